This design comes from an exercise in tuning for small area, a short achievable clock period and few clock cycles on the open sky130 flow, not from production work. RTL that was checked went through simulation tests only; none was proved equivalent to the original. The runs stand in the order in which they began. Some may have run side by side, so a run need not build on the results above it, and the first need not be the original design. Some runs may be left out. An edit can pass the tests and still lose a function that they never use. No functional check of the RTL was part of runs 5 to 10, 17, 18, 27, 28, 31 and 35. Power and IR drop assume default switching activity.

[flow/config.mk]
export PLATFORM = sky130hd
export DESIGN_NAME = Core
export DESIGN_NICKNAME = Core
export VERILOG_FILES = /design/flow/design.v
export SDC_FILE = /design/flow/constraint.sdc
export NUM_CORES = 4
export LEC_CHECK = 0
export CAP_MARGIN = 20
export CORE_MARGIN = 2
export CORE_UTILIZATION = 40
export SLEW_MARGIN = 20
[flow/constraint.sdc]
create_clock -name core_clock -period 7.0 [get_ports {clk}]
set_input_delay 1.4000 -clock core_clock [delete_from_list [all_inputs] [get_ports {clk}]]
set_output_delay 1.4000 -clock core_clock [all_outputs]
set_load 0.01 [all_outputs]
[flow/design.v]
`timescale 1ns / 1ps
module reg_file(
	input clk,
	input write_en,
	input [3:0] wrData,
	input [15:0] DataIn,
	input [3:0] rdDataA,
	input [3:0] rdDataB,
	output reg [15:0] A,
	output reg [15:0] B);
	reg [15:0] reg1,  reg2,  reg3,  reg4;
   reg [15:0] reg5,  reg6,  reg7,  reg8;
   reg [15:0] reg9,  reg10, reg11, reg12;
   reg [15:0] reg13, reg14, reg15;
	always@(*)
	begin
		case (rdDataA)
		 0 : A = 0;
		 1 : A = reg1;
		 2 : A = reg2;
		 3 : A = reg3;
		 4 : A = reg4;
		 5 : A = reg5;
		 6 : A = reg6;
		 7 : A = reg7;
		 8 : A = reg8;
		 9 : A = reg9;
		 10 : A = reg10;
		 11 : A = reg11;
		 12 : A = reg12;
		 13 : A = reg13;
		 14 : A = reg14;
		 15 : A = reg15;
		endcase
		case (rdDataB)
		 0 : B = 0;
		 1 : B = reg1;
		 2 : B = reg2;
		 3 : B = reg3;
		 4 : B = reg4;
		 5 : B = reg5;
		 6 : B = reg6;
		 7 : B = reg7;
		 8 : B = reg8;
		 9 : B = reg9;
		 10 : B = reg10;
		 11 : B = reg11;
		 12 : B = reg12;
		 13 : B = reg13;
		 14 : B = reg14;
		 15 : B = reg15;
		endcase	
	end
	always@(posedge clk)
	begin
	   if (write_en)
			case (wrData)
				0 : begin end
				1 : reg1 <= DataIn;
				2 : reg2 <= DataIn;
				3 : reg3 <= DataIn;
				4 : reg4 <= DataIn;
				5 : reg5 <= DataIn;
				6 : reg6 <= DataIn;
				7 : reg7 <= DataIn;
				8 : reg8 <= DataIn;
				9 : reg9 <= DataIn;
			  10 : reg10 <= DataIn;
			  11 : reg11 <= DataIn;
			  12 : reg12 <= DataIn;
			  13 : reg13 <= DataIn;
			  14 : reg14 <= DataIn;
			  15 : reg15 <= DataIn;
			endcase
	end
endmodule
`timescale 1ns / 1ps
module Core(
	input             clk,
	input             rst,                        
	input      [15:0] mem_to_core_data,           
	output reg [15:0] core_to_mem_data,           
	output reg [23:0] core_to_mem_address,        
	output reg        core_to_mem_write_enable);  
	parameter ADD  = 4'b0000;
	parameter ADDI = 4'b0001;
	parameter SUB  = 4'b0010;
	parameter LW   = 4'b0011;
	parameter SW   = 4'b0100;
	parameter LUI  = 4'b0101;
	parameter CMP  = 4'b0110;
	parameter BR   = 4'b0111;
	parameter JMP  = 4'b1000;
	parameter SLL  = 4'b1001;
	parameter SLR  = 4'b1010;
	parameter AND  = 4'b1011;
	parameter NAND = 4'b1100;
	parameter OR   = 4'b1101;
	parameter NOT  = 4'b1110;
	parameter LLI  = 4'b1111;
	parameter FETCH   = 3'b000;
	parameter DECODE  = 3'b001;
	parameter EXECUTE = 3'b010;
	parameter LOAD1   = 3'b011;
	parameter LOAD2   = 3'b100;
	parameter STORE   = 3'b101;
	parameter BRANCH  = 3'b110;
	parameter JUMP    = 3'b111;
	reg        zero;                   
	reg        negative;               
	reg        addr_ext;               
	reg [2:0]  core_state;             
	reg [23:0] pc;                     
	reg [3:0]  opcode;
	reg [3:0]  offset;
	reg [3:0]  dest_index;
	reg [3:0]  branch_index;
	reg [7:0]  immediate;
	reg [15:0] reg_data1;
	reg [15:0] reg_data2;
	reg         write_enable;
	reg  [3:0]  read_index1;
	reg  [3:0]  read_index2;
	reg  [3:0]  write_index;
	reg  [15:0] write_data;
	wire [15:0] read_data1;
	wire [15:0] read_data2;
	reg_file _reg_file(
	 .clk      (clk), 
	 .rdDataA  (read_index1),
	 .rdDataB  (read_index2),
	 .write_en (write_enable),
	 .DataIn   (write_data),
	 .wrData   (write_index),
	 .A		  (read_data1),
	 .B		  (read_data2));
	always@(*)
	begin
	 read_index1  = 0;
	 read_index2  = 0;
	 write_data   = 0;
	 write_enable = 0;
	 write_index  = 0;
	 core_to_mem_address      = 0;
	 core_to_mem_data         = 0;
	 core_to_mem_write_enable = 0;
	 case (core_state)
	  FETCH:   core_to_mem_address = pc;
	  DECODE:  begin 
				   read_index1 = mem_to_core_data[11:8];  
				   read_index2 = mem_to_core_data[7:4];   
			     end
	  EXECUTE: begin 
	            write_index  = dest_index;
				   write_enable = 1;
				   if      (opcode == ADD)
				    write_data = reg_data1 + reg_data2;
				   else if (opcode == ADDI)
				    write_data = reg_data1 + immediate;
				   else if (opcode == SUB)
				    write_data = reg_data2 - reg_data1;						 
				   else if (opcode == SLL)
				    write_data = reg_data1 << offset;
				   else if (opcode == SLR)
				    write_data = reg_data1 >> offset;
				   else if (opcode == AND)
				    write_data = reg_data1 & reg_data2;
				   else if (opcode == NAND)
				    write_data = ~(reg_data1 & reg_data2);
				   else if (opcode == OR)
				    write_data = reg_data1 | reg_data2;
				   else if (opcode == NOT)
				    write_data = ~reg_data1;
				   else if (opcode == LUI)
				    write_data = {immediate, reg_data1[7:0]};
				   else if (opcode == LLI)
				    write_data = {reg_data1[15:8], immediate};
				   else if (opcode == CMP)
				    write_enable = 0;
				  end
	  LOAD1:   begin
					if (addr_ext == 0)
				    core_to_mem_address = pc;
					else
					 core_to_mem_address = {immediate, mem_to_core_data};
				  end
	  LOAD2:   begin
				   write_enable = 1;
				   write_index  = dest_index;
				   write_data   = mem_to_core_data;
				  end
	  STORE:   begin
					if (addr_ext == 0)
					 core_to_mem_address = pc;
					else
					 begin
					  core_to_mem_address      = {immediate,mem_to_core_data};
					  core_to_mem_data         = reg_data1;
				     core_to_mem_write_enable = 1;
					 end
				  end
	  BRANCH: begin 
					if (addr_ext == 0)
				    core_to_mem_address = pc;
					else
					 core_to_mem_address = core_to_mem_address;
				 end
	  JUMP:   begin 
			      if (addr_ext == 0)
				    core_to_mem_address = pc;
					else
					 core_to_mem_address = core_to_mem_address;
				 end
	 endcase
	end
	always@(posedge clk)
	 begin	
	 if (rst)
	  begin
	   core_state <= FETCH;
	   pc         <= 24'h3c8c;
	   addr_ext   <= 0;
	  end
	 else
	 case (core_state)
	  FETCH:   begin 
			      core_state <= DECODE;
			      pc         <= pc + 1'b1;
			     end
	  DECODE:  begin
				   opcode        = mem_to_core_data[15:12];
				   immediate    <= mem_to_core_data[7:0];
				   offset       <= mem_to_core_data[3:0];
				   reg_data1    <= read_data1;
				   reg_data2    <= read_data2;
					branch_index <= mem_to_core_data[11:8];
				   if (opcode == LW || opcode == LUI || opcode == LLI || opcode == ADDI)
				    dest_index <= mem_to_core_data[11:8];
				   else
				    dest_index <= mem_to_core_data[7:4];
				   if (opcode == ADD  ||
				       opcode == ADDI ||
				       opcode == SUB  ||
				       opcode == CMP  ||
				       opcode == SLL  ||
				       opcode == SLR  ||
				       opcode == AND  ||
				       opcode == NAND ||
				       opcode == OR   ||
				       opcode == LUI  ||
				       opcode == LLI  ||
				       opcode == NOT)
				    core_state <= EXECUTE;
				   else if (opcode == LW)
				    core_state <= LOAD1;
				   else if (opcode == SW)
				    core_state <= STORE;
				   else if (opcode == BR)
				    core_state <= BRANCH;
				   else if (opcode == JMP)
				    core_state <= JUMP;
				  end
	  EXECUTE: begin 
				   if (opcode == CMP) 
				    begin
					  zero <= reg_data1 == reg_data2;
					  if (reg_data1 < reg_data2)
					   negative <= 1;	
					  else
					   negative <= 0;
				    end
				   core_state <= FETCH;
				  end
	  LOAD1:   begin
				   if (addr_ext == 1)
				    begin 
				     core_state <= LOAD2;
			        addr_ext   <= 0;
				    end
				   else
				    addr_ext <= 1;
				  end
	  LOAD2:   begin
	            core_state <= FETCH;
					pc         <= pc + 1'b1;
	           end
	  STORE:   begin
				   if (addr_ext == 1)
					 begin
				     core_state <= FETCH;
					  pc         <= pc + 1'b1;
					  addr_ext   <= 0;
					 end
				   else
				    addr_ext <= 1;
				  end
	  BRANCH:  begin
					if (addr_ext == 1)
				    begin 
				     if      (branch_index == 4'b0000)  
				      if (zero)
				       pc <= {immediate, mem_to_core_data};
				      else
				       pc <= pc + 1'b1; 
				     else if (branch_index == 4'b0001)  
				      if (!zero)
				       pc <= {immediate, mem_to_core_data};	
				      else
				       pc <= pc + 1'b1; 					  
				     else if (branch_index == 4'b0010)  
				      if (negative)
				       pc <= {immediate, mem_to_core_data};	
				      else
				       pc <= pc + 1'b1;
				     else if (branch_index == 4'b0011)  
				      if (zero || negative)
				       pc <= {immediate, mem_to_core_data};	
				      else
				       pc <= pc + 1'b1;					  
				     else if (branch_index == 4'b0100)  
				      if (!negative && !zero)
				       pc <= {immediate, mem_to_core_data}; 
				      else
				       pc <= pc + 1'b1;
				     else if (branch_index == 4'b0101)  
				      if (!negative || zero)
				       pc <= {immediate, mem_to_core_data};
				      else
				       pc <= pc + 1'b1;  
				     core_state <= FETCH;
				     addr_ext   <= 0;
				    end
				   else
				    addr_ext <= 1;
				  end
	  JUMP:    begin
				   if (addr_ext == 1)
				    begin 
			        pc <= {immediate, mem_to_core_data};
				     core_state <= FETCH;
			        addr_ext <= 0;
				    end
				   else
				    addr_ext <= 1;
				  end	
	  endcase
	 end
endmodule
[flow/run.sh]
#!/bin/bash
# synth_recipe.tcl (not shown) runs the flow's synth.tcl, then flattens the netlist and writes it again
# the make line also repeats each setting of config.mk as NAME=value (left out here)
make -C /OpenROAD-flow-scripts/flow DESIGN_CONFIG=/design/flow/config.mk WORK_HOME=/design/flow/orfs CLKGATE_MAP_FILE= SYNTH_SCRIPT=/design/flow/synth_recipe.tcl finish
==> run notes, run 1 <==
P&R area growth vs syn=12.6%; leakage power=7.63 nW; Slew Limit Headroom=20.1%; most frequent cells in the layout=edfxtp_1, a22oi_1, nor2_1, nand2_1, o21ai_0; DR vias=18794; core area=0.0511 sq mm; Crit Path Max Fanout=39; Hold EP=pc[22]; share of layout cells above drive strength 1=11.2%; Crit path largest cell delay=0.76 ns; Critical-path top delay cell=nor2_4; FFs w/ async S/R, synth=0%; Routability Congestion=0.984; Post-DP HPWL=54100 microns; via-per-instance ratio=6.81; Top-Level Pins=59; post-route clock period utilization=70.6%; mux share of post-synthesis cell area=4.24%; latest clock arrival within the worst-skew pair=0.56 ns; reg2reg start=immediate[0]; placed cells=2692; Final Critical Period=4.94 ns; area fraction in compound gates after synthesis=24.3%; synth warn=2; crit path DAT=3.54 ns; Setup CP Type=flip-flop to primary output; H-tree depth=2; clk sinks=322; worst-path cell chain=buf_4, nand2_1, nor2_4, a22oi_1, o21ai_0, clkdlybuf4s50_1; WP data required=5.60 ns; Net Count, Synth=2124; Yosys cell types=94; first-pass GRT wire length=119000 microns; Pins Over Slew Limit=0; Worst VDD drop=0.000246 V; hold path startpoint=pc[22]; register area=0.00939 sq mm; Worst Clk Skew=0.0156 ns; row count=83; Most flops, register=pc; antenna violations before repair=0; Post-CTS Setup Inserts=0; gr usage total=29.8%; setup TNS=0 ns; reg2reg setup slack=2.42 ns; number of global-route vias before repair=17836; DRC errors left=0; largest family of logic cells by synthesized area=compound AO/OA/AOI/OAI gates; final hold violations=0; Seq/Total Area, Yosys=45.6%; CTS Buf Count=37; Hold WC Path Type=flip-flop to flip-flop; Setup crit start kind=flip-flop; Adder-Cell Fraction of Synth Area=3.81%; drt total wl=80800 microns; initial core utilization=40.3%; DRT Pass-1 Iters=9; Die Area=0.0533 sq mm; die height=231 microns; hold buffers post-CTS=0; TritonCTS clock tree=yes; Non-Filler Instances=2759; Post-Synth Simple-Gate Area=15.1%; Top FF cell, synth=edfxtp_1; leading cell type in the layout, fill and taps excluded=edfxtp_1; result of the run=finished clean; Synth Area in XOR/XNOR=2.25%; setup repair after global routing missed its margin=no; Post-synth EDFFs=294; R2R depth=12; total gr overflow=0; Port Buffer Count=58; post-route ant nets=0; Max Fclk=202 MHz; WL/cell=29.3 microns; max reg flops=24; DIE WIDTH=231 microns; final setup fails=0; Max Root-Sink Buffers=3; Mapped Area=0.0206 sq mm; MaxCap Viol Count=0; Final nets=2130; post-CTS sizing=0; Post-Synthesis Cells=2045; post-synthesis register bit count=322; reg2reg end=_reg_file.reg9[14]; Tightest Pin Transition=1.20 ns; clk root buf=clkbuf_16; synthesized area per cell=10.1 sq um; largest net degree at the start of global routing=53; initial DRC count=2861; clock-pin transition on the worst setup and hold timing paths=0.06 ns; Multi-input gate area=0.0104 sq mm; WHS=0.570 ns; cell area power density=238 mW/mm^2; fill cell count=4834; CP Capture Type=primary output; WHS Path Cells=2
per-stage QoR:
step | setup WS, ns | utilization [%] | area, sq um | power (W)
after floorplan | 2.71 | - | 20600 | 0.00311
after global placement | 2.23 | 43.0 | 22000 | 0.00354
after detailed placement | 2.19 | 43.0 | 22000 | 0.00355
after CTS | 1.73 | 45.4 | 23200 | 0.00549
after global routing | 1.82 | 45.4 | 23200 | 0.00571
final | 2.06 | 45.4 | 23200 | 0.00552
where the power goes:
part | internal [W] | leakage, nW | total, W | switching (W)
Combinational | 0.000439 | 4.11 | 0.00124 | 0.000805
Sequential | 0.00220 | 2.92 | 0.00231 | 0.000111
Clock | 0.00115 | 0.597 | 0.00197 | 0.000815
kinds of logic (layout without fill, tap and decap cells):
family,after synthesis,count (layout)
AOI/OAI and AO/OA,706,706
xor gates and xnor gates,52,52
and+or+nand+nor,603,603
muxes,72,72
other,0,1
buffers and inverters,229,262
DFF,322,322
adders and majority gates,61,61
worst max-delay path by stage:
| stage | end | slack, ns | startpoint |
|---|---|---|---|
| final | core_to_mem_address[6] | 2.06 | core_state[2] |
| after global routing | core_to_mem_address[16] | 1.82 | core_state[2] |
| after CTS | core_to_mem_address[17] | 1.73 | core_state[2] |
| after detailed placement | core_to_mem_address[8] | 2.19 | mem_to_core_data[8] |
| after global placement | core_to_mem_address[11] | 2.23 | mem_to_core_data[11] |
| after floorplan | branch_index[0] | 2.71 | rst |
worst max-delay path: cells and delay by family, from the launching register on:
family	cells	cell delay, ns
AOI/OAI and AO/OA	2	0.31
and+or+nand+nor	2	1.44
DFF	1	0.31
buffers and inverters	2	0.91
synthesized netlist by cell type, types with 8 or more instances:
| library cell | count | area (sq um) |
|---|---|---|
| o31ai_1 | 14 | 105 |
| a22oi_1 | 179 | 1340 |
| and3_1 | 40 | 250 |
| buf_2 | 49 | 245 |
| o221ai_1 | 10 | 87.6 |
| mux2i_1 | 39 | 390 |
| nor2_1 | 179 | 672 |
| a31oi_1 | 15 | 93.8 |
| o22ai_1 | 22 | 138 |
| ha_1 | 58 | 726 |
| xor2_1 | 14 | 123 |
| nor2b_1 | 14 | 87.6 |
| a22o_1 | 39 | 342 |
| nand2_1 | 136 | 510 |
| dfxtp_1 | 28 | 561 |
| mux4_2 | 10 | 225 |
| nand4_1 | 37 | 231 |
| or3_1 | 8 | 50.1 |
| o2bb2ai_1 | 9 | 78.8 |
| nand3b_1 | 10 | 75.1 |
| nor3_1 | 51 | 255 |
| mux2_2 | 23 | 259 |
| inv_1 | 65 | 244 |
| xnor2_1 | 37 | 324 |
| a221oi_1 | 48 | 420 |
| edfxtp_1 | 294 | 8830 |
| nand2b_1 | 25 | 156 |
| o21ai_0 | 112 | 561 |
| nand3_1 | 41 | 205 |
| a21o_1 | 9 | 67.6 |
| a21oi_1 | 109 | 546 |
| a222oi_1 | 29 | 290 |
| buf_4 | 10 | 75.1 |
| and2_1 | 9 | 56.3 |
| a211oi_1 | 24 | 180 |
| o211ai_1 | 19 | 143 |
| clkbuf_1 | 94 | 353 |
layer usage:
metal / vias up / part of all wire [%] / GRT usage [%]
met4: 0 / 5.5 / 14.8
met3: 320 / 11 / 6.05
met1: 9108 / 40 / 40.1
li1: 8037 / - / -
met5: - / 0 / 0
met2: 1329 / 44 / 45.7
layout make-up:
| type | instances | area share, % |
|---|---|---|
| inverters | 66 | 1.07 |
| diodes | 1 | 0.0108 |
| clock inverters | 24 | 1.12 |
| clock buffers | 42 | 4.16 |
| multi-input cells | 1494 | 44.7 |
| repair buffers | 130 | 4.83 |
| flip-flops and latches | 322 | 40.5 |
| well taps | 680 | 3.67 |
Testbench counts, summed over its fixed seeds: cycles 110,023.
==> inputs of run 2 (changes only) <==
==> flow/design.v (replaced) <==
`timescale 1ns / 1ps
module reg_file(
	input         clk,
	input         we_hi,
	input         we_lo,
	input  [3:0]  wr_idx,
	input  [15:0] wr_data,
	input  [3:0]  rd_idx_a,
	input  [3:0]  rd_idx_b,
	output [15:0] rd_a,
	output [15:0] rd_b);
	reg [15:0] regs [1:15];
	assign rd_a = (rd_idx_a == 4'd0) ? 16'h0000 : regs[rd_idx_a];
	assign rd_b = (rd_idx_b == 4'd0) ? 16'h0000 : regs[rd_idx_b];
	integer i;
	always @(posedge clk)
		for (i = 1; i < 16; i = i + 1)
			if (wr_idx == i) begin
				if (we_hi) regs[i][15:8] <= wr_data[15:8];
				if (we_lo) regs[i][7:0]  <= wr_data[7:0];
			end
endmodule
`timescale 1ns / 1ps
module Core(
	input             clk,
	input             rst,                        
	input      [15:0] mem_to_core_data,           
	output     [15:0] core_to_mem_data,           
	output     [23:0] core_to_mem_address,        
	output            core_to_mem_write_enable);  
	localparam ADD  = 4'b0000;
	localparam ADDI = 4'b0001;
	localparam SUB  = 4'b0010;
	localparam LW   = 4'b0011;
	localparam SW   = 4'b0100;
	localparam LUI  = 4'b0101;
	localparam CMP  = 4'b0110;
	localparam BR   = 4'b0111;
	localparam JMP  = 4'b1000;
	localparam SLL  = 4'b1001;
	localparam SLR  = 4'b1010;
	localparam AND  = 4'b1011;
	localparam NAND = 4'b1100;
	localparam OR   = 4'b1101;
	localparam NOT  = 4'b1110;
	localparam LLI  = 4'b1111;
	wire [15:0] md = mem_to_core_data;
	reg [23:0] addr;         
	reg [23:0] save;         
	reg        dslot;        
	reg        dslot_ld;     
	reg        we;           
	reg        a_data;       
	reg        a_ld;         
	reg        nf_lo;        
	reg        nf_kill;      
	reg [3:0]  ld_dest;
	reg        ld_we;
	reg [15:0] ir;           
	reg        r_valid;      
	reg        zero, negative;
	reg [15:0] opa, opb;
	reg        e_valid;      
	reg        e_cmp;
	reg        e_sub;        
	reg [1:0]  e_sel;        
	reg [3:0]  e_tt;         
	reg        e_we_hi, e_we_lo;
	reg [3:0]  e_dest;
	wire [15:0] a_in = e_sub ? ~opa : opa;
	wire [16:0] sum  = {1'b0, opb} + {1'b0, a_in} + {16'b0, e_sub};
	wire        eq   = (opa == opb);
	wire        lt   = sum[16] & ~eq;    
	reg  [15:0] logic_r;
	integer k;
	always @(*)
		for (k = 0; k < 16; k = k + 1)
			logic_r[k] = e_tt[{opa[k], opb[k]}];
	reg [15:0] result;
	always @(*)
		case (e_sel)
			2'd0: result = sum[15:0];
			2'd1: result = logic_r;
			2'd2: result = opa << opb[3:0];
			default: result = opa >> opb[3:0];
		endcase
	wire        w_hi  = a_ld ? ld_we : (e_valid & e_we_hi);
	wire        w_lo  = a_ld ? ld_we : (e_valid & e_we_lo);
	wire [3:0]  w_idx = a_ld ? ld_dest : e_dest;
	wire [15:0] w_data = a_ld ? md : result;
	wire [3:0] op = ir[15:12];
	wire [3:0] ra = ir[11:8];
	wire [3:0] rb = ir[7:4];
	wire [7:0] imm = ir[7:0];
	wire [15:0] rf_a, rf_b;
	reg_file _reg_file(
		.clk(clk), .we_hi(w_hi), .we_lo(w_lo), .wr_idx(w_idx), .wr_data(w_data),
		.rd_idx_a(ra), .rd_idx_b(rb), .rd_a(rf_a), .rd_b(rf_b));
	wire hit_a = (w_idx == ra);
	wire hit_b = (w_idx == rb);
	wire [15:0] fwd_a = {(hit_a & w_hi) ? w_data[15:8] : rf_a[15:8],
	                     (hit_a & w_lo) ? w_data[7:0]  : rf_a[7:0]};
	wire [15:0] fwd_b = {(hit_b & w_hi) ? w_data[15:8] : rf_b[15:8],
	                     (hit_b & w_lo) ? w_data[7:0]  : rf_b[7:0]};
	reg        d_alu, d_cmp, d_sub, d_imm, d_hi, d_lo, d_desta;
	reg [1:0]  d_sel;
	reg [3:0]  d_tt;
	reg [15:0] d_immv;
	always @(*) begin
		d_alu = 1; d_cmp = 0; d_sub = 0; d_imm = 0; d_hi = 1; d_lo = 1; d_desta = 0;
		d_sel = 2'd0; d_tt = 4'b0000; d_immv = {8'h00, imm};
		case (op)
			ADD:  ;
			ADDI: begin d_imm = 1; d_desta = 1; end
			SUB:  d_sub = 1;
			CMP:  begin d_cmp = 1; d_sub = 1; d_hi = 0; d_lo = 0; end
			SLL:  begin d_imm = 1; d_sel = 2'd2; end
			SLR:  begin d_imm = 1; d_sel = 2'd3; end
			AND:  begin d_sel = 2'd1; d_tt = 4'b1000; end
			NAND: begin d_sel = 2'd1; d_tt = 4'b0111; end
			OR:   begin d_sel = 2'd1; d_tt = 4'b1110; end
			NOT:  begin d_sel = 2'd1; d_tt = 4'b0011; end
			LUI:  begin d_imm = 1; d_sel = 2'd1; d_tt = 4'b1010; d_desta = 1; d_lo = 0; d_immv = {imm, imm}; end
			LLI:  begin d_imm = 1; d_sel = 2'd1; d_tt = 4'b1010; d_desta = 1; d_hi = 0; d_immv = {imm, imm}; end
			default: begin d_alu = 0; d_hi = 0; d_lo = 0; end
		endcase
	end
	wire [3:0] d_dest = d_desta ? ra : rb;
	wire       d_dnz  = (d_dest != 4'd0);
	wire a_fs    = ~a_data;
	wire is_ins  = a_fs & ~nf_lo & ~nf_kill;
	wire is_lo   = a_fs & nf_lo;
	wire [3:0] mop = md[15:12];
	wire needs_lo = (mop == LW) | (mop == SW) | (mop == JMP) |
	                ((mop == BR) & (md[11:8] < 4'd6));
	wire z_eff = (e_valid & e_cmp) ? eq : zero;
	wire n_eff = (e_valid & e_cmp) ? lt : negative;
	reg  cond;
	always @(*)
		case (ra[2:0])
			3'd0: cond = z_eff;
			3'd1: cond = ~z_eff;
			3'd2: cond = n_eff;
			3'd3: cond = z_eff | n_eff;
			3'd4: cond = ~n_eff & ~z_eff;
			default: cond = ~n_eff | z_eff;
		endcase
	wire lo_ldst  = is_lo & ((op == LW) | (op == SW));
	wire lo_jump  = is_lo & ((op == JMP) | ((op == BR) & cond));
	always @(posedge clk) begin
		save <= addr + 24'd1;
		if (rst) begin
			addr    <= 24'h3c8c;
			dslot   <= 0;
			we      <= 0;
			a_data  <= 0;
			nf_lo   <= 0;
			nf_kill <= 1;
			r_valid <= 0;
			e_valid <= 0;
			a_ld    <= 0;
		end else begin
			if (dslot)
				addr <= save;
			else if (lo_ldst | lo_jump)
				addr <= {imm, md};
			else
				addr <= addr + 24'd1;
			dslot    <= lo_ldst;
			dslot_ld <= is_lo & (op == LW);
			we       <= is_lo & (op == SW);
			a_data   <= dslot;
			a_ld     <= dslot & dslot_ld;
			if (a_fs) begin
				nf_lo   <= is_ins & needs_lo;
				nf_kill <= lo_jump;
			end
			r_valid <= is_ins;
			e_valid <= r_valid & d_alu;
		end
		if (is_lo) begin
			ld_dest <= ra;
			ld_we   <= (ra != 4'd0);
		end
		if (is_ins)
			ir <= md;
		if (e_valid & e_cmp) begin
			zero     <= eq;
			negative <= lt;
		end
		if (r_valid)
			opa <= fwd_a;           
		opb <= d_imm ? d_immv : fwd_b;
		e_cmp   <= d_cmp;
		e_sub   <= d_sub;
		e_sel   <= d_sel;
		e_tt    <= d_tt;
		e_we_hi <= d_hi & d_dnz;
		e_we_lo <= d_lo & d_dnz;
		e_dest  <= d_dest;
	end
	assign core_to_mem_address      = addr;
	assign core_to_mem_data         = opa;
	assign core_to_mem_write_enable = we;
endmodule
==> run notes, run 2 <==
H-tree depth=2; gr usage total=27.5%; crit path DAT=5.07 ns; clk root buf=clkbuf_16; DIE WIDTH=222 microns; share of layout cells above drive strength 1=13.3%; dpl ws=2.38 ns; Seq/Total Area, Yosys=53.0%; drt total wl=69600 microns; Yosys cell types=86; CTS Buf Count=41; CP Capture Point=addr[23]; Post-synth EDFFs=278; Top FF cell, synth=edfxtp_1; Top-Level Pins=59; Hold WC Path Type=flip-flop to flip-flop; Comb pwr share=19.2%; Max Fclk=218 MHz; result of the run=finished clean; die height=222 microns; Most flops, register=_reg_file.regs; final hold violations=0; leading cell type in the layout, fill and taps excluded=edfxtp_1; core area=0.0468 sq mm; clk sinks=366; Synth area leader=edfxtp_1; synth warn=19; antenna violations before repair=0; Tightest Pin Transition=1.28 ns; number of global-route vias before repair=15222; Net Count, Synth=1739; Worst VDD drop=0.000220 V; Final nets=1762; R2R depth=10; DRC errors left=0; cell area power density=274 mW/mm^2; Post-Synthesis Cells=1703; P_int=0.00422 W; reg2reg end=addr[23]; largest net degree at the start of global routing=45; WP data required=7.48 ns; synthesized area per cell=11.2 sq um; post-route ant nets=0; Post-CTS Setup Inserts=0; reg2reg start=e_sub; Largest regs=_reg_file.regs x240, addr x24, save x24; Post-DP HPWL=45500 microns; MaxCap Viol Count=0; Antenna diodes=0; Port Buffer Count=58; total gr overflow=0; latest clock arrival within the worst-skew pair=0.58 ns; hold buffers post-CTS=0; CP startpoint=e_sub; clock group share of total power=36.8%; Pins Over Slew Limit=0; most frequent cells after synthesis=edfxtp_1, nor2_1, nand2_1; CP Capture Type=flip-flop; Seq pwr share=44.0%; Routability Congestion=0.964; Mapped Area=0.0191 sq mm; Crit Path Max Fanout=16; P&R area growth vs syn=14.6%; reg2reg setup slack=2.40 ns; Max Root-Sink Buffers=3; top cells by area, synth=edfxtp_1, dfxtp_1, a22oi_1; WHS=0.455 ns; Post-DP Area=0.0204 sq mm; clock-pin transition on the worst setup and hold timing paths=0.06 ns; switching share of power=29.5%; count leader, synth=edfxtp_1; setup TNS=0 ns; Slew Limit Headroom=14.5%; Worst Clk Skew=0.0329 ns; FFs w/ async S/R, synth=0%; design area=0.0218 sq mm; post-synthesis register bit count=366; via-per-instance ratio=6.69; post-synth top area share=43.8%; first-pass GRT wire length=101000 microns; NetSw=0.00176 W; Final Worst Setup Slack=2.40 ns; Die Area=0.0494 sq mm; max reg flops=240; Setup CP Type=flip-flop to flip-flop; final setup fails=0; leakage power=7.50 nW; WL/cell=29.4 microns; Setup crit start kind=flip-flop; DRT Pass-1 Iters=7; DR vias=15832; initial core utilization=40.8%; row count=79; Final Critical Period=4.60 ns; initial DRC count=2397; post-CTS sizing=0; most frequent cells in the layout=edfxtp_1, nor2_1, nand2_1, a22oi_1, dfxtp_1; post-route clock period utilization=65.7%; setup repair after global routing missed its margin=no; TritonCTS clock tree=yes
## run 2: cell types whose count changed in the layout (fill, tap and decap cells not counted), moves of 17 or more
cell and delta:
a22oi_1 -67, mux4_2 +20, buf_4 -20, inv_1 -39
and3_1 -19, a221oi_1 -20, a22o_1 -17, o21ai_0 -57
dfxtp_1 +59, ha_1 -41, xor2_1 +27, a21oi_1 -24
nor2_1 -28
## run 2: kinds of logic after synthesis
group / after synthesis / synth area share [%]
compound gates: 506 / 19.3
fa+ha+maj: 18 / 1.22
flops: 366 / 53.0
simple gates: 489 / 12.5
xor+xnor: 66 / 3.03
buf+inv: 159 / 3.54
mux: 99 / 7.32
## run 2: power by group through the flow
| stage | Combinational, W | Clock, W | Sequential, W |
|---|---|---|---|
| final | 0.00115 | 0.00220 | 0.00263 |
| after global routing | 0.00123 | 0.00229 | 0.00264 |
| after CTS | 0.00112 | 0.00221 | 0.00263 |
| after detailed placement | 0.00111 | 0 | 0.00267 |
| after global placement | 0.00111 | 0 | 0.00267 |
| after floorplan | 0.000751 | 0 | 0.00262 |
## run 2: per-stage QoR
step	power (W)	util (%)	std cells
finish	0.00598	46.7	2365
global placement	0.00378	43.7	2286
CTS	0.00595	46.6	2362
floorplan	0.00337	-	1703
detailed placement	0.00378	43.7	2287
global route	0.00615	46.7	2365
## run 2: layout make-up
class                   instances  area [sq um]
clock buffers                  50          1110
clock inverters                25           260
fillers                      4216         24900
inverters                      26          97.6
multi-input cells            1178          8510
flip-flops and latches        366         10100
well taps                     607           759
repair buffers                113          1000
## run 2: how the worst min path moves through the flow
stage | startpoint | to | slack [ns] | cells after the start
2_1_floorplan | save[10] | addr[10] | 0.42 | 2
3_3_place_gp | save[10] | addr[10] | 0.43 | 2
5_1_grt | save[10] | addr[10] | 0.47 | 2
6_report | save[13] | addr[13] | 0.46 | 2
4_1_cts | save[10] | addr[10] | 0.45 | 2
3_5_place_dp | save[13] | addr[13] | 0.43 | 2
## run 2: layer usage
metal	global-route usage [%]	share of wire, %
met4	13.9	5.7
met2	42.3	44
met5	0	0
met3	7.00	12
met1	36.1	39
## run 2: critical path: stages (launching register included)
cell and delay [ns]:
dfxtp_1 0.96, xor2_1 0.15, ha_1 0.43, o21ai_0 0.19, o21a_1 0.27, nor4_4 0.42, o311a_1 0.26, o21bai_2 0.11
a41oi_1 0.91, nand2_1 0.49, o221ai_1 0.32
Testbench counts for the RTL of run 2, summed over its fixed seeds: cycles 52,730.
==> inputs of run 3 (changes only) <==
--- a/flow/config.mk
+++ b/flow/config.mk
@@ -6,6 +6,8 @@
 export NUM_CORES = 4
 export LEC_CHECK = 0
+export ABC_AREA = 1
 export CAP_MARGIN = 20
 export CORE_MARGIN = 2
 export CORE_UTILIZATION = 40
+export SETUP_SLACK_MARGIN = 3.5
 export SLEW_MARGIN = 20
==> run notes, run 3 <==
WP data required=7.21 ns; switching share of power=31.1%; clk root buf=clkbuf_16; MaxCap Viol Count=0; Post-Synthesis Cells=2192; Post-DP HPWL=51000 microns; post-synthesis register bit count=366; DRT Pass-1 Iters=7; Synth area leader=edfxtp_1; final setup fails=0; WHS=0.424 ns; Seq/Total Area, Yosys=53.1%; Worst Clk Skew=0.0451 ns; Final Critical Period=3.54 ns; Max Root-Sink Buffers=3; Mapped Area=0.0190 sq mm; Routability Congestion=1.03; leading cell type in the layout, fill and taps excluded=nand2_1; hold buffers post-CTS=0; initial core utilization=40.7%; share of layout cells above drive strength 1=5.91%; initial DRC count=1875; top cells by area, synth=edfxtp_1, dfxtp_1, nand2_1; total gr overflow=0; count leader, synth=nand2_1; CTS Buf Count=40; Seq pwr share=45.5%; crit path DAT=3.75 ns; Multi-input gate area=0.00748 sq mm; Post-synth EDFFs=278; P&R area growth vs syn=13.8%; CP Capture Type=flip-flop; most frequent cells in the layout=nand2_1, inv_1, edfxtp_1, o21ai_0, a21oi_1; cell area power density=266 mW/mm^2; synth warn=19; WL/cell=23.9 microns; number of global-route vias before repair=16225; Port Buffer Count=58; leakage power=8.57 nW; post-synth top area share=43.8%; TritonCTS clock tree=yes; Max Fclk=282 MHz; Pins Over Slew Limit=0; Most flops, register=_reg_file.regs; result of the run=finished clean; Top-Level Pins=59; Yosys cell types=56; clock group share of total power=35.5%; final hold violations=0; Final Worst Setup Slack=3.46 ns; Setup CP Type=flip-flop to flip-flop; latest clock arrival within the worst-skew pair=0.59 ns; Die Area=0.0494 sq mm; most frequent cells after synthesis=nand2_1, inv_1, edfxtp_1; clock-pin transition on the worst setup and hold timing paths=0.06 ns; FFs w/ async S/R, synth=0%; max reg flops=240; Final nets=2291; Largest regs=_reg_file.regs x240, addr x24, save x24; register area=0.0101 sq mm; largest net degree at the start of global routing=36; clk sinks=366; Antenna diodes=0; antenna violations before repair=2; drt total wl=69000 microns; Setup crit start kind=flip-flop; H-tree depth=2; first-pass GRT wire length=102000 microns; Tightest Pin Transition=0.998 ns; post-route ant nets=0; Hold WC Path Type=flip-flop to flip-flop; die height=222 microns; synthesized area per cell=8.69 sq um; fill cell count=4586; core area=0.0468 sq mm; P_int=0.00397 W; DR vias=16997; DRC errors left=0; Worst VDD drop=0.000199 V; Crit Path Max Fanout=24; dpl ws=3.14 ns; Net Count, Synth=2228; Slew Limit Headroom=33.2%; setup repair after global routing missed its margin=yes; row count=79; NetSw=0.00180 W; gr usage total=27.4%; post-route clock period utilization=50.6%; Comb pwr share=19.0%; setup TNS=0 ns; DIE WIDTH=222 microns; via-per-instance ratio=5.88; Top FF cell, synth=edfxtp_1
==> run 3: changes by cell type after synthesis, moves of 71 or more <==
cell,previous run,this run
a22oi_1,112,2
nand2_1,125,466
nand3_1,41,112
o21ai_0,56,171
inv_1,26,302
a21oi_1,86,157
==> run 3: cell type report <==
type	count	share of cell area (%)
Sequential cell	366	46.7
Clock inverter	15	0.687
Clock buffer	57	5.05
Timing Repair Buffer	93	3.89
Tap cell	607	3.51
Inverter	322	5.64
Multi-Input combinational cell	1431	34.5
Timing Repair inverter	1	0.0231
==> run 3: cells by family after synthesis <==
family / synth area share, %
AO/OA/AOI/OAI: 18.1
XOR/XNOR: 1.93
adder cells (fa/ha/maj): 1.22
buffers and inverters: 8.06
flip-flops: 53.1
multiplexers: 0.105
AND/OR/NAND/NOR: 17.5
==> run 3: worst max-delay path: stages (launching register included) <==
cell and delay, ns:
dfxtp_1 0.31, buf_4 0.33, inv_2 0.28, or2_1 0.28, o21ai_0 0.31, inv_1 0.28
nor2_1 0.47, nand2_1 0.17, nor2_1 0.73
==> run 3: path summary, 6_finish.rpt <==
kind / startpoint / to / slack, ns / cells past startpoint
setup / recovery: a_ld / _reg_file.regs[6][13] / 3.46 / 8
setup reg to reg: a_ld / _reg_file.regs[6][13] / 3.46 / 8
hold reg to reg: save[22] / addr[22] / 0.42 / 2
hold / removal: save[22] / addr[22] / 0.42 / 2
==> run 3: metrics by stage <==
stage | instance area (sq um) | power, W | utilization [%] | std cells
2_1_floorplan | 19000 | 0.00328 | - | 2192
3_3_place_gp | 20300 | 0.00370 | 43.4 | 2809
3_5_place_dp | 20300 | 0.00371 | 43.4 | 2809
4_1_cts | 21500 | 0.00575 | 46.1 | 2882
5_1_grt | 21700 | 0.00597 | 46.3 | 2892
6_report | 21700 | 0.00577 | 46.3 | 2892
==> run 3: power by group through the flow <==
stage / Sequential, W / Combinational, W / Clock (W)
after floorplan: 0.00262 / 0.000660 / 0
after CTS: 0.00262 / 0.00105 / 0.00207
after detailed placement: 0.00267 / 0.00104 / 0
after global placement: 0.00267 / 0.00103 / 0
final: 0.00262 / 0.00110 / 0.00205
after global routing: 0.00263 / 0.00120 / 0.00215
==> run 3: per-layer routing <==
layer / global-route usage (%) / share of wire (%)
met1: 37.7 / 42
met2: 43.1 / 45
met3: 4.84 / 9.2
met4: 10.6 / 4.0
met5: 0 / 0.035
==> run 3: timing repair <==
item,CTS,global route
cloned,1,1
setup buffers,0,9
pin swaps,0,1
resized for setup,5,13
setup endpoints to repair,121,128
==> inputs of run 4 (changes only) <==
--- a/flow/config.mk
+++ b/flow/config.mk
@@ -6,5 +6,4 @@
 export NUM_CORES = 4
 export LEC_CHECK = 0
-export ABC_AREA = 1
 export CAP_MARGIN = 20
 export CORE_MARGIN = 2
==> run notes, run 4 <==
crit path DAT=3.88 ns; Die Area=0.0494 sq mm; gr usage total=27.9%; DR vias=16257; core area=0.0468 sq mm; count leader, synth=edfxtp_1; Slew Limit Headroom=15.5%; drt total wl=71200 microns; initial DRC count=2506; Antenna diodes=0; most frequent cells in the layout=edfxtp_1, nor2_1, nand2_1, a22oi_1, a21oi_1; largest net degree at the start of global routing=45; MaxCap Viol Count=0; antenna violations before repair=0; Max Root-Sink Buffers=3; leakage power=7.67 nW; hold path startpoint=save[13]; clock-pin transition on the worst setup and hold timing paths=0.06 ns; Top FF cell, synth=edfxtp_1; design area=0.0223 sq mm; WL/cell=29.7 microns; Setup CP Type=flip-flop to flip-flop; result of the run=finished clean; Crit Path Max Fanout=10; Max Fclk=291 MHz; via-per-instance ratio=6.78; setup repair after global routing missed its margin=yes; Top-Level Pins=59; die height=222 microns; latest clock arrival within the worst-skew pair=0.58 ns; number of global-route vias before repair=15373; Pins Over Slew Limit=0; CP startpoint=opa[0]; R2R depth=10; Largest regs=_reg_file.regs x240, addr x24, save x24; H-tree depth=2; share of layout cells above drive strength 1=15.8%; initial core utilization=40.8%; Mapped Area=0.0191 sq mm; synth warn=19; final hold violations=0; DRC errors left=0; post-synthesis register bit count=366; Post-DP HPWL=45400 microns; Final nets=1797; post-route ant nets=0; Util after Layout=47.6%; Port Buffer Count=58; clk root buf=clkbuf_16; post-route clock period utilization=49.1%; Final Critical Period=3.44 ns; Worst VDD drop=0.000211 V; max reg flops=240; Routability Congestion=0.967; top cells by area, synth=edfxtp_1, dfxtp_1, a22oi_1; reg2reg start=opa[0]; Tightest Pin Transition=1.26 ns; Post-synth EDFFs=278; DIE WIDTH=222 microns; TritonCTS clock tree=yes; Setup crit start kind=flip-flop; P&R area growth vs syn=16.7%; Net Count, Synth=1739; Hold WC Path Type=flip-flop to flip-flop; Seq/Total Area, Yosys=53.0%; Post-DP Area=0.0205 sq mm; final setup fails=0; row count=79; WHS Path Cells=2; Synth area leader=edfxtp_1; setup TNS=0 ns; total gr overflow=0; post-synth top area share=43.8%; CP Capture Type=flip-flop; first-pass GRT wire length=102000 microns; Post-Synthesis Cells=1703; leading cell type in the layout, fill and taps excluded=edfxtp_1; Yosys cell types=86; DRT Pass-1 Iters=7; CTS Buf Count=41; synthesized area per cell=11.2 sq um; Most flops, register=_reg_file.regs; Worst Clk Skew=0.0370 ns; clk sinks=366; cell area power density=271 mW/mm^2; FFs w/ async S/R, synth=0%; WP data required=7.45 ns; most frequent cells after synthesis=edfxtp_1, nor2_1, nand2_1
## run 4: cells by family after synthesis
group | Yosys count | share of synthesized area, %
muxes | 99 | 7.32
xor gates and xnor gates | 66 | 3.03
and+or+nand+nor | 489 | 12.5
buffers and inverters | 159 | 3.54
adders and majority gates | 18 | 1.22
AOI/OAI and AO/OA | 506 | 19.3
DFF | 366 | 53.0
## run 4: per-stage QoR
stage               power [W]  hold WS [ns]  worst slack (ns)  std cells
finish                0.00603         0.450              3.56       2399
global route          0.00621         0.471              3.46       2399
CTS                   0.00597         0.451              3.50       2374
detailed placement    0.00378         0.442              2.62       2288
global placement      0.00378         0.427              2.67       2287
floorplan             0.00337         0.420              3.59       1703
## run 4: what timing repair did
action	CTS	global route
setup endpoints to repair	191	119
gates cloned	1	2
hold buffers	0	0
endpoints found under the hold margin	0	0
setup buffers	11	20
gates resized for setup	20	11
pin swaps	2	6
## run 4: per-layer routing
layer	global-route usage (%)	vias to the layer above	routed length, microns	share of wire, %
met5	0	-	0	0
met4	14.3	0	3870	5.4
met3	6.32	301	8140	11
met2	43.4	1206	32000	45
met1	36.5	7907	27200	38
li1	-	6843	-	-
## run 4: cell type report
type / instances / area (sq um)
fillers: 4212 / 24500
flip-flops and latches: 366 / 10100
multi-input cells: 1180 / 8640
repair buffers: 146 / 1270
clock buffers: 50 / 1080
well taps: 607 / 759
clock inverters: 24 / 277
inverters: 26 / 101
## run 4: report_power, final
group / internal [W] / switching (W)
Combinational: 0.000436 / 0.000787
Sequential: 0.00253 / 0.0000910
Clock: 0.00127 / 0.000913
Total: 0.00424 / 0.00179
## run 4: critical path: stages, from the launching register on
cell      delay [ns]
edfxtp_1        0.40
mux2_2          0.39
fa_1            0.46
a211oi_2        0.31
o21a_2          0.25
nor4_4          0.08
o311a_1         0.40
o21bai_4        0.23
a41o_4          0.32
nor2_1          0.13
a311o_1         0.34
## run 4: worst paths after layout
check             end  slack [ns]
max reg2reg  addr[16]        3.56
min          addr[13]        0.45
max          addr[16]        3.56
min reg2reg  addr[13]        0.45
==> inputs of run 5 (changes only) <==
--- a/flow/design.v
+++ b/flow/design.v
@@ -70,6 +70,22 @@
 	wire [15:0] a_in = e_sub ? ~opa : opa;
 	wire [16:0] sum  = {1'b0, opb} + {1'b0, a_in} + {16'b0, e_sub};
-	wire        eq   = (opa == opb);
-	wire        lt   = sum[16] & ~eq;    
+	wire [15:0] c_eq = ~(opa ^ opb);
+	wire [15:0] c_lt = ~opa & opb;
+	reg  [15:0] ge, gl;
+	reg  [15:0] te, tl;
+	integer lv, j;
+	always @(*) begin
+		te = c_eq; tl = c_lt;
+		for (lv = 1; lv < 16; lv = lv * 2) begin
+			ge = te; gl = tl;
+			for (j = 0; j < 16; j = j + 2 * lv) begin
+				gl[j] = tl[j + lv] | (te[j + lv] & tl[j]);
+				ge[j] = te[j + lv] & te[j];
+			end
+			te = ge; tl = gl;
+		end
+	end
+	wire eq = te[0];
+	wire lt = tl[0];
 	reg  [15:0] logic_r;
 	integer k;
@@ -77,14 +93,12 @@
 		for (k = 0; k < 16; k = k + 1)
 			logic_r[k] = e_tt[{opa[k], opb[k]}];
-	reg [15:0] result;
-	always @(*)
-		case (e_sel)
-			2'd0: result = sum[15:0];
-			2'd1: result = logic_r;
-			2'd2: result = opa << opb[3:0];
-			default: result = opa >> opb[3:0];
-		endcase
-	wire        w_hi  = a_ld ? ld_we : (e_valid & e_we_hi);
-	wire        w_lo  = a_ld ? ld_we : (e_valid & e_we_lo);
+	wire [15:0] other  = ({16{e_sel == 2'd1}} & logic_r) |
+	                     ({16{e_sel == 2'd2}} & (opa << opb[3:0])) |
+	                     ({16{e_sel == 2'd3}} & (opa >> opb[3:0]));
+	wire [15:0] result = (e_sel == 2'd0) ? sum[15:0] : other;
+	wire        e_hi  = e_valid & e_we_hi;
+	wire        e_lo  = e_valid & e_we_lo;
+	wire        w_hi  = a_ld ? ld_we : e_hi;
+	wire        w_lo  = a_ld ? ld_we : e_lo;
 	wire [3:0]  w_idx = a_ld ? ld_dest : e_dest;
 	wire [15:0] w_data = a_ld ? md : result;
@@ -97,10 +111,12 @@
 		.clk(clk), .we_hi(w_hi), .we_lo(w_lo), .wr_idx(w_idx), .wr_data(w_data),
 		.rd_idx_a(ra), .rd_idx_b(rb), .rd_a(rf_a), .rd_b(rf_b));
-	wire hit_a = (w_idx == ra);
-	wire hit_b = (w_idx == rb);
-	wire [15:0] fwd_a = {(hit_a & w_hi) ? w_data[15:8] : rf_a[15:8],
-	                     (hit_a & w_lo) ? w_data[7:0]  : rf_a[7:0]};
-	wire [15:0] fwd_b = {(hit_b & w_hi) ? w_data[15:8] : rf_b[15:8],
-	                     (hit_b & w_lo) ? w_data[7:0]  : rf_b[7:0]};
+	wire ea = (e_dest == ra), eb = (e_dest == rb);
+	wire la = a_ld & ld_we & (ld_dest == ra), lb = a_ld & ld_we & (ld_dest == rb);
+	wire [15:0] ld_a = la ? md : rf_a;
+	wire [15:0] ld_b = lb ? md : rf_b;
+	wire [15:0] fwd_a = {(ea & e_hi) ? result[15:8] : ld_a[15:8],
+	                     (ea & e_lo) ? result[7:0]  : ld_a[7:0]};
+	wire [15:0] fwd_b = {(eb & e_hi) ? result[15:8] : ld_b[15:8],
+	                     (eb & e_lo) ? result[7:0]  : ld_b[7:0]};
 	reg        d_alu, d_cmp, d_sub, d_imm, d_hi, d_lo, d_desta;
 	reg [1:0]  d_sel;
@@ -161,8 +177,8 @@
 			a_ld    <= 0;
 		end else begin
-			if (dslot)
+			if (lo_ldst | lo_jump)
+				addr <= {imm, md};
+			else if (dslot)
 				addr <= save;
-			else if (lo_ldst | lo_jump)
-				addr <= {imm, md};
 			else
 				addr <= addr + 24'd1;
--- a/flow/config.mk
+++ b/flow/config.mk
@@ -9,4 +9,4 @@
 export CORE_MARGIN = 2
 export CORE_UTILIZATION = 40
-export SETUP_SLACK_MARGIN = 3.5
+export SETUP_SLACK_MARGIN = 4.0
 export SLEW_MARGIN = 20
==> run notes, run 5 <==
latest clock arrival within the worst-skew pair=0.58 ns; DIE WIDTH=225 microns; Net Count, Synth=1781; CP Depth=2; Crit Path Max Fanout=10; max reg flops=240; Mapped Area=0.0195 sq mm; H-tree depth=2; Post-DP Area=0.0209 sq mm; Port Buffer Count=58; worst-path cell chain=buf_4, clkdlybuf4s50_1; P&R area growth vs syn=22.6%; post-synthesis register bit count=366; Synth area leader=edfxtp_1; Setup CP Type=flip-flop to primary output; cell family with most CP delay=buffers and inverters; top cells by area, synth=edfxtp_1, dfxtp_1, a22oi_1; Final Critical Period=3.19 ns; drt total wl=75600 microns; post-synth top area share=42.9%; leading cell type in the layout, fill and taps excluded=edfxtp_1; FFs w/ async S/R, synth=0%; WL met2=32800 microns; DRT Pass-1 Iters=7; Yosys cell types=77; Max Root-Sink Buffers=3; Crit path largest cell delay=0.56 ns; Post-synth EDFFs=278; initial core utilization=40.7%; Setup crit start kind=flip-flop; Routability Congestion=0.885; result of the run=finished clean; initial DRC count=2781; synthesized area per cell=11.2 sq um; post-route clock period utilization=45.6%; clock-pin transition on the worst setup and hold timing paths=0.06 ns; antenna violations before repair=1; DR vias=16962; WP data required=5.60 ns; hold path startpoint=addr[0]; synth warn=19; Post-Synthesis Cells=1730; met3 wire length=9900 microns; Largest regs=_reg_file.regs x240, addr x24, save x24; reg2reg setup slack=3.82 ns; DRC errors left=0; setup TNS=0 ns; Pins Over Slew Limit=0; cell area power density=265 mW/mm^2; most frequent cells after synthesis=edfxtp_1, nand2_1, a22oi_1; Tightest Pin Transition=1.25 ns; Hold EP=save[0]; worst path buffer plus inverter count=2; die height=225 microns; Seq/Total Area, Yosys=52.0%; Max Fclk=313 MHz; leakage power=8.30 nW; share of layout cells above drive strength 1=23.3%; post-route ant nets=0; reg2reg start=opa[8]; total gr overflow=0; crit path DAT=1.79 ns; row count=80; reg2reg end=_reg_file.regs[8][12]; R2R depth=12; CTS Buf Count=41; design area=0.0239 sq mm; TritonCTS clock tree=yes; Die Area=0.0504 sq mm; CP Capture Type=primary output; final setup fails=0; core area=0.0478 sq mm; setup repair after global routing missed its margin=yes; Non-Filler Instances=2498; Final nets=1901; Critical-path top delay cell=clkdlybuf4s50_1; Hold WC Path Type=flip-flop to flip-flop; number of global-route vias before repair=15727; Top FF cell, synth=edfxtp_1; placed cells=2316; via-per-instance ratio=6.79; Antenna diodes=0; WL/cell=30.3 microns; fill cell count=4154; most frequent cells in the layout=edfxtp_1, nand2_1, a22oi_1, buf_4, nor2_1; Slew Limit Headroom=16.7%; Most flops, register=_reg_file.regs; Worst VDD drop=0.000161 V; Top-Level Pins=59; count leader, synth=edfxtp_1; Util after Layout=49.9%; Post-DP HPWL=45900 microns; WHS Path Cells=1; clk root buf=clkbuf_16; largest net degree at the start of global routing=44; Top Layer Used=met4; final hold violations=0; Worst Clk Skew=0.0408 ns; gr usage total=29.1%; MaxCap Viol Count=0; M1 wire length=28500 microns; first-pass GRT wire length=108000 microns; clk sinks=366
==> run 5: per-stage QoR <==
step           hold WS [ns]  setup WS [ns]  total power [W]
2_1_floorplan         0.418           4.00          0.00340
3_3_place_gp          0.423           3.17          0.00380
3_5_place_dp          0.453           3.07          0.00382
4_1_cts               0.441           3.81          0.00612
5_1_grt               0.465           3.74          0.00651
6_report              0.441           3.81          0.00631
==> run 5: per-layer routing <==
metal | GRT usage (%) | vias up
met5 | 0 | -
met3 | 5.87 | 320
met1 | 39.8 | 8207
met2 | 44.4 | 1381
met4 | 14.1 | 0
li1 | - | 7054
==> run 5: cells by family (layout without fill, tap and decap cells) <==
family	count (synthesis)	after routing	share of synthesized area, %
mux	120	124	8.99
flops	366	366	52.0
xor+xnor	63	63	2.84
fa+ha+maj	33	33	2.16
simple gates	447	447	11.1
compound gates	519	519	19.1
buf+inv	182	331	3.78
==> run 5: how the worst max path moves through the flow <==
stage          startpoint                     to
6_report           opa[9]    core_to_mem_data[9]
5_1_grt            opa[5]               addr[10]
4_1_cts            opa[9]    core_to_mem_data[9]
3_5_place_dp        e_sub  _reg_file.regs[7][10]
3_3_place_gp        e_sub  _reg_file.regs[10][8]
2_1_floorplan       e_sub  _reg_file.regs[10][9]
==> run 5: final cells by class <==
class | count | area [sq um] | area share [%]
Clock buffer | 52 | 1150 | 4.82
Inverter | 38 | 144 | 0.603
Tap cell | 615 | 769 | 3.23
Sequential cell | 366 | 10100 | 42.4
Timing Repair Buffer | 217 | 2080 | 8.71
Multi-Input combinational cell | 1186 | 9400 | 39.4
Clock inverter | 24 | 194 | 0.813
==> run 5: repair_timing <==
item                                   CTS  global route
setup endpoints to repair              286           248
endpoints found under the hold margin    0             0
hold buffers                             0             0
pin swaps                               30            33
gates cloned                             5             5
buffers inserted                        72            24
gates resized for setup                100            72
==> run 5: where the power goes <==
part | internal, W | leakage [nW] | total, W | switching, W
Sequential | 0.00253 | 3.26 | 0.00261 | 0.0000818
Clock | 0.00124 | 0.675 | 0.00215 | 0.000909
Combinational | 0.000646 | 4.37 | 0.00155 | 0.000902
==> inputs of run 6 (changes only) <==
--- a/flow/config.mk
+++ b/flow/config.mk
@@ -9,4 +9,4 @@
 export CORE_MARGIN = 2
 export CORE_UTILIZATION = 40
-export SETUP_SLACK_MARGIN = 4.0
+export SETUP_SLACK_MARGIN = 4.6
 export SLEW_MARGIN = 20
==> run notes, run 6 <==
clock group share of total power=33.3%; setup TNS=0 ns; Worst Clk Skew=0.0440 ns; total power=0.00656 W; share of layout cells above drive strength 1=32.4%; MaxCap Viol Count=0; mux share of post-synthesis cell area=8.99%; setup repair after global routing missed its margin=yes; most frequent cells after synthesis=edfxtp_1, nand2_1, a22oi_1; Largest regs=_reg_file.regs x240, addr x24, save x24; Seq pwr share=39.9%; Setup crit start kind=flip-flop; Post-Synth Simple-Gate Area=11.1%; cell area power density=260 mW/mm^2; Port Buffer Count=58; Setup CP Type=flip-flop to flip-flop; Most flops, register=_reg_file.regs; Tightest Pin Transition=1.36 ns; first-pass GRT wire length=108000 microns; Non-Filler Instances=2573; die height=225 microns; WL/cell=30.0 microns; Max Root-Sink Buffers=3; Synth Area in XOR/XNOR=2.84%; DR vias=17386; final setup fails=0; largest net degree at the start of global routing=40; CTS Buf Count=40; result of the run=finished clean; WHS=0.490 ns; post-synthesis register bit count=366; clock-pin transition on the worst setup and hold timing paths=0.06 ns; count leader, synth=edfxtp_1; Post-synth EDFFs=278; switching share of power=30.5%; FFs w/ async S/R, synth=0%; CP Capture Type=flip-flop; post-synth top area share=42.9%; leakage power=8.89 nW; post-route ant nets=0; Post-Synthesis Cells=1730; Net Count, Synth=1781; Routability Congestion=0.919; Die Area=0.0504 sq mm; Final Critical Period=3.40 ns; antenna violations before repair=5; DRT Pass-1 Iters=13; Synth area leader=edfxtp_1; H-tree depth=2; Adder-Cell Fraction of Synth Area=2.16%; DRC errors left=0; dpl ws=3.17 ns; most frequent cells in the layout=edfxtp_1, buf_4, nand2_1, a22oi_1, buf_6; Top-Level Pins=59; Hold WC Path Type=flip-flop to flip-flop; total gr overflow=0; hold buffers post-CTS=0; Top FF cell, synth=edfxtp_1; synth warn=19; Multi-input gate area=0.00988 sq mm; Comb pwr share=26.8%; Worst VDD drop=0.000173 V; P_int=0.00456 W; largest family of logic cells by synthesized area=compound AO/OA/AOI/OAI gates; core area=0.0478 sq mm; latest clock arrival within the worst-skew pair=0.60 ns; drt total wl=77100 microns; Mapped Area=0.0195 sq mm; Yosys cell types=77; clk sinks=366; Final Worst Setup Slack=3.60 ns; Seq/Total Area, Yosys=52.0%; Post-DP HPWL=44900 microns; clk root buf=clkbuf_16; Pins Over Slew Limit=0; max reg flops=240; WP data required=7.44 ns; number of global-route vias before repair=16186; P&R area growth vs syn=29.8%; initial DRC count=2802; Max Fclk=294 MHz; Final nets=1976; gr usage total=29.1%; top cells by area, synth=edfxtp_1, dfxtp_1, a22oi_1; register area=0.0102 sq mm; initial core utilization=40.7%; via-per-instance ratio=6.76; leading cell type in the layout, fill and taps excluded=edfxtp_1; area fraction in compound gates after synthesis=19.1%; NetSw=0.00200 W; placed cells=2304; final hold violations=0; DIE WIDTH=225 microns; TritonCTS clock tree=yes; crit path DAT=3.84 ns; Crit Path Max Fanout=5; row count=80; fill cell count=4003; post-route clock period utilization=48.6%; synthesized area per cell=11.2 sq um; Slew Limit Headroom=9.45%
==> run 6: cell count changes in the layout (fill, tap and decap cells not counted), moves of 7 or more <==
cell	before	now
buf_6	19	103
clkdlybuf4s50_1	43	15
dfxtp_4	1	17
buf_4	123	146
a21oi_1	87	79
nor2_4	0	22
mux2_4	12	19
clkinv_2	15	6
dfxtp_1	78	57
nor2_1	107	87
dlygate4sd2_1	15	0
o21ai_0	50	35
==> run 6: logic make-up (layout without fill, tap and decap cells) <==
group | after synthesis | count (layout)
fa+ha+maj | 33 | 33
flops | 366 | 366
other cells | 0 | 2
mux | 120 | 127
xor+xnor | 63 | 63
simple gates | 447 | 447
buf+inv | 182 | 401
compound gates | 519 | 519
==> run 6: area by class of cell <==
| type | count | area share [%] |
|---|---|---|
| multi-input cells | 1189 | 39.1 |
| clock inverters | 25 | 1.15 |
| inverters | 38 | 0.605 |
| diodes | 2 | 0.0198 |
| clock buffers | 48 | 4.17 |
| repair buffers | 289 | 11.5 |
| well taps | 615 | 3.05 |
| flip-flops and latches | 366 | 40.4 |
| repair inverters | 1 | 0.0297 |
==> run 6: power groups by stage <==
| stage | Combinational (W) | Clock, W | Sequential [W] |
|---|---|---|---|
| 2_1_floorplan | 0.000839 | 0 | 0.00262 |
| 4_1_cts | 0.00151 | 0.00220 | 0.00262 |
| 5_1_grt | 0.00184 | 0.00229 | 0.00262 |
| 3_5_place_dp | 0.00117 | 0 | 0.00270 |
| 6_report | 0.00176 | 0.00219 | 0.00261 |
| 3_3_place_gp | 0.00115 | 0 | 0.00270 |
==> run 6: final timing paths <==
| path | start | endpoint | slack [ns] | cells past startpoint |
|---|---|---|---|---|
| setup / recovery | opa[7] | addr[23] | 3.60 | 12 |
| hold / removal | nf_kill | r_valid | 0.49 | 1 |
| setup reg to reg | opa[7] | addr[23] | 3.60 | 12 |
| hold reg to reg | nf_kill | r_valid | 0.49 | 1 |
==> run 6: through the flow <==
step | instance area, sq um | utilization, %
floorplan | 19800 | -
global placement | 21000 | 43.9
detailed placement | 21000 | 43.9
CTS | 24400 | 51.1
global route | 25200 | 52.8
finish | 25300 | 52.8
==> run 6: repair_timing <==
item | 4_1_cts | 5_1_grt
gates resized for setup | 428 | 116
setup endpoints to repair | 580 | 526
buffers inserted | 136 | 42
cloned | 11 | 5
pin swaps | 36 | 30
endpoints found under the hold margin | 0 | 0
==> run 6: critical path: stages, from the launching register on <==
cell and delay, ns:
edfxtp_1 0.47, inv_2 0.07, ha_4 0.26, nand4_1 0.26
or4_4 0.59, o21ai_4 0.31, mux2i_2 0.32, a211oi_4 0.07
o41ai_4 0.28, buf_4 0.23, buf_12 0.14, mux2i_1 0.21
nor2_1 0.06
==> run 6: layer usage <==
layer	GRT usage, %	wire (microns)	vias up
met2	43.8	33300	1386
met3	8.16	10100	334
met1	39.2	29200	8434
li1	-	-	7226
met5	0	78	-
met4	13.4	4360	6
==> inputs of run 7 (changes only) <==
--- a/flow/design.v
+++ b/flow/design.v
@@ -70,22 +70,6 @@
 	wire [15:0] a_in = e_sub ? ~opa : opa;
 	wire [16:0] sum  = {1'b0, opb} + {1'b0, a_in} + {16'b0, e_sub};
-	wire [15:0] c_eq = ~(opa ^ opb);
-	wire [15:0] c_lt = ~opa & opb;
-	reg  [15:0] ge, gl;
-	reg  [15:0] te, tl;
-	integer lv, j;
-	always @(*) begin
-		te = c_eq; tl = c_lt;
-		for (lv = 1; lv < 16; lv = lv * 2) begin
-			ge = te; gl = tl;
-			for (j = 0; j < 16; j = j + 2 * lv) begin
-				gl[j] = tl[j + lv] | (te[j + lv] & tl[j]);
-				ge[j] = te[j + lv] & te[j];
-			end
-			te = ge; tl = gl;
-		end
-	end
-	wire eq = te[0];
-	wire lt = tl[0];
+	wire eq = (opa == opb);
+	wire lt = sum[16] & ~eq;    
 	reg  [15:0] logic_r;
 	integer k;
@@ -111,12 +95,4 @@
 		.clk(clk), .we_hi(w_hi), .we_lo(w_lo), .wr_idx(w_idx), .wr_data(w_data),
 		.rd_idx_a(ra), .rd_idx_b(rb), .rd_a(rf_a), .rd_b(rf_b));
-	wire ea = (e_dest == ra), eb = (e_dest == rb);
-	wire la = a_ld & ld_we & (ld_dest == ra), lb = a_ld & ld_we & (ld_dest == rb);
-	wire [15:0] ld_a = la ? md : rf_a;
-	wire [15:0] ld_b = lb ? md : rf_b;
-	wire [15:0] fwd_a = {(ea & e_hi) ? result[15:8] : ld_a[15:8],
-	                     (ea & e_lo) ? result[7:0]  : ld_a[7:0]};
-	wire [15:0] fwd_b = {(eb & e_hi) ? result[15:8] : ld_b[15:8],
-	                     (eb & e_lo) ? result[7:0]  : ld_b[7:0]};
 	reg        d_alu, d_cmp, d_sub, d_imm, d_hi, d_lo, d_desta;
 	reg [1:0]  d_sel;
@@ -144,24 +120,36 @@
 	wire [3:0] d_dest = d_desta ? ra : rb;
 	wire       d_dnz  = (d_dest != 4'd0);
+	wire ea = (e_dest == ra), eb = (e_dest == rb) & ~d_imm;
+	wire la = a_ld & ld_we & (ld_dest == ra), lb = a_ld & ld_we & (ld_dest == rb);
+	wire [15:0] ld_a = la ? md : rf_a;
+	wire [15:0] ld_b = d_imm ? d_immv : lb ? md : rf_b;
+	wire [15:0] fwd_a = {(ea & e_hi) ? result[15:8] : ld_a[15:8],
+	                     (ea & e_lo) ? result[7:0]  : ld_a[7:0]};
+	wire [15:0] fwd_b = {(eb & e_hi) ? result[15:8] : ld_b[15:8],
+	                     (eb & e_lo) ? result[7:0]  : ld_b[7:0]};
 	wire a_fs    = ~a_data;
-	wire is_ins  = a_fs & ~nf_lo & ~nf_kill;
-	wire is_lo   = a_fs & nf_lo;
+	wire kill    = nf_kill | b_hit;
+	wire is_ins  = a_fs & ~kill & ~nf_lo;
+	wire is_lo   = a_fs & ~kill & nf_lo;
 	wire [3:0] mop = md[15:12];
 	wire needs_lo = (mop == LW) | (mop == SW) | (mop == JMP) |
 	                ((mop == BR) & (md[11:8] < 4'd6));
-	wire z_eff = (e_valid & e_cmp) ? eq : zero;
-	wire n_eff = (e_valid & e_cmp) ? lt : negative;
 	reg  cond;
 	always @(*)
 		case (ra[2:0])
-			3'd0: cond = z_eff;
-			3'd1: cond = ~z_eff;
-			3'd2: cond = n_eff;
-			3'd3: cond = z_eff | n_eff;
-			3'd4: cond = ~n_eff & ~z_eff;
-			default: cond = ~n_eff | z_eff;
+			3'd0: cond = zero;
+			3'd1: cond = ~zero;
+			3'd2: cond = negative;
+			3'd3: cond = zero | negative;
+			3'd4: cond = ~negative & ~zero;
+			default: cond = ~negative | zero;
 		endcase
+	reg  bpend;              
+	wire b_adj    = e_valid & e_cmp;
 	wire lo_ldst  = is_lo & ((op == LW) | (op == SW));
-	wire lo_jump  = is_lo & ((op == JMP) | ((op == BR) & cond));
+	wire lo_jump  = is_lo & ((op == JMP) | ((op == BR) & (b_adj | cond)));
+	wire b_pred   = is_lo & (op == BR) & b_adj;
+	wire b_miss   = bpend & ~cond;       
+	wire b_hit    = bpend & cond;        
 	always @(posedge clk) begin
 		save <= addr + 24'd1;
@@ -176,8 +164,9 @@
 			e_valid <= 0;
 			a_ld    <= 0;
+			bpend   <= 0;
 		end else begin
 			if (lo_ldst | lo_jump)
 				addr <= {imm, md};
-			else if (dslot)
+			else if (dslot | b_miss)
 				addr <= save;
 			else
@@ -189,7 +178,9 @@
 			a_ld     <= dslot & dslot_ld;
 			if (a_fs) begin
-				nf_lo   <= is_ins & needs_lo;
-				nf_kill <= lo_jump;
+				if (~kill)
+					nf_lo <= is_ins & needs_lo;
+				nf_kill <= (lo_jump & ~b_pred) | b_miss;
 			end
+			bpend <= b_pred;
 			r_valid <= is_ins;
 			e_valid <= r_valid & d_alu;
@@ -207,5 +198,5 @@
 		if (r_valid)
 			opa <= fwd_a;           
-		opb <= d_imm ? d_immv : fwd_b;
+		opb <= fwd_b;
 		e_cmp   <= d_cmp;
 		e_sub   <= d_sub;
--- a/flow/config.mk
+++ b/flow/config.mk
@@ -9,4 +9,4 @@
 export CORE_MARGIN = 2
 export CORE_UTILIZATION = 40
-export SETUP_SLACK_MARGIN = 4.6
+export SETUP_SLACK_MARGIN = 4.0
 export SLEW_MARGIN = 20
==> run notes, run 7 <==
most frequent cells after synthesis=edfxtp_1, nor2_1, nand2_1; leakage power=8.56 nW; total power=0.00643 W; result of the run=finished clean; post-route ant nets=0; DRC errors left=0; fill cell count=4701; clk root buf=clkbuf_16; Yosys cell types=83; Top FF cell, synth=edfxtp_1; leading cell type in the layout, fill and taps excluded=edfxtp_1; area fraction in compound gates after synthesis=18.8%; mux share of post-synthesis cell area=11.4%; DR vias=17933; number of global-route vias before repair=16991; Seq/Total Area, Yosys=49.0%; Port Buffer Count=58; Net Count, Synth=1962; Crit Path Max Fanout=8; initial DRC count=2714; Synth area leader=edfxtp_1; Top-Level Pins=59; Worst VDD drop=0.000158 V; latest clock arrival within the worst-skew pair=0.60 ns; clock group share of total power=33.1%; Setup CP Type=flip-flop to flip-flop; first-pass GRT wire length=118000 microns; Critical-path top delay cell=or4_4; MaxCap Viol Count=0; post-synthesis register bit count=367; Post-synth EDFFs=280; Routability Congestion=0.985; switching share of power=31.9%; count leader, synth=edfxtp_1; post-route clock period utilization=47.9%; Hold WC Path Type=flip-flop to flip-flop; Max Root-Sink Buffers=3; most frequent CP cell=mux2_4; gr usage total=29.7%; setup TNS=0 ns; top cells by area, synth=edfxtp_1, dfxtp_1, mux2i_1; most frequent cells in the layout=edfxtp_1, nor2_1, nand2_1, a21oi_1, buf_4; final setup fails=0; Post-DP HPWL=54000 microns; DIE WIDTH=232 microns; worst path buffer plus inverter count=0; setup repair after global routing missed its margin=yes; Tightest Pin Transition=0.973 ns; Die Area=0.0537 sq mm; via-per-instance ratio=6.60; Final nets=2042; Final Critical Period=3.35 ns; total gr overflow=0; worst-path cell chain=mux2_4, fa_2, a21oi_4, o211ai_2, a211oi_4, xor2_1, nor2_1, or4_4, mux2_4; largest family of logic cells by synthesized area=compound AO/OA/AOI/OAI gates; cell area power density=263 mW/mm^2; final hold violations=0; Slew Limit Headroom=35.0%; cell family with most CP delay=multiplexers; NetSw=0.00205 W; WP data required=7.32 ns; P_int=0.00438 W; share of layout cells above drive strength 1=18.8%; Synth Area in XOR/XNOR=3.38%; row count=83; synthesized area per cell=10.8 sq um; Max Fclk=298 MHz; P&R area growth vs syn=17.9%; antenna violations before repair=2; clock-pin transition on the worst setup and hold timing paths=0.06 ns; Seq pwr share=41.1%; Most flops, register=_reg_file.regs; drt total wl=81000 microns; synth warn=19; core area=0.0513 sq mm; Comb pwr share=25.8%; Mapped Area=0.0207 sq mm; Adder-Cell Fraction of Synth Area=1.12%; CP Capture Type=flip-flop; Post-Synthesis Cells=1926; die height=232 microns; Util after Layout=47.6%; FFs w/ async S/R, synth=0%; Worst Clk Skew=0.0375 ns; H-tree depth=2; Pins Over Slew Limit=0; TritonCTS clock tree=yes; initial core utilization=40.4%; largest net degree at the start of global routing=49; Post-Synth Simple-Gate Area=12.1%; Setup crit start kind=flip-flop; post-synth top area share=40.6%; clk sinks=367; Crit path largest cell delay=0.61 ns; CTS Buf Count=40; DRT Pass-1 Iters=6; crit path DAT=3.67 ns; max reg flops=240; WL/cell=29.8 microns; Largest regs=_reg_file.regs x240, addr x24, save x24
-- run 7: cell types whose count changed after synthesis, sizes merged, moves of 15 or more --
cell,change
a21oi,+33
a222oi,-29
a22oi,-69
a32oi,+20
buf,+51
clkbuf,-36
ha,-15
mux2,+18
mux2i,+55
nor2,+17
nor2b,+31
xnor2,+25
-- run 7: what timing repair did --
| action | in CTS | in global routing |
|---|---|---|
| resized for setup | 80 | 49 |
| hold buffers | 0 | 0 |
| pin swaps | 15 | 6 |
| buffers inserted | 60 | 14 |
| setup endpoints to repair | 336 | 327 |
| gates cloned | 2 | 1 |
-- run 7: power groups by stage --
stage               sequential [W]  combinational [W]  clock (W)
floorplan                  0.00264           0.000911          0
detailed placement         0.00271            0.00133          0
CTS                        0.00264            0.00154    0.00214
global route               0.00265            0.00173    0.00222
finish                     0.00264            0.00166    0.00213
global placement           0.00271            0.00131          0
-- run 7: through the flow --
stage               area [sq um]  setup slack [ns]  cells  hold WS (ns)
floorplan                  20700              3.84   1926         0.420
global placement           21900              2.88   2561         0.432
detailed placement         22000              2.84   2566         0.443
CTS                        24100              3.70   2700         0.463
global route               24400              3.62   2716         0.482
finish                     24400              3.65   2717         0.456
-- run 7: cell type report --
class / count / area, sq um / share of cell area, %
Inverter: 38 / 151 / 0.620
Tap cell: 680 / 851 / 3.48
Sequential cell: 367 / 10200 / 41.6
Multi-Input combinational cell: 1365 / 10200 / 41.6
Clock buffer: 50 / 1060 / 4.33
Antenna cell: 1 / 2.50 / 0.0102
Timing Repair Buffer: 194 / 1810 / 7.39
Clock inverter: 22 / 233 / 0.953
-- run 7: final timing paths --
kind / startpoint / end / slack (ns) / cells past startpoint
hold / removal: dslot_ld / a_ld / 0.46 / 1
setup / recovery: opa[0] / _reg_file.regs[5][10] / 3.65 / 9
setup reg to reg: opa[0] / _reg_file.regs[5][10] / 3.65 / 9
hold reg to reg: dslot_ld / a_ld / 0.46 / 1
-- run 7: logic make-up (layout without fill, tap and decap cells) --
logic type	after synthesis	in the layout
AOI/OAI and AO/OA	560	560
xor gates and xnor gates	80	80
adders and majority gates	18	18
buffers and inverters	197	304
DFF	367	367
muxes	187	190
other	0	1
and+or+nand+nor	517	517
-- run 7: layer usage --
metal	vias to the layer above	part of all wire [%]	GRT usage (%)
met4	2	7.0	17.1
met3	324	12	7.65
met1	8701	39	39.9
met2	1293	42	43.3
li1	7613	-	-
met5	-	0.016	0
==> inputs of run 8 (changes only) <==
--- a/flow/design.v
+++ b/flow/design.v
@@ -61,15 +61,13 @@
 	reg        zero, negative;
 	reg [15:0] opa, opb;
-	reg        e_valid;      
-	reg        e_cmp;
-	reg        e_sub;        
-	reg [1:0]  e_sel;        
+	reg        e_cmp;        
+	reg        e_kadd, e_ksub, e_klog, e_kshl, e_kshr;    
 	reg [3:0]  e_tt;         
 	reg        e_we_hi, e_we_lo;
 	reg [3:0]  e_dest;
-	wire [15:0] a_in = e_sub ? ~opa : opa;
-	wire [16:0] sum  = {1'b0, opb} + {1'b0, a_in} + {16'b0, e_sub};
+	wire [15:0] sum_add = opa + opb;
+	wire [16:0] sum_sub = {1'b0, opb} + {1'b0, ~opa} + 17'd1;
 	wire eq = (opa == opb);
-	wire lt = sum[16] & ~eq;    
+	wire lt = sum_sub[16] & ~eq;    
 	reg  [15:0] logic_r;
 	integer k;
@@ -77,14 +75,14 @@
 		for (k = 0; k < 16; k = k + 1)
 			logic_r[k] = e_tt[{opa[k], opb[k]}];
-	wire [15:0] other  = ({16{e_sel == 2'd1}} & logic_r) |
-	                     ({16{e_sel == 2'd2}} & (opa << opb[3:0])) |
-	                     ({16{e_sel == 2'd3}} & (opa >> opb[3:0]));
-	wire [15:0] result = (e_sel == 2'd0) ? sum[15:0] : other;
-	wire        e_hi  = e_valid & e_we_hi;
-	wire        e_lo  = e_valid & e_we_lo;
+	wire [15:0] other  = ({16{e_klog}} & logic_r) |
+	                     ({16{e_kshl}} & (opa << opb[3:0])) |
+	                     ({16{e_kshr}} & (opa >> opb[3:0]));
+	wire [15:0] result = ({16{e_kadd}} & sum_add) | ({16{e_ksub}} & sum_sub[15:0]) | other;
+	wire        e_hi  = e_we_hi;
+	wire        e_lo  = e_we_lo;
 	wire        w_hi  = a_ld ? ld_we : e_hi;
 	wire        w_lo  = a_ld ? ld_we : e_lo;
 	wire [3:0]  w_idx = a_ld ? ld_dest : e_dest;
-	wire [15:0] w_data = a_ld ? md : result;
+	wire [15:0] w_data = ({16{a_ld}} & md) | result;    
 	wire [3:0] op = ir[15:12];
 	wire [3:0] ra = ir[11:8];
@@ -146,5 +144,5 @@
 		endcase
 	reg  bpend;              
-	wire b_adj    = e_valid & e_cmp;
+	wire b_adj    = e_cmp;
 	wire lo_ldst  = is_lo & ((op == LW) | (op == SW));
 	wire lo_jump  = is_lo & ((op == JMP) | ((op == BR) & (b_adj | cond)));
@@ -162,5 +160,4 @@
 			nf_kill <= 1;
 			r_valid <= 0;
-			e_valid <= 0;
 			a_ld    <= 0;
 			bpend   <= 0;
@@ -184,5 +181,4 @@
 			bpend <= b_pred;
 			r_valid <= is_ins;
-			e_valid <= r_valid & d_alu;
 		end
 		if (is_lo) begin
@@ -192,5 +188,5 @@
 		if (is_ins)
 			ir <= md;
-		if (e_valid & e_cmp) begin
+		if (e_cmp) begin
 			zero     <= eq;
 			negative <= lt;
@@ -199,10 +195,24 @@
 			opa <= fwd_a;           
 		opb <= fwd_b;
-		e_cmp   <= d_cmp;
-		e_sub   <= d_sub;
-		e_sel   <= d_sel;
 		e_tt    <= d_tt;
-		e_we_hi <= d_hi & d_dnz;
-		e_we_lo <= d_lo & d_dnz;
+		if (rst) begin
+			e_cmp   <= 0;
+			e_kadd  <= 0;
+			e_ksub  <= 0;
+			e_klog  <= 0;
+			e_kshl  <= 0;
+			e_kshr  <= 0;
+			e_we_hi <= 0;
+			e_we_lo <= 0;
+		end else begin
+			e_cmp   <= r_valid & d_cmp;
+			e_kadd  <= r_valid & d_alu & (d_sel == 2'd0) & ~d_sub;
+			e_ksub  <= r_valid & d_alu & (d_sel == 2'd0) & d_sub & ~d_cmp;
+			e_klog  <= r_valid & d_alu & (d_sel == 2'd1);
+			e_kshl  <= r_valid & d_alu & (d_sel == 2'd2);
+			e_kshr  <= r_valid & d_alu & (d_sel == 2'd3);
+			e_we_hi <= r_valid & d_hi & d_dnz;
+			e_we_lo <= r_valid & d_lo & d_dnz;
+		end
 		e_dest  <= d_dest;
 	end
==> run notes, run 8 <==
Mapped Area=0.0212 sq mm; CP Capture Type=flip-flop; worst path buffer plus inverter count=1; Hold EP=a_ld; Slew Limit Headroom=21.9%; number of global-route vias before repair=18233; H-tree depth=2; Routability Congestion=0.955; Most flops, register=_reg_file.regs; Top FF cell, synth=edfxtp_1; Crit path largest cell delay=0.53 ns; total gr overflow=0; Post-Synth Simple-Gate Area=11.9%; Pins Over Slew Limit=0; core area=0.0524 sq mm; leading cell type in the layout, fill and taps excluded=edfxtp_1; synthesized area per cell=10.4 sq um; crit path DAT=3.49 ns; result of the run=finished clean; total power=0.00619 W; mux share of post-synthesis cell area=11.0%; latest clock arrival within the worst-skew pair=0.58 ns; Worst Clk Skew=0.0274 ns; drt total wl=87000 microns; row count=84; clk root buf=clkbuf_16; most frequent cells in the layout=edfxtp_1, nor2_1, a21oi_1, nand2_1, buf_4; post-route ant nets=0; P&R area growth vs syn=21.5%; via-per-instance ratio=6.73; Largest regs=_reg_file.regs x240, addr x24, save x24; post-synth top area share=39.7%; DRT Pass-1 Iters=7; WP data required=7.31 ns; final setup fails=0; Top-Level Pins=59; Port Buffer Count=58; synth warn=19; cell family with most CP delay=compound AO/OA/AOI/OAI gates; Setup crit start kind=flip-flop; reg2reg end=opa[15]; die height=234 microns; Tightest Pin Transition=1.17 ns; dpl ws=2.80 ns; WL/cell=30.3 microns; Post-Synthesis Cells=2037; top cells by area, synth=edfxtp_1, dfxtp_1, mux2i_1; area fraction in compound gates after synthesis=20.7%; largest net degree at the start of global routing=60; Setup CP Type=flip-flop to flip-flop; Hold WC Path Type=flip-flop to flip-flop; CTS Buf Count=40; placed cells=2687; TritonCTS clock tree=yes; WHS Path Cells=1; Post-synth EDFFs=280; post-route clock period utilization=45.3%; MaxCap Viol Count=0; initial core utilization=40.3%; FFs w/ async S/R, synth=0%; reg2reg start=opa[8]; Final nets=2199; clk sinks=368; DRC errors left=0; final hold violations=0; antenna violations before repair=0; max reg flops=240; Seq/Total Area, Yosys=48.1%; largest family of logic cells by synthesized area=compound AO/OA/AOI/OAI gates; setup TNS=0 ns; Synth area leader=edfxtp_1; setup repair after global routing missed its margin=yes; Adder-Cell Fraction of Synth Area=2.08%; hold buffers post-CTS=0; Non-Filler Instances=2867; Post-DP HPWL=54900 microns; DR vias=19284; clock-pin transition on the worst setup and hold timing paths=0.06 ns; Max Root-Sink Buffers=3; R2R depth=10; Synth Area in XOR/XNOR=1.78%; hold path startpoint=dslot_ld; worst-path cell chain=inv_2, ha_4, nor2_1, a221o_1, a221oi_2, o2111a_2, nor4_2, or4_1, o41a_4, mux2_4; reg2reg setup slack=3.83 ns; Worst VDD drop=0.000139 V; cell area power density=241 mW/mm^2; gr usage total=30.8%; most frequent cells after synthesis=edfxtp_1, nor2_1, nand2_1; Yosys cell types=86; design area=0.0257 sq mm; Post-DP Area=0.0225 sq mm; Critical-path top delay cell=or4_1; share of layout cells above drive strength 1=20.9%; first-pass GRT wire length=123000 microns; Final Worst Setup Slack=3.83 ns; count leader, synth=edfxtp_1; DIE WIDTH=234 microns; Final Critical Period=3.17 ns; initial DRC count=3131; leakage power=9.42 nW; post-synthesis register bit count=368; Crit Path Max Fanout=6; Net Count, Synth=2089; Max Fclk=315 MHz; Die Area=0.0547 sq mm
[run 8: cell types whose count changed in the layout (fill, tap and decap cells not counted), sizes merged, moves of 15 or more]
cell | before | now
inv | 37 | 68
a21oi | 131 | 153
a21o | 2 | 17
xnor2 | 49 | 23
a221oi | 28 | 55
a22oi | 60 | 43
nand2 | 130 | 157
ha | 17 | 32
nand3 | 58 | 39
nor2 | 145 | 187
[run 8: metrics by stage]
step	utilization (%)	hold slack, ns
2_1_floorplan	-	0.420
3_3_place_gp	42.8	0.450
3_5_place_dp	42.9	0.449
4_1_cts	47.7	0.474
5_1_grt	49.0	0.483
6_report	49.0	0.464
[run 8: how the worst max path moves through the flow]
stage / cells after the start / endpoint / start / slack, ns
CTS: 10 / opa[15] / opa[1] / 3.86
floorplan: 11 / opa[15] / opa[8] / 3.98
global placement: 8 / opa[3] / ir[11] / 2.53
finish: 10 / opa[15] / opa[8] / 3.83
global route: 12 / _reg_file.regs[1][13] / opa[5] / 3.79
detailed placement: 8 / opa[3] / ir[11] / 2.80
[run 8: cell type report]
| type | count | area [sq um] |
|---|---|---|
| Inverter | 74 | 313 |
| Timing Repair Buffer | 214 | 2130 |
| Clock buffer | 57 | 1150 |
| Tap cell | 688 | 861 |
| Multi-Input combinational cell | 1448 | 10900 |
| Fill cell | 4696 | 26800 |
| Antenna cell | 1 | 2.50 |
| Sequential cell | 368 | 10200 |
| Timing Repair inverter | 1 | 5.00 |
| Clock inverter | 16 | 143 |
[run 8: timing repair]
| item | in CTS | in global routing |
|---|---|---|
| cloned | 9 | 6 |
| pin swaps | 33 | 14 |
| hold endpoints to repair | 0 | 0 |
| setup buffers | 65 | 25 |
| setup endpoints to repair | 329 | 263 |
| gates resized for setup | 160 | 82 |
[run 8: power breakdown]
group / total (W) / leakage [nW] / internal (W) / switching, W
Combinational: 0.00153 / 5.51 / 0.000593 / 0.000941
Clock: 0.00212 / 0.629 / 0.00122 / 0.000902
Sequential: 0.00254 / 3.28 / 0.00246 / 0.0000759
[run 8: per-layer routing]
metal	vias up	track usage [%]	wire, microns
met2	1517	47.5	38100
met3	344	8.09	10700
met1	9353	40.2	32700
li1	8070	-	-
met4	0	15.1	5360
met5	-	0	0
[run 8: logic make-up (layout without fill, tap and decap cells)]
kind of cell	count (synthesis)	in the layout
other cells	0	1
buf+inv	227	362
fa+ha+maj	34	34
flops	368	368
simple gates	553	555
mux	188	188
compound gates	624	628
xor+xnor	43	43
==> inputs of run 9 (changes only) <==
==> flow/flow/run.sh (new file) <==
#!/bin/bash
# The standard layout (standard.sh, unchanged synthesis and steps), except
# that the input and output port buffers are buf_4 cells instead of the delay
# buffers (clkdlybuf4s50_1) that buffer_ports picks by default.
set -euo pipefail
export BUFFER_PORTS_ARGS="-buffer_cell sky130_fd_sc_hd__buf_4"
bash standard.sh > standard.log 2>&1
==> flow/standard.sh (new file) <==
#!/bin/bash
# synth_recipe.tcl (not shown) runs the flow's synth.tcl, then flattens the netlist and writes it again
# the make line also repeats each setting of config.mk as NAME=value (left out here)
make -C /OpenROAD-flow-scripts/flow DESIGN_CONFIG=/design/flow/config.mk WORK_HOME=/design/flow/orfs CLKGATE_MAP_FILE= SYNTH_SCRIPT=/design/flow/synth_recipe.tcl "${@:-finish}"
removed: flow/run.sh
==> run notes, run 9 <==
result of the run=finished clean; Final nets=2190; Seq/Total Area, Yosys=48.1%; die height=234 microns; antenna violations before repair=1; CTS Buf Count=40; clk sinks=368; most frequent cells after synthesis=edfxtp_1, nor2_1, nand2_1; Final Critical Period=3.26 ns; row count=84; setup repair after global routing missed its margin=yes; Pins Over Slew Limit=0; TritonCTS clock tree=yes; first-pass GRT wire length=122000 microns; DR vias=19385; Tightest Pin Transition=1.15 ns; Worst VDD drop=0.000159 V; post-route clock period utilization=46.6%; Max Root-Sink Buffers=3; Hold WC Path Type=flip-flop to flip-flop; Largest regs=_reg_file.regs x240, addr x24, save x24; Post-DP Area=0.0223 sq mm; leakage power=9.41 nW; cell area power density=244 mW/mm^2; Post-synth EDFFs=280; count leader, synth=edfxtp_1; clock-pin transition on the worst setup and hold timing paths=0.06 ns; number of global-route vias before repair=17810; Routability Congestion=0.985; WP data required=7.30 ns; post-route ant nets=0; Post-Synthesis Cells=2037; post-synth top area share=39.7%; H-tree depth=2; Yosys cell types=86; Setup crit start kind=flip-flop; initial DRC count=3374; Top FF cell, synth=edfxtp_1; Slew Limit Headroom=22.9%; Max Fclk=307 MHz; via-per-instance ratio=6.78; initial core utilization=40.3%; total gr overflow=0; Net Count, Synth=2089; WL/cell=30.4 microns; design area=0.0255 sq mm; Top-Level Pins=59; MaxCap Viol Count=0; top cells by area, synth=edfxtp_1, dfxtp_1, mux2i_1; gr usage total=30.4%; Synth area leader=edfxtp_1; post-synthesis register bit count=368; Util after Layout=48.6%; FFs w/ async S/R, synth=0%; Mapped Area=0.0212 sq mm; Post-DP HPWL=55100 microns; final hold violations=0; share of layout cells above drive strength 1=23.0%; Most flops, register=_reg_file.regs; largest net degree at the start of global routing=59; leading cell type in the layout, fill and taps excluded=edfxtp_1; max reg flops=240; DRT Pass-1 Iters=7; crit path DAT=3.56 ns; setup TNS=0 ns; synth warn=19; Setup CP Type=flip-flop to flip-flop; drt total wl=86800 microns; clk root buf=clkbuf_16; Crit Path Max Fanout=5; latest clock arrival within the worst-skew pair=0.57 ns; Antenna diodes=0; P&R area growth vs syn=20.5%; core area=0.0524 sq mm; DIE WIDTH=234 microns; DRC errors left=0; synthesized area per cell=10.4 sq um; Worst Clk Skew=0.0255 ns; Port Buffer Count=58; final setup fails=0; most frequent cells in the layout=edfxtp_1, buf_4, nor2_1, a21oi_1, nand2_1; CP Capture Type=flip-flop; Die Area=0.0547 sq mm
run 9: cell counts after synthesis:
No cell type changed its count.
run 9: layout make-up:
cell class                 count  area (sq um)
multi-input combinational   1449         10900
clock inverter                25           215
timing repair buffer         205          1950
inverter                      74           300
clock buffer                  49          1080
sequential                   368         10200
tap                          688           861
fill                        4668         27000
run 9: stage by stage:
| stage | hold slack (ns) | instances | power [W] | worst slack, ns |
|---|---|---|---|---|
| floorplan | 0.420 | 2037 | 0.00337 | 3.98 |
| global placement | 0.446 | 2684 | 0.00377 | 3.15 |
| detailed placement | 0.452 | 2685 | 0.00378 | 3.05 |
| CTS | 0.471 | 2821 | 0.00604 | 3.80 |
| global route | 0.503 | 2858 | 0.00639 | 3.71 |
| finish | 0.461 | 2858 | 0.00622 | 3.74 |
run 9: final timing paths:
| check | cells past startpoint | to | startpoint | slack (ns) |
|---|---|---|---|---|
| max | 8 | opa[15] | opa[7] | 3.74 |
| min | 1 | a_ld | dslot_ld | 0.46 |
| max reg2reg | 8 | opa[15] | opa[7] | 3.74 |
| min reg2reg | 1 | a_ld | dslot_ld | 0.46 |
run 9: kinds of logic after synthesis:
| logic type | share of synthesized area, % |
|---|---|
| and+or+nand+nor | 11.9 |
| AOI/OAI and AO/OA | 20.7 |
| xor gates and xnor gates | 1.78 |
| adders and majority gates | 2.08 |
| DFF | 48.1 |
| buffers and inverters | 4.38 |
| muxes | 11.0 |
run 9: worst max-delay path, cell delays in order (launching register included):
cell and delay, ns:
edfxtp_1 0.53, buf_6 0.20, buf_4 0.16, mux4_2 0.46
mux2i_2 0.25, o221ai_1 0.33, or4_4 0.60, o41a_4 0.17
mux2_4 0.29
run 9: per-layer routing:
metal  global-route usage, %  wire (microns)  vias to the layer above
met4                    15.8            5670                        4
met2                    46.1           37200                     1598
met1                    40.4           32400                     9363
met5                   0.714              51                        -
met3                    7.42           11400                      370
li1                        -               -                     8050
run 9: repair_timing:
item,4_1_cts,5_1_grt
resized for setup,126,77
endpoints found under the hold margin,0,0
hold buffers,0,0
endpoints found under the setup margin,308,245
setup buffers,53,31
cloned,9,5
pin swaps,24,22
run 9: where the power goes:
group	internal, W	total (W)	switching [W]
Clock	0.00121	0.00211	0.000901
Sequential	0.00246	0.00254	0.0000786
Combinational	0.000605	0.00157	0.000965
==> inputs of run 10 (changes only) <==
==> flow/flow/run.sh (replaced) <==
#!/bin/bash
# The standard layout (standard.sh: same synthesis script, registers and
# steps), with two changes to how cells are picked:
#  - ADDER_MAP_FILE is empty, so synthesis leaves adders to abc as plain logic
#    instead of fixed full/half adder cells;
#  - the input and output port buffers are buf_4 cells instead of the delay
#    buffers (clkdlybuf4s50_1) that buffer_ports picks by default.
# ORFS writes each step's full log under orfs/logs; make's output goes to
# standard.log.
set -euo pipefail
export ADDER_MAP_FILE=
export BUFFER_PORTS_ARGS="-buffer_cell sky130_fd_sc_hd__buf_4"
bash standard.sh > standard.log 2>&1
==> run notes, run 10 <==
Worst VDD drop=0.000196 V; Seq pwr share=43.4%; largest net degree at the start of global routing=47; clk root buf=clkbuf_16; MaxCap Viol Count=0; max reg flops=240; hold buffers post-CTS=0; H-tree depth=2; final setup fails=0; final hold violations=0; reg2reg setup slack=3.89 ns; core area=0.0478 sq mm; die height=224 microns; cell area power density=246 mW/mm^2; Max Root-Sink Buffers=3; Most flops, register=_reg_file.regs; Pins Over Slew Limit=0; DR vias=16794; drt total wl=71200 microns; Port Buffer Count=58; P&R area growth vs syn=20.3%; CP Capture Point=_reg_file.regs[1][15]; TritonCTS clock tree=yes; R2R depth=9; Final Critical Period=3.11 ns; Worst Clk Skew=0.0262 ns; reg2reg end=_reg_file.regs[1][15]; top cells by area, synth=edfxtp_1, dfxtp_1, a22oi_1; reg2reg start=opa[13]; Final nets=1963; Routability Congestion=0.946; DRC errors left=0; most frequent cells in the layout=edfxtp_1, buf_4, nor2_1, nand2_1, a22oi_1; Final Worst Setup Slack=3.89 ns; Post-synth EDFFs=280; DRT Pass-1 Iters=9; Yosys cell types=95; Setup crit start kind=flip-flop; Top-Level Pins=59; post-route clock period utilization=44.5%; Largest regs=_reg_file.regs x240, addr x24, save x24; clock group share of total power=37.3%; P_int=0.00412 W; Antenna diodes=0; antenna violations before repair=0; post-route ant nets=0; first-pass GRT wire length=104000 microns; leakage power=8.30 nW; WL/cell=27.5 microns; FFs w/ async S/R, synth=0%; setup TNS=0 ns; dpl ws=2.90 ns; Hold WC Path Type=flip-flop to flip-flop; Synth area leader=edfxtp_1; Net Count, Synth=1851; WP data required=7.29 ns; gr usage total=27.6%; Tightest Pin Transition=1.22 ns; post-synth top area share=43.3%; latest clock arrival within the worst-skew pair=0.57 ns; NetSw=0.00164 W; Top FF cell, synth=edfxtp_1; Setup CP Type=flip-flop to flip-flop; Util after Layout=48.8%; leading cell type in the layout, fill and taps excluded=edfxtp_1; crit path DAT=3.41 ns; CTS Buf Count=40; Comb pwr share=19.4%; clk sinks=368; DIE WIDTH=224 microns; CP startpoint=opa[13]; synth warn=19; via-per-instance ratio=6.49; number of global-route vias before repair=15985; Max Fclk=321 MHz; Die Area=0.0504 sq mm; Seq/Total Area, Yosys=52.3%; CP Capture Type=flip-flop; Crit Path Max Fanout=8; initial DRC count=2425; setup repair after global routing missed its margin=yes; initial core utilization=40.6%; Post-Synthesis Cells=1833; share of layout cells above drive strength 1=21.3%; most frequent cells after synthesis=edfxtp_1, nor2_1, nand2_1; total gr overflow=0; Mapped Area=0.0194 sq mm; Post-DP HPWL=44400 microns; row count=80; result of the run=finished clean; clock-pin transition on the worst setup and hold timing paths=0.06 ns; synthesized area per cell=10.6 sq um; Slew Limit Headroom=18.6%; count leader, synth=edfxtp_1; post-synthesis register bit count=368; switching share of power=28.5%
==> run 10: routing by layer <==
layer | vias up | wire (microns) | track usage (%)
met1 | 8126 | 28200 | 37.1
met4 | 0 | 3870 | 13.7
met3 | 278 | 7380 | 5.20
met5 | - | 0 | 0
li1 | 7278 | - | -
met2 | 1112 | 31700 | 42.9
==> run 10: worst max-delay path, cell delays in order (launching register included) <==
cell	delay (ns)
edfxtp_1	0.47
xor2_4	0.19
or4_4	0.56
or3b_4	0.42
a211oi_4	0.33
o21ai_2	0.15
a21oi_2	0.21
o311ai_4	0.12
buf_12	0.17
a21o_4	0.23
==> run 10: power groups by stage <==
| stage | combinational, W | sequential [W] | clock (W) |
|---|---|---|---|
| final | 0.00111 | 0.00250 | 0.00215 |
| after global routing | 0.00119 | 0.00250 | 0.00224 |
| after CTS | 0.00101 | 0.00249 | 0.00216 |
| after detailed placement | 0.000857 | 0.00256 | 0 |
| after global placement | 0.000852 | 0.00256 | 0 |
| after floorplan | 0.000673 | 0.00248 | 0 |
==> run 10: cell type report <==
| type | instances | area, sq um |
|---|---|---|
| inverters | 41 | 164 |
| repair buffers | 199 | 1740 |
| fillers | 4282 | 24500 |
| multi-input cells | 1295 | 9200 |
| well taps | 615 | 769 |
| clock buffers | 50 | 1090 |
| flip-flops and latches | 368 | 10200 |
| clock inverters | 21 | 219 |
==> run 10: cells by family (layout without fill, tap and decap cells) <==
group	after synthesis	count (layout)	share of synthesized area, %
adders and majority gates	11	11	0.567
AOI/OAI and AO/OA	569	571	20.3
xor gates and xnor gates	73	73	3.37
and+or+nand+nor	543	546	13.3
buffers and inverters	175	311	3.82
DFF	368	368	52.3
muxes	94	94	6.25
==> run 10: timing repair <==
action / in CTS / in global routing
buffers inserted: 66 / 28
gates cloned: 5 / 3
endpoints found under the setup margin: 297 / 281
pin swaps: 24 / 14
gates resized for setup: 84 / 44
==> run 10: through the flow <==
stage / cell area, sq um / hold WS [ns] / cells / power [W]
floorplan: 19400 / 0.420 / 1833 / 0.00315
global placement: 20500 / 0.444 / 2414 / 0.00341
detailed placement: 20500 / 0.437 / 2414 / 0.00342
CTS: 22900 / 0.449 / 2556 / 0.00567
global route: 23400 / 0.474 / 2589 / 0.00593
finish: 23400 / 0.444 / 2589 / 0.00576
==> run 10: how the worst min path moves through the flow <==
stage	from	endpoint	slack (ns)	cells after the start
finish	dslot_ld	a_ld	0.44	1
CTS	dslot_ld	a_ld	0.45	1
global route	dslot_ld	a_ld	0.47	1
floorplan	dslot_ld	a_ld	0.42	1
global placement	dslot_ld	a_ld	0.44	1
detailed placement	dslot_ld	a_ld	0.44	1
==> inputs of run 11 (changes only) <==
--- a/flow/design.v
+++ b/flow/design.v
@@ -61,4 +61,5 @@
 	reg        zero, negative;
 	reg [15:0] opa, opb;
+	reg [15:0] sdata;        
 	reg        e_cmp;        
 	reg        e_kadd, e_ksub, e_klog, e_kshl, e_kshr;    
@@ -66,6 +67,8 @@
 	reg        e_we_hi, e_we_lo;
 	reg [3:0]  e_dest;
-	wire [15:0] sum_add = opa + opb;
-	wire [16:0] sum_sub = {1'b0, opb} + {1'b0, ~opa} + 17'd1;
+	wire [15:0] sum_add;
+	wire [16:0] sum_sub;
+	add16 _add(.a(opa),  .b(opb), .cin(1'b0), .s(sum_add), .cout());
+	add16 _sub(.a(~opa), .b(opb), .cin(1'b1), .s(sum_sub[15:0]), .cout(sum_sub[16]));
 	wire eq = (opa == opb);
 	wire lt = sum_sub[16] & ~eq;    
@@ -192,6 +195,7 @@
 			negative <= lt;
 		end
-		if (r_valid)
-			opa <= fwd_a;           
+		opa <= fwd_a;
+		if (r_valid & (op == SW))
+			sdata <= fwd_a;
 		opb <= fwd_b;
 		e_tt    <= d_tt;
@@ -218,5 +222,51 @@
 	end
 	assign core_to_mem_address      = addr;
-	assign core_to_mem_data         = opa;
+	assign core_to_mem_data         = sdata;
 	assign core_to_mem_write_enable = we;
 endmodule
+module add16(
+	input  [15:0] a,
+	input  [15:0] b,
+	input         cin,
+	output [15:0] s,
+	output        cout);
+	wire [15:0] p = a ^ b;
+	wire [15:0] g0 = a & b;
+	wire [15:0] g = {g0[15:1], g0[0] | (p[0] & cin)};
+	wire [15:0] G1, P1, G2, P2, G3, P3, G4, P4;
+	genvar i;
+	generate
+		for (i = 0; i < 16; i = i + 1) begin : pf
+			if (i & 1) begin
+				assign G1[i] = g[i] | (p[i] & g[i - 1]);
+				assign P1[i] = p[i] & p[i - 1];
+			end else begin
+				assign G1[i] = g[i];
+				assign P1[i] = p[i];
+			end
+			if (i & 2) begin
+				assign G2[i] = G1[i] | (P1[i] & G1[(i & ~3) + 1]);
+				assign P2[i] = P1[i] & P1[(i & ~3) + 1];
+			end else begin
+				assign G2[i] = G1[i];
+				assign P2[i] = P1[i];
+			end
+			if (i & 4) begin
+				assign G3[i] = G2[i] | (P2[i] & G2[(i & ~7) + 3]);
+				assign P3[i] = P2[i] & P2[(i & ~7) + 3];
+			end else begin
+				assign G3[i] = G2[i];
+				assign P3[i] = P2[i];
+			end
+			if (i & 8) begin
+				assign G4[i] = G3[i] | (P3[i] & G3[(i & ~15) + 7]);
+				assign P4[i] = P3[i] & P3[(i & ~15) + 7];
+			end else begin
+				assign G4[i] = G3[i];
+				assign P4[i] = P3[i];
+			end
+		end
+	endgenerate
+	assign s = p ^ {G4[14:0], cin};
+	assign cout = G4[15];
+endmodule
==> run notes, run 11 <==
H-tree depth=2; post-route clock period utilization=44.4%; most frequent cells in the layout=edfxtp_1, buf_4, nor2_1, nand2_1, a22oi_1; Yosys cell types=95; most frequent cells after synthesis=edfxtp_1, nor2_1, nand2_1; Worst VDD drop=0.000188 V; initial core utilization=40.2%; WHS Path Cells=1; DIE WIDTH=228 microns; crit path DAT=3.40 ns; count leader, synth=edfxtp_1; Hold WC Path Type=flip-flop to flip-flop; largest net degree at the start of global routing=35; Final Critical Period=3.11 ns; DRC errors left=0; reg2reg start=opb[0]; fill cell count=4411; post-synth top area share=41.9%; hold path startpoint=dslot_ld; setup TNS=0 ns; first-pass GRT wire length=108000 microns; Most flops, register=_reg_file.regs; share of layout cells above drive strength 1=23.3%; Slew Limit Headroom=18.2%; total gr overflow=0; Max Fclk=322 MHz; Routability Congestion=0.974; leading cell type in the layout, fill and taps excluded=edfxtp_1; Crit Path Max Fanout=15; post-synthesis register bit count=384; WL/cell=28.5 microns; Final nets=1935; number of global-route vias before repair=16303; hold buffers post-CTS=0; Synth area leader=edfxtp_1; DRT Pass-1 Iters=9; DR vias=17366; latest clock arrival within the worst-skew pair=0.58 ns; Setup CP Type=flip-flop to flip-flop; Mapped Area=0.0201 sq mm; synth warn=19; leakage power=8.52 nW; setup repair after global routing missed its margin=yes; P&R area growth vs syn=20.2%; result of the run=finished clean; MaxCap Viol Count=0; TritonCTS clock tree=yes; clock-pin transition on the worst setup and hold timing paths=0.06 ns; Seq/Total Area, Yosys=52.3%; Port Buffer Count=58; reg2reg end=_reg_file.regs[15][13]; Net Count, Synth=1848; top cells by area, synth=edfxtp_1, dfxtp_1, a22oi_1; Largest regs=_reg_file.regs x240, addr x24, save x24; drt total wl=74800 microns; CP Capture Type=flip-flop; CTS Buf Count=42; core area=0.0499 sq mm; cell area power density=258 mW/mm^2; Die Area=0.0519 sq mm; final hold violations=0; R2R depth=10; WP data required=7.30 ns; Top FF cell, synth=edfxtp_1; row count=82; gr usage total=27.5%; Antenna diodes=0; final setup fails=0; Hold EP=a_ld; clk sinks=384; Pins Over Slew Limit=0; Post-Synthesis Cells=1830; clk root buf=clkbuf_16; initial DRC count=3210; Crit path largest cell delay=0.52 ns; antenna violations before repair=1; Top-Level Pins=59; FFs w/ async S/R, synth=0%; Post-synth EDFFs=280; Max Root-Sink Buffers=3; Worst Clk Skew=0.0264 ns; max reg flops=240; via-per-instance ratio=6.63; worst-path cell chain=buf_4, clkbuf_16, mux2_2, nand2_1, o21ai_2, mux4_2, a211oi_2, o21ai_1, a2111o_1, a21o_4; post-route ant nets=0; reg2reg setup slack=3.89 ns; Setup crit start kind=flip-flop; Tightest Pin Transition=1.22 ns; Post-DP HPWL=46600 microns; Critical-path top delay cell=mux4_2; synthesized area per cell=11.0 sq um; die height=228 microns; total power=0.00623 W
run 11: cell types whose count changed after synthesis, moves of 15 or more:
cell	previous run	this run
nand2_1	162	141
dfxtp_1	88	104
o21ai_0	107	76
a22oi_1	145	121
a21oi_1	117	100
a221oi_1	16	32
a22o_1	9	24
run 11: where the power goes:
group / leakage, nW / switching [W] / total, W / internal (W)
clock: 0.675 / 0.000937 / 0.00223 / 0.00129
combinational: 4.41 / 0.000763 / 0.00133 / 0.000571
sequential: 3.43 / 0.000153 / 0.00266 / 0.00251
run 11: worst max-delay path by stage:
stage	startpoint	slack (ns)	endpoint	cells past startpoint
floorplan	opb[0]	4.09	_reg_file.regs[10][11]	9
global placement	opb[3]	2.85	_reg_file.regs[7][11]	8
detailed placement	opb[3]	2.79	_reg_file.regs[2][11]	8
CTS	opb[4]	4.01	_reg_file.regs[7][8]	8
global route	opb[0]	3.86	_reg_file.regs[15][13]	10
finish	opb[0]	3.89	_reg_file.regs[15][13]	10
run 11: critical path: cells and delay by family (launching register included):
kind	cells	cell delay [ns]
DFF	1	0.39
AOI/OAI and AO/OA	5	1.17
muxes	2	0.88
buffers and inverters	2	0.28
and+or+nand+nor	1	0.11
run 11: cell families after synthesis:
group | after synthesis | synth area share (%)
XOR/XNOR | 72 | 3.29
AO/OA/AOI/OAI | 539 | 19.2
flip-flops | 384 | 52.3
multiplexers | 127 | 8.40
buffers and inverters | 182 | 3.88
adder cells (fa/ha/maj) | 10 | 0.512
AND/OR/NAND/NOR | 516 | 12.4
run 11: what timing repair did:
| item | 4_1_cts | 5_1_grt |
|---|---|---|
| pin swaps | 18 | 28 |
| endpoints found under the setup margin | 310 | 268 |
| setup buffers | 21 | 38 |
| cloned | 8 | 5 |
| gates resized for setup | 77 | 88 |
run 11: through the flow:
stage	hold slack, ns	instances	worst slack, ns	util, %	instance area, sq um
final	0.465	2621	3.89	48.3	24100
after global routing	0.486	2621	3.86	48.3	24100
after CTS	0.471	2574	4.01	46.8	23300
after detailed placement	0.444	2469	2.79	42.8	21300
after global placement	0.449	2468	2.85	42.7	21300
after floorplan	0.420	1830	4.09	-	20100
run 11: final cells by class:
type	count	area, sq um	share of cell area (%)
repair buffers	184	1630	6.75
inverters	36	139	0.576
flip-flops and latches	384	10600	43.8
clock inverters	21	209	0.867
multi-input cells	1268	9570	39.7
clock buffers	55	1160	4.82
repair inverters	1	5.00	0.0208
well taps	672	841	3.49
run 11: layer usage:
metal | vias to the layer above | global-route usage, % | routed length (microns)
met2 | 1376 | 41.5 | 32100
met1 | 8340 | 36.4 | 28600
li1 | 7321 | - | -
met3 | 329 | 7.96 | 9710
met5 | - | 0 | 0
met4 | 0 | 13.0 | 4470
Testbench counts for the RTL of run 11, summed over its fixed seeds: cycles 53,178.
==> inputs of run 12 (changes only) <==
--- a/flow/config.mk
+++ b/flow/config.mk
@@ -9,4 +9,6 @@
 export CORE_MARGIN = 2
 export CORE_UTILIZATION = 40
+export CTS_CLUSTER_DIAMETER = 150
+export CTS_CLUSTER_SIZE = 20
 export SETUP_SLACK_MARGIN = 4.0
 export SLEW_MARGIN = 20
==> run notes, run 12 <==
setup repair after global routing missed its margin=yes; total gr overflow=0; first-pass GRT wire length=107000 microns; CTS Buf Count=23; initial core utilization=40.2%; worst path buffer plus inverter count=1; Top FF cell, synth=edfxtp_1; Setup CP Type=flip-flop to flip-flop; P&R area growth vs syn=15.7%; DIE WIDTH=228 microns; Worst Clk Skew=0.0351 ns; final setup fails=0; Post-synth EDFFs=280; via-per-instance ratio=6.63; count leader, synth=edfxtp_1; Post-DP HPWL=46600 microns; post-synth top area share=41.9%; Adder-Cell Fraction of Synth Area=0.512%; R2R depth=9; Synth Area in XOR/XNOR=3.29%; final hold violations=0; most frequent cells after synthesis=edfxtp_1, nor2_1, nand2_1; WL/cell=28.7 microns; Seq/Total Area, Yosys=52.3%; Largest regs=_reg_file.regs x240, addr x24, save x24; cell family with most CP delay=compound AO/OA/AOI/OAI gates; crit path DAT=3.44 ns; Slew Limit Headroom=16.3%; Final nets=1904; setup TNS=0 ns; Port Buffer Count=58; Tightest Pin Transition=1.25 ns; WP data required=7.33 ns; Post-Synth Simple-Gate Area=12.4%; hold path startpoint=dslot_ld; hold buffers post-CTS=0; result of the run=finished clean; post-route clock period utilization=44.4%; largest net degree at the start of global routing=35; antenna violations before repair=0; Worst VDD drop=0.000250 V; DR vias=17075; latest clock arrival within the worst-skew pair=0.59 ns; H-tree depth=1; Routability Congestion=0.974; Final Critical Period=3.11 ns; mux share of post-synthesis cell area=8.40%; FFs w/ async S/R, synth=0%; fill cell count=4519; row count=82; top cells by area, synth=edfxtp_1, dfxtp_1, a22oi_1; CP Capture Type=flip-flop; Setup crit start kind=flip-flop; leading cell type in the layout, fill and taps excluded=edfxtp_1; DRC errors left=0; cell area power density=232 mW/mm^2; gr usage total=27.2%; number of global-route vias before repair=16114; largest family of logic cells by synthesized area=compound AO/OA/AOI/OAI gates; leakage power=8.07 nW; WHS Path Cells=1; DRT Pass-1 Iters=7; Yosys cell types=95; synth warn=19; Multi-input gate area=0.00950 sq mm; initial DRC count=3238; post-synthesis register bit count=384; Pins Over Slew Limit=0; Top-Level Pins=59; reg2reg start=opb[0]; Mapped Area=0.0201 sq mm; WHS=0.479 ns; reg2reg end=sdata[13]; Antenna diodes=0; reg2reg setup slack=3.89 ns; drt total wl=74000 microns; TritonCTS clock tree=yes; area fraction in compound gates after synthesis=19.2%; max reg flops=240; clock-pin transition on the worst setup and hold timing paths=0.09 ns; core area=0.0499 sq mm; register area=0.0105 sq mm; die height=228 microns; Hold WC Path Type=flip-flop to flip-flop; Die Area=0.0519 sq mm; Crit Path Max Fanout=6; Max Fclk=322 MHz; share of layout cells above drive strength 1=20.8%; post-route ant nets=0; Post-DP Area=0.0213 sq mm; Crit path largest cell delay=0.54 ns; synthesized area per cell=11.0 sq um; Most flops, register=_reg_file.regs; MaxCap Viol Count=0; Max Root-Sink Buffers=3; design area=0.0232 sq mm; Critical-path top delay cell=mux4_2; clk root buf=clkbuf_16; Hold EP=a_ld; most frequent cells in the layout=edfxtp_1, buf_4, nor2_1, nand2_1, a22oi_1; Net Count, Synth=1848; worst-path cell chain=buf_12, nand2b_1, a21boi_1, nor2_1, mux4_2, a211oi_2, o21ai_0, a2111o_1, mux2_4; clk sinks=384; Post-Synthesis Cells=1830; Synth area leader=edfxtp_1
[run 12: cell counts after synthesis]
No cell type changed its count.
[run 12: worst max path at each step]
stage,start,endpoint,cells after the start
after global routing,opb[0],sdata[13],9
after floorplan,opb[0],_reg_file.regs[10][11],9
after detailed placement,opb[3],_reg_file.regs[2][11],8
after global placement,opb[3],_reg_file.regs[7][11],8
after CTS,opb[2],_reg_file.regs[5][15],12
final,opb[0],sdata[13],9
[run 12: cell families (layout without fill, tap and decap cells)]
logic type | count (synthesis) | after routing
compound gates | 539 | 541
xor+xnor | 72 | 72
fa+ha+maj | 10 | 10
buf+inv | 182 | 251
flops | 384 | 384
mux | 127 | 127
simple gates | 516 | 518
[run 12: repair_timing]
item | in CTS | in global routing
buffers inserted | 31 | 20
setup endpoints to repair | 310 | 252
cloned | 8 | 2
gates resized for setup | 85 | 55
pin swaps | 18 | 20
[run 12: power by group]
group / internal, W / total, W / switching [W]
Sequential: 0.00251 / 0.00266 / 0.000152
Clock: 0.000636 / 0.00143 / 0.000793
Combinational: 0.000539 / 0.00128 / 0.000741
Total: 0.00368 / 0.00537 / 0.00169
[run 12: worst register-to-register path, stage by stage (launching register included)]
cell      delay (ns)
dfxtp_4         0.42
buf_12          0.14
nand2b_1        0.12
a21boi_1        0.30
nor2_1          0.18
mux4_2          0.54
a211oi_2        0.24
o21ai_0         0.13
a2111o_1        0.46
mux2_4          0.33
[run 12: metrics by stage]
stage          power [W]  cells  setup WS [ns]  utilization (%)
6_report         0.00537   2575           3.89             46.5
5_1_grt          0.00553   2575           3.85             46.5
4_1_cts          0.00527   2550           3.97             45.6
3_5_place_dp     0.00372   2469           2.79             42.8
3_3_place_gp     0.00372   2468           2.85             42.7
2_1_floorplan    0.00341   1830           4.09                -
[run 12: routing by layer]
layer	global-route usage, %	routed length (microns)	vias up
li1	-	-	7224
met1	36.6	28400	8225
met2	41.0	31700	1323
met3	7.03	9280	303
met4	13.0	4570	0
met5	0	0	-
[run 12: layout make-up]
class                           count  area share, %
Sequential cell                   384           45.5
Clock inverter                      2          0.156
Inverter                           36          0.604
Clock buffer                       40           2.76
Tap cell                          672           3.63
Multi-Input combinational cell   1268           41.0
Timing Repair inverter              1         0.0216
Timing Repair Buffer              172           6.43
==> inputs of run 13 (changes only) <==
--- a/flow/design.v
+++ b/flow/design.v
@@ -6,12 +6,18 @@
 	input  [3:0]  wr_idx,
 	input  [15:0] wr_data,
-	input  [3:0]  rd_idx_a,
-	input  [3:0]  rd_idx_b,
-	output [15:0] rd_a,
-	output [15:0] rd_b);
+	input  [15:1] sel_a,
+	input  [15:1] sel_b,
+	output reg [15:0] rd_a,
+	output reg [15:0] rd_b);
 	reg [15:0] regs [1:15];
-	assign rd_a = (rd_idx_a == 4'd0) ? 16'h0000 : regs[rd_idx_a];
-	assign rd_b = (rd_idx_b == 4'd0) ? 16'h0000 : regs[rd_idx_b];
 	integer i;
+	always @(*) begin
+		rd_a = 16'h0000;
+		rd_b = 16'h0000;
+		for (i = 1; i < 16; i = i + 1) begin
+			rd_a = rd_a | (regs[i] & {16{sel_a[i]}});
+			rd_b = rd_b | (regs[i] & {16{sel_b[i]}});
+		end
+	end
 	always @(posedge clk)
 		for (i = 1; i < 16; i = i + 1)
@@ -58,4 +64,5 @@
 	reg        ld_we;
 	reg [15:0] ir;           
+	reg [15:1] oh_a, oh_b;   
 	reg        r_valid;      
 	reg        zero, negative;
@@ -63,5 +70,6 @@
 	reg [15:0] sdata;        
 	reg        e_cmp;        
-	reg        e_kadd, e_ksub, e_klog, e_kshl, e_kshr;    
+	reg        e_kadd, e_ksub, e_klog;    
+	reg [3:0]  e_s0l, e_s0r, e_s1;        
 	reg [3:0]  e_tt;         
 	reg        e_we_hi, e_we_lo;
@@ -78,7 +86,19 @@
 		for (k = 0; k < 16; k = k + 1)
 			logic_r[k] = e_tt[{opa[k], opb[k]}];
+	reg [15:0] shl1, shr1, shl, shr;
+	integer m;
+	always @(*) begin
+		shl1 = 16'h0000; shr1 = 16'h0000; shl = 16'h0000; shr = 16'h0000;
+		for (m = 0; m < 4; m = m + 1) begin
+			shl1 = shl1 | ((opa << m) & {16{e_s0l[m]}});
+			shr1 = shr1 | ((opa >> m) & {16{e_s0r[m]}});
+		end
+		for (m = 0; m < 4; m = m + 1) begin
+			shl = shl | ((shl1 << (4 * m)) & {16{e_s1[m]}});
+			shr = shr | ((shr1 >> (4 * m)) & {16{e_s1[m]}});
+		end
+	end
 	wire [15:0] other  = ({16{e_klog}} & logic_r) |
-	                     ({16{e_kshl}} & (opa << opb[3:0])) |
-	                     ({16{e_kshr}} & (opa >> opb[3:0]));
+	                     shl | shr;
 	wire [15:0] result = ({16{e_kadd}} & sum_add) | ({16{e_ksub}} & sum_sub[15:0]) | other;
 	wire        e_hi  = e_we_hi;
@@ -95,5 +115,5 @@
 	reg_file _reg_file(
 		.clk(clk), .we_hi(w_hi), .we_lo(w_lo), .wr_idx(w_idx), .wr_data(w_data),
-		.rd_idx_a(ra), .rd_idx_b(rb), .rd_a(rf_a), .rd_b(rf_b));
+		.sel_a(oh_a), .sel_b(oh_b), .rd_a(rf_a), .rd_b(rf_b));
 	reg        d_alu, d_cmp, d_sub, d_imm, d_hi, d_lo, d_desta;
 	reg [1:0]  d_sel;
@@ -153,4 +173,5 @@
 	wire b_miss   = bpend & ~cond;       
 	wire b_hit    = bpend & cond;        
+	integer q;
 	always @(posedge clk) begin
 		save <= addr + 24'd1;
@@ -191,4 +212,8 @@
 		if (is_ins)
 			ir <= md;
+		for (q = 1; q < 16; q = q + 1) begin
+			oh_a[q] <= (md[11:8] == q);
+			oh_b[q] <= (md[7:4] == q);
+		end
 		if (e_cmp) begin
 			zero     <= eq;
@@ -200,4 +225,6 @@
 		opb <= fwd_b;
 		e_tt    <= d_tt;
+		for (q = 0; q < 4; q = q + 1)
+			e_s1[q] <= (imm[3:2] == q);
 		if (rst) begin
 			e_cmp   <= 0;
@@ -205,6 +232,6 @@
 			e_ksub  <= 0;
 			e_klog  <= 0;
-			e_kshl  <= 0;
-			e_kshr  <= 0;
+			e_s0l   <= 0;
+			e_s0r   <= 0;
 			e_we_hi <= 0;
 			e_we_lo <= 0;
@@ -214,6 +241,8 @@
 			e_ksub  <= r_valid & d_alu & (d_sel == 2'd0) & d_sub & ~d_cmp;
 			e_klog  <= r_valid & d_alu & (d_sel == 2'd1);
-			e_kshl  <= r_valid & d_alu & (d_sel == 2'd2);
-			e_kshr  <= r_valid & d_alu & (d_sel == 2'd3);
+			for (q = 0; q < 4; q = q + 1) begin
+				e_s0l[q] <= r_valid & (d_sel == 2'd2) & (imm[1:0] == q);
+				e_s0r[q] <= r_valid & (d_sel == 2'd3) & (imm[1:0] == q);
+			end
 			e_we_hi <= r_valid & d_hi & d_dnz;
 			e_we_lo <= r_valid & d_lo & d_dnz;
==> run notes, run 13 <==
fill cell count=4728; die height=229 microns; final setup fails=0; clk sinks=424; max reg flops=240; cell area power density=228 mW/mm^2; Seq pwr share=57.0%; row count=82; latest clock arrival within the worst-skew pair=0.58 ns; most frequent cells after synthesis=edfxtp_1, nand2_1, a22oi_1; drt total wl=70700 microns; clock-pin transition on the worst setup and hold timing paths=0.10 ns; final hold violations=0; Seq/Total Area, Yosys=55.7%; post-synth top area share=41.5%; most frequent cells in the layout=edfxtp_1, nand2_1, a22oi_1, nor2_1, dfxtp_1; Top-Level Pins=59; largest net degree at the start of global routing=33; via-per-instance ratio=6.59; Final Critical Period=2.93 ns; antenna violations before repair=0; Post-DP Area=0.0212 sq mm; Final Worst Setup Slack=4.07 ns; share of layout cells above drive strength 1=12.5%; Net Count, Synth=1873; reg2reg start=opb[11]; P_int=0.00368 W; H-tree depth=1; gr usage total=26.1%; CP startpoint=opb[11]; Worst VDD drop=0.000182 V; DRT Pass-1 Iters=10; post-synthesis register bit count=424; DRC errors left=0; dpl ws=3.21 ns; Setup CP Type=flip-flop to flip-flop; top cells by area, synth=edfxtp_1, dfxtp_1, a22oi_1; CTS Buf Count=25; Comb pwr share=13.0%; switching share of power=27.3%; Largest regs=_reg_file.regs x240, addr x24, save x24; DIE WIDTH=229 microns; initial DRC count=2410; Yosys cell types=70; Critical-path top delay cell=dfxtp_1; Slew Limit Headroom=16.6%; Post-DP HPWL=45700 microns; Post-synth EDFFs=280; setup TNS=0 ns; setup repair after global routing missed its margin=no; Mapped Area=0.0203 sq mm; MaxCap Viol Count=0; post-route clock period utilization=41.8%; total gr overflow=0; NetSw=0.00138 W; Routability Congestion=0.932; Crit Path Max Fanout=15; Pins Over Slew Limit=0; total power=0.00506 W; core area=0.0501 sq mm; WHS=0.449 ns; Most flops, register=_reg_file.regs; Antenna diodes=0; Final nets=1833; leakage power=7.33 nW; Top FF cell, synth=edfxtp_1; P&R area growth vs syn=9.52%; Die Area=0.0524 sq mm; result of the run=finished clean; Hold WC Path Type=flip-flop to flip-flop; number of global-route vias before repair=15415; Synth area leader=edfxtp_1; DR vias=16508; FFs w/ async S/R, synth=0%; Tightest Pin Transition=1.25 ns; crit path DAT=3.24 ns; WP data required=7.31 ns; Port Buffer Count=58; count leader, synth=edfxtp_1; clk root buf=clkbuf_16; Max Fclk=341 MHz; hold path startpoint=dslot_ld; design area=0.0222 sq mm; WL/cell=28.2 microns; synth warn=3; clock group share of total power=30.0%; Setup crit start kind=flip-flop; initial core utilization=40.5%; Crit path largest cell delay=0.55 ns; TritonCTS clock tree=yes; Post-Synthesis Cells=1855; CP Capture Type=flip-flop; first-pass GRT wire length=103000 microns; post-route ant nets=0; synthesized area per cell=10.9 sq um; Max Root-Sink Buffers=3; Worst Clk Skew=0.0331 ns; worst-path cell chain=xor2_1, or4_4, nand2b_1, o221a_4, a32o_1, a2111oi_4, buf_4, nand2_4; leading cell type in the layout, fill and taps excluded=edfxtp_1
==> run 13: cell types whose count changed after synthesis, sizes merged, moves of 14 or more <==
cell,delta
a21oi,-47
nor2,-22
mux2,-21
a211oi,-16
clkbuf,+53
a22oi,+37
a221oi,+20
and3,+14
mux4,-14
dfxtp,+40
mux2i,-37
a22o,+25
nand2,+30
buf,-29
==> run 13: cell families after synthesis <==
group	synth area share, %
simple gates	12.1
fa+ha+maj	0.667
xor+xnor	3.11
flops	55.7
compound gates	20.7
mux	3.74
buf+inv	3.90
==> run 13: final cells by class <==
class / count / area, sq um / share of cell area (%)
flip-flops and latches: 424 / 11300 / 51.1
multi-input cells: 1228 / 8400 / 37.9
well taps: 672 / 841 / 3.79
repair buffers: 102 / 766 / 3.45
clock buffers: 44 / 697 / 3.14
inverters: 34 / 128 / 0.575
clock inverters: 1 / 16.3 / 0.0733
==> run 13: repair_timing <==
item	CTS	global route
hold buffers	0	0
gates cloned	0	1
endpoints found under the setup margin	166	236
buffers inserted	2	4
resized for setup	36	33
pin swaps	2	5
==> run 13: worst paths after layout <==
path | slack, ns | to | cells after the start
worst min register to register | 0.45 | a_ld | 1
worst min-delay path | 0.45 | a_ld | 1
worst max-delay path | 4.07 | _reg_file.regs[8][13] | 8
worst max register to register | 4.07 | _reg_file.regs[8][13] | 8
==> run 13: per-layer routing <==
layer / vias to the layer above / global-route usage (%) / part of all wire (%)
met5: - / 0 / 0
met4: 0 / 11.9 / 5.7
met3: 305 / 5.23 / 12
met2: 1123 / 40.2 / 44
met1: 8000 / 35.5 / 38
li1: 7080 / - / -
==> run 13: critical path: cells and delay by family (launching register included) <==
family	cells	cell delay [ns]
AOI/OAI and AO/OA	3	0.87
xor gates and xnor gates	1	0.26
buffers and inverters	1	0.20
DFF	1	0.55
and+or+nand+nor	3	0.77
==> run 13: power groups by stage <==
stage          logic, W  registers (W)  clock network, W
3_3_place_gp   0.000605        0.00293                 0
6_report       0.000659        0.00289           0.00152
2_1_floorplan  0.000528        0.00281                 0
3_5_place_dp   0.000609        0.00293                 0
4_1_cts        0.000623        0.00288           0.00153
5_1_grt        0.000711        0.00290           0.00162
==> run 13: per-stage QoR <==
| stage | util, % | cells |
|---|---|---|
| after floorplan | - | 1855 |
| after global placement | 42.2 | 2451 |
| after detailed placement | 42.3 | 2453 |
| after CTS | 44.0 | 2500 |
| after global routing | 44.3 | 2505 |
| final | 44.3 | 2505 |
Testbench counts for the RTL of run 13, summed over its fixed seeds: cycles 53,178.
==> inputs of run 14 (changes only) <==
--- a/flow/config.mk
+++ b/flow/config.mk
@@ -11,4 +11,4 @@
 export CTS_CLUSTER_DIAMETER = 150
 export CTS_CLUSTER_SIZE = 20
-export SETUP_SLACK_MARGIN = 4.0
+export SETUP_SLACK_MARGIN = 4.3
 export SLEW_MARGIN = 20
==> run notes, run 14 <==
Top-Level Pins=59; TritonCTS clock tree=yes; Critical-path top delay cell=nor2_1; Crit path largest cell delay=0.96 ns; result of the run=finished clean; mux share of post-synthesis cell area=3.74%; largest family of logic cells by synthesized area=compound AO/OA/AOI/OAI gates; Most flops, register=_reg_file.regs; Routability Congestion=0.941; via-per-instance ratio=6.64; number of global-route vias before repair=15533; WL/cell=28.9 microns; Synth Area in XOR/XNOR=3.11%; most frequent cells in the layout=edfxtp_1, nand2_1, a22oi_1, buf_4, nor2_1; Yosys cell types=70; WP data required=7.20 ns; Non-Filler Instances=2557; crit path DAT=3.10 ns; fill cell count=4608; gr usage total=26.5%; drt total wl=73800 microns; Slew Limit Headroom=9.15%; DRC errors left=0; cell family with most CP delay=simple AND/OR/NAND/NOR gates; clk sinks=424; count leader, synth=edfxtp_1; setup TNS=0 ns; CTS Buf Count=25; Worst Clk Skew=0.0261 ns; Die Area=0.0524 sq mm; cell area power density=227 mW/mm^2; antenna violations before repair=0; post-synthesis register bit count=424; Port Buffer Count=58; clk root buf=clkbuf_16; Tightest Pin Transition=1.36 ns; Seq/Total Area, Yosys=55.7%; worst-path cell chain=buf_4, mux2i_1, nand2_1, nor2_1; Post-DP HPWL=46000 microns; leading cell type in the layout, fill and taps excluded=edfxtp_1; DIE WIDTH=229 microns; register area=0.0114 sq mm; WHS=0.474 ns; Final nets=1885; hold buffers post-CTS=0; Multi-input gate area=0.00879 sq mm; DR vias=16989; Mapped Area=0.0203 sq mm; post-route ant nets=0; Worst VDD drop=0.000156 V; leakage power=7.75 nW; Final Critical Period=2.91 ns; Net Count, Synth=1873; FFs w/ async S/R, synth=0%; post-synth top area share=41.5%; row count=82; Top FF cell, synth=edfxtp_1; Adder-Cell Fraction of Synth Area=0.667%; total gr overflow=0; Antenna diodes=0; most frequent cells after synthesis=edfxtp_1, nand2_1, a22oi_1; Pins Over Slew Limit=0; DRT Pass-1 Iters=7; synthesized area per cell=10.9 sq um; post-route clock period utilization=41.6%; Max Root-Sink Buffers=3; largest net degree at the start of global routing=33; Crit Path Max Fanout=32; max reg flops=240; setup repair after global routing missed its margin=yes; P&R area growth vs syn=13.7%; initial DRC count=3289; Setup crit start kind=flip-flop; synth warn=3; final hold violations=0; H-tree depth=1; Final Worst Setup Slack=4.09 ns; Synth area leader=edfxtp_1; first-pass GRT wire length=105000 microns; Post-Synth Simple-Gate Area=12.1%; Post-synth EDFFs=280; clock-pin transition on the worst setup and hold timing paths=0.09 ns; placed cells=2453; latest clock arrival within the worst-skew pair=0.58 ns; final setup fails=0; area fraction in compound gates after synthesis=20.7%; MaxCap Viol Count=0; reg2reg setup slack=4.09 ns; Max Fclk=344 MHz; Hold WC Path Type=flip-flop to flip-flop; Largest regs=_reg_file.regs x240, addr x24, save x24; share of layout cells above drive strength 1=18.0%; Post-Synthesis Cells=1855; top cells by area, synth=edfxtp_1, dfxtp_1, a22oi_1; Setup CP Type=flip-flop to flip-flop; CP Capture Type=flip-flop; die height=229 microns; dpl ws=3.32 ns; worst path buffer plus inverter count=1; initial core utilization=40.5%; core area=0.0501 sq mm
==> run 14: cells by family after synthesis <==
group	Yosys count
buffers and inverters	204
AO/OA/AOI/OAI	562
flip-flops	424
adder cells (fa/ha/maj)	13
AND/OR/NAND/NOR	525
multiplexers	55
XOR/XNOR	72
==> run 14: cell type report <==
cell class              instances  area share (%)
repair buffers                149            5.04
inverters                      34           0.571
multi-input cells            1233            38.2
well taps                     672            3.65
clock buffers                  43            3.10
flip-flops and latches        424            49.3
clock inverters                 2           0.109
==> run 14: report_power, final <==
| part | internal (W) | switching [W] |
|---|---|---|
| clock | 0.000703 | 0.000851 |
| combinational | 0.000334 | 0.000457 |
| sequential | 0.00273 | 0.000147 |
| total | 0.00377 | 0.00146 |
==> run 14: path summary, 6_finish.rpt <==
kind | depth (start not counted) | endpoint | start
worst min-delay path | 1 | a_data | dslot
worst min register to register | 1 | a_data | dslot
worst max-delay path | 4 | _reg_file.regs[2][9] | a_ld
worst max register to register | 4 | _reg_file.regs[2][9] | a_ld
==> run 14: metrics by stage <==
stage	total power (W)	util (%)	area (sq um)
6_report	0.00522	46.0	23000
5_1_grt	0.00537	46.0	23000
4_1_cts	0.00513	44.9	22500
3_5_place_dp	0.00355	42.3	21200
3_3_place_gp	0.00354	42.2	21200
2_1_floorplan	0.00334	-	20300
==> run 14: layer usage <==
metal  part of all wire, %  vias to the layer above  track usage, %
met5                     0                        -               0
met4                   5.2                        0            11.3
met3                    12                      260            5.50
met2                    44                     1255            40.6
met1                    39                     8287            36.4
li1                      -                     7187               -
==> run 14: worst reg2reg max path, delay by kind of cell, from the launching register on <==
family	cells	cell delay, ns
buffers and inverters	1	0.39
muxes	1	0.59
DFF	1	0.33
and+or+nand+nor	2	1.22
==> run 14: repair_timing <==
| action | CTS | global route |
|---|---|---|
| buffers inserted | 23 | 29 |
| gates resized for setup | 99 | 66 |
| gates cloned | 3 | 3 |
| pin swaps | 21 | 15 |
| setup endpoints to repair | 350 | 304 |
==> inputs of run 15 (changes only) <==
--- a/flow/config.mk
+++ b/flow/config.mk
@@ -11,4 +11,4 @@
 export CTS_CLUSTER_DIAMETER = 150
 export CTS_CLUSTER_SIZE = 20
-export SETUP_SLACK_MARGIN = 4.3
+export SETUP_SLACK_MARGIN = 4.6
 export SLEW_MARGIN = 20
==> run notes, run 15 <==
result of the run=finished clean; H-tree depth=1; M1 wire length=28200 microns; NetSw=0.00146 W; Most flops, register=_reg_file.regs; reg2reg start=opa[8]; antenna violations before repair=1; synth warn=3; WL met2=31700 microns; clock group share of total power=29.5%; total power=0.00527 W; first-pass GRT wire length=106000 microns; Final Worst Setup Slack=4.25 ns; Worst VDD drop=0.000180 V; MaxCap Viol Count=0; CP Capture Type=flip-flop; clock-pin transition on the worst setup and hold timing paths=0.10 ns; largest net degree at the start of global routing=33; initial core utilization=40.5%; DRT Pass-1 Iters=7; WP data required=7.31 ns; reg2reg end=_reg_file.regs[14][13]; met3 wire length=8860 microns; Crit Path Max Fanout=15; latest clock arrival within the worst-skew pair=0.59 ns; Seq/Total Area, Yosys=55.7%; CP startpoint=opa[8]; Synth area leader=edfxtp_1; Routability Congestion=0.908; Die Area=0.0524 sq mm; row count=82; Net Count, Synth=1873; post-route clock period utilization=39.3%; Port Buffer Count=58; fill cell count=4518; Yosys cell types=70; synthesized area per cell=10.9 sq um; Antenna diodes=0; FFs w/ async S/R, synth=0%; number of global-route vias before repair=15966; dpl ws=3.68 ns; reg2reg setup slack=4.25 ns; DRC errors left=0; die height=229 microns; Max Fclk=363 MHz; post-synth top area share=41.5%; P&R area growth vs syn=18.8%; leading cell type in the layout, fill and taps excluded=edfxtp_1; drt total wl=73500 microns; Setup crit start kind=flip-flop; hold buffers post-CTS=0; Final nets=1938; DR vias=17032; Post-synth EDFFs=280; crit path DAT=3.06 ns; Worst Clk Skew=0.0310 ns; WL/cell=28.2 microns; total gr overflow=0; leakage power=8.14 nW; Comb pwr share=16.0%; Post-DP HPWL=45400 microns; DIE WIDTH=229 microns; Hold WC Path Type=flip-flop to flip-flop; final hold violations=0; Slew Limit Headroom=16.0%; P_int=0.00380 W; post-synthesis register bit count=424; Max Root-Sink Buffers=3; Tightest Pin Transition=1.26 ns; post-route ant nets=0; share of layout cells above drive strength 1=23.7%; top cells by area, synth=edfxtp_1, dfxtp_1, a22oi_1; count leader, synth=edfxtp_1; clk root buf=clkbuf_16; hold path startpoint=dslot; CTS Buf Count=25; via-per-instance ratio=6.53; switching share of power=27.8%; Largest regs=_reg_file.regs x240, addr x24, save x24; most frequent cells in the layout=edfxtp_1, a22oi_1, nand2_1, buf_4, nor2_1; R2R depth=9; core area=0.0501 sq mm; setup repair after global routing missed its margin=yes; initial DRC count=2607; most frequent cells after synthesis=edfxtp_1, nand2_1, a22oi_1; gr usage total=26.8%; Top Layer Used=met4; clk sinks=424; cell area power density=219 mW/mm^2; final setup fails=0; max reg flops=240; Post-Synthesis Cells=1855; Final Critical Period=2.75 ns; setup TNS=0 ns; Seq pwr share=54.5%; CP Capture Point=_reg_file.regs[14][13]; Setup CP Type=flip-flop to flip-flop; Top-Level Pins=59; Mapped Area=0.0203 sq mm; TritonCTS clock tree=yes; Top FF cell, synth=edfxtp_1; Pins Over Slew Limit=0
-- run 15: worst min path at each step --
stage / slack (ns) / depth (start not counted) / to
6_report: 0.49 / 1 / a_data
2_1_floorplan: 0.42 / 1 / a_ld
3_5_place_dp: 0.47 / 1 / a_data
5_1_grt: 0.50 / 1 / a_data
3_3_place_gp: 0.47 / 1 / save[23]
4_1_cts: 0.49 / 1 / a_data
-- run 15: critical path: stages, from the launching register on --
cell and delay, ns:
dfxtp_4 0.39, nand2b_4 0.15, maj3_2 0.30, maj3_2 0.29, maj3_2 0.33, o221a_4 0.14, a32o_2 0.26, a2111oi_4 0.32
buf_6 0.19, nand2_8 0.09
-- run 15: repair_timing --
action | CTS | global route
cloned | 2 | 5
setup buffers | 68 | 39
resized for setup | 225 | 94
endpoints found under the setup margin | 489 | 479
pin swaps | 20 | 26
-- run 15: cell type report --
class	count	area, sq um	share of cell area, %
Inverter	34	136	0.567
Sequential cell	424	11400	47.6
Multi-Input combinational cell	1234	9080	37.7
Clock inverter	2	46.3	0.192
Tap cell	672	841	3.49
Timing Repair Buffer	201	1820	7.58
Clock buffer	43	693	2.88
-- run 15: per-layer routing --
| metal | vias up | GRT usage [%] |
|---|---|---|
| met3 | 300 | 6.06 |
| li1 | 7295 | - |
| met1 | 8206 | 35.8 |
| met2 | 1231 | 40.8 |
| met5 | - | 0 |
| met4 | 0 | 13.7 |
-- run 15: power groups by stage --
stage	clock network, W	registers [W]	logic [W]
4_1_cts	0.00156	0.00286	0.000753
3_5_place_dp	0	0.00294	0.000624
5_1_grt	0.00165	0.00288	0.000899
2_1_floorplan	0	0.00281	0.000555
6_report	0.00155	0.00287	0.000844
3_3_place_gp	0	0.00294	0.000620
-- run 15: through the flow --
stage	hold slack (ns)	instances	utilization (%)	cell area [sq um]
6_report	0.486	2610	48.1	24100
5_1_grt	0.505	2610	48.1	24100
4_1_cts	0.487	2564	46.6	23300
3_5_place_dp	0.474	2449	42.5	21300
3_3_place_gp	0.470	2448	42.5	21300
2_1_floorplan	0.420	1855	-	20400
-- run 15: kinds of logic (layout without fill, tap and decap cells) --
| logic type | count (synthesis) | in the layout | synth area share (%) |
|---|---|---|---|
| XOR/XNOR | 72 | 72 | 3.11 |
| AND/OR/NAND/NOR | 525 | 532 | 12.1 |
| multiplexers | 55 | 55 | 3.74 |
| buffers and inverters | 204 | 280 | 3.90 |
| flip-flops | 424 | 424 | 55.7 |
| AO/OA/AOI/OAI | 562 | 562 | 20.7 |
| adder cells (fa/ha/maj) | 13 | 13 | 0.667 |
==> inputs of run 16 (changes only) <==
--- a/flow/config.mk
+++ b/flow/config.mk
@@ -8,5 +8,5 @@
 export CAP_MARGIN = 20
 export CORE_MARGIN = 2
-export CORE_UTILIZATION = 40
+export CORE_UTILIZATION = 60
 export CTS_CLUSTER_DIAMETER = 150
 export CTS_CLUSTER_SIZE = 20
==> run notes, run 16 <==
DRC errors left=0; die height=188 microns; Pins Over Slew Limit=0; Final nets=1937; gr usage total=39.4%; largest net degree at the start of global routing=33; synthesized area per cell=10.9 sq um; Die Area=0.0352 sq mm; Crit Path Max Fanout=15; Max Fclk=368 MHz; synth warn=3; setup repair after global routing missed its margin=yes; total gr overflow=0; WP data required=7.31 ns; Non-Filler Instances=2386; Net Count, Synth=1873; number of global-route vias before repair=16374; DRT Pass-1 Iters=7; post-route ant nets=0; Slew Limit Headroom=14.8%; cell area power density=222 mW/mm^2; via-per-instance ratio=7.27; Final Worst Setup Slack=4.29 ns; share of layout cells above drive strength 1=24.7%; row count=67; count leader, synth=edfxtp_1; max reg flops=240; Routability Congestion=0.967; final hold violations=0; Largest regs=_reg_file.regs x240, addr x24, save x24; Post-Synthesis Cells=1855; Worst VDD drop=0.000212 V; H-tree depth=1; clock-pin transition on the worst setup and hold timing paths=0.09 ns; P&R area growth vs syn=18.1%; core area=0.0334 sq mm; Mapped Area=0.0203 sq mm; MaxCap Viol Count=0; most frequent cells in the layout=edfxtp_1, a22oi_1, nand2_1, buf_4, nor2_1; setup TNS=0 ns; Yosys cell types=70; Worst Clk Skew=0.0356 ns; initial DRC count=2570; Post-DP HPWL=43600 microns; Synth area leader=edfxtp_1; clk sinks=424; antenna violations before repair=1; CTS Buf Count=25; placed cells=2215; design area=0.0239 sq mm; Post-synth EDFFs=280; DR vias=17349; CP Capture Type=flip-flop; Final Critical Period=2.71 ns; leakage power=8.22 nW; post-route clock period utilization=38.8%; Seq/Total Area, Yosys=55.7%; latest clock arrival within the worst-skew pair=0.58 ns; post-synthesis register bit count=424; leading cell type in the layout, fill and taps excluded=edfxtp_1; Post-DP Area=0.0209 sq mm; Top FF cell, synth=edfxtp_1; most frequent cells after synthesis=edfxtp_1, nand2_1, a22oi_1; DIE WIDTH=188 microns; TritonCTS clock tree=yes; final setup fails=0; Most flops, register=_reg_file.regs; FFs w/ async S/R, synth=0%; Max Root-Sink Buffers=3; Port Buffer Count=58; Setup CP Type=flip-flop to flip-flop; post-synth top area share=41.5%; top cells by area, synth=edfxtp_1, dfxtp_1, a22oi_1; result of the run=finished clean; WL/cell=30.1 microns; crit path DAT=3.02 ns; first-pass GRT wire length=104000 microns; dpl ws=3.58 ns; clk root buf=clkbuf_16; Util after Layout=71.7%; Top-Level Pins=59; Hold WC Path Type=flip-flop to flip-flop; drt total wl=71900 microns; Setup crit start kind=flip-flop; initial core utilization=60.7%; Tightest Pin Transition=1.28 ns
[run 16: cell count changes in the layout (fill, tap and decap cells not counted), moves of 5 or more]
cell / previous run / this run
a21o_4: 0 / 7
buf_6: 55 / 63
dfxtp_1: 84 / 79
dfxtp_2: 27 / 33
nor2_2: 3 / 24
nor2_4: 19 / 2
xnor2_1: 50 / 44
[run 16: final timing paths]
| kind | from | to | slack [ns] | cells past startpoint |
|---|---|---|---|---|
| max | opa[8] | _reg_file.regs[1][13] | 4.29 | 9 |
| min | dslot | a_data | 0.50 | 1 |
| max reg2reg | opa[8] | _reg_file.regs[1][13] | 4.29 | 9 |
| min reg2reg | dslot | a_data | 0.50 | 1 |
[run 16: area by class of cell]
type,instances,area [sq um]
diodes,1,2.50
clock buffers,43,693
clock inverters,2,25.0
fillers,2371,9450
inverters,34,134
multi-input cells,1233,9250
flip-flops and latches,424,11500
well taps,448,561
repair buffers,201,1810
[run 16: cells by family (layout without fill, tap and decap cells)]
logic type / count (synthesis) / count (layout) / share of synthesized area [%]
multiplexers: 55 / 55 / 3.74
XOR/XNOR: 72 / 72 / 3.11
flip-flops: 424 / 424 / 55.7
adder cells (fa/ha/maj): 13 / 13 / 0.667
other: 0 / 1 / 0
buffers and inverters: 204 / 280 / 3.90
AO/OA/AOI/OAI: 562 / 563 / 20.7
AND/OR/NAND/NOR: 525 / 530 / 12.1
[run 16: repair_timing]
action / 4_1_cts / 5_1_grt
pin swaps: 27 / 23
cloned: 4 / 2
gates resized for setup: 268 / 77
hold buffers: 0 / 0
setup endpoints to repair: 492 / 363
setup buffers: 77 / 42
[run 16: per-layer routing]
metal / GRT usage [%] / vias to the layer above / wire, microns
met5: 0.275 / - / 0
li1: - / 7280 / -
met3: 8.37 / 298 / 9500
met2: 62.3 / 1447 / 32600
met4: 18.0 / 0 / 4040
met1: 52.6 / 8324 / 25800
[run 16: power breakdown]
part	switching (W)	total [W]	internal [W]
Clock	0.000824	0.00151	0.000683
Sequential	0.000158	0.00289	0.00273
Combinational	0.000508	0.000925	0.000416
[run 16: critical path, cell delays in order, from the launching register on]
cell	delay [ns]
dfxtp_4	0.38
nand2b_4	0.14
maj3_2	0.29
maj3_2	0.29
maj3_2	0.34
o221a_4	0.15
a32o_2	0.27
a2111oi_4	0.30
buf_6	0.19
nand2_8	0.09
[run 16: metrics by stage]
stage          power, W  hold WS [ns]
3_3_place_gp    0.00355         0.470
4_1_cts         0.00520         0.494
5_1_grt         0.00547         0.520
3_5_place_dp    0.00356         0.486
6_report        0.00532         0.496
2_1_floorplan   0.00337         0.420
==> inputs of run 17 (changes only) <==
--- a/flow/design.v
+++ b/flow/design.v
@@ -108,4 +108,7 @@
 	wire [3:0]  w_idx = a_ld ? ld_dest : e_dest;
 	wire [15:0] w_data = ({16{a_ld}} & md) | result;    
+	reg        wb_hi, wb_lo;
+	reg [3:0]  wb_idx;
+	reg [15:0] wb_data;
 	wire [3:0] op = ir[15:12];
 	wire [3:0] ra = ir[11:8];
@@ -114,5 +117,5 @@
 	wire [15:0] rf_a, rf_b;
 	reg_file _reg_file(
-		.clk(clk), .we_hi(w_hi), .we_lo(w_lo), .wr_idx(w_idx), .wr_data(w_data),
+		.clk(clk), .we_hi(wb_hi), .we_lo(wb_lo), .wr_idx(wb_idx), .wr_data(wb_data),
 		.sel_a(oh_a), .sel_b(oh_b), .rd_a(rf_a), .rd_b(rf_b));
 	reg        d_alu, d_cmp, d_sub, d_imm, d_hi, d_lo, d_desta;
@@ -143,6 +146,11 @@
 	wire ea = (e_dest == ra), eb = (e_dest == rb) & ~d_imm;
 	wire la = a_ld & ld_we & (ld_dest == ra), lb = a_ld & ld_we & (ld_dest == rb);
-	wire [15:0] ld_a = la ? md : rf_a;
-	wire [15:0] ld_b = d_imm ? d_immv : lb ? md : rf_b;
+	wire wa = (wb_idx == ra), wb_ = (wb_idx == rb) & ~d_imm;
+	wire [15:0] rw_a = {(wa & wb_hi) ? wb_data[15:8] : rf_a[15:8],
+	                    (wa & wb_lo) ? wb_data[7:0]  : rf_a[7:0]};
+	wire [15:0] rw_b = {(wb_ & wb_hi) ? wb_data[15:8] : rf_b[15:8],
+	                    (wb_ & wb_lo) ? wb_data[7:0]  : rf_b[7:0]};
+	wire [15:0] ld_a = la ? md : rw_a;
+	wire [15:0] ld_b = d_imm ? d_immv : lb ? md : rw_b;
 	wire [15:0] fwd_a = {(ea & e_hi) ? result[15:8] : ld_a[15:8],
 	                     (ea & e_lo) ? result[7:0]  : ld_a[7:0]};
@@ -221,4 +229,13 @@
 		end
 		opa <= fwd_a;
+		wb_data <= w_data;
+		wb_idx  <= w_idx;
+		if (rst) begin
+			wb_hi <= 0;
+			wb_lo <= 0;
+		end else begin
+			wb_hi <= w_hi;
+			wb_lo <= w_lo;
+		end
 		if (r_valid & (op == SW))
 			sdata <= fwd_a;
==> run notes, run 17 <==
drt total wl=72500 microns; Post-DP HPWL=44000 microns; Max Root-Sink Buffers=3; Die Area=0.0365 sq mm; Crit path largest cell delay=0.38 ns; Post-synth EDFFs=280; DR vias=17807; Yosys cell types=72; total gr overflow=0; H-tree depth=1; DIE WIDTH=191 microns; crit path DAT=3.04 ns; Hold WC Path Type=flip-flop to flip-flop; clk sinks=446; Pins Over Slew Limit=0; most frequent cells in the layout=edfxtp_1, buf_4, a22oi_1, nand2_1, nor2_1; Top-Level Pins=59; CP Capture Type=flip-flop; via-per-instance ratio=7.25; Max Fclk=368 MHz; fill cell count=2472; latest clock arrival within the worst-skew pair=0.60 ns; Worst Clk Skew=0.0212 ns; DRT Pass-1 Iters=8; antenna violations before repair=1; Net Count, Synth=1919; number of global-route vias before repair=16610; Tightest Pin Transition=1.22 ns; TritonCTS clock tree=yes; Worst VDD drop=0.000244 V; count leader, synth=edfxtp_1; Slew Limit Headroom=18.4%; post-route clock period utilization=38.8%; Top FF cell, synth=edfxtp_1; clock-pin transition on the worst setup and hold timing paths=0.09 ns; Post-Synthesis Cells=1901; P&R area growth vs syn=16.9%; MaxCap Viol Count=0; WP data required=7.33 ns; Synth area leader=edfxtp_1; max reg flops=240; die height=191 microns; clk root buf=clkbuf_16; WL/cell=29.5 microns; Port Buffer Count=58; post-synth top area share=40.1%; post-route ant nets=0; result of the run=finished clean; Seq/Total Area, Yosys=55.9%; post-synthesis register bit count=446; Antenna diodes=0; setup TNS=0 ns; Final nets=1999; Setup crit start kind=flip-flop; synthesized area per cell=11.0 sq um; Crit Path Max Fanout=5; Largest regs=_reg_file.regs x240, addr x24, save x24; final setup fails=0; cell area power density=228 mW/mm^2; Routability Congestion=0.951; setup repair after global routing missed its margin=yes; initial DRC count=2941; Setup CP Type=flip-flop to flip-flop; Final Critical Period=2.71 ns; worst-path cell chain=nand2b_4, maj3_2, maj3_2, o21a_1, nor3b_4, maj3_2, xor2_1, a221oi_2, mux2i_1; Util after Layout=71.2%; core area=0.0345 sq mm; row count=68; top cells by area, synth=edfxtp_1, dfxtp_1, a22oi_1; leakage power=8.78 nW; synth warn=3; CTS Buf Count=26; most frequent cells after synthesis=edfxtp_1, dfxtp_1, a22oi_1; most frequent CP cell=maj3_2; final hold violations=0; largest net degree at the start of global routing=42; DRC errors left=0; Most flops, register=_reg_file.regs; Mapped Area=0.0210 sq mm; leading cell type in the layout, fill and taps excluded=edfxtp_1; initial core utilization=60.9%; share of layout cells above drive strength 1=23.8%; gr usage total=38.4%; FFs w/ async S/R, synth=0%; first-pass GRT wire length=104000 microns; Critical-path top delay cell=dfxtp_4
[run 17: changes by cell type in the layout (fill, tap and decap cells not counted), moves of 16 or more]
cell	previous run	this run
nand2b_1	24	41
buf_4	131	162
a21oi_1	38	54
o21ai_0	56	73
nor2_2	24	7
nand2_1	154	135
[run 17: layout make-up]
type                       count  area, sq um  share of cell area, %
inverter                      26         97.6                  0.398
multi-input combinational   1261         9300                   37.9
clock buffer                  46          726                   2.96
sequential                   446        11900                   48.6
clock inverter                 2         46.3                  0.189
timing repair buffer         220         1880                   7.65
tap                          455          569                   2.32
[run 17: what timing repair did]
action,in CTS,in global routing
pin swaps,21,49
hold buffers,0,0
endpoints found under the setup margin,129,124
gates cloned,1,5
setup buffers,75,66
resized for setup,205,95
[run 17: path summary, 6_finish.rpt]
check / endpoint / slack, ns / start / cells after the start
min: a_ld / 0.45 / dslot_ld / 1
max reg2reg: sdata[13] / 4.29 / opa[8] / 9
max: sdata[13] / 4.29 / opa[8] / 9
min reg2reg: a_ld / 0.45 / dslot_ld / 1
[run 17: stage by stage]
stage	setup slack [ns]	power [W]	hold WS (ns)	instance area (sq um)	cells
detailed placement	3.66	0.00374	0.438	21500	2258
finish	4.29	0.00559	0.454	24500	2456
global route	4.18	0.00575	0.473	24500	2456
global placement	3.68	0.00373	0.430	21500	2256
floorplan	4.38	0.00354	0.420	21000	1901
CTS	4.28	0.00542	0.456	23600	2382
[run 17: worst max-delay path: cells and delay by family, from the launching register on]
family	cells	cell delay [ns]
AOI/OAI and AO/OA	2	0.49
xor gates and xnor gates	1	0.17
adders and majority gates	3	0.98
DFF	1	0.38
muxes	1	0.13
and+or+nand+nor	2	0.30
[run 17: kinds of logic after synthesis]
group,Yosys count,share of synthesized area (%)
and+or+nand+nor,532,12.3
buffers and inverters,198,3.62
adders and majority gates,5,0.256
DFF,446,55.9
xor gates and xnor gates,81,3.49
muxes,66,4.16
AOI/OAI and AO/OA,573,20.3
[run 17: layer usage]
metal	track usage, %	part of all wire (%)	vias to the layer above
li1	-	-	7534
met1	52.7	37	8501
met2	56.7	43	1451
met3	11.0	14	317
met4	17.3	5.5	4
met5	0.824	0.070	-
[run 17: power by group]
part	switching, W	internal, W
sequential	0.000200	0.00286
combinational	0.000499	0.000438
clock	0.000877	0.000717
==> inputs of run 18 (changes only) <==
--- a/flow/config.mk
+++ b/flow/config.mk
@@ -11,4 +11,4 @@
 export CTS_CLUSTER_DIAMETER = 150
 export CTS_CLUSTER_SIZE = 20
-export SETUP_SLACK_MARGIN = 4.6
+export SETUP_SLACK_MARGIN = 4.0
 export SLEW_MARGIN = 20
==> run notes, run 18 <==
result of the run=finished clean; DRC errors left=0; Final nets=1856; Setup CP Type=flip-flop to flip-flop; Largest regs=_reg_file.regs x240, addr x24, save x24; Multi-input gate area=0.00869 sq mm; DRT Pass-1 Iters=9; clock-pin transition on the worst setup and hold timing paths=0.10 ns; Mapped Area=0.0210 sq mm; top cells by area, synth=edfxtp_1, dfxtp_1, a22oi_1; row count=68; final setup fails=0; setup TNS=0 ns; post-route ant nets=0; Comb pwr share=12.3%; Worst VDD drop=0.000316 V; DIE WIDTH=191 microns; Tightest Pin Transition=1.35 ns; hold buffers post-CTS=0; post-synth top area share=40.1%; total gr overflow=0; count leader, synth=edfxtp_1; WP data required=7.31 ns; max reg flops=240; Yosys cell types=72; Top FF cell, synth=edfxtp_1; worst path buffer plus inverter count=0; cell area power density=236 mW/mm^2; Top-Level Pins=59; MaxCap Viol Count=0; Pins Over Slew Limit=0; die height=191 microns; post-synthesis register bit count=446; P&R area growth vs syn=7.35%; Crit path largest cell delay=0.43 ns; Net Count, Synth=1919; Post-synth EDFFs=280; leading cell type in the layout, fill and taps excluded=edfxtp_1; design area=0.0225 sq mm; largest net degree at the start of global routing=33; reg2reg setup slack=4.12 ns; first-pass GRT wire length=101000 microns; Seq pwr share=58.0%; WL/cell=29.9 microns; Setup crit start kind=flip-flop; initial DRC count=2870; CTS Buf Count=26; gr usage total=37.3%; register area=0.0118 sq mm; cell family with most CP delay=adder cells; clock group share of total power=29.8%; Slew Limit Headroom=9.66%; crit path DAT=3.19 ns; switching share of power=27.4%; number of global-route vias before repair=15972; Crit Path Max Fanout=18; latest clock arrival within the worst-skew pair=0.59 ns; most frequent cells after synthesis=edfxtp_1, dfxtp_1, a22oi_1; clk sinks=446; post-route clock period utilization=41.2%; Worst Clk Skew=0.0307 ns; Die Area=0.0365 sq mm; core area=0.0345 sq mm; NetSw=0.00145 W; final hold violations=0; Critical-path top delay cell=dfxtp_4; share of layout cells above drive strength 1=11.5%; drt total wl=69300 microns; most frequent CP cell=maj3_2; synthesized area per cell=11.0 sq um; TritonCTS clock tree=yes; Routability Congestion=0.928; Most flops, register=_reg_file.regs; P_int=0.00386 W; setup repair after global routing missed its margin=yes; Post-Synthesis Cells=1901; Synth area leader=edfxtp_1; leakage power=7.81 nW; via-per-instance ratio=7.30; antenna violations before repair=1; Hold WC Path Type=flip-flop to flip-flop; CP Capture Type=flip-flop; Post-DP HPWL=44500 microns; most frequent cells in the layout=edfxtp_1, a22oi_1, nand2_1, dfxtp_1, nor2_1; fill cell count=2662; Final Critical Period=2.88 ns; Post-DP Area=0.0215 sq mm; Max Fclk=347 MHz; DR vias=16898; FFs w/ async S/R, synth=0%; initial core utilization=60.9%; H-tree depth=1; Port Buffer Count=58; clk root buf=clkbuf_16; worst-path cell chain=nand2b_4, maj3_2, maj3_2, o21a_1, nor3b_1, maj3_2, xor2_1, a221oi_2, mux2i_1; synth warn=3; Max Root-Sink Buffers=3; Seq/Total Area, Yosys=55.9%
run 18: cell type report:
type,count,area share [%]
antenna,1,0.0111
tap,455,2.53
clock inverter,2,0.205
multi-input combinational,1258,38.6
sequential,446,52.3
inverter,26,0.433
clock buffer,46,3.22
timing repair buffer,80,2.73
run 18: path summary, 6_finish.rpt:
path,startpoint,endpoint,cells past startpoint
max reg2reg,opa[8],sdata[13],9
max,opa[8],sdata[13],9
min,dslot_ld,a_ld,1
min reg2reg,dslot_ld,a_ld,1
run 18: cells by family after synthesis:
group | Yosys count | synth area share [%]
flops | 446 | 55.9
mux | 66 | 4.16
compound gates | 573 | 20.3
xor+xnor | 81 | 3.49
simple gates | 532 | 12.3
buf+inv | 198 | 3.62
fa+ha+maj | 5 | 0.256
run 18: timing repair:
action,CTS,global route
pin swaps,0,2
setup buffers,0,3
setup endpoints to repair,37,60
gates cloned,0,1
gates resized for setup,17,37
run 18: metal layers:
layer | up-vias | routed length (microns) | global-route usage, %
li1 | 7234 | - | -
met1 | 8138 | 26100 | 52.8
met4 | 0 | 3210 | 15.9
met3 | 228 | 10200 | 9.44
met5 | - | 0 | 0
met2 | 1298 | 29700 | 54.6
run 18: stage by stage:
step / setup WS (ns) / total power, W / util (%) / hold WS [ns] / instances
6_report: 4.12 / 0.00532 / 65.4 / 0.450 / 2314
5_1_grt: 3.96 / 0.00547 / 65.4 / 0.465 / 2313
4_1_cts: 3.93 / 0.00526 / 64.7 / 0.452 / 2307
3_5_place_dp: 3.59 / 0.00373 / 62.3 / 0.433 / 2259
3_3_place_gp: 3.65 / 0.00372 / 62.3 / 0.429 / 2257
2_1_floorplan: 4.36 / 0.00352 / - / 0.420 / 1901
run 18: power by group through the flow:
stage | Combinational, W | Sequential, W | Clock [W]
after CTS | 0.000616 | 0.00306 | 0.00158
final | 0.000653 | 0.00308 | 0.00158
after detailed placement | 0.000607 | 0.00312 | 0
after global routing | 0.000705 | 0.00309 | 0.00167
after floorplan | 0.000563 | 0.00296 | 0
after global placement | 0.000598 | 0.00312 | 0
==> inputs of run 19 (changes only) <==
--- a/flow/design.v
+++ b/flow/design.v
@@ -108,7 +108,4 @@
 	wire [3:0]  w_idx = a_ld ? ld_dest : e_dest;
 	wire [15:0] w_data = ({16{a_ld}} & md) | result;    
-	reg        wb_hi, wb_lo;
-	reg [3:0]  wb_idx;
-	reg [15:0] wb_data;
 	wire [3:0] op = ir[15:12];
 	wire [3:0] ra = ir[11:8];
@@ -117,5 +114,5 @@
 	wire [15:0] rf_a, rf_b;
 	reg_file _reg_file(
-		.clk(clk), .we_hi(wb_hi), .we_lo(wb_lo), .wr_idx(wb_idx), .wr_data(wb_data),
+		.clk(clk), .we_hi(w_hi), .we_lo(w_lo), .wr_idx(w_idx), .wr_data(w_data),
 		.sel_a(oh_a), .sel_b(oh_b), .rd_a(rf_a), .rd_b(rf_b));
 	reg        d_alu, d_cmp, d_sub, d_imm, d_hi, d_lo, d_desta;
@@ -146,11 +143,6 @@
 	wire ea = (e_dest == ra), eb = (e_dest == rb) & ~d_imm;
 	wire la = a_ld & ld_we & (ld_dest == ra), lb = a_ld & ld_we & (ld_dest == rb);
-	wire wa = (wb_idx == ra), wb_ = (wb_idx == rb) & ~d_imm;
-	wire [15:0] rw_a = {(wa & wb_hi) ? wb_data[15:8] : rf_a[15:8],
-	                    (wa & wb_lo) ? wb_data[7:0]  : rf_a[7:0]};
-	wire [15:0] rw_b = {(wb_ & wb_hi) ? wb_data[15:8] : rf_b[15:8],
-	                    (wb_ & wb_lo) ? wb_data[7:0]  : rf_b[7:0]};
-	wire [15:0] ld_a = la ? md : rw_a;
-	wire [15:0] ld_b = d_imm ? d_immv : lb ? md : rw_b;
+	wire [15:0] ld_a = la ? md : rf_a;
+	wire [15:0] ld_b = d_imm ? d_immv : lb ? md : rf_b;
 	wire [15:0] fwd_a = {(ea & e_hi) ? result[15:8] : ld_a[15:8],
 	                     (ea & e_lo) ? result[7:0]  : ld_a[7:0]};
@@ -229,13 +221,4 @@
 		end
 		opa <= fwd_a;
-		wb_data <= w_data;
-		wb_idx  <= w_idx;
-		if (rst) begin
-			wb_hi <= 0;
-			wb_lo <= 0;
-		end else begin
-			wb_hi <= w_hi;
-			wb_lo <= w_lo;
-		end
 		if (r_valid & (op == SW))
 			sdata <= fwd_a;
==> run notes, run 19 <==
Non-Filler Instances=2277; crit path DAT=3.22 ns; synthesized area per cell=10.9 sq um; via-per-instance ratio=7.24; Die Area=0.0352 sq mm; Util after Layout=65.6%; fill cell count=2605; R2R depth=8; largest net degree at the start of global routing=32; reg2reg setup slack=4.08 ns; TritonCTS clock tree=yes; Adder-Cell Fraction of Synth Area=0.667%; most frequent cells in the layout=edfxtp_1, nand2_1, a22oi_1, nor2_1, dfxtp_1; largest family of logic cells by synthesized area=compound AO/OA/AOI/OAI gates; DRT Pass-1 Iters=9; Final nets=1828; initial DRC count=2413; Post-DP HPWL=43100 microns; Largest regs=_reg_file.regs x240, addr x24, save x24; Pins Over Slew Limit=0; CP Capture Type=flip-flop; most frequent cells after synthesis=edfxtp_1, nand2_1, a22oi_1; Crit Path Max Fanout=17; register area=0.0113 sq mm; MaxCap Viol Count=0; result of the run=finished clean; Most flops, register=_reg_file.regs; Hold EP=save[23]; Setup crit start kind=flip-flop; WHS Path Cells=1; post-route clock period utilization=41.7%; leakage power=7.31 nW; post-synthesis register bit count=424; first-pass GRT wire length=97900 microns; total gr overflow=0; hold path startpoint=addr[23]; synth warn=3; top cells by area, synth=edfxtp_1, dfxtp_1, a22oi_1; number of global-route vias before repair=15314; post-route ant nets=0; Routability Congestion=0.990; Multi-input gate area=0.00837 sq mm; WL/cell=29.5 microns; drt total wl=67100 microns; cell area power density=231 mW/mm^2; Worst Clk Skew=0.0233 ns; die height=188 microns; Setup CP Type=flip-flop to flip-flop; count leader, synth=edfxtp_1; clock-pin transition on the worst setup and hold timing paths=0.09 ns; DIE WIDTH=188 microns; Slew Limit Headroom=11.5%; FFs w/ async S/R, synth=0%; Post-Synth Simple-Gate Area=12.1%; Net Count, Synth=1873; Seq/Total Area, Yosys=55.7%; WP data required=7.30 ns; hold buffers post-CTS=0; antenna violations before repair=2; row count=67; Hold WC Path Type=flip-flop to flip-flop; Yosys cell types=70; max reg flops=240; initial core utilization=60.7%; Final Critical Period=2.92 ns; Top-Level Pins=59; Max Fclk=342 MHz; H-tree depth=1; P&R area growth vs syn=7.99%; Tightest Pin Transition=1.32 ns; placed cells=2221; latest clock arrival within the worst-skew pair=0.58 ns; post-synth top area share=41.5%; core area=0.0334 sq mm; leading cell type in the layout, fill and taps excluded=edfxtp_1; DR vias=16494; Port Buffer Count=58; reg2reg start=opa[10]; Synth area leader=edfxtp_1; gr usage total=37.1%; Max Root-Sink Buffers=3; setup repair after global routing missed its margin=no; area fraction in compound gates after synthesis=20.7%; clk root buf=clkbuf_16; reg2reg end=_reg_file.regs[10][13]; final hold violations=0; Worst VDD drop=0.000276 V; Top FF cell, synth=edfxtp_1; share of layout cells above drive strength 1=12.0%; clk sinks=424; Synth Area in XOR/XNOR=3.11%; setup TNS=0 ns; mux share of post-synthesis cell area=3.74%; DRC errors left=0; Post-synth EDFFs=280; Mapped Area=0.0203 sq mm; Post-Synthesis Cells=1855; final setup fails=0; CTS Buf Count=25
-- run 19: power breakdown --
part | internal [W] | leakage, nW | total, W | switching (W)
logic | 0.000267 | 3.21 | 0.000655 | 0.000388
clock network | 0.000687 | 0.346 | 0.00151 | 0.000820
registers | 0.00273 | 3.76 | 0.00289 | 0.000162
-- run 19: how the worst max path moves through the flow --
stage                  from                endpoint  slack (ns)  depth (start not counted)
floorplan            opa[8]  _reg_file.regs[10][13]        4.19                          9
global placement    opa[10]  _reg_file.regs[11][14]        3.27                          7
detailed placement   opa[5]    _reg_file.regs[2][8]        3.16                          8
CTS                   ir[8]                 addr[7]        4.02                          8
global route         opb[6]   _reg_file.regs[8][10]        4.00                          8
finish              opa[10]  _reg_file.regs[10][13]        4.08                          8
-- run 19: area by class of cell --
class / instances / share of cell area, %
repair buffers: 98 / 3.43
clock inverters: 2 / 0.166
inverters: 34 / 0.583
multi-input cells: 1227 / 38.3
well taps: 448 / 2.56
clock buffers: 43 / 3.17
diodes: 1 / 0.0114
flip-flops and latches: 424 / 51.8
-- run 19: cell families after synthesis --
| family | Yosys count |
|---|---|
| compound gates | 562 |
| buf+inv | 204 |
| mux | 55 |
| flops | 424 |
| fa+ha+maj | 13 |
| simple gates | 525 |
| xor+xnor | 72 |
-- run 19: through the flow --
stage	setup WS [ns]	hold slack [ns]	total power, W	cell area [sq um]
floorplan	4.19	0.420	0.00334	20300
global placement	3.27	0.463	0.00353	20800
detailed placement	3.16	0.477	0.00354	20800
CTS	4.02	0.489	0.00502	21700
global route	4.00	0.509	0.00521	21900
finish	4.08	0.490	0.00505	21900
-- run 19: metal layers --
| layer | up-vias | part of all wire, % | GRT usage (%) |
|---|---|---|---|
| li1 | 7058 | - | - |
| met1 | 7835 | 38 | 50.7 |
| met2 | 1267 | 43 | 55.9 |
| met3 | 332 | 13 | 8.65 |
| met4 | 2 | 6.7 | 18.9 |
| met5 | - | 0.016 | 0 |
-- run 19: worst max-delay path: stages, from the launching register on --
cell and delay [ns]:
dfxtp_4 0.47, xor2_1 0.19, or4_4 0.59, nand2b_1 0.19, o221a_4 0.26, a32o_1 0.29, a2111oi_4 0.33, buf_4 0.20
nand2_4 0.11
-- run 19: repair_timing --
action | in CTS | in global routing
endpoints found under the setup margin | 200 | 233
setup buffers | 0 | 7
pin swaps | 2 | 4
gates resized for setup | 41 | 24
Testbench counts for the RTL of run 19, summed over its fixed seeds: cycles 53,178.
==> inputs of run 20 (changes only) <==
==> flow/flow/run.sh (replaced) <==
#!/bin/bash
# The standard layout (standard.sh: same synthesis script, registers and
# steps), with three changes to how cells are picked:
#  - ADDER_MAP_FILE is empty, so synthesis leaves adders to abc as plain logic
#    instead of fixed full/half adder cells;
#  - the slow 4-input OR cells are not used (added to DONT_USE_CELLS);
#  - the input and output port buffers are buf_4 cells instead of the delay
#    buffers (clkdlybuf4s50_1) that buffer_ports picks by default.
# ORFS writes each step's full log under orfs/logs; make's output goes to
# standard.log.
set -euo pipefail
export ADDER_MAP_FILE=
export DONT_USE_CELLS="sky130_fd_sc_hd__or4_1 sky130_fd_sc_hd__or4_2 sky130_fd_sc_hd__or4_4 sky130_fd_sc_hd__or4b_1 sky130_fd_sc_hd__or4b_2 sky130_fd_sc_hd__or4b_4 sky130_fd_sc_hd__or4bb_1 sky130_fd_sc_hd__or4bb_2 sky130_fd_sc_hd__or4bb_4"
export BUFFER_PORTS_ARGS="-buffer_cell sky130_fd_sc_hd__buf_4"
bash standard.sh > standard.log 2>&1
==> run notes, run 20 <==
switching share of power=27.1%; Max Root-Sink Buffers=3; TritonCTS clock tree=yes; number of global-route vias before repair=15314; most frequent cells after synthesis=edfxtp_1, nand2_1, a22oi_1; DIE WIDTH=188 microns; Hold WC Path Type=flip-flop to flip-flop; Post-DP HPWL=43100 microns; result of the run=finished clean; clk root buf=clkbuf_16; initial core utilization=60.7%; Setup crit start kind=flip-flop; Top FF cell, synth=edfxtp_1; first-pass GRT wire length=97900 microns; largest net degree at the start of global routing=32; met3 wire length=8640 microns; P&R area growth vs syn=7.99%; P_int=0.00368 W; clk sinks=424; Tightest Pin Transition=1.32 ns; WP data required=7.30 ns; WHS=0.490 ns; total power=0.00505 W; setup TNS=0 ns; drt total wl=67100 microns; Port Buffer Count=58; final hold violations=0; CP Capture Type=flip-flop; post-synth top area share=41.5%; share of layout cells above drive strength 1=12.0%; Comb pwr share=13.0%; WL/cell=29.5 microns; cell area power density=231 mW/mm^2; Synth area leader=edfxtp_1; Routability Congestion=0.990; post-route ant nets=0; Slew Limit Headroom=11.5%; Pins Over Slew Limit=0; top cells by area, synth=edfxtp_1, dfxtp_1, a22oi_1; Die Area=0.0352 sq mm; row count=67; synth warn=3; DR vias=16494; Net Count, Synth=1873; clock group share of total power=29.8%; DRC errors left=0; die height=188 microns; CTS Buf Count=25; max reg flops=240; synthesized area per cell=10.9 sq um; WL met2=28800 microns; Post-Synthesis Cells=1855; FFs w/ async S/R, synth=0%; Top-Level Pins=59; Top Layer Used=met5; leading cell type in the layout, fill and taps excluded=edfxtp_1; Final Critical Period=2.92 ns; DRT Pass-1 Iters=9; Seq/Total Area, Yosys=55.7%; via-per-instance ratio=7.24; Final nets=1828; gr usage total=37.1%; clock-pin transition on the worst setup and hold timing paths=0.09 ns; Setup CP Type=flip-flop to flip-flop; latest clock arrival within the worst-skew pair=0.58 ns; Most flops, register=_reg_file.regs; post-route clock period utilization=41.7%; leakage power=7.31 nW; NetSw=0.00137 W; most frequent cells in the layout=edfxtp_1, nand2_1, a22oi_1, nor2_1, dfxtp_1; Seq pwr share=57.2%; Worst VDD drop=0.000276 V; M1 wire length=25200 microns; MaxCap Viol Count=0; final setup fails=0; post-synthesis register bit count=424; Crit Path Max Fanout=17; initial DRC count=2413; Mapped Area=0.0203 sq mm; Post-synth EDFFs=280; count leader, synth=edfxtp_1; H-tree depth=1; antenna violations before repair=2; setup repair after global routing missed its margin=no; core area=0.0334 sq mm; total gr overflow=0; Worst Clk Skew=0.0233 ns; Largest regs=_reg_file.regs x240, addr x24, save x24; crit path DAT=3.22 ns; Yosys cell types=70; Max Fclk=342 MHz
[run 20: cell counts after synthesis]
No cell type changed its count.
[run 20: path summary, 6_finish.rpt]
check	startpoint	end	cells past startpoint	slack (ns)
worst max-delay path	opa[10]	_reg_file.regs[10][13]	8	4.08
worst min-delay path	addr[23]	save[23]	1	0.49
worst max register to register	opa[10]	_reg_file.regs[10][13]	8	4.08
worst min register to register	addr[23]	save[23]	1	0.49
[run 20: power by group through the flow]
| stage | registers (W) | clock network (W) | logic [W] |
|---|---|---|---|
| 6_report | 0.00289 | 0.00151 | 0.000655 |
| 5_1_grt | 0.00290 | 0.00161 | 0.000700 |
| 4_1_cts | 0.00288 | 0.00151 | 0.000623 |
| 3_5_place_dp | 0.00293 | 0 | 0.000605 |
| 3_3_place_gp | 0.00293 | 0 | 0.000601 |
| 2_1_floorplan | 0.00281 | 0 | 0.000528 |
[run 20: per-stage QoR]
stage | util, % | setup WS, ns | cells | area [sq um]
floorplan | - | 4.19 | 1855 | 20300
global placement | 62.4 | 3.27 | 2220 | 20800
detailed placement | 62.4 | 3.16 | 2221 | 20800
CTS | 65.0 | 4.02 | 2266 | 21700
global route | 65.5 | 4.00 | 2276 | 21900
finish | 65.6 | 4.08 | 2277 | 21900
[run 20: final cells by class]
type | count | area [sq um]
fill | 2605 | 11500
sequential | 424 | 11300
multi-input combinational | 1227 | 8370
timing repair buffer | 98 | 751
clock buffer | 43 | 693
tap | 448 | 561
inverter | 34 | 128
clock inverter | 2 | 36.3
antenna | 1 | 2.50
[run 20: repair_timing]
| item | in CTS | in global routing |
|---|---|---|
| hold buffers | 0 | 0 |
| buffers inserted | 0 | 7 |
| setup endpoints to repair | 200 | 233 |
| resized for setup | 41 | 24 |
| pin swaps | 2 | 4 |
| cloned | 0 | 0 |
[run 20: cells by family after synthesis]
| family | count (synthesis) | synth area share (%) |
|---|---|---|
| compound gates | 562 | 20.7 |
| xor+xnor | 72 | 3.11 |
| fa+ha+maj | 13 | 0.667 |
| buf+inv | 204 | 3.90 |
| flops | 424 | 55.7 |
| mux | 55 | 3.74 |
| simple gates | 525 | 12.1 |
[run 20: metal layers]
layer	global-route usage, %	vias up
li1	-	7058
met5	0	-
met3	8.65	332
met1	50.7	7835
met4	18.9	2
met2	55.9	1267
[run 20: critical path, stage by stage, from the launching register on]
cell       delay (ns)
dfxtp_4          0.47
xor2_1           0.19
or4_4            0.59
nand2b_1         0.19
o221a_4          0.26
a32o_1           0.29
a2111oi_4        0.33
buf_4            0.20
nand2_4          0.11
==> inputs of run 21 (changes only) <==
==> flow/flow/run.sh (replaced) <==
#!/bin/bash
# The standard layout (standard.sh: same synthesis script, registers and
# steps), with two changes to how cells are picked:
#  - ADDER_MAP_FILE is empty, so synthesis leaves adders to abc as plain logic
#    instead of fixed full/half adder cells;
#  - the input and output port buffers are buf_4 cells instead of the delay
#    buffers (clkdlybuf4s50_1) that buffer_ports picks by default.
# ORFS writes each step's full log under orfs/logs; make's output goes to
# standard.log.
set -euo pipefail
export ADDER_MAP_FILE=
export BUFFER_PORTS_ARGS="-buffer_cell sky130_fd_sc_hd__buf_4"
bash standard.sh > standard.log 2>&1
--- a/flow/config.mk
+++ b/flow/config.mk
@@ -11,4 +11,4 @@
 export CTS_CLUSTER_DIAMETER = 150
 export CTS_CLUSTER_SIZE = 20
-export SETUP_SLACK_MARGIN = 4.0
+export SETUP_SLACK_MARGIN = 4.2
 export SLEW_MARGIN = 20
==> run notes, run 21 <==
P_int=0.00373 W; Port Buffer Count=58; cell area power density=230 mW/mm^2; total gr overflow=0; Non-Filler Instances=2299; first-pass GRT wire length=99400 microns; Routability Congestion=0.939; final setup fails=0; largest family of logic cells by synthesized area=compound AO/OA/AOI/OAI gates; WP data required=7.33 ns; clk sinks=424; Max Root-Sink Buffers=3; antenna violations before repair=1; area fraction in compound gates after synthesis=20.7%; MaxCap Viol Count=0; Seq/Total Area, Yosys=55.7%; Max Fclk=354 MHz; top cells by area, synth=edfxtp_1, dfxtp_1, a22oi_1; Post-Synth Simple-Gate Area=12.1%; gr usage total=37.8%; Synth area leader=edfxtp_1; H-tree depth=1; leading cell type in the layout, fill and taps excluded=edfxtp_1; Largest regs=_reg_file.regs x240, addr x24, save x24; clock group share of total power=29.6%; CTS Buf Count=25; most frequent cells in the layout=edfxtp_1, nand2_1, a22oi_1, nor2_1, dfxtp_1; NetSw=0.00140 W; placed cells=2223; setup repair after global routing missed its margin=yes; fill cell count=2625; clk root buf=clkbuf_16; Worst VDD drop=0.000285 V; register area=0.0113 sq mm; Top-Level Pins=59; crit path DAT=3.16 ns; result of the run=finished clean; hold buffers post-CTS=0; Hold WC Path Type=flip-flop to flip-flop; FFs w/ async S/R, synth=0%; Net Count, Synth=1873; TritonCTS clock tree=yes; DRT Pass-1 Iters=8; Setup crit start kind=flip-flop; synthesized area per cell=10.9 sq um; Seq pwr share=56.3%; Comb pwr share=14.1%; latest clock arrival within the worst-skew pair=0.60 ns; DR vias=16693; synth warn=3; Tightest Pin Transition=1.28 ns; post-synth top area share=41.5%; WL/cell=29.7 microns; Util after Layout=66.9%; switching share of power=27.3%; Post-Synthesis Cells=1855; Slew Limit Headroom=14.3%; clock-pin transition on the worst setup and hold timing paths=0.09 ns; Pins Over Slew Limit=0; Yosys cell types=70; most frequent cells after synthesis=edfxtp_1, nand2_1, a22oi_1; post-synthesis register bit count=424; die height=188 microns; Worst Clk Skew=0.0543 ns; count leader, synth=edfxtp_1; Adder-Cell Fraction of Synth Area=0.667%; Final Critical Period=2.83 ns; leakage power=7.52 nW; core area=0.0334 sq mm; Antenna diodes=0; number of global-route vias before repair=15318; largest net degree at the start of global routing=33; Die Area=0.0352 sq mm; row count=67; Final nets=1851; initial DRC count=2462; post-route ant nets=0; drt total wl=68300 microns; Top FF cell, synth=edfxtp_1; Mapped Area=0.0203 sq mm; initial core utilization=60.7%; max reg flops=240; via-per-instance ratio=7.26; WHS=0.501 ns; mux share of post-synthesis cell area=3.74%; DRC errors left=0; DIE WIDTH=188 microns; Post-DP HPWL=43400 microns; Multi-input gate area=0.00859 sq mm; final hold violations=0; post-route clock period utilization=40.4%; Crit Path Max Fanout=8; Setup CP Type=flip-flop to flip-flop; Most flops, register=_reg_file.regs; Post-synth EDFFs=280; Synth Area in XOR/XNOR=3.11%; setup TNS=0 ns; P&R area growth vs syn=10.1%; share of layout cells above drive strength 1=14.4%; CP Capture Type=flip-flop
run 21: cell counts after synthesis:
No cell type changed its count.
run 21: stage by stage:
step	area (sq um)	worst slack, ns	power, W
final	22300	4.17	0.00513
after global placement	20800	3.12	0.00353
after global routing	22300	4.09	0.00528
after floorplan	20300	4.22	0.00334
after CTS	21800	4.18	0.00503
after detailed placement	20800	3.06	0.00354
run 21: power by group through the flow:
| stage | Clock (W) | Sequential (W) | Combinational [W] |
|---|---|---|---|
| final | 0.00152 | 0.00289 | 0.000722 |
| after global routing | 0.00161 | 0.00290 | 0.000769 |
| after CTS | 0.00152 | 0.00288 | 0.000630 |
| after detailed placement | 0 | 0.00294 | 0.000598 |
| after global placement | 0 | 0.00293 | 0.000595 |
| after floorplan | 0 | 0.00281 | 0.000528 |
run 21: worst paths after layout:
path,slack (ns),endpoint,depth (start not counted),from
min,0.50,a_data,1,dslot
max,4.17,_reg_file.regs[12][13],10,opa[8]
max reg2reg,4.17,_reg_file.regs[12][13],10,opa[8]
min reg2reg,0.50,a_data,1,dslot
run 21: final cells by class:
cell class / instances / area share [%]
clock buffers: 43 / 3.11
repair buffers: 118 / 4.29
flip-flops and latches: 424 / 50.9
multi-input cells: 1230 / 38.5
well taps: 448 / 2.51
clock inverters: 2 / 0.163
inverters: 34 / 0.572
run 21: repair_timing:
| item | in CTS | in global routing |
|---|---|---|
| endpoints found under the setup margin | 244 | 255 |
| gates resized for setup | 63 | 55 |
| pin swaps | 7 | 18 |
| setup buffers | 7 | 21 |
| cloned | 1 | 2 |
run 21: kinds of logic after synthesis:
group                    after synthesis
AO/OA/AOI/OAI                        562
AND/OR/NAND/NOR                      525
flip-flops                           424
buffers and inverters                204
XOR/XNOR                              72
multiplexers                          55
adder cells (fa/ha/maj)               13
run 21: metal layers:
metal | share of wire, % | vias up | wire length [microns] | global-route usage, %
met5 | 0 | - | 0 | 0
met4 | 6.5 | 0 | 4460 | 20.1
met3 | 13 | 323 | 8760 | 6.25
met2 | 44 | 1361 | 29900 | 57.6
met1 | 37 | 7896 | 25200 | 52.2
li1 | - | 7113 | - | -
run 21: critical path: stages (launching register included):
cell and delay [ns]:
dfxtp_2 0.34, buf_12 0.13, nand2b_4 0.13, maj3_2 0.29
maj3_2 0.29, maj3_2 0.33, o221a_4 0.15, a32o_2 0.26
a2111oi_4 0.35, buf_6 0.22, nand2_8 0.09
==> inputs of run 22 (changes only) <==
--- a/flow/config.mk
+++ b/flow/config.mk
@@ -11,4 +11,4 @@
 export CTS_CLUSTER_DIAMETER = 150
 export CTS_CLUSTER_SIZE = 20
-export SETUP_SLACK_MARGIN = 4.2
+export SETUP_SLACK_MARGIN = 3.7
 export SLEW_MARGIN = 20
==> run notes, run 22 <==
result of the run=finished clean; leakage power=7.26 nW; Worst VDD drop=0.000275 V; first-pass GRT wire length=97900 microns; GR Util met3=8.82%; initial core utilization=60.7%; core area=0.0334 sq mm; Final nets=1820; Worst Clk Skew=0.0255 ns; design area=0.0217 sq mm; dpl ws=3.16 ns; Post-DP HPWL=43100 microns; initial DRC count=2576; Top-Level Pins=59; Pins Over Slew Limit=0; WL/cell=29.5 microns; Crit Path Max Fanout=15; latest clock arrival within the worst-skew pair=0.58 ns; Hold WC Path Type=flip-flop to flip-flop; met1 Resource Use GR=50.7%; Routability Congestion=0.990; Post-synth EDFFs=280; post-synthesis register bit count=424; top cells by area, synth=edfxtp_1, dfxtp_1, a22oi_1; FFs w/ async S/R, synth=0%; setup repair after global routing missed its margin=no; Max Fclk=316 MHz; clock-pin transition on the worst setup and hold timing paths=0.10 ns; TritonCTS clock tree=yes; clk root buf=clkbuf_16; DRC errors left=0; total power=0.00504 W; Net Count, Synth=1873; MaxCap Viol Count=0; share of layout cells above drive strength 1=10.5%; post-route clock period utilization=45.3%; Seq/Total Area, Yosys=55.7%; DR vias=16410; hold buffers post-CTS=0; CTS Buf Count=25; antenna violations before repair=1; CP Capture Type=flip-flop; gr usage total=37.1%; leading cell type in the layout, fill and taps excluded=edfxtp_1; Setup crit start kind=flip-flop; cell area power density=232 mW/mm^2; clk sinks=424; grt met2 use=55.6%; post-route ant nets=0; crit path DAT=3.32 ns; Most flops, register=_reg_file.regs; DIE WIDTH=188 microns; count leader, synth=edfxtp_1; Final Worst Setup Slack=3.83 ns; Slew Limit Headroom=11.3%; final hold violations=0; fill cell count=2612; Antenna diodes=0; number of global-route vias before repair=15285; synth warn=3; Yosys cell types=70; die height=188 microns; WP data required=7.15 ns; Setup CP Type=flip-flop to flip-flop; Final Critical Period=3.17 ns; Port Buffer Count=58; synthesized area per cell=10.9 sq um; Die Area=0.0352 sq mm; DRT Pass-1 Iters=9; Post-CTS Setup Inserts=0; Post-DP Area=0.0208 sq mm; Tightest Pin Transition=1.33 ns; row count=67; Top FF cell, synth=edfxtp_1; max reg flops=240; Mapped Area=0.0203 sq mm; Post-Synthesis Cells=1855; Max Root-Sink Buffers=3; Synth area leader=edfxtp_1; H-tree depth=1; most frequent cells after synthesis=edfxtp_1, nand2_1, a22oi_1; layer with the highest usage=met2; P&R area growth vs syn=7.08%; total gr overflow=0; largest net degree at the start of global routing=32; most frequent cells in the layout=edfxtp_1, nand2_1, a22oi_1, nor2_1, dfxtp_1; Largest regs=_reg_file.regs x240, addr x24, save x24; final setup fails=0; via-per-instance ratio=7.24; setup TNS=0 ns; post-synth top area share=41.5%; drt total wl=66800 microns
run 22: layout make-up:
cell class / count / area (sq um) / area share, %
repair buffers: 90 / 683 / 3.15
well taps: 448 / 561 / 2.58
multi-input cells: 1227 / 8280 / 38.2
inverters: 34 / 128 / 0.588
clock inverters: 2 / 36.3 / 0.167
clock buffers: 43 / 693 / 3.20
flip-flops and latches: 424 / 11300 / 52.2
run 22: path summary, 6_finish.rpt:
path | startpoint | to | slack [ns] | cells after the start
max | opa[1] | _reg_file.regs[4][3] | 3.83 | 6
min | addr[23] | save[23] | 0.49 | 1
max reg2reg | opa[1] | _reg_file.regs[4][3] | 3.83 | 6
min reg2reg | addr[23] | save[23] | 0.49 | 1
run 22: power breakdown:
| group | internal, W | switching [W] | leakage (nW) |
|---|---|---|---|
| Clock | 0.000687 | 0.000822 | 0.346 |
| Combinational | 0.000260 | 0.000378 | 3.16 |
| Sequential | 0.00273 | 0.000162 | 3.75 |
run 22: repair_timing:
| item | 4_1_cts | 5_1_grt |
|---|---|---|
| endpoints found under the hold margin | 0 | 0 |
| endpoints found under the setup margin | 108 | 150 |
| resized for setup | 13 | 18 |
run 22: layer usage:
metal,routed length [microns],up-vias
met1,24700,7773
met2,28700,1271
met4,4480,2
met5,52,-
met3,8930,324
li1,-,7040
run 22: worst max-delay path: stages, from the launching register on:
cell	delay (ns)
dfxtp_1	0.55
inv_1	0.10
maj3_1	0.40
a21oi_1	0.26
xnor2_1	0.11
a221oi_1	0.73
nand2_1	0.57
run 22: cells by family after synthesis:
| group | after synthesis | synth area share, % |
|---|---|---|
| AO/OA/AOI/OAI | 562 | 20.7 |
| XOR/XNOR | 72 | 3.11 |
| adder cells (fa/ha/maj) | 13 | 0.667 |
| buffers and inverters | 204 | 3.90 |
| flip-flops | 424 | 55.7 |
| multiplexers | 55 | 3.74 |
| AND/OR/NAND/NOR | 525 | 12.1 |
run 22: stage by stage:
| step | instances | hold WS, ns | util [%] |
|---|---|---|---|
| after global placement | 2220 | 0.463 | 62.4 |
| after floorplan | 1855 | 0.420 | - |
| after CTS | 2266 | 0.489 | 64.7 |
| after global routing | 2268 | 0.509 | 65.0 |
| after detailed placement | 2221 | 0.477 | 62.4 |
| final | 2268 | 0.490 | 65.0 |
==> inputs of run 23 (changes only) <==
--- a/flow/config.mk
+++ b/flow/config.mk
@@ -11,4 +11,4 @@
 export CTS_CLUSTER_DIAMETER = 150
 export CTS_CLUSTER_SIZE = 20
-export SETUP_SLACK_MARGIN = 3.7
+export SETUP_SLACK_MARGIN = 4.4
 export SLEW_MARGIN = 20
==> run notes, run 23 <==
most frequent cells after synthesis=edfxtp_1, nand2_1, a22oi_1; Tightest Pin Transition=1.30 ns; via-per-instance ratio=7.29; Most flops, register=_reg_file.regs; reg2reg setup slack=4.29 ns; cell family with most CP delay=adder cells; Worst VDD drop=0.000233 V; Comb pwr share=16.3%; switching share of power=27.9%; Largest regs=_reg_file.regs x240, addr x24, save x24; CP startpoint=opa[8]; FFs w/ async S/R, synth=0%; initial core utilization=60.7%; H-tree depth=1; max reg flops=240; Synth area leader=edfxtp_1; antenna violations before repair=0; synth warn=3; DRT Pass-1 Iters=6; Seq pwr share=54.9%; Die Area=0.0352 sq mm; Top-Level Pins=59; most frequent cells in the layout=edfxtp_1, nand2_1, a22oi_1, buf_4, nor2_1; leakage power=7.78 nW; Worst Clk Skew=0.0246 ns; final hold violations=0; Slew Limit Headroom=13.0%; cell area power density=229 mW/mm^2; Final nets=1884; WL/cell=29.8 microns; Yosys cell types=70; Hold WC Path Type=flip-flop to flip-flop; Port Buffer Count=58; Max Fclk=369 MHz; synthesized area per cell=10.9 sq um; Seq/Total Area, Yosys=55.7%; setup repair after global routing missed its margin=yes; CP Depth=9; Post-DP HPWL=43400 microns; post-synthesis register bit count=424; reg2reg start=opa[8]; drt total wl=69600 microns; post-route clock period utilization=38.7%; DIE WIDTH=188 microns; placed cells=2217; Critical-path top delay cell=dfxtp_4; leading cell type in the layout, fill and taps excluded=edfxtp_1; largest net degree at the start of global routing=33; first-pass GRT wire length=102000 microns; final setup fails=0; Setup crit start kind=flip-flop; gr usage total=38.5%; Setup CP Type=flip-flop to flip-flop; total power=0.00526 W; post-synth top area share=41.5%; Crit path largest cell delay=0.37 ns; clk root buf=clkbuf_16; clock-pin transition on the worst setup and hold timing paths=0.09 ns; top cells by area, synth=edfxtp_1, dfxtp_1, a22oi_1; share of layout cells above drive strength 1=18.8%; TritonCTS clock tree=yes; CTS Buf Count=25; core area=0.0334 sq mm; MaxCap Viol Count=0; result of the run=finished clean; crit path DAT=3.03 ns; latest clock arrival within the worst-skew pair=0.57 ns; die height=188 microns; Top FF cell, synth=edfxtp_1; Final Critical Period=2.71 ns; Net Count, Synth=1873; count leader, synth=edfxtp_1; Post-synth EDFFs=280; reg2reg end=_reg_file.regs[11][13]; Pins Over Slew Limit=0; Non-Filler Instances=2332; CP Capture Point=_reg_file.regs[11][13]; CP Capture Type=flip-flop; Max Root-Sink Buffers=3; Routability Congestion=0.954; clk sinks=424; R2R depth=9; Crit Path Max Fanout=7; post-route ant nets=0; Post-Synthesis Cells=1855; WP data required=7.32 ns; total gr overflow=0; setup TNS=0 ns; worst path buffer plus inverter count=1; P_int=0.00379 W; worst-path cell chain=nand2b_4, maj3_2, maj3_2, maj3_2, o221a_4, a32o_2, a2111oi_4, buf_6, nand2_4; Mapped Area=0.0203 sq mm; DR vias=17007; P&R area growth vs syn=13.5%; hold path startpoint=addr[0]; Antenna diodes=0; number of global-route vias before repair=15753; NetSw=0.00147 W; DRC errors left=0; initial DRC count=2708; clock group share of total power=28.8%; row count=67; most frequent CP cell=maj3_2
## run 23: cell count changes in the layout (fill, tap and decap cells not counted), moves of 6 or more
cell	delta
nand2_8	+9
nor2_2	+8
nor2_1	-8
xnor2_1	-6
o21ai_0	-9
buf_4	+45
a21oi_2	+10
buf_6	+8
dfxtp_1	-17
nand2_1	-9
dfxtp_4	+18
a21oi_1	-13
## run 23: repair_timing
item / in CTS / in global routing
cloned: 6 / 0
setup buffers: 39 / 25
pin swaps: 27 / 21
resized for setup: 137 / 72
endpoints found under the hold margin: 0 / 0
endpoints found under the setup margin: 291 / 362
hold buffers: 0 / 0
## run 23: worst min path at each step
stage	end	slack, ns	depth (start not counted)
6_report	save[0]	0.46	1
4_1_cts	save[0]	0.46	1
3_5_place_dp	a_ld	0.47	1
2_1_floorplan	a_ld	0.42	1
5_1_grt	save[0]	0.47	1
3_3_place_gp	a_ld	0.47	1
## run 23: area by class of cell
type / instances / area (sq um)
sequential: 424 / 11400
fill: 2556 / 10400
multi-input combinational: 1233 / 9000
timing repair buffer: 148 / 1200
clock buffer: 43 / 693
tap: 448 / 561
inverter: 34 / 131
clock inverter: 2 / 25.0
## run 23: per-stage QoR
stage,cell area [sq um],hold WS [ns],setup slack (ns),util [%]
2_1_floorplan,20300,0.420,4.38,-
3_3_place_gp,20800,0.467,3.18,62.4
3_5_place_dp,20800,0.469,3.15,62.4
4_1_cts,22500,0.455,4.25,67.3
5_1_grt,23000,0.473,4.20,68.9
6_report,23000,0.457,4.29,68.9
## run 23: cell families after synthesis
family / after synthesis / share of synthesized area, %
compound gates: 562 / 20.7
simple gates: 525 / 12.1
flops: 424 / 55.7
buf+inv: 204 / 3.90
xor+xnor: 72 / 3.11
mux: 55 / 3.74
fa+ha+maj: 13 / 0.667
## run 23: routing by layer
metal | vias to the layer above | global-route usage, % | routed length [microns]
li1 | 7185 | - | -
met1 | 8066 | 52.4 | 25600
met2 | 1441 | 58.6 | 30200
met3 | 315 | 8.97 | 9400
met4 | 0 | 18.5 | 4410
met5 | - | 0 | 0
## run 23: power groups by stage
stage	sequential, W	clock, W	combinational, W
floorplan	0.00281	0	0.000533
global placement	0.00294	0	0.000598
detailed placement	0.00294	0	0.000602
CTS	0.00288	0.00151	0.000748
global route	0.00289	0.00159	0.000907
finish	0.00289	0.00151	0.000857
## run 23: worst reg2reg max path, cell delays in order (launching register included)
cell       delay [ns]
dfxtp_4          0.37
nand2b_4         0.14
maj3_2           0.29
maj3_2           0.29
maj3_2           0.33
o221a_4          0.15
a32o_2           0.27
a2111oi_4        0.31
buf_6            0.21
nand2_4          0.09
==> inputs of run 24 (changes only) <==
--- a/flow/design.v
+++ b/flow/design.v
@@ -70,15 +70,15 @@
 	reg [15:0] sdata;        
 	reg        e_cmp;        
-	reg        e_kadd, e_ksub, e_klog;    
+	reg        e_kadd, e_klog;            
+	reg        e_cin;                     
 	reg [3:0]  e_s0l, e_s0r, e_s1;        
 	reg [3:0]  e_tt;         
 	reg        e_we_hi, e_we_lo;
 	reg [3:0]  e_dest;
-	wire [15:0] sum_add;
-	wire [16:0] sum_sub;
-	add16 _add(.a(opa),  .b(opb), .cin(1'b0), .s(sum_add), .cout());
-	add16 _sub(.a(~opa), .b(opb), .cin(1'b1), .s(sum_sub[15:0]), .cout(sum_sub[16]));
-	wire eq = (opa == opb);
-	wire lt = sum_sub[16] & ~eq;    
+	wire [15:0] sum;
+	wire        cout;
+	add16 _add(.a(opa), .b(opb), .cin(e_cin), .s(sum), .cout(cout));
+	wire eq = &(opa ^ opb);
+	wire lt = cout & ~eq;    
 	reg  [15:0] logic_r;
 	integer k;
@@ -101,5 +101,5 @@
 	wire [15:0] other  = ({16{e_klog}} & logic_r) |
 	                     shl | shr;
-	wire [15:0] result = ({16{e_kadd}} & sum_add) | ({16{e_ksub}} & sum_sub[15:0]) | other;
+	wire [15:0] result = ({16{e_kadd}} & sum) | other;
 	wire        e_hi  = e_we_hi;
 	wire        e_lo  = e_we_lo;
@@ -144,9 +144,18 @@
 	wire la = a_ld & ld_we & (ld_dest == ra), lb = a_ld & ld_we & (ld_dest == rb);
 	wire [15:0] ld_a = la ? md : rf_a;
-	wire [15:0] ld_b = d_imm ? d_immv : lb ? md : rf_b;
+	wire [15:0] ld_br = lb ? md : rf_b;
+	wire [15:0] ld_b = d_imm ? d_immv : ld_br;
 	wire [15:0] fwd_a = {(ea & e_hi) ? result[15:8] : ld_a[15:8],
 	                     (ea & e_lo) ? result[7:0]  : ld_a[7:0]};
-	wire [15:0] fwd_b = {(eb & e_hi) ? result[15:8] : ld_b[15:8],
-	                     (eb & e_lo) ? result[7:0]  : ld_b[7:0]};
+	wire        ebr = (e_dest == rb);
+	wire        xa_hi = d_sub ? (ebr & e_hi) : (ea & e_hi);
+	wire        xa_lo = d_sub ? (ebr & e_lo) : (ea & e_lo);
+	wire        xb_hi = d_sub ? (ea & e_hi) : (eb & e_hi);
+	wire        xb_lo = d_sub ? (ea & e_lo) : (eb & e_lo);
+	wire [15:0] sa = d_sub ? ld_br : ld_a;
+	wire [15:0] sb = d_sub ? ~ld_a : ld_b;
+	wire [15:0] rx = d_sub ? ~result : result;
+	wire [15:0] opa_n = {xa_hi ? result[15:8] : sa[15:8], xa_lo ? result[7:0] : sa[7:0]};
+	wire [15:0] opb_n = {xb_hi ? rx[15:8] : sb[15:8], xb_lo ? rx[7:0] : sb[7:0]};
 	wire a_fs    = ~a_data;
 	wire kill    = nf_kill | b_hit;
@@ -220,8 +229,8 @@
 			negative <= lt;
 		end
-		opa <= fwd_a;
+		opa <= opa_n;
 		if (r_valid & (op == SW))
 			sdata <= fwd_a;
-		opb <= fwd_b;
+		opb <= opb_n;
 		e_tt    <= d_tt;
 		for (q = 0; q < 4; q = q + 1)
@@ -230,5 +239,5 @@
 			e_cmp   <= 0;
 			e_kadd  <= 0;
-			e_ksub  <= 0;
+			e_cin   <= 0;
 			e_klog  <= 0;
 			e_s0l   <= 0;
@@ -238,6 +247,6 @@
 		end else begin
 			e_cmp   <= r_valid & d_cmp;
-			e_kadd  <= r_valid & d_alu & (d_sel == 2'd0) & ~d_sub;
-			e_ksub  <= r_valid & d_alu & (d_sel == 2'd0) & d_sub & ~d_cmp;
+			e_kadd  <= r_valid & d_alu & (d_sel == 2'd0) & ~d_cmp;
+			e_cin   <= d_sub;
 			e_klog  <= r_valid & d_alu & (d_sel == 2'd1);
 			for (q = 0; q < 4; q = q + 1) begin
--- a/flow/config.mk
+++ b/flow/config.mk
@@ -11,4 +11,4 @@
 export CTS_CLUSTER_DIAMETER = 150
 export CTS_CLUSTER_SIZE = 20
-export SETUP_SLACK_MARGIN = 4.4
+export SETUP_SLACK_MARGIN = 4.2
 export SLEW_MARGIN = 20
==> run notes, run 24 <==
core area=0.0327 sq mm; setup repair after global routing missed its margin=yes; die height=187 microns; CP Capture Type=flip-flop; Setup CP Type=flip-flop to flip-flop; final setup fails=0; CTS Buf Count=25; Non-Filler Instances=2290; Net Count, Synth=1867; top cells by area, synth=edfxtp_1, dfxtp_1, nand2_1; post-synthesis register bit count=424; leading cell type in the layout, fill and taps excluded=edfxtp_1; clk sinks=424; TritonCTS clock tree=yes; Slew Limit Headroom=11.5%; Post-Synthesis Cells=1849; Max Fclk=354 MHz; DR vias=16496; Hold WC Path Type=flip-flop to flip-flop; Pins Over Slew Limit=0; DRC errors left=0; MaxCap Viol Count=0; clock-pin transition on the worst setup and hold timing paths=0.08 ns; first-pass GRT wire length=98700 microns; FFs w/ async S/R, synth=0%; via-per-instance ratio=7.20; Die Area=0.0349 sq mm; clock group share of total power=30.6%; Final nets=1846; NetSw=0.00133 W; switching share of power=26.7%; Setup crit start kind=flip-flop; DRT Pass-1 Iters=10; Crit Path Max Fanout=16; post-route ant nets=0; Top-Level Pins=59; initial DRC count=2394; post-synth top area share=41.9%; Worst VDD drop=0.000253 V; setup TNS=0 ns; most frequent cells after synthesis=edfxtp_1, nand2_1, nor2_1; hold buffers post-CTS=0; crit path DAT=3.17 ns; placed cells=2214; Largest regs=_reg_file.regs x240, addr x24, save x24; Post-synth EDFFs=280; total gr overflow=0; count leader, synth=edfxtp_1; WP data required=7.35 ns; Tightest Pin Transition=1.32 ns; gr usage total=37.6%; number of global-route vias before repair=15486; synthesized area per cell=10.8 sq um; Final Critical Period=2.82 ns; initial core utilization=61.3%; Post-DP HPWL=42300 microns; leakage power=7.67 nW; total power=0.00500 W; result of the run=finished clean; Mapped Area=0.0201 sq mm; clk root buf=clkbuf_16; Comb pwr share=11.6%; Yosys cell types=71; reg2reg setup slack=4.18 ns; DIE WIDTH=187 microns; final hold violations=0; Max Root-Sink Buffers=3; max reg flops=240; Seq/Total Area, Yosys=56.3%; largest net degree at the start of global routing=38; Port Buffer Count=58; post-route clock period utilization=40.3%; H-tree depth=1; P&R area growth vs syn=8.73%; latest clock arrival within the worst-skew pair=0.58 ns; Seq pwr share=57.7%; drt total wl=67400 microns; WL/cell=29.4 microns; cell area power density=229 mW/mm^2; share of layout cells above drive strength 1=13.5%; Routability Congestion=1.00; synth warn=3; row count=66; P_int=0.00366 W; Worst Clk Skew=0.0248 ns; most frequent cells in the layout=edfxtp_1, nand2_1, nor2_1, a22oi_1, dfxtp_1; Top FF cell, synth=edfxtp_1; antenna violations before repair=1; Synth area leader=edfxtp_1; Most flops, register=_reg_file.regs
[run 24: timing repair]
action                                 4_1_cts  5_1_grt
endpoints found under the hold margin        0        0
resized for setup                           45       37
setup endpoints to repair                  426      239
pin swaps                                    3        6
setup buffers                                5       24
[run 24: logic make-up (layout without fill, tap and decap cells)]
| logic type | Yosys count | count (layout) | synth area share [%] |
|---|---|---|---|
| adder cells (fa/ha/maj) | 6 | 6 | 0.299 |
| multiplexers | 59 | 59 | 4.04 |
| buffers and inverters | 189 | 187 | 3.73 |
| other | 0 | 1 | 0 |
| flip-flops | 424 | 424 | 56.3 |
| XOR/XNOR | 70 | 70 | 3.09 |
| AND/OR/NAND/NOR | 568 | 568 | 12.6 |
| AO/OA/AOI/OAI | 533 | 533 | 20.0 |
[run 24: worst max-delay path, stage by stage (launching register included)]
cell	delay (ns)
dfxtp_1	1.09
a22oi_1	0.24
and3_1	0.26
a41oi_1	0.72
nand2_1	0.10
o21ai_0	0.20
[run 24: cell type report]
class / instances / area, sq um
clock buffers: 44 / 697
multi-input cells: 1236 / 8190
diodes: 1 / 2.50
fillers: 2553 / 10900
repair buffers: 112 / 853
well taps: 442 / 553
flip-flops and latches: 424 / 11400
inverters: 29 / 109
clock inverters: 2 / 36.3
[run 24: path summary, 6_finish.rpt]
path | from | end | cells after the start
setup reg to reg | oh_a[4] | sdata[13] | 5
hold reg to reg | addr[0] | save[0] | 1
setup / recovery | oh_a[4] | sdata[13] | 5
hold / removal | addr[0] | save[0] | 1
[run 24: power groups by stage]
stage / Combinational (W) / Clock (W) / Sequential [W]
2_1_floorplan: 0.000438 / 0 / 0.00282
3_3_place_gp: 0.000512 / 0 / 0.00293
3_5_place_dp: 0.000516 / 0 / 0.00293
4_1_cts: 0.000532 / 0.00152 / 0.00288
5_1_grt: 0.000627 / 0.00162 / 0.00289
6_report: 0.000582 / 0.00153 / 0.00288
[run 24: metal layers]
layer  GRT usage (%)  part of all wire, %  vias up
met1            50.2                   36     7797
met5               0                0.092        -
met2            57.5                   44     1333
met3            8.61                   13      335
met4            20.5                  6.8        2
li1                -                    -     7029
[run 24: stage by stage]
| stage | util (%) | setup WS (ns) | hold WS (ns) | area (sq um) |
|---|---|---|---|---|
| after global routing | 66.7 | 4.15 | 0.474 | 21800 |
| after global placement | 63.0 | 3.61 | 0.469 | 20600 |
| after CTS | 65.8 | 4.20 | 0.469 | 21500 |
| after floorplan | - | 4.28 | 0.420 | 20100 |
| final | 66.7 | 4.18 | 0.465 | 21800 |
| after detailed placement | 63.0 | 3.56 | 0.488 | 20600 |
Testbench counts for the RTL of run 24, summed over its fixed seeds: cycles 53,178.
==> inputs of run 25 (changes only) <==
--- a/flow/config.mk
+++ b/flow/config.mk
@@ -11,4 +11,4 @@
 export CTS_CLUSTER_DIAMETER = 150
 export CTS_CLUSTER_SIZE = 20
-export SETUP_SLACK_MARGIN = 4.2
+export SETUP_SLACK_MARGIN = 4.6
 export SLEW_MARGIN = 20
==> run notes, run 25 <==
Max Root-Sink Buffers=3; core area=0.0327 sq mm; Die Area=0.0349 sq mm; Slew Limit Headroom=21.9%; synthesized area per cell=10.8 sq um; post-synthesis register bit count=424; Post-Synthesis Cells=1849; FFs w/ async S/R, synth=0%; count leader, synth=edfxtp_1; Final nets=1928; DRT Pass-1 Iters=9; H-tree depth=1; final hold violations=0; synth warn=3; Critical-path top delay cell=or4_4; Top FF cell, synth=edfxtp_1; first-pass GRT wire length=101000 microns; max reg flops=240; Multi-input gate area=0.00882 sq mm; most frequent cells in the layout=edfxtp_1, nand2_1, nor2_1, buf_4, a22oi_1; dpl ws=3.56 ns; setup repair after global routing missed its margin=yes; via-per-instance ratio=7.22; cell area power density=220 mW/mm^2; share of layout cells above drive strength 1=24.5%; Crit path largest cell delay=0.54 ns; CP Capture Type=flip-flop; die height=187 microns; Routability Congestion=0.970; clk sinks=424; latest clock arrival within the worst-skew pair=0.60 ns; hold path startpoint=dslot; initial DRC count=2506; Net Count, Synth=1867; clock-pin transition on the worst setup and hold timing paths=0.10 ns; WL/cell=29.9 microns; Seq/Total Area, Yosys=56.3%; final setup fails=0; Worst VDD drop=0.000265 V; leakage power=8.24 nW; Final Worst Setup Slack=4.25 ns; number of global-route vias before repair=16051; Largest regs=_reg_file.regs x240, addr x24, save x24; Antenna diodes=0; post-route ant nets=0; fill cell count=2353; MaxCap Viol Count=0; result of the run=finished clean; clk root buf=clkbuf_16; Mapped Area=0.0201 sq mm; Most flops, register=_reg_file.regs; CP startpoint=opa[4]; total gr overflow=0; Post-synth EDFFs=280; top cells by area, synth=edfxtp_1, dfxtp_1, nand2_1; leading cell type in the layout, fill and taps excluded=edfxtp_1; antenna violations before repair=0; WP data required=7.30 ns; post-route clock period utilization=39.3%; Yosys cell types=71; Setup crit start kind=flip-flop; DIE WIDTH=187 microns; Top-Level Pins=59; most frequent cells after synthesis=edfxtp_1, nand2_1, nor2_1; reg2reg start=opa[4]; most frequent CP cell=a21o_1; crit path DAT=3.05 ns; Worst Clk Skew=0.0301 ns; row count=66; Setup CP Type=flip-flop to flip-flop; setup TNS=0 ns; drt total wl=70900 microns; CTS Buf Count=25; largest net degree at the start of global routing=38; P&R area growth vs syn=16.5%; Hold WC Path Type=flip-flop to flip-flop; Port Buffer Count=58; post-synth top area share=41.9%; worst-path cell chain=a21o_1, a211oi_2, or4_4, a222oi_1, a21o_1, buf_4, xor2_1, a21oi_4, nand2_4; Post-DP HPWL=42300 microns; DR vias=17108; Synth area leader=edfxtp_1; Crit Path Max Fanout=8; gr usage total=38.7%; TritonCTS clock tree=yes; Tightest Pin Transition=1.17 ns; DRC errors left=0; hold buffers post-CTS=0; Max Fclk=364 MHz; register area=0.0115 sq mm; Pins Over Slew Limit=0; Final Critical Period=2.75 ns; initial core utilization=61.3%
==> run 25: cell counts after synthesis <==
No cell type changed its count.
==> run 25: routing by layer <==
layer | wire [microns] | share of wire, % | GRT usage [%] | vias up
met1 | 25600 | 36 | 50.8 | 8169
met4 | 4960 | 7.0 | 21.3 | 0
met2 | 31200 | 44 | 59.4 | 1400
met5 | 0 | 0 | 0 | -
met3 | 9150 | 13 | 9.61 | 344
li1 | - | - | - | 7195
==> run 25: cell type report <==
cell class,count,area share [%]
clock buffers,44,2.98
clock inverters,2,0.155
inverters,29,0.482
multi-input cells,1241,37.7
flip-flops and latches,424,49.0
well taps,442,2.37
repair buffers,189,7.28
==> run 25: worst paths after layout <==
| path | to | slack, ns | cells after the start |
|---|---|---|---|
| max | _reg_file.regs[9][10] | 4.25 | 9 |
| min | a_data | 0.49 | 1 |
| max reg2reg | _reg_file.regs[9][10] | 4.25 | 9 |
| min reg2reg | a_data | 0.49 | 1 |
==> run 25: report_power, final <==
part	switching, W	internal [W]	total (W)	leakage, nW
Sequential	0.000144	0.00273	0.00287	3.76
Clock	0.000847	0.000689	0.00154	0.348
Combinational	0.000410	0.000317	0.000728	4.14
==> run 25: cell families (layout without fill, tap and decap cells) <==
logic type	Yosys count	in the layout	synth area share [%]
xor gates and xnor gates	70	70	3.09
DFF	424	424	56.3
and+or+nand+nor	568	572	12.6
adders and majority gates	6	6	0.299
buffers and inverters	189	264	3.73
muxes	59	59	4.04
AOI/OAI and AO/OA	533	534	20.0
==> run 25: worst max-delay path: cells and delay by family, from the launching register on <==
family | cells | cell delay (ns)
buf+inv | 1 | 0.11
compound gates | 5 | 1.17
xor+xnor | 1 | 0.09
simple gates | 2 | 0.70
flops | 1 | 0.39
==> run 25: per-stage QoR <==
step                hold WS (ns)  util (%)  std cells  total power, W  instance area [sq um]
CTS                        0.481      69.2       2336         0.00502                  22600
global placement           0.441      63.4       2215         0.00346                  20700
detailed placement         0.444      63.4       2215         0.00347                  20700
finish                     0.486      71.5       2371         0.00513                  23400
global route               0.503      71.5       2371         0.00526                  23400
floorplan                  0.420         -       1849         0.00328                  20200
==> run 25: timing repair <==
action	CTS	global route
gates resized for setup	210	112
gates cloned	2	3
pin swaps	37	43
setup buffers	73	32
endpoints found under the setup margin	569	414
==> inputs of run 26 (changes only) <==
--- a/flow/config.mk
+++ b/flow/config.mk
@@ -11,4 +11,4 @@
 export CTS_CLUSTER_DIAMETER = 150
 export CTS_CLUSTER_SIZE = 20
-export SETUP_SLACK_MARGIN = 4.6
+export SETUP_SLACK_MARGIN = 4.4
 export SLEW_MARGIN = 20
==> run notes, run 26 <==
Routability Congestion=0.948; Hold WC Path Type=flip-flop to flip-flop; Tightest Pin Transition=1.21 ns; setup TNS=0 ns; WHS Path Cells=1; post-route ant nets=0; most frequent cells after synthesis=edfxtp_1, nand2_1, nor2_1; share of layout cells above drive strength 1=17.9%; Hold EP=save[0]; Seq pwr share=57.0%; Net Count, Synth=1867; final hold violations=0; DRC errors left=0; register area=0.0114 sq mm; clock group share of total power=30.2%; first-pass GRT wire length=98800 microns; FFs w/ async S/R, synth=0%; leakage power=7.83 nW; CTS Buf Count=25; DR vias=16526; post-route clock period utilization=38.2%; Post-Synthesis Cells=1849; TritonCTS clock tree=yes; via-per-instance ratio=7.14; Top FF cell, synth=edfxtp_1; most frequent cells in the layout=edfxtp_1, nand2_1, nor2_1, buf_4, a22oi_1; Mapped Area=0.0201 sq mm; Setup CP Type=flip-flop to flip-flop; Synth area leader=edfxtp_1; Crit Path Max Fanout=16; Multi-input gate area=0.00852 sq mm; core area=0.0327 sq mm; Antenna diodes=0; final setup fails=0; result of the run=finished clean; R2R depth=6; mux share of post-synthesis cell area=4.04%; Pins Over Slew Limit=0; initial core utilization=61.3%; Largest regs=_reg_file.regs x240, addr x24, save x24; reg2reg start=oh_b[14]; reg2reg end=opb[11]; worst-path cell chain=a22oi_1, and3_1, a41oi_1, a221oi_1, a211o_1, o21ai_0; Synth Area in XOR/XNOR=3.09%; Worst Clk Skew=0.0233 ns; H-tree depth=1; clk root buf=clkbuf_16; WL/cell=29.5 microns; leading cell type in the layout, fill and taps excluded=edfxtp_1; Crit path largest cell delay=1.13 ns; total gr overflow=0; synth warn=3; largest family of logic cells by synthesized area=compound AO/OA/AOI/OAI gates; post-synth top area share=41.9%; P&R area growth vs syn=11.5%; Post-synth EDFFs=280; P_int=0.00369 W; Post-DP HPWL=42200 microns; Critical-path top delay cell=dfxtp_1; Slew Limit Headroom=19.5%; number of global-route vias before repair=15436; synthesized area per cell=10.8 sq um; Top-Level Pins=59; drt total wl=68300 microns; Non-Filler Instances=2313; Die Area=0.0349 sq mm; initial DRC count=2675; total power=0.00505 W; fill cell count=2512; crit path DAT=3.18 ns; antenna violations before repair=0; area fraction in compound gates after synthesis=20.0%; Most flops, register=_reg_file.regs; Seq/Total Area, Yosys=56.3%; count leader, synth=edfxtp_1; max reg flops=240; switching share of power=26.9%; NetSw=0.00136 W; reg2reg setup slack=4.32 ns; design area=0.0224 sq mm; Yosys cell types=71; clk sinks=424; Post-Synth Simple-Gate Area=12.6%; clock-pin transition on the worst setup and hold timing paths=0.09 ns; DRT Pass-1 Iters=9; gr usage total=37.8%; hold path startpoint=addr[0]; Post-DP Area=0.0206 sq mm; setup repair after global routing missed its margin=yes; Setup crit start kind=flip-flop; latest clock arrival within the worst-skew pair=0.58 ns; DIE WIDTH=187 microns; cell area power density=226 mW/mm^2; post-synthesis register bit count=424; row count=66; Max Fclk=374 MHz; largest net degree at the start of global routing=38; placed cells=2217; MaxCap Viol Count=0; Comb pwr share=12.8%; Worst VDD drop=0.000207 V; top cells by area, synth=edfxtp_1, dfxtp_1, nand2_1; Final Critical Period=2.68 ns; Port Buffer Count=58; WP data required=7.51 ns; Final nets=1870; die height=187 microns; Adder-Cell Fraction of Synth Area=0.299%; Max Root-Sink Buffers=3; CP Capture Type=flip-flop
[run 26: changes by cell type in the layout (fill, tap and decap cells not counted), moves of 8 or more]
cell,previous run,this run
buf_6,60,6
dfxtp_1,70,99
dfxtp_2,47,27
o21ai_0,74,92
o21ai_1,15,4
dfxtp_4,27,18
nand2_2,15,7
[run 26: cell families (layout without fill, tap and decap cells)]
group,after synthesis,count (layout)
compound gates,533,535
flops,424,424
xor+xnor,70,70
buf+inv,189,208
simple gates,568,569
fa+ha+maj,6,6
mux,59,59
[run 26: per-layer routing]
layer | up-vias | share of wire, % | GRT usage, %
met5 | - | 0 | 0
met4 | 0 | 7.0 | 20.2
met3 | 297 | 14 | 8.82
met2 | 1277 | 43 | 57.4
met1 | 7877 | 36 | 50.8
li1 | 7075 | - | -
[run 26: worst max-delay path by stage]
stage / slack (ns) / end / from / depth (start not counted)
floorplan: 4.41 / addr[23] / addr[5] / 10
global placement: 3.65 / _reg_file.regs[15][15] / opa[4] / 8
detailed placement: 3.55 / _reg_file.regs[10][15] / opa[4] / 8
CTS: 4.28 / sdata[14] / opa[8] / 10
global route: 4.27 / opb[15] / opa[4] / 10
finish: 4.32 / opb[11] / oh_b[14] / 6
[run 26: final cells by class]
cell class | instances | area share, %
multi-input combinational | 1239 | 38.1
clock buffer | 44 | 3.12
clock inverter | 2 | 0.162
tap | 442 | 2.47
inverter | 29 | 0.487
sequential | 424 | 50.9
timing repair buffer | 133 | 4.73
[run 26: power by group through the flow]
stage / combinational (W) / sequential, W / clock, W
6_report: 0.000649 / 0.00288 / 0.00152
3_5_place_dp: 0.000522 / 0.00293 / 0
4_1_cts: 0.000551 / 0.00288 / 0.00153
5_1_grt: 0.000690 / 0.00289 / 0.00162
3_3_place_gp: 0.000515 / 0.00293 / 0
2_1_floorplan: 0.000439 / 0.00282 / 0
[run 26: per-stage QoR]
| stage | setup slack [ns] | hold slack (ns) | util, % |
|---|---|---|---|
| 6_report | 4.32 | 0.459 | 68.4 |
| 5_1_grt | 4.27 | 0.472 | 68.4 |
| 4_1_cts | 4.28 | 0.451 | 66.5 |
| 3_5_place_dp | 3.55 | 0.432 | 63.1 |
| 3_3_place_gp | 3.65 | 0.427 | 63.1 |
| 2_1_floorplan | 4.41 | 0.420 | - |
[run 26: what timing repair did]
| item | 4_1_cts | 5_1_grt |
|---|---|---|
| buffers inserted | 12 | 35 |
| gates cloned | 0 | 3 |
| pin swaps | 9 | 17 |
| gates resized for setup | 86 | 81 |
| setup endpoints to repair | 466 | 346 |
| hold buffers | 0 | 0 |
[run 26: worst max-delay path: cells and delay by family, from the launching register on]
| kind | cells | cell delay [ns] |
|---|---|---|
| AO/OA/AOI/OAI | 5 | 1.21 |
| flip-flops | 1 | 1.13 |
| AND/OR/NAND/NOR | 1 | 0.25 |
==> inputs of run 27 (changes only) <==
--- a/flow/design.v
+++ b/flow/design.v
@@ -72,5 +72,5 @@
 	reg        e_kadd, e_klog;            
 	reg        e_cin;                     
-	reg [3:0]  e_s0l, e_s0r, e_s1;        
+	reg [6:0]  e_s0, e_s1;                
 	reg [3:0]  e_tt;         
 	reg        e_we_hi, e_we_lo;
@@ -86,19 +86,18 @@
 		for (k = 0; k < 16; k = k + 1)
 			logic_r[k] = e_tt[{opa[k], opb[k]}];
-	reg [15:0] shl1, shr1, shl, shr;
+	reg [15:0] sh1, shf;
 	integer m;
 	always @(*) begin
-		shl1 = 16'h0000; shr1 = 16'h0000; shl = 16'h0000; shr = 16'h0000;
-		for (m = 0; m < 4; m = m + 1) begin
-			shl1 = shl1 | ((opa << m) & {16{e_s0l[m]}});
-			shr1 = shr1 | ((opa >> m) & {16{e_s0r[m]}});
-		end
-		for (m = 0; m < 4; m = m + 1) begin
-			shl = shl | ((shl1 << (4 * m)) & {16{e_s1[m]}});
-			shr = shr | ((shr1 >> (4 * m)) & {16{e_s1[m]}});
+		sh1 = opa & {16{e_s0[3]}};
+		for (m = 1; m < 4; m = m + 1) begin
+			sh1 = sh1 | ((opa << m) & {16{e_s0[3 - m]}}) | ((opa >> m) & {16{e_s0[3 + m]}});
+		end
+		shf = sh1 & {16{e_s1[3]}};
+		for (m = 1; m < 4; m = m + 1) begin
+			shf = shf | ((sh1 << (4 * m)) & {16{e_s1[3 - m]}}) | ((sh1 >> (4 * m)) & {16{e_s1[3 + m]}});
 		end
 	end
 	wire [15:0] other  = ({16{e_klog}} & logic_r) |
-	                     shl | shr;
+	                     shf;
 	wire [15:0] result = ({16{e_kadd}} & sum) | other;
 	wire        e_hi  = e_we_hi;
@@ -234,6 +233,9 @@
 		opb <= opb_n;
 		e_tt    <= d_tt;
-		for (q = 0; q < 4; q = q + 1)
-			e_s1[q] <= (imm[3:2] == q);
+		e_s1[3] <= (imm[3:2] == 2'd0);
+		for (q = 1; q < 4; q = q + 1) begin
+			e_s1[3 - q] <= (d_sel == 2'd2) & (imm[3:2] == q);
+			e_s1[3 + q] <= (d_sel == 2'd3) & (imm[3:2] == q);
+		end
 		if (rst) begin
 			e_cmp   <= 0;
@@ -241,6 +243,5 @@
 			e_cin   <= 0;
 			e_klog  <= 0;
-			e_s0l   <= 0;
-			e_s0r   <= 0;
+			e_s0    <= 0;
 			e_we_hi <= 0;
 			e_we_lo <= 0;
@@ -250,7 +251,8 @@
 			e_cin   <= d_sub;
 			e_klog  <= r_valid & d_alu & (d_sel == 2'd1);
-			for (q = 0; q < 4; q = q + 1) begin
-				e_s0l[q] <= r_valid & (d_sel == 2'd2) & (imm[1:0] == q);
-				e_s0r[q] <= r_valid & (d_sel == 2'd3) & (imm[1:0] == q);
+			e_s0[3] <= r_valid & d_sel[1] & (imm[1:0] == 2'd0);
+			for (q = 1; q < 4; q = q + 1) begin
+				e_s0[3 - q] <= r_valid & (d_sel == 2'd2) & (imm[1:0] == q);
+				e_s0[3 + q] <= r_valid & (d_sel == 2'd3) & (imm[1:0] == q);
 			end
 			e_we_hi <= r_valid & d_hi & d_dnz;
==> run notes, run 27 <==
Top FF cell, synth=edfxtp_1; Post-Synthesis Cells=1827; post-synth top area share=42.0%; final hold violations=0; Setup crit start kind=flip-flop; DRC errors left=0; share of layout cells above drive strength 1=17.2%; P&R area growth vs syn=10.2%; largest net degree at the start of global routing=40; drt total wl=67900 microns; reg2reg start=oh_a[11]; total power=0.00506 W; CTS Buf Count=25; Hold EP=save[0]; Port Buffer Count=58; FFs w/ async S/R, synth=0%; Hold WC Path Type=flip-flop to flip-flop; clk sinks=426; post-route ant nets=0; WL/cell=30.0 microns; Antenna diodes=0; WHS=0.447 ns; Setup CP Type=flip-flop to flip-flop; R2R depth=6; Yosys cell types=76; cell family with most CP delay=compound AO/OA/AOI/OAI gates; Seq pwr share=57.4%; Worst VDD drop=0.000223 V; WP data required=7.43 ns; Worst Clk Skew=0.0253 ns; most frequent cells after synthesis=edfxtp_1, nand2_1, nor2_1; initial core utilization=61.3%; CP Capture Type=flip-flop; P_int=0.00369 W; post-synthesis register bit count=426; number of global-route vias before repair=15294; Most flops, register=_reg_file.regs; NetSw=0.00137 W; hold buffers post-CTS=0; reg2reg end=opb[1]; dpl ws=3.86 ns; Critical-path top delay cell=dfxtp_1; fill cell count=2501; Slew Limit Headroom=15.1%; WHS Path Cells=1; Die Area=0.0349 sq mm; clock-pin transition on the worst setup and hold timing paths=0.09 ns; Max Fclk=371 MHz; initial DRC count=2698; Max Root-Sink Buffers=3; latest clock arrival within the worst-skew pair=0.58 ns; Mapped Area=0.0200 sq mm; H-tree depth=1; total gr overflow=0; Final Worst Setup Slack=4.30 ns; worst-path cell chain=a221oi_1, and3_1, a41oi_1, a21oi_1, nand2_1, o21ai_0; Pins Over Slew Limit=0; die height=187 microns; hold path startpoint=addr[0]; count leader, synth=edfxtp_1; Post-DP HPWL=42800 microns; cell area power density=229 mW/mm^2; most frequent cells in the layout=edfxtp_1, nand2_1, nor2_1, a22oi_1, buf_4; synthesized area per cell=11.0 sq um; setup repair after global routing missed its margin=yes; leading cell type in the layout, fill and taps excluded=edfxtp_1; DR vias=16702; DIE WIDTH=187 microns; row count=66; result of the run=finished clean; Largest regs=_reg_file.regs x240, addr x24, save x24; reg2reg setup slack=4.30 ns; Tightest Pin Transition=1.27 ns; Post-synth EDFFs=280; TritonCTS clock tree=yes; Final Critical Period=2.70 ns; crit path DAT=3.13 ns; Seq/Total Area, Yosys=56.6%; Util after Layout=67.5%; synth warn=3; Net Count, Synth=1845; setup TNS=0 ns; core area=0.0327 sq mm; gr usage total=37.6%; final setup fails=0; Comb pwr share=12.5%; DRT Pass-1 Iters=7; max reg flops=240; clock group share of total power=30.1%; MaxCap Viol Count=0; clk root buf=clkbuf_16; antenna violations before repair=1; first-pass GRT wire length=98800 microns; top cells by area, synth=edfxtp_1, dfxtp_1, a22oi_1; Top-Level Pins=59; Crit Path Max Fanout=16; Crit path largest cell delay=1.06 ns; Routability Congestion=0.957; Final nets=1820; via-per-instance ratio=7.38; leakage power=7.48 nW; switching share of power=27.1%; post-route clock period utilization=38.5%; worst path buffer plus inverter count=0; Synth area leader=edfxtp_1
==> run 27: power groups by stage <==
stage                     clock [W]  combinational, W  sequential [W]
after floorplan                   0          0.000466         0.00283
after global placement            0          0.000532         0.00294
after detailed placement          0          0.000541         0.00295
after CTS                   0.00152          0.000577         0.00289
after global routing        0.00162          0.000673         0.00291
final                       0.00152          0.000631         0.00290
==> run 27: worst max path at each step <==
stage                        start                endpoint  slack, ns  cells past startpoint
after floorplan             opa[2]   _reg_file.regs[10][7]       4.46                      9
after global placement      ir[13]                  opb[8]       3.89                      9
after detailed placement    opa[2]   _reg_file.regs[14][7]       3.86                      8
after CTS                 oh_b[10]                  opb[8]       4.39                      8
after global routing        opb[4]  _reg_file.regs[15][14]       4.19                      8
final                     oh_a[11]                  opb[1]       4.30                      6
==> run 27: kinds of logic (layout without fill, tap and decap cells) <==
group / count (synthesis) / in the layout / synth area share (%)
flops: 426 / 426 / 56.6
simple gates: 557 / 558 / 12.6
fa+ha+maj: 5 / 5 / 0.250
xor+xnor: 69 / 69 / 3.09
compound gates: 541 / 543 / 20.5
buf+inv: 183 / 173 / 3.67
mux: 46 / 46 / 3.31
==> run 27: timing repair <==
| item | 4_1_cts | 5_1_grt |
|---|---|---|
| gates cloned | 1 | 2 |
| setup buffers | 11 | 17 |
| resized for setup | 74 | 86 |
| endpoints found under the setup margin | 293 | 442 |
| pin swaps | 2 | 14 |
==> run 27: stage by stage <==
step,instances,area [sq um]
after floorplan,1827,20000
after global placement,2185,20500
after detailed placement,2185,20500
after CTS,2242,21600
after global routing,2262,22100
final,2262,22100
==> run 27: area by class of cell <==
| class | instances | area (sq um) | share of cell area (%) |
|---|---|---|---|
| clock inverters | 2 | 36.3 | 0.164 |
| flip-flops and latches | 426 | 11400 | 51.8 |
| repair buffers | 107 | 857 | 3.88 |
| inverters | 21 | 78.8 | 0.357 |
| clock buffers | 43 | 693 | 3.14 |
| multi-input cells | 1221 | 8430 | 38.2 |
| well taps | 442 | 553 | 2.51 |
==> run 27: per-layer routing <==
metal  global-route usage (%)  wire length [microns]  up-vias
li1                         -                      -     7024
met1                     49.3                  24800     8053
met2                     59.4                  30300     1312
met3                     8.56                   8470      311
met4                     18.3                   4410        2
met5                        0                     36        -
==> inputs of run 28 (changes only) <==
==> flow/flow/run.sh (replaced) <==
#!/bin/bash
# The standard layout (standard.sh: same synthesis script, registers and
# steps), with two changes to how cells are picked:
#  - ADDER_MAP_FILE is empty, so synthesis leaves adders to abc as plain logic
#    instead of fixed full/half adder cells;
#  - the input and output port buffers are buf_2 cells instead of the delay
#    buffers (clkdlybuf4s50_1) that buffer_ports picks by default.
# ORFS writes each step's full log under orfs/logs; make's output goes to
# standard.log.
set -euo pipefail
export ADDER_MAP_FILE=
export BUFFER_PORTS_ARGS="-buffer_cell sky130_fd_sc_hd__buf_2"
bash standard.sh > standard.log 2>&1
==> run notes, run 28 <==
result of the run=finished clean; clk root buf=clkbuf_16; share of layout cells above drive strength 1=19.0%; Largest regs=_reg_file.regs x240, addr x24, save x24; NetSw=0.00140 W; total gr overflow=0; Util after Layout=68.4%; Post-Synthesis Cells=1827; Worst VDD drop=0.000247 V; DRC errors left=0; CTS Buf Count=25; CP Capture Type=flip-flop; leading cell type in the layout, fill and taps excluded=edfxtp_1; Mapped Area=0.0200 sq mm; clock-pin transition on the worst setup and hold timing paths=0.09 ns; initial DRC count=2488; Final nets=1853; final setup fails=0; row count=66; post-synthesis register bit count=426; MaxCap Viol Count=0; fill cell count=2465; TritonCTS clock tree=yes; die height=187 microns; Crit Path Max Fanout=33; Post-synth EDFFs=280; DR vias=16887; Post-DP HPWL=43000 microns; largest net degree at the start of global routing=40; WP data required=7.17 ns; setup TNS=0 ns; Pins Over Slew Limit=0; Top Layer Used=met4; Top FF cell, synth=edfxtp_1; Worst Clk Skew=0.0373 ns; crit path DAT=2.89 ns; post-route clock period utilization=38.8%; WL met2=30700 microns; post-route ant nets=0; Net Count, Synth=1845; synth warn=3; register area=0.0114 sq mm; cell area power density=229 mW/mm^2; number of global-route vias before repair=15397; M1 wire length=24900 microns; setup repair after global routing missed its margin=yes; Hold WC Path Type=flip-flop to flip-flop; switching share of power=27.4%; latest clock arrival within the worst-skew pair=0.59 ns; H-tree depth=1; Routability Congestion=0.932; leakage power=7.65 nW; final hold violations=0; Setup CP Type=flip-flop to flip-flop; Seq/Total Area, Yosys=56.6%; DIE WIDTH=187 microns; Die Area=0.0349 sq mm; Port Buffer Count=58; most frequent cells in the layout=edfxtp_1, nand2_1, nor2_1, a22oi_1, dfxtp_1; Slew Limit Headroom=18.0%; drt total wl=69200 microns; Tightest Pin Transition=1.22 ns; Most flops, register=_reg_file.regs; WL/cell=30.1 microns; gr usage total=38.0%; core area=0.0327 sq mm; DRT Pass-1 Iters=8; clock group share of total power=29.8%; FFs w/ async S/R, synth=0%; count leader, synth=edfxtp_1; clk sinks=426; initial core utilization=61.3%; Comb pwr share=13.5%; Setup crit start kind=flip-flop; top cells by area, synth=edfxtp_1, dfxtp_1, a22oi_1; Max Root-Sink Buffers=3; Top-Level Pins=59; synthesized area per cell=11.0 sq um; P_int=0.00371 W; via-per-instance ratio=7.35; post-synth top area share=42.0%; Max Fclk=368 MHz; met3 wire length=9360 microns; first-pass GRT wire length=99600 microns; antenna violations before repair=0; Final Critical Period=2.72 ns; P&R area growth vs syn=11.6%; hold buffers post-CTS=0; max reg flops=240; Seq pwr share=56.7%; Yosys cell types=76; Antenna diodes=0; Multi-input gate area=0.00860 sq mm; Synth area leader=edfxtp_1; most frequent cells after synthesis=edfxtp_1, nand2_1, nor2_1
run 28: cell counts after synthesis:
Identical to the previous run, type by type.
run 28: repair_timing:
action / CTS / global route
buffers inserted: 14 / 36
cloned: 1 / 3
resized for setup: 78 / 119
endpoints found under the hold margin: 0 / 0
setup endpoints to repair: 356 / 403
pin swaps: 4 / 32
run 28: routing by layer:
layer  vias up  GRT usage (%)
li1       7100              -
met1      8070           50.9
met4         0           16.9
met5         -              0
met3       344           9.42
met2      1373           58.8
run 28: worst max-delay path, cell delays in order (launching register included):
cell and delay (ns):
dfxtp_1 0.36, buf_6 0.27, nand2_1 0.19, o21ai_0 0.26, nand2_1 0.25, nor2_1 0.97
run 28: final cells by class:
| type | count | area share [%] |
|---|---|---|
| clock buffer | 44 | 3.12 |
| clock inverter | 2 | 0.112 |
| inverter | 21 | 0.353 |
| multi-input combinational | 1222 | 38.5 |
| sequential | 426 | 51.1 |
| tap | 442 | 2.47 |
| timing repair buffer | 139 | 4.34 |
run 28: kinds of logic after synthesis:
logic type | share of synthesized area, %
AO/OA/AOI/OAI | 20.5
XOR/XNOR | 3.09
flip-flops | 56.6
adder cells (fa/ha/maj) | 0.250
multiplexers | 3.31
AND/OR/NAND/NOR | 12.6
buffers and inverters | 3.67
run 28: through the flow:
step | instances | power, W | area [sq um] | setup slack (ns) | hold slack [ns]
2_1_floorplan | 1827 | 0.00330 | 20000 | 4.46 | 0.420
3_3_place_gp | 2196 | 0.00347 | 20500 | 3.81 | 0.444
3_5_place_dp | 2196 | 0.00348 | 20500 | 3.89 | 0.450
4_1_cts | 2257 | 0.00497 | 21500 | 4.31 | 0.457
5_1_grt | 2296 | 0.00526 | 22400 | 4.28 | 0.487
6_report | 2296 | 0.00512 | 22400 | 4.28 | 0.471
run 28: path summary, 6_finish.rpt:
path,start,endpoint,slack [ns],depth (start not counted)
setup / recovery,a_ld,_reg_file.regs[5][11],4.28,5
hold / removal,addr[0],save[0],0.47,1
setup reg to reg,a_ld,_reg_file.regs[5][11],4.28,5
hold reg to reg,addr[0],save[0],0.47,1
run 28: power groups by stage:
stage | Clock (W) | Combinational (W) | Sequential [W]
3_3_place_gp | 0 | 0.000529 | 0.00294
4_1_cts | 0.00151 | 0.000573 | 0.00289
5_1_grt | 0.00162 | 0.000736 | 0.00290
3_5_place_dp | 0 | 0.000538 | 0.00294
6_report | 0.00152 | 0.000693 | 0.00290
2_1_floorplan | 0 | 0.000466 | 0.00283
==> inputs of run 29 (changes only) <==
--- a/flow/design.v
+++ b/flow/design.v
@@ -140,21 +140,16 @@
 	wire [3:0] d_dest = d_desta ? ra : rb;
 	wire       d_dnz  = (d_dest != 4'd0);
-	wire ea = (e_dest == ra), eb = (e_dest == rb) & ~d_imm;
-	wire la = a_ld & ld_we & (ld_dest == ra), lb = a_ld & ld_we & (ld_dest == rb);
+	wire [3:0]  pa = d_sub ? rb : ra;
+	wire [3:0]  pb = d_sub ? ra : rb;
+	wire ea = (e_dest == pa), eb = (e_dest == pb) & ~d_imm;
+	wire la = a_ld & ld_we & (ld_dest == pa), lb = a_ld & ld_we & (ld_dest == pb);
 	wire [15:0] ld_a = la ? md : rf_a;
 	wire [15:0] ld_br = lb ? md : rf_b;
-	wire [15:0] ld_b = d_imm ? d_immv : ld_br;
-	wire [15:0] fwd_a = {(ea & e_hi) ? result[15:8] : ld_a[15:8],
-	                     (ea & e_lo) ? result[7:0]  : ld_a[7:0]};
-	wire        ebr = (e_dest == rb);
-	wire        xa_hi = d_sub ? (ebr & e_hi) : (ea & e_hi);
-	wire        xa_lo = d_sub ? (ebr & e_lo) : (ea & e_lo);
-	wire        xb_hi = d_sub ? (ea & e_hi) : (eb & e_hi);
-	wire        xb_lo = d_sub ? (ea & e_lo) : (eb & e_lo);
-	wire [15:0] sa = d_sub ? ld_br : ld_a;
-	wire [15:0] sb = d_sub ? ~ld_a : ld_b;
+	wire [15:0] ld_b = d_imm ? d_immv : d_sub ? ~ld_br : ld_br;
 	wire [15:0] rx = d_sub ? ~result : result;
-	wire [15:0] opa_n = {xa_hi ? result[15:8] : sa[15:8], xa_lo ? result[7:0] : sa[7:0]};
-	wire [15:0] opb_n = {xb_hi ? rx[15:8] : sb[15:8], xb_lo ? rx[7:0] : sb[7:0]};
+	wire [15:0] opa_n = {(ea & e_hi) ? result[15:8] : ld_a[15:8],
+	                     (ea & e_lo) ? result[7:0]  : ld_a[7:0]};
+	wire [15:0] opb_n = {(eb & e_hi) ? rx[15:8] : ld_b[15:8],
+	                     (eb & e_lo) ? rx[7:0]  : ld_b[7:0]};
 	wire a_fs    = ~a_data;
 	wire kill    = nf_kill | b_hit;
@@ -162,4 +157,5 @@
 	wire is_lo   = a_fs & ~kill & nf_lo;
 	wire [3:0] mop = md[15:12];
+	wire m_sub = (mop == SUB) | (mop == CMP);
 	wire needs_lo = (mop == LW) | (mop == SW) | (mop == JMP) |
 	                ((mop == BR) & (md[11:8] < 4'd6));
@@ -221,6 +217,6 @@
 			ir <= md;
 		for (q = 1; q < 16; q = q + 1) begin
-			oh_a[q] <= (md[11:8] == q);
-			oh_b[q] <= (md[7:4] == q);
+			oh_a[q] <= m_sub ? (md[7:4] == q) : (md[11:8] == q);
+			oh_b[q] <= m_sub ? (md[11:8] == q) : (md[7:4] == q);
 		end
 		if (e_cmp) begin
@@ -230,5 +226,5 @@
 		opa <= opa_n;
 		if (r_valid & (op == SW))
-			sdata <= fwd_a;
+			sdata <= opa_n;         
 		opb <= opb_n;
 		e_tt    <= d_tt;
==> flow/flow/run.sh (replaced) <==
#!/bin/bash
# The standard layout (standard.sh: same synthesis script, registers and
# steps), with these changes to how cells are picked:
#  - ADDER_MAP_FILE is empty, so synthesis leaves adders to abc as plain logic
#    instead of fixed full/half adder cells;
#  - placement's first gate sizing (repair_design) sizes each driver for at
#    least 4 times its load's input capacitance (EARLY_SIZING_CAP_RATIO);
#  - the input and output port buffers are buf_4 cells instead of the delay
#    buffers (clkdlybuf4s50_1) that buffer_ports picks by default.
# ORFS writes each step's full log under orfs/logs; make's output goes to
# standard.log.
set -euo pipefail
export ADDER_MAP_FILE=
export EARLY_SIZING_CAP_RATIO=4
export BUFFER_PORTS_ARGS="-buffer_cell sky130_fd_sc_hd__buf_4"
bash standard.sh > standard.log 2>&1
==> run notes, run 29 <==
most frequent cells in the layout=edfxtp_1, a22oi_1, buf_4, dfxtp_1, nand2_1; post-route clock period utilization=38.2%; via-per-instance ratio=7.37; Final nets=1782; post-route ant nets=0; result of the run=finished clean; Net Count, Synth=1770; Port Buffer Count=58; most frequent cells after synthesis=edfxtp_1, dfxtp_1, a22oi_1; MaxCap Viol Count=0; Crit Path Max Fanout=6; clk sinks=426; Post-DP HPWL=43000 microns; initial core utilization=60.4%; Seq pwr share=56.3%; share of layout cells above drive strength 1=18.9%; Top Layer Used=met4; setup TNS=0 ns; leakage power=7.62 nW; max reg flops=240; cell area power density=229 mW/mm^2; row count=67; leading cell type in the layout, fill and taps excluded=edfxtp_1; synthesized area per cell=11.5 sq um; DIE WIDTH=187 microns; count leader, synth=edfxtp_1; first-pass GRT wire length=99300 microns; CP Capture Type=flip-flop; Post-Synthesis Cells=1752; NetSw=0.00145 W; Setup crit start kind=flip-flop; Top FF cell, synth=edfxtp_1; die height=187 microns; P_int=0.00375 W; Mapped Area=0.0201 sq mm; Util after Layout=68.0%; Largest regs=_reg_file.regs x240, addr x24, save x24; clock group share of total power=29.7%; drt total wl=68600 microns; Most flops, register=_reg_file.regs; total gr overflow=0; final hold violations=0; CTS Buf Count=25; synth warn=3; latest clock arrival within the worst-skew pair=0.60 ns; top cells by area, synth=edfxtp_1, dfxtp_1, a22oi_1; post-synth top area share=41.8%; Worst Clk Skew=0.0352 ns; setup repair after global routing missed its margin=yes; post-synthesis register bit count=426; Synth area leader=edfxtp_1; clock-pin transition on the worst setup and hold timing paths=0.09 ns; DRT Pass-1 Iters=10; Max Fclk=374 MHz; core area=0.0333 sq mm; Yosys cell types=71; M1 wire length=24900 microns; P&R area growth vs syn=12.6%; gr usage total=37.9%; clk root buf=clkbuf_16; Slew Limit Headroom=12.9%; Pins Over Slew Limit=0; WP data required=7.47 ns; WL met2=31000 microns; largest net degree at the start of global routing=47; Antenna diodes=0; Tightest Pin Transition=1.31 ns; Routability Congestion=0.956; Die Area=0.0350 sq mm; hold path startpoint=addr[0]; initial DRC count=2693; crit path DAT=3.14 ns; Hold WC Path Type=flip-flop to flip-flop; Top-Level Pins=59; DRC errors left=0; Seq/Total Area, Yosys=56.4%; DR vias=16441; CP startpoint=opb[0]; WL/cell=30.7 microns; H-tree depth=1; Worst VDD drop=0.000269 V; antenna violations before repair=0; FFs w/ async S/R, synth=0%; reg2reg start=opb[0]; Final Critical Period=2.67 ns; number of global-route vias before repair=15097; Setup CP Type=flip-flop to flip-flop; final setup fails=0; Max Root-Sink Buffers=3; TritonCTS clock tree=yes; met3 wire length=8240 microns; Post-synth EDFFs=280; Comb pwr share=13.9%; switching share of power=27.9%
## run 29: layout make-up
type                       instances  area (sq um)
clock buffer                      44           697
clock inverter                     2          36.3
fill                            2502         10700
inverter                          17          67.6
multi-input combinational       1158          8720
sequential                       426         11400
tap                              448           561
timing repair buffer             136          1150
## run 29: kinds of logic after synthesis
kind of cell / after synthesis / share of synthesized area [%]
AOI/OAI and AO/OA: 491 / 18.9
adders and majority gates: 4 / 0.212
DFF: 426 / 56.4
xor gates and xnor gates: 92 / 4.01
muxes: 87 / 5.49
buffers and inverters: 172 / 3.47
and+or+nand+nor: 480 / 11.5
## run 29: path summary, 6_finish.rpt
kind / end / slack (ns) / cells after the start
worst max-delay path: opb[13] / 4.33 / 10
worst min-delay path: save[0] / 0.45 / 1
worst max register to register: opb[13] / 4.33 / 10
worst min register to register: save[0] / 0.45 / 1
## run 29: critical path, stage by stage, from the launching register on
cell and delay, ns:
dfxtp_4 0.36, maj3_2 0.32, maj3_2 0.38, o211ai_4 0.29
a31oi_4 0.20, buf_4 0.19, mux2i_1 0.14, a21oi_4 0.32
buf_4 0.17, xnor2_1 0.10, a21oi_1 0.08
## run 29: per-stage QoR
step	worst slack (ns)	hold WS (ns)	total power (W)	instance area [sq um]	std cells
final	4.33	0.452	0.00519	22600	2231
after global routing	4.22	0.473	0.00532	22600	2231
after floorplan	4.44	0.420	0.00335	20100	1752
after CTS	4.30	0.448	0.00510	22000	2200
after detailed placement	3.52	0.473	0.00357	20600	2123
after global placement	3.25	0.472	0.00356	20600	2121
## run 29: repair_timing
item / 4_1_cts / 5_1_grt
endpoints found under the setup margin: 524 / 417
cloned: 3 / 5
hold buffers: 0 / 0
pin swaps: 19 / 49
gates resized for setup: 100 / 111
setup buffers: 28 / 26
## run 29: layer usage
layer,vias up,GRT usage [%]
met5,-,0
met4,0,19.0
met3,306,8.18
met2,1275,59.4
met1,7952,50.2
li1,6908,-
## run 29: power groups by stage
| stage | Sequential [W] | Combinational (W) | Clock (W) |
|---|---|---|---|
| floorplan | 0.00284 | 0.000511 | 0 |
| global placement | 0.00297 | 0.000587 | 0 |
| detailed placement | 0.00297 | 0.000596 | 0 |
| CTS | 0.00291 | 0.000647 | 0.00154 |
| global route | 0.00293 | 0.000769 | 0.00162 |
| finish | 0.00292 | 0.000723 | 0.00154 |
Testbench counts for the RTL of run 29, summed over its fixed seeds: cycles 53,178.
==> inputs of run 30 (changes only) <==
==> flow/flow/run.sh (replaced) <==
#!/bin/bash
# The standard layout (standard.sh: same synthesis script, registers and
# steps), with two changes to how cells are picked:
#  - ADDER_MAP_FILE is empty, so synthesis leaves adders to abc as plain logic
#    instead of fixed full/half adder cells;
#  - the input and output port buffers are buf_4 cells instead of the delay
#    buffers (clkdlybuf4s50_1) that buffer_ports picks by default.
# ORFS writes each step's full log under orfs/logs; make's output goes to
# standard.log.
set -euo pipefail
export ADDER_MAP_FILE=
export BUFFER_PORTS_ARGS="-buffer_cell sky130_fd_sc_hd__buf_4"
bash standard.sh > standard.log 2>&1
==> run notes, run 30 <==
worst-path cell chain=maj3_2, maj3_2, o211ai_4, a31oi_4, buf_4, mux2i_1, a21oi_4, buf_4, xnor2_1, a21oi_1; most frequent cells after synthesis=edfxtp_1, dfxtp_1, a22oi_1; Synth area leader=edfxtp_1; DRT Pass-1 Iters=10; Yosys cell types=71; gr usage total=37.9%; post-route ant nets=0; Pins Over Slew Limit=0; crit path DAT=3.14 ns; CP Capture Point=opb[13]; CP Depth=10; post-route clock period utilization=38.2%; Setup crit start kind=flip-flop; Routability Congestion=0.956; leading cell type in the layout, fill and taps excluded=edfxtp_1; MaxCap Viol Count=0; max reg flops=240; Final Worst Setup Slack=4.33 ns; synthesized area per cell=11.5 sq um; CTS Buf Count=25; result of the run=finished clean; Crit Path Max Fanout=6; post-synth top area share=41.8%; clock-pin transition on the worst setup and hold timing paths=0.09 ns; Critical-path top delay cell=maj3_2; FFs w/ async S/R, synth=0%; DR vias=16441; Largest regs=_reg_file.regs x240, addr x24, save x24; most frequent cells in the layout=edfxtp_1, a22oi_1, buf_4, dfxtp_1, nand2_1; Max Root-Sink Buffers=3; clk sinks=426; switching share of power=27.9%; Slew Limit Headroom=12.9%; cell family with most CP delay=compound AO/OA/AOI/OAI gates; worst path buffer plus inverter count=2; Net Count, Synth=1770; NetSw=0.00145 W; Crit path largest cell delay=0.38 ns; WL/cell=30.7 microns; P_int=0.00375 W; largest net degree at the start of global routing=47; drt total wl=68600 microns; post-synthesis register bit count=426; Mapped Area=0.0201 sq mm; Top-Level Pins=59; reg2reg end=opb[13]; core area=0.0333 sq mm; Comb pwr share=13.9%; CP startpoint=opb[0]; Post-Synthesis Cells=1752; Hold WC Path Type=flip-flop to flip-flop; die height=187 microns; Worst VDD drop=0.000269 V; latest clock arrival within the worst-skew pair=0.60 ns; R2R depth=10; Post-DP HPWL=43000 microns; Post-synth EDFFs=280; Antenna diodes=0; final hold violations=0; TritonCTS clock tree=yes; clock group share of total power=29.7%; leakage power=7.62 nW; H-tree depth=1; Tightest Pin Transition=1.31 ns; share of layout cells above drive strength 1=18.9%; P&R area growth vs syn=12.6%; via-per-instance ratio=7.37; dpl ws=3.52 ns; Final Critical Period=2.67 ns; DIE WIDTH=187 microns; reg2reg start=opb[0]; clk root buf=clkbuf_16; setup TNS=0 ns; WP data required=7.47 ns; Max Fclk=374 MHz; cell area power density=229 mW/mm^2; total gr overflow=0; Die Area=0.0350 sq mm; Port Buffer Count=58; Worst Clk Skew=0.0352 ns; initial DRC count=2693; CP Capture Type=flip-flop; row count=67; DRC errors left=0; Top FF cell, synth=edfxtp_1; setup repair after global routing missed its margin=yes; initial core utilization=60.4%; final setup fails=0; reg2reg setup slack=4.33 ns; top cells by area, synth=edfxtp_1, dfxtp_1, a22oi_1; Most flops, register=_reg_file.regs; number of global-route vias before repair=15097; Setup CP Type=flip-flop to flip-flop; Seq/Total Area, Yosys=56.4%; count leader, synth=edfxtp_1; Seq pwr share=56.3%; synth warn=3; Final nets=1782; antenna violations before repair=0; first-pass GRT wire length=99300 microns
==> run 30: cell counts in the layout (fill, tap and decap cells not counted) <==
No cell type changed its count.
==> run 30: power groups by stage <==
stage               clock network (W)  logic (W)  registers, W
finish                        0.00154   0.000723       0.00292
global route                  0.00162   0.000769       0.00293
CTS                           0.00154   0.000647       0.00291
detailed placement                  0   0.000596       0.00297
global placement                    0   0.000587       0.00297
floorplan                           0   0.000511       0.00284
==> run 30: cell type report <==
class                      count  area [sq um]
inverter                      17          67.6
timing repair buffer         136          1150
clock inverter                 2          36.3
tap                          448           561
multi-input combinational   1158          8720
sequential                   426         11400
clock buffer                  44           697
fill                        2502         10700
==> run 30: worst min-delay path by stage <==
stage | start | cells past startpoint | slack (ns) | end
2_1_floorplan | dslot_ld | 1 | 0.42 | a_ld
3_3_place_gp | addr[23] | 1 | 0.47 | save[23]
3_5_place_dp | addr[0] | 1 | 0.47 | save[0]
4_1_cts | addr[0] | 1 | 0.45 | save[0]
5_1_grt | addr[0] | 1 | 0.47 | save[0]
6_report | addr[0] | 1 | 0.45 | save[0]
==> run 30: repair_timing <==
item,CTS,global route
gates cloned,3,5
pin swaps,19,49
endpoints found under the setup margin,524,417
setup buffers,28,26
hold buffers,0,0
gates resized for setup,100,111
==> run 30: routing by layer <==
metal	vias up	routed length, microns	global-route usage, %
met5	-	0	0
met4	0	4360	19.0
li1	6908	-	-
met3	306	8240	8.18
met1	7952	24900	50.2
met2	1275	31000	59.4
==> run 30: stage by stage <==
step                total power (W)  std cells  utilization [%]  instance area, sq um  hold WS (ns)
floorplan                   0.00335       1752                -                 20100         0.420
global placement            0.00356       2121             61.9                 20600         0.472
detailed placement          0.00357       2123             62.0                 20600         0.473
CTS                         0.00510       2200             66.0                 22000         0.448
global route                0.00532       2231             68.0                 22600         0.473
finish                      0.00519       2231             68.0                 22600         0.452
==> run 30: logic make-up after synthesis <==
| kind of cell | after synthesis | synth area share [%] |
|---|---|---|
| compound gates | 491 | 18.9 |
| xor+xnor | 92 | 4.01 |
| fa+ha+maj | 4 | 0.212 |
| buf+inv | 172 | 3.47 |
| flops | 426 | 56.4 |
| mux | 87 | 5.49 |
| simple gates | 480 | 11.5 |
==> inputs of run 31 (changes only) <==
--- a/flow/design.v
+++ b/flow/design.v
@@ -2,7 +2,6 @@
 module reg_file(
 	input         clk,
-	input         we_hi,
-	input         we_lo,
-	input  [3:0]  wr_idx,
+	input  [15:1] wen_hi,
+	input  [15:1] wen_lo,
 	input  [15:0] wr_data,
 	input  [15:1] sel_a,
@@ -21,9 +20,8 @@
 	end
 	always @(posedge clk)
-		for (i = 1; i < 16; i = i + 1)
-			if (wr_idx == i) begin
-				if (we_hi) regs[i][15:8] <= wr_data[15:8];
-				if (we_lo) regs[i][7:0]  <= wr_data[7:0];
-			end
+		for (i = 1; i < 16; i = i + 1) begin
+			if (wen_hi[i]) regs[i][15:8] <= wr_data[15:8];
+			if (wen_lo[i]) regs[i][7:0]  <= wr_data[7:0];
+		end
 endmodule
 `timescale 1ns / 1ps
@@ -107,4 +105,11 @@
 	wire [3:0]  w_idx = a_ld ? ld_dest : e_dest;
 	wire [15:0] w_data = ({16{a_ld}} & md) | result;    
+	reg  [15:1] wen_hi, wen_lo;
+	integer p;
+	always @(*)
+		for (p = 1; p < 16; p = p + 1) begin
+			wen_hi[p] = ((e_dest == p) & e_hi) | ((ld_dest == p) & a_ld & ld_we);
+			wen_lo[p] = ((e_dest == p) & e_lo) | ((ld_dest == p) & a_ld & ld_we);
+		end
 	wire [3:0] op = ir[15:12];
 	wire [3:0] ra = ir[11:8];
@@ -113,5 +118,5 @@
 	wire [15:0] rf_a, rf_b;
 	reg_file _reg_file(
-		.clk(clk), .we_hi(w_hi), .we_lo(w_lo), .wr_idx(w_idx), .wr_data(w_data),
+		.clk(clk), .wen_hi(wen_hi), .wen_lo(wen_lo), .wr_data(w_data),
 		.sel_a(oh_a), .sel_b(oh_b), .rd_a(rf_a), .rd_b(rf_b));
 	reg        d_alu, d_cmp, d_sub, d_imm, d_hi, d_lo, d_desta;
==> run notes, run 31 <==
most frequent cells after synthesis=edfxtp_1, dfxtp_1, nand2_1; area fraction in compound gates after synthesis=19.6%; design area=0.0227 sq mm; first-pass GRT wire length=98000 microns; Post-synth EDFFs=280; row count=66; fill cell count=2374; FFs w/ async S/R, synth=0%; post-route ant nets=0; Final Worst Setup Slack=4.25 ns; Synth area leader=edfxtp_1; DR vias=16307; P&R area growth vs syn=13.8%; DRT Pass-1 Iters=6; DRC errors left=0; Adder-Cell Fraction of Synth Area=0.251%; Most flops, register=_reg_file.regs; largest net degree at the start of global routing=47; Mapped Area=0.0200 sq mm; Post-Synthesis Cells=1726; Max Root-Sink Buffers=3; Net Count, Synth=1744; synth warn=3; Final nets=1797; Die Area=0.0348 sq mm; post-route clock period utilization=39.3%; CTS Buf Count=25; leading cell type in the layout, fill and taps excluded=edfxtp_1; drt total wl=68000 microns; Slew Limit Headroom=8.84%; H-tree depth=1; leakage power=7.79 nW; total power=0.00517 W; final hold violations=0; initial core utilization=61.2%; Setup crit start kind=flip-flop; gr usage total=37.4%; Final Critical Period=2.75 ns; result of the run=finished clean; clock-pin transition on the worst setup and hold timing paths=0.09 ns; antenna violations before repair=0; Critical-path top delay cell=dfxtp_1; initial DRC count=2430; final setup fails=0; via-per-instance ratio=7.28; worst-path cell chain=a22oi_1, and3_1, nand4_1, mux2i_4, xnor2_1, a221oi_1, a21oi_1; Routability Congestion=0.927; setup repair after global routing missed its margin=yes; share of layout cells above drive strength 1=20.7%; Pins Over Slew Limit=0; count leader, synth=edfxtp_1; Seq/Total Area, Yosys=56.7%; WL/cell=30.4 microns; CP startpoint=oh_b[2]; Post-DP HPWL=42400 microns; max reg flops=240; reg2reg start=oh_b[2]; Port Buffer Count=58; Worst VDD drop=0.000243 V; TritonCTS clock tree=yes; cell area power density=227 mW/mm^2; Post-DP Area=0.0207 sq mm; die height=186 microns; Yosys cell types=69; Worst Clk Skew=0.0285 ns; DIE WIDTH=186 microns; Hold WC Path Type=flip-flop to flip-flop; Tightest Pin Transition=1.37 ns; Largest regs=_reg_file.regs x240, addr x24, save x24; Post-Synth Simple-Gate Area=10.6%; Crit path largest cell delay=1.17 ns; hold buffers post-CTS=0; number of global-route vias before repair=15236; MaxCap Viol Count=0; CP Capture Type=flip-flop; top cells by area, synth=edfxtp_1, dfxtp_1, a22oi_1; total gr overflow=0; Setup CP Type=flip-flop to flip-flop; latest clock arrival within the worst-skew pair=0.58 ns; post-synth top area share=42.1%; clk root buf=clkbuf_16; mux share of post-synthesis cell area=5.03%; Crit Path Max Fanout=16; largest family of logic cells by synthesized area=compound AO/OA/AOI/OAI gates; crit path DAT=3.20 ns; clk sinks=426; hold path startpoint=addr[0]; dpl ws=3.28 ns; setup TNS=0 ns; Max Fclk=363 MHz; WP data required=7.45 ns; most frequent cells in the layout=edfxtp_1, buf_4, a22oi_1, nand2_1, dfxtp_1; Top FF cell, synth=edfxtp_1; synthesized area per cell=11.6 sq um; Synth Area in XOR/XNOR=4.25%; Top-Level Pins=59; core area=0.0326 sq mm; post-synthesis register bit count=426
## run 31: cell types whose count changed after synthesis, moves of 8 or more
cell      delta
a211oi_1    -10
a21oi_1     +14
a221oi_1    +15
a22oi_1      -9
and2_1      -10
buf_2        +8
nand2_1     +12
nor2_1      -73
o211ai_1     +9
o21ai_0     +27
or2_2       +15
xor2_1      +12
## run 31: cell type report
type	count	area (sq um)	share of cell area [%]
Multi-Input combinational cell	1131	8560	37.7
Inverter	22	82.6	0.363
Clock inverter	2	25.0	0.110
Clock buffer	43	693	3.05
Tap cell	442	553	2.43
Antenna cell	1	2.50	0.0110
Sequential cell	426	11400	50.2
Timing Repair Buffer	173	1390	6.13
## run 31: repair_timing
action	CTS	global route
gates resized for setup	120	53
cloned	5	2
endpoints found under the hold margin	0	0
setup endpoints to repair	283	293
pin swaps	22	27
buffers inserted	41	29
## run 31: through the flow
stage	utilization, %	hold slack [ns]	instances
after detailed placement	63.4	0.481	2116
final	69.7	0.470	2240
after CTS	68.2	0.462	2207
after global placement	63.4	0.481	2116
after global routing	69.6	0.486	2239
after floorplan	-	0.420	1726
## run 31: critical path: cells and delay by family, from the launching register on
kind / cells / cell delay, ns
AO/OA/AOI/OAI: 3 / 0.64
XOR/XNOR: 1 / 0.16
AND/OR/NAND/NOR: 2 / 0.52
flip-flops: 1 / 1.17
multiplexers: 1 / 0.13
## run 31: final timing paths
path         slack (ns)  cells past startpoint  endpoint
min                0.47                      1   save[0]
min reg2reg        0.47                      1   save[0]
max reg2reg        4.25                      7    opb[8]
max                4.25                      7    opb[8]
## run 31: logic make-up after synthesis
kind of cell             after synthesis
AO/OA/AOI/OAI                        524
multiplexers                          79
adder cells (fa/ha/maj)                5
XOR/XNOR                              97
AND/OR/NAND/NOR                      420
flip-flops                           426
buffers and inverters                175
## run 31: layer usage
metal  wire, microns  GRT usage [%]  vias up
met5               0              0        -
met4            4060           18.3        0
met3            8650           8.69      303
met2           30600           58.5     1274
met1           24700           49.6     7839
li1                -              -     6891
## run 31: power breakdown
part           switching (W)  total, W  internal, W
Clock               0.000834   0.00152     0.000682
Sequential          0.000157   0.00290      0.00274
Combinational       0.000419  0.000748     0.000329
==> inputs of run 32 (changes only) <==
--- a/flow/design.v
+++ b/flow/design.v
@@ -2,6 +2,7 @@
 module reg_file(
 	input         clk,
-	input  [15:1] wen_hi,
-	input  [15:1] wen_lo,
+	input         we_hi,
+	input         we_lo,
+	input  [3:0]  wr_idx,
 	input  [15:0] wr_data,
 	input  [15:1] sel_a,
@@ -20,8 +21,9 @@
 	end
 	always @(posedge clk)
-		for (i = 1; i < 16; i = i + 1) begin
-			if (wen_hi[i]) regs[i][15:8] <= wr_data[15:8];
-			if (wen_lo[i]) regs[i][7:0]  <= wr_data[7:0];
-		end
+		for (i = 1; i < 16; i = i + 1)
+			if (wr_idx == i) begin
+				if (we_hi) regs[i][15:8] <= wr_data[15:8];
+				if (we_lo) regs[i][7:0]  <= wr_data[7:0];
+			end
 endmodule
 `timescale 1ns / 1ps
@@ -105,11 +107,4 @@
 	wire [3:0]  w_idx = a_ld ? ld_dest : e_dest;
 	wire [15:0] w_data = ({16{a_ld}} & md) | result;    
-	reg  [15:1] wen_hi, wen_lo;
-	integer p;
-	always @(*)
-		for (p = 1; p < 16; p = p + 1) begin
-			wen_hi[p] = ((e_dest == p) & e_hi) | ((ld_dest == p) & a_ld & ld_we);
-			wen_lo[p] = ((e_dest == p) & e_lo) | ((ld_dest == p) & a_ld & ld_we);
-		end
 	wire [3:0] op = ir[15:12];
 	wire [3:0] ra = ir[11:8];
@@ -118,5 +113,5 @@
 	wire [15:0] rf_a, rf_b;
 	reg_file _reg_file(
-		.clk(clk), .wen_hi(wen_hi), .wen_lo(wen_lo), .wr_data(w_data),
+		.clk(clk), .we_hi(w_hi), .we_lo(w_lo), .wr_idx(w_idx), .wr_data(w_data),
 		.sel_a(oh_a), .sel_b(oh_b), .rd_a(rf_a), .rd_b(rf_b));
 	reg        d_alu, d_cmp, d_sub, d_imm, d_hi, d_lo, d_desta;
--- a/flow/config.mk
+++ b/flow/config.mk
@@ -8,5 +8,5 @@
 export CAP_MARGIN = 20
 export CORE_MARGIN = 2
-export CORE_UTILIZATION = 60
+export CORE_UTILIZATION = 75
 export CTS_CLUSTER_DIAMETER = 150
 export CTS_CLUSTER_SIZE = 20
==> run notes, run 32 <==
Post-synth EDFFs=280; Max Root-Sink Buffers=3; R2R depth=7; Comb pwr share=13.8%; largest net degree at the start of global routing=47; Crit path largest cell delay=0.76 ns; core area=0.0262 sq mm; CP Depth=7; Top Layer Used=met4; row count=59; DRT Pass-1 Iters=11; count leader, synth=edfxtp_1; Die Area=0.0281 sq mm; initial DRC count=4157; max reg flops=240; hold path startpoint=addr[0]; WL met2=29600 microns; die height=168 microns; Setup CP Type=flip-flop to flip-flop; cell area power density=232 mW/mm^2; Synth area leader=edfxtp_1; H-tree depth=1; reg2reg end=opb[5]; final setup fails=0; Most flops, register=_reg_file.regs; leading cell type in the layout, fill and taps excluded=edfxtp_1; gr usage total=47.4%; Worst Clk Skew=0.0524 ns; most frequent cells after synthesis=edfxtp_1, dfxtp_1, a22oi_1; Final nets=1770; Yosys cell types=71; Seq/Total Area, Yosys=56.4%; Post-DP HPWL=41800 microns; clock-pin transition on the worst setup and hold timing paths=0.10 ns; fill cell count=1316; via-per-instance ratio=8.22; Post-Synthesis Cells=1752; Worst VDD drop=0.000269 V; met3 wire length=11300 microns; worst-path cell chain=a222oi_1, and3_1, nand4_1, mux2i_1, xnor2_1, o22ai_1, a21oi_1; Seq pwr share=56.7%; Net Count, Synth=1770; final hold violations=0; Top-Level Pins=59; reg2reg start=oh_b[9]; Crit Path Max Fanout=16; DRC errors left=0; latest clock arrival within the worst-skew pair=0.60 ns; Setup crit start kind=flip-flop; worst path buffer plus inverter count=0; result of the run=finished clean; Final Worst Setup Slack=4.19 ns; P&R area growth vs syn=11.0%; crit path DAT=3.30 ns; MaxCap Viol Count=0; top cells by area, synth=edfxtp_1, dfxtp_1, a22oi_1; Hold WC Path Type=flip-flop to flip-flop; clock group share of total power=29.5%; hold buffers post-CTS=0; CP startpoint=oh_b[9]; Final Critical Period=2.81 ns; Port Buffer Count=58; Mapped Area=0.0201 sq mm; CP Capture Type=flip-flop; P_int=0.00374 W; FFs w/ async S/R, synth=0%; share of layout cells above drive strength 1=17.4%; total power=0.00518 W; drt total wl=69200 microns; leakage power=7.59 nW; dpl ws=3.52 ns; Pins Over Slew Limit=0; WHS=0.463 ns; total gr overflow=0; TritonCTS clock tree=yes; post-route clock period utilization=40.1%; DR vias=17325; NetSw=0.00145 W; post-synthesis register bit count=426; CP Capture Point=opb[5]; most frequent cells in the layout=edfxtp_1, a22oi_1, dfxtp_1, nand2_1, nor2_1; Tightest Pin Transition=1.31 ns; number of global-route vias before repair=16025; setup repair after global routing missed its margin=yes; setup TNS=0 ns; Critical-path top delay cell=dfxtp_1; WP data required=7.50 ns; post-synth top area share=41.8%; Largest regs=_reg_file.regs x240, addr x24, save x24; clk root buf=clkbuf_16; switching share of power=27.9%; Slew Limit Headroom=12.4%; post-route ant nets=0; Routability Congestion=1.05; synth warn=3; initial core utilization=76.7%; WL/cell=32.8 microns; Top FF cell, synth=edfxtp_1; DIE WIDTH=168 microns; antenna violations before repair=1; CTS Buf Count=25; Max Fclk=356 MHz; reg2reg setup slack=4.19 ns; M1 wire length=22000 microns; clk sinks=426; synthesized area per cell=11.5 sq um; cell family with most CP delay=compound AO/OA/AOI/OAI gates; first-pass GRT wire length=99700 microns
-- run 32: cell types whose count changed after synthesis, moves of 8 or more --
cell	previous run	this run
o21ai_0	82	55
buf_2	19	11
a21oi_1	57	43
a221oi_1	64	49
o211ai_1	23	14
and2_1	7	17
a211oi_1	4	14
a22oi_1	133	142
xor2_1	30	18
or2_2	19	4
nand2_1	140	128
nor2_1	53	126
-- run 32: kinds of logic after synthesis --
kind of cell | Yosys count | share of synthesized area [%]
buffers and inverters | 172 | 3.47
and+or+nand+nor | 480 | 11.5
adders and majority gates | 4 | 0.212
xor gates and xnor gates | 92 | 4.01
AOI/OAI and AO/OA | 491 | 18.9
muxes | 87 | 5.49
DFF | 426 | 56.4
-- run 32: stage by stage --
stage               cells  cell area (sq um)  utilization [%]
finish               2107              22300             85.2
global route         2106              22300             85.1
CTS                  2084              21800             83.2
detailed placement   2002              20400             78.0
global placement     2001              20400             77.9
floorplan            1752              20100                -
-- run 32: power by group through the flow --
| stage | clock [W] | sequential (W) | combinational, W |
|---|---|---|---|
| finish | 0.00153 | 0.00294 | 0.000716 |
| detailed placement | 0 | 0.00298 | 0.000576 |
| global placement | 0 | 0.00297 | 0.000557 |
| CTS | 0.00149 | 0.00292 | 0.000635 |
| global route | 0.00158 | 0.00294 | 0.000748 |
| floorplan | 0 | 0.00284 | 0.000511 |
-- run 32: repair_timing --
action / 4_1_cts / 5_1_grt
endpoints found under the setup margin: 524 / 392
setup buffers: 32 / 18
pin swaps: 23 / 37
gates resized for setup: 92 / 82
cloned: 4 / 2
-- run 32: final cells by class --
class / instances / area (sq um) / share of cell area [%]
Sequential cell: 426 / 11400 / 51.0
Multi-Input combinational cell: 1158 / 8660 / 38.8
Antenna cell: 1 / 2.50 / 0.0112
Tap cell: 335 / 419 / 1.88
Clock inverter: 2 / 36.3 / 0.163
Inverter: 17 / 67.6 / 0.303
Clock buffer: 44 / 697 / 3.12
Timing Repair Buffer: 124 / 1040 / 4.68
-- run 32: worst min-delay path by stage --
stage	depth (start not counted)	end
finish	1	save[0]
global route	1	save[0]
floorplan	1	a_ld
global placement	1	save[23]
detailed placement	1	save[0]
CTS	1	save[0]
-- run 32: per-layer routing --
metal,global-route usage (%),vias to the layer above
met3,15.4,529
met5,0,-
met1,60.3,8065
met4,28.7,0
met2,71.6,1852
li1,-,6879
-- run 32: worst register-to-register path, cell delays in order, from the launching register on --
cell	delay [ns]
dfxtp_1	0.76
a222oi_1	0.61
and3_1	0.26
nand4_1	0.35
mux2i_1	0.30
xnor2_1	0.17
o22ai_1	0.11
a21oi_1	0.18
Testbench counts for the RTL of run 32, summed over its fixed seeds: cycles 53,178.
==> inputs of run 33 (changes only) <==
--- a/flow/config.mk
+++ b/flow/config.mk
@@ -8,7 +8,8 @@
 export CAP_MARGIN = 20
 export CORE_MARGIN = 2
-export CORE_UTILIZATION = 75
+export CORE_UTILIZATION = 60
 export CTS_CLUSTER_DIAMETER = 150
 export CTS_CLUSTER_SIZE = 20
+export GPL_ROUTABILITY_DRIVEN = 0
 export SETUP_SLACK_MARGIN = 4.4
 export SLEW_MARGIN = 20
==> run notes, run 33 <==
Hold WC Path Type=flip-flop to flip-flop; top cells by area, synth=edfxtp_1, dfxtp_1, a22oi_1; drt total wl=67200 microns; DRC errors left=0; H-tree depth=1; first-pass GRT wire length=98700 microns; Slew Limit Headroom=14.2%; Crit path largest cell delay=0.44 ns; Synth Area in XOR/XNOR=4.01%; Die Area=0.0350 sq mm; cell family with most CP delay=simple AND/OR/NAND/NOR gates; Adder-Cell Fraction of Synth Area=0.212%; WP data required=7.31 ns; post-synth top area share=41.8%; R2R depth=11; Worst VDD drop=0.000231 V; reg2reg start=ir[12]; Seq/Total Area, Yosys=56.4%; synth warn=3; Tightest Pin Transition=1.29 ns; FFs w/ async S/R, synth=0%; clock-pin transition on the worst setup and hold timing paths=0.09 ns; CTS Buf Count=25; hold path startpoint=addr[0]; TritonCTS clock tree=yes; CP Capture Type=flip-flop; Pins Over Slew Limit=0; Final Critical Period=2.75 ns; Max Fclk=364 MHz; Post-Synth Simple-Gate Area=11.5%; initial core utilization=60.4%; setup TNS=0 ns; reg2reg end=sdata[5]; Final nets=1775; antenna violations before repair=0; Setup crit start kind=flip-flop; WL/cell=30.2 microns; Synth area leader=edfxtp_1; final setup fails=0; setup repair after global routing missed its margin=yes; post-route clock period utilization=39.2%; Largest regs=_reg_file.regs x240, addr x24, save x24; result of the run=finished clean; Max Root-Sink Buffers=3; clk root buf=clkbuf_16; Net Count, Synth=1770; Post-synth EDFFs=280; Critical-path top delay cell=edfxtp_1; Post-DP HPWL=42900 microns; Antenna diodes=0; CP startpoint=ir[12]; clk sinks=426; crit path DAT=3.05 ns; CP Capture Point=sdata[5]; mux share of post-synthesis cell area=5.49%; latest clock arrival within the worst-skew pair=0.59 ns; synthesized area per cell=11.5 sq um; Crit Path Max Fanout=6; Top FF cell, synth=edfxtp_1; count leader, synth=edfxtp_1; row count=67; most frequent cells in the layout=edfxtp_1, a22oi_1, dfxtp_1, buf_4, nand2_1; leading cell type in the layout, fill and taps excluded=edfxtp_1; P&R area growth vs syn=11.4%; total gr overflow=0; reg2reg setup slack=4.25 ns; Worst Clk Skew=0.0416 ns; MaxCap Viol Count=0; worst-path cell chain=buf_4, nor3b_2, buf_6, mux2i_4, xnor2_1, nor2_1, nand4_1, buf_6, nand4_1, o211ai_1, o21ai_2; most frequent cells after synthesis=edfxtp_1, dfxtp_1, a22oi_1; Setup CP Type=flip-flop to flip-flop; worst path buffer plus inverter count=3; initial DRC count=2470; Top-Level Pins=59; Mapped Area=0.0201 sq mm; share of layout cells above drive strength 1=17.2%; final hold violations=0; post-synthesis register bit count=426; DIE WIDTH=187 microns; Post-Synthesis Cells=1752; number of global-route vias before repair=15354; hold buffers post-CTS=0; largest net degree at the start of global routing=47; Most flops, register=_reg_file.regs; core area=0.0333 sq mm; CP Depth=11; largest family of logic cells by synthesized area=compound AO/OA/AOI/OAI gates; cell area power density=229 mW/mm^2; DRT Pass-1 Iters=9; total power=0.00514 W; area fraction in compound gates after synthesis=18.9%; gr usage total=37.5%; max reg flops=240; Yosys cell types=71; die height=187 microns; post-route ant nets=0; via-per-instance ratio=7.27; Port Buffer Count=58; leakage power=7.54 nW; DR vias=16170
run 33: cell counts after synthesis:
No cell type changed its count.
run 33: timing repair:
item                                    in CTS  in global routing
endpoints found under the setup margin     285                350
cloned                                       3                  1
setup buffers                               28                 17
resized for setup                           89                 69
pin swaps                                   23                 27
run 33: cell type report:
class                           instances  area, sq um
Sequential cell                       426        11400
Fill cell                            2509        10900
Multi-Input combinational cell       1156         8560
Clock inverter                          2         36.3
Clock buffer                           44          697
Inverter                               17         67.6
Tap cell                              448          561
Timing Repair Buffer                  131         1090
run 33: power by group:
part	total (W)	switching (W)	internal, W	leakage (nW)
sequential	0.00292	0.000179	0.00274	3.78
combinational	0.000698	0.000396	0.000302	3.42
clock	0.00152	0.000827	0.000690	0.348
total	0.00514	0.00140	0.00374	7.54
run 33: worst min path at each step:
stage	slack, ns	depth (start not counted)	to
2_1_floorplan	0.42	1	a_ld
3_3_place_gp	0.47	1	save[23]
3_5_place_dp	0.48	1	save[23]
4_1_cts	0.47	1	save[0]
5_1_grt	0.48	1	save[0]
6_report	0.46	1	save[0]
run 33: logic make-up (layout without fill, tap and decap cells):
kind of cell    after synthesis  after routing
simple gates                480            481
fa+ha+maj                     4              4
xor+xnor                     92             92
compound gates              491            492
flops                       426            426
buf+inv                     172            194
mux                          87             87
run 33: through the flow:
step / instances / worst slack (ns) / util (%) / instance area, sq um / hold slack [ns]
3_5_place_dp: 2129 / 3.53 / 62.1 / 20700 / 0.477
2_1_floorplan: 1752 / 4.44 / - / 20100 / 0.420
4_1_cts: 2206 / 4.35 / 66.2 / 22000 / 0.467
3_3_place_gp: 2125 / 3.25 / 62.0 / 20600 / 0.470
6_report: 2224 / 4.25 / 67.3 / 22400 / 0.458
5_1_grt: 2224 / 4.19 / 67.3 / 22400 / 0.480
run 33: per-layer routing:
layer / track usage (%) / vias up / routed length [microns]
met5: 0 / - / 0
met4: 18.5 / 0 / 3660
met3: 8.35 / 280 / 8100
met2: 58.3 / 1187 / 30300
met1: 50.0 / 7821 / 25200
li1: - / 6882 / -
==> inputs of run 34 (changes only) <==
--- a/flow/config.mk
+++ b/flow/config.mk
@@ -8,8 +8,8 @@
 export CAP_MARGIN = 20
 export CORE_MARGIN = 2
-export CORE_UTILIZATION = 60
+export CORE_UTILIZATION = 50
 export CTS_CLUSTER_DIAMETER = 150
 export CTS_CLUSTER_SIZE = 20
-export GPL_ROUTABILITY_DRIVEN = 0
+export PLACE_DENSITY = 0.75
 export SETUP_SLACK_MARGIN = 4.4
 export SLEW_MARGIN = 20
==> run notes, run 34 <==
Seq pwr share=56.5%; Post-synth EDFFs=280; clock-pin transition on the worst setup and hold timing paths=0.10 ns; TritonCTS clock tree=yes; Crit Path Max Fanout=9; post-route clock period utilization=39.0%; Tightest Pin Transition=1.31 ns; first-pass GRT wire length=95100 microns; setup repair after global routing missed its margin=yes; Setup CP Type=flip-flop to flip-flop; Hold WC Path Type=flip-flop to flip-flop; row count=73; most frequent cells after synthesis=edfxtp_1, dfxtp_1, a22oi_1; Post-Synthesis Cells=1752; reg2reg setup slack=4.27 ns; Post-DP Area=0.0207 sq mm; synthesized area per cell=11.5 sq um; Die Area=0.0418 sq mm; WL/cell=28.9 microns; initial DRC count=3668; Routability Congestion=0.941; fill cell count=3142; clk root buf=clkbuf_16; layer with the highest usage=met2; Setup crit start kind=flip-flop; Max Fclk=367 MHz; Pins Over Slew Limit=0; largest net degree at the start of global routing=47; final hold violations=0; CP Capture Type=flip-flop; met1 Resource Use GR=39.2%; Worst Clk Skew=0.0275 ns; Top FF cell, synth=edfxtp_1; DRT Pass-1 Iters=13; share of layout cells above drive strength 1=18.1%; Comb pwr share=13.8%; latest clock arrival within the worst-skew pair=0.59 ns; gr usage total=30.2%; initial core utilization=50.6%; number of global-route vias before repair=15286; post-route ant nets=0; GR Util met3=8.03%; die height=205 microns; leakage power=7.65 nW; P_int=0.00374 W; clock group share of total power=29.7%; top cells by area, synth=edfxtp_1, dfxtp_1, a22oi_1; DRC errors left=0; Final nets=1781; Most flops, register=_reg_file.regs; register area=0.0114 sq mm; DIE WIDTH=205 microns; DR vias=16590; Largest regs=_reg_file.regs x240, addr x24, save x24; total gr overflow=0; Slew Limit Headroom=12.4%; drt total wl=66700 microns; P&R area growth vs syn=13.0%; CTS Buf Count=25; cell area power density=228 mW/mm^2; Mapped Area=0.0201 sq mm; design area=0.0227 sq mm; antenna violations before repair=2; crit path DAT=3.22 ns; WP data required=7.49 ns; result of the run=finished clean; setup TNS=0 ns; max reg flops=240; NetSw=0.00144 W; Top-Level Pins=59; via-per-instance ratio=7.19; Worst VDD drop=0.000193 V; Final Critical Period=2.73 ns; Max Root-Sink Buffers=3; Net Count, Synth=1770; H-tree depth=1; Synth area leader=edfxtp_1; final setup fails=0; Multi-input gate area=0.00875 sq mm; grt met2 use=47.4%; leading cell type in the layout, fill and taps excluded=edfxtp_1; switching share of power=27.8%; Post-DP HPWL=41300 microns; count leader, synth=edfxtp_1; most frequent cells in the layout=edfxtp_1, a22oi_1, dfxtp_1, nand2_1, buf_4; clk sinks=426; post-synth top area share=41.8%; Port Buffer Count=58; post-synthesis register bit count=426; synth warn=3; Yosys cell types=71; FFs w/ async S/R, synth=0%; Seq/Total Area, Yosys=56.4%; core area=0.0397 sq mm; MaxCap Viol Count=0
-- run 34: cell types whose count changed in the layout (fill, tap and decap cells not counted), sizes merged --
cell    previous run  this run
a21o              10         9
buf              130       132
bufbuf             1         0
clkbuf            44        45
diode              0         1
nand2            129       134
-- run 34: worst paths after layout --
check,start,to,cells past startpoint
worst min register to register,addr[0],save[0],1
worst min-delay path,addr[0],save[0],1
worst max register to register,ir[15],opb[2],11
worst max-delay path,ir[15],opb[2],11
-- run 34: cells by family after synthesis --
logic type               after synthesis  synth area share, %
AND/OR/NAND/NOR                      480                 11.5
XOR/XNOR                              92                 4.01
adder cells (fa/ha/maj)                4                0.212
multiplexers                          87                 5.49
AO/OA/AOI/OAI                        491                 18.9
buffers and inverters                172                 3.47
flip-flops                           426                 56.4
-- run 34: repair_timing --
item,CTS,global route
cloned,2,6
gates resized for setup,85,108
pin swaps,17,46
endpoints found under the setup margin,321,373
buffers inserted,20,37
hold buffers,0,0
-- run 34: power groups by stage --
stage	clock, W	combinational (W)	sequential [W]
finish	0.00154	0.000717	0.00293
global route	0.00162	0.000761	0.00293
CTS	0.00152	0.000621	0.00291
detailed placement	0	0.000577	0.00297
global placement	0	0.000564	0.00297
floorplan	0	0.000511	0.00284
-- run 34: metal layers --
metal  share of wire, %  wire length [microns]
met1                 35                  23700
met2                 45                  29800
met3                 14                   9300
met4                5.9                   3940
met5                  0                      0
-- run 34: critical path, stage by stage (launching register included) --
cell and delay, ns:
edfxtp_1 0.47, or3b_4 0.43, buf_12 0.16, mux2i_4 0.19, xor2_1 0.20, nand4_1 0.21
buf_4 0.21, buf_12 0.14, mux2i_2 0.18, xnor2_1 0.14, nor2_1 0.06, a211oi_1 0.24
-- run 34: layout make-up --
cell class,instances,share of cell area [%]
tap,525,2.89
clock inverter,2,0.110
inverter,17,0.297
timing repair buffer,133,5.06
clock buffer,44,3.07
antenna,1,0.0110
sequential,426,50.0
multi-input combinational,1160,38.5
-- run 34: stage by stage --
step	utilization, %	hold WS (ns)	power (W)	setup slack [ns]	cells
after CTS	55.2	0.458	0.00506	4.35	2263
final	57.2	0.460	0.00518	4.27	2308
after global routing	57.2	0.473	0.00531	4.19	2307
after detailed placement	52.1	0.467	0.00355	3.45	2195
after floorplan	-	0.420	0.00335	4.44	1752
after global placement	52.0	0.467	0.00353	3.25	2194
==> inputs of run 35 (changes only) <==
--- a/flow/design.v
+++ b/flow/design.v
@@ -153,5 +153,5 @@
 	                     (eb & e_lo) ? rx[7:0]  : ld_b[7:0]};
 	wire a_fs    = ~a_data;
-	wire kill    = nf_kill | b_hit;
+	wire kill    = nf_kill;
 	wire is_ins  = a_fs & ~kill & ~nf_lo;
 	wire is_lo   = a_fs & ~kill & nf_lo;
@@ -160,21 +160,18 @@
 	wire needs_lo = (mop == LW) | (mop == SW) | (mop == JMP) |
 	                ((mop == BR) & (md[11:8] < 4'd6));
+	wire z_eff = e_cmp ? eq : zero;
+	wire n_eff = e_cmp ? lt : negative;
 	reg  cond;
 	always @(*)
 		case (ra[2:0])
-			3'd0: cond = zero;
-			3'd1: cond = ~zero;
-			3'd2: cond = negative;
-			3'd3: cond = zero | negative;
-			3'd4: cond = ~negative & ~zero;
-			default: cond = ~negative | zero;
+			3'd0: cond = z_eff;
+			3'd1: cond = ~z_eff;
+			3'd2: cond = n_eff;
+			3'd3: cond = z_eff | n_eff;
+			3'd4: cond = ~n_eff & ~z_eff;
+			default: cond = ~n_eff | z_eff;
 		endcase
-	reg  bpend;              
-	wire b_adj    = e_cmp;
 	wire lo_ldst  = is_lo & ((op == LW) | (op == SW));
-	wire lo_jump  = is_lo & ((op == JMP) | ((op == BR) & (b_adj | cond)));
-	wire b_pred   = is_lo & (op == BR) & b_adj;
-	wire b_miss   = bpend & ~cond;       
-	wire b_hit    = bpend & cond;        
+	wire lo_jump  = is_lo & ((op == JMP) | ((op == BR) & cond));
 	integer q;
 	always @(posedge clk) begin
@@ -189,9 +186,8 @@
 			r_valid <= 0;
 			a_ld    <= 0;
-			bpend   <= 0;
 		end else begin
 			if (lo_ldst | lo_jump)
 				addr <= {imm, md};
-			else if (dslot | b_miss)
+			else if (dslot)
 				addr <= save;
 			else
@@ -205,7 +201,6 @@
 				if (~kill)
 					nf_lo <= is_ins & needs_lo;
-				nf_kill <= (lo_jump & ~b_pred) | b_miss;
+				nf_kill <= lo_jump;
 			end
-			bpend <= b_pred;
 			r_valid <= is_ins;
 		end
--- a/flow/config.mk
+++ b/flow/config.mk
@@ -8,8 +8,7 @@
 export CAP_MARGIN = 20
 export CORE_MARGIN = 2
-export CORE_UTILIZATION = 50
+export CORE_UTILIZATION = 60
 export CTS_CLUSTER_DIAMETER = 150
 export CTS_CLUSTER_SIZE = 20
-export PLACE_DENSITY = 0.75
 export SETUP_SLACK_MARGIN = 4.4
 export SLEW_MARGIN = 20
==> run notes, run 35 <==
result of the run=finished clean; Hold WC Path Type=flip-flop to flip-flop; WP data required=7.44 ns; leading cell type in the layout, fill and taps excluded=edfxtp_1; first-pass GRT wire length=101000 microns; Critical-path top delay cell=edfxtp_1; Crit path largest cell delay=0.59 ns; cell family with most CP delay=compound AO/OA/AOI/OAI gates; total gr overflow=0; Synth area leader=edfxtp_1; WL met2=30800 microns; DIE WIDTH=187 microns; DRT Pass-1 Iters=10; Net Count, Synth=1759; top cells by area, synth=edfxtp_1, dfxtp_1, a22oi_1; Post-Synthesis Cells=1741; reg2reg start=ir[8]; reg2reg setup slack=4.19 ns; hold path startpoint=addr[0]; number of global-route vias before repair=15410; Final Critical Period=2.81 ns; Yosys cell types=73; Post-DP HPWL=43400 microns; hold buffers post-CTS=0; MaxCap Viol Count=0; Crit Path Max Fanout=13; P&R area growth vs syn=14.1%; Largest regs=_reg_file.regs x240, addr x24, save x24; largest net degree at the start of global routing=47; gr usage total=38.5%; Die Area=0.0350 sq mm; drt total wl=69700 microns; row count=67; max reg flops=240; Worst VDD drop=0.000266 V; CP Capture Type=flip-flop; Max Fclk=356 MHz; Setup crit start kind=flip-flop; leakage power=7.99 nW; FFs w/ async S/R, synth=0%; clk sinks=425; via-per-instance ratio=7.41; antenna violations before repair=1; CTS Buf Count=25; Top FF cell, synth=edfxtp_1; Port Buffer Count=58; final setup fails=0; clk root buf=clkbuf_16; Worst Clk Skew=0.0382 ns; core area=0.0333 sq mm; Tightest Pin Transition=1.33 ns; worst-path cell chain=nor2_1, o22ai_1, nand2_1, nand4_1, a41o_1, a2111oi_4, o31ai_4, buf_6, clkbuf_16, mux2i_1, nor2_1; Pins Over Slew Limit=0; synthesized area per cell=11.5 sq um; Max Root-Sink Buffers=3; count leader, synth=edfxtp_1; R2R depth=11; Post-synth EDFFs=278; cell area power density=232 mW/mm^2; DR vias=16487; latest clock arrival within the worst-skew pair=0.60 ns; Most flops, register=_reg_file.regs; setup repair after global routing missed its margin=yes; post-route clock period utilization=40.1%; CP Depth=11; met3 wire length=9030 microns; Final nets=1777; final hold violations=0; die height=187 microns; initial core utilization=60.4%; WL/cell=31.3 microns; reg2reg end=addr[5]; total power=0.00531 W; most frequent cells after synthesis=edfxtp_1, dfxtp_1, a22oi_1; setup TNS=0 ns; most frequent CP cell=nor2_1; Seq/Total Area, Yosys=56.2%; Util after Layout=68.9%; Antenna diodes=0; WHS Path Cells=1; Top Layer Used=met5; Final Worst Setup Slack=4.19 ns; Top-Level Pins=59; Setup CP Type=flip-flop to flip-flop; DRC errors left=0; clock-pin transition on the worst setup and hold timing paths=0.08 ns; H-tree depth=1; post-synth top area share=41.5%; share of layout cells above drive strength 1=21.4%; post-synthesis register bit count=425; Routability Congestion=0.945; Slew Limit Headroom=11.2%; Mapped Area=0.0201 sq mm; most frequent cells in the layout=edfxtp_1, a22oi_1, buf_4, nand2_1, dfxtp_1; Post-DP Area=0.0207 sq mm; TritonCTS clock tree=yes; M1 wire length=25600 microns; post-route ant nets=0; dpl ws=3.44 ns; worst path buffer plus inverter count=2; design area=0.0229 sq mm; Hold EP=save[0]; initial DRC count=3027; synth warn=3; crit path DAT=3.25 ns
-- run 35: layout make-up --
| cell class | count | area, sq um |
|---|---|---|
| multi-input cells | 1150 | 8930 |
| repair buffers | 147 | 1290 |
| well taps | 448 | 561 |
| fillers | 2438 | 10300 |
| flip-flops and latches | 425 | 11400 |
| clock buffers | 43 | 693 |
| inverters | 10 | 37.5 |
| clock inverters | 2 | 36.3 |
-- run 35: worst max-delay path by stage --
| stage | start | slack, ns | end |
|---|---|---|---|
| 2_1_floorplan | opa[9] | 4.27 | addr[10] |
| 3_3_place_gp | ir[12] | 3.12 | opb[10] |
| 3_5_place_dp | opa[7] | 3.44 | _reg_file.regs[5][10] |
| 4_1_cts | opb[10] | 4.16 | addr[12] |
| 5_1_grt | ir[8] | 4.07 | addr[12] |
| 6_report | ir[8] | 4.19 | addr[5] |
-- run 35: repair_timing --
item,CTS,global route
cloned,3,3
setup buffers,34,26
pin swaps,22,30
setup endpoints to repair,256,318
gates resized for setup,118,106
hold endpoints to repair,0,0
-- run 35: logic make-up (layout without fill, tap and decap cells) --
family,after synthesis,count (layout),share of synthesized area (%)
AO/OA/AOI/OAI,486,486,18.7
XOR/XNOR,100,100,4.36
adder cells (fa/ha/maj),4,4,0.199
buffers and inverters,169,202,3.28
flip-flops,425,425,56.2
multiplexers,104,104,6.37
AND/OR/NAND/NOR,453,456,10.9
-- run 35: worst reg2reg max path: cells and delay by family (launching register included) --
family,cells,cell delay [ns]
AND/OR/NAND/NOR,4,0.71
multiplexers,1,0.14
AO/OA/AOI/OAI,4,0.90
flip-flops,1,0.59
buffers and inverters,2,0.34
-- run 35: where the power goes --
group	total [W]	switching [W]	internal [W]
Combinational	0.000867	0.000483	0.000384
Sequential	0.00292	0.000178	0.00274
Clock	0.00153	0.000839	0.000687
-- run 35: layer usage --
layer / up-vias / global-route usage, %
met5: - / 0
met4: 2 / 17.9
met3: 301 / 8.65
met2: 1398 / 60.3
met1: 7915 / 51.5
li1: 6871 / -
-- run 35: stage by stage --
stage	instances	hold WS [ns]
after floorplan	1741	0.420
after global placement	2106	0.460
after detailed placement	2111	0.471
after CTS	2193	0.451
after global routing	2225	0.476
final	2225	0.450

## static timing again, ports no longer ideal
No port has a modelled driver above. Below, the same layouts with a new extraction and two added sets of constraints.
Step 1 (the two cells are an assumption about what drives the block):
set clk [get_ports {clk}]
set_driving_cell -lib_cell sky130_fd_sc_hd__clkbuf_16 $clk
set_driving_cell -lib_cell sky130_fd_sc_hd__buf_2 [delete_from_list [all_inputs] $clk]
Step 2 times the ports against the registers' clock, not the clock port: input delays grow and output delays shrink by t, the midpoint of the rising clock arrivals with the driver on.
Slacks: no drivers / after step 1 / after step 2; pairs: no drivers / after step 1.
run	t, ns	setup WS [ns]	worst setup path after step 2	clock arrival spread, ns
run 1	0.611	2.057 / 2.001 / 2.173	input to output	0.016 / 0.015
run 2	0.619	2.403 / 2.403 / 2.403	register to register	0.033 / 0.033
run 3	0.627	3.458 / 3.458 / 3.458	register to register	0.045 / 0.045
run 4	0.613	3.565 / 3.565 / 3.346	input to register	0.037 / 0.037
run 5	0.613	3.807 / 3.752 / 3.699	input to register	0.040 / 0.041
run 6	0.634	3.599 / 3.599 / 3.599	register to register	0.044 / 0.044
run 7	0.641	3.648 / 3.648 / 3.648	register to register	0.038 / 0.038
run 8	0.621	3.827 / 3.827 / 3.769	input to register	0.028 / 0.027
run 9	0.614	3.739 / 3.739 / 3.739	register to register	0.025 / 0.026
run 10	0.613	3.886 / 3.886 / 3.886	register to register	0.027 / 0.027
run 11	0.623	3.894 / 3.894 / 3.696	input to register	0.027 / 0.027
run 12	0.635	3.891 / 3.891 / 3.711	input to register	0.035 / 0.035
run 13	0.627	4.071 / 4.071 / 3.747	input to register	0.034 / 0.033
run 14	0.626	4.091 / 4.091 / 4.013	input to register	0.026 / 0.026
run 15	0.633	4.247 / 4.247 / 4.153	input to register	0.031 / 0.031
run 16	0.613	4.285 / 4.285 / 4.091	input to register	0.036 / 0.036
run 17	0.647	4.286 / 4.286 / 4.099	input to register	0.023 / 0.023
run 18	0.629	4.117 / 4.117 / 4.117	register to register	0.030 / 0.030
run 19	0.623	4.079 / 4.079 / 3.745	input to register	0.025 / 0.025
run 20	0.623	4.079 / 4.079 / 3.745	input to register	0.025 / 0.025
run 21	0.635	4.173 / 4.173 / 4.173	register to register	0.055 / 0.054
run 22	0.623	3.831 / 3.831 / 3.778	input to register	0.027 / 0.027
run 23	0.620	4.290 / 4.290 / 4.124	input to register	0.029 / 0.028
run 24	0.625	4.179 / 4.179 / 4.047	input to register	0.025 / 0.026
run 25	0.634	4.249 / 4.249 / 4.152	input to register	0.030 / 0.030
run 26	0.629	4.324 / 4.324 / 4.065	input to register	0.027 / 0.027
run 27	0.628	4.302 / 4.302 / 4.052	input to register	0.026 / 0.026
run 28	0.627	4.281 / 4.281 / 3.996	input to register	0.038 / 0.038
run 29	0.631	4.325 / 4.325 / 4.074	input to register	0.038 / 0.038
run 30	0.631	4.325 / 4.325 / 4.074	input to register	0.038 / 0.038
run 31	0.620	4.249 / 4.249 / 4.249	register to register	0.031 / 0.032
run 32	0.631	4.194 / 4.194 / 4.079	input to register	0.052 / 0.053
run 33	0.627	4.255 / 4.255 / 4.032	input to register	0.042 / 0.042
run 34	0.637	4.272 / 4.272 / 3.969	input to register	0.028 / 0.028
run 35	0.632	4.190 / 4.190 / 4.093	input to register	0.044 / 0.044
After both steps setup and hold are still met in every run listed.
